What follows belongs to an exercise in optimizing a design on an open flow for small area; a production flow would make more cautious choices.
RTL that was checked went through simulation tests only; none was proved equivalent to the original.
Order is by start time. A run may have started before the one above it ended, and the first run may already hold edits.
Not every run is shown, and edits may drop behaviour that the tests do not exercise.
No functional check of the RTL was part of run 22.
Power and IR drop assume default switching activity. The clock port is modelled as an ideal driver; clocking choices that lean on that would not hold on a real chip.

==> config.mk <==
export PLATFORM = sky130hd
export DESIGN_NAME = risc_v
export DESIGN_NICKNAME = risc_v
export VERILOG_FILES = /design/flow/design.v
export SDC_FILE = /design/flow/constraint.sdc
export NUM_CORES = 8
export LEC_CHECK = 0
export CAP_MARGIN = 20
export CORE_MARGIN = 2
export CORE_UTILIZATION = 30
export SLEW_MARGIN = 20
==> constraint.sdc <==
create_clock -name core_clock -period 20.0 [get_ports {CLK}]
set_input_delay 4.0000 -clock core_clock [delete_from_list [all_inputs] [get_ports {CLK}]]
set_output_delay 4.0000 -clock core_clock [all_outputs]
set_load 0.01 [all_outputs]
==> design.v <==
module PC #(parameter width = 32 )
           (
            input wire [width-1 : 0] PCNext ,
            input wire CLK ,
	          input wire RST ,
	          output reg [width-1 : 0] PC 
    );
  always @(posedge CLK or negedge RST)
  begin
   if(!RST)
     begin
       PC <= 32'b0 ;
     end
   else
	    begin
		     PC <= PCNext ;
		  end
	 end	
endmodule
module PCPlus4 (PC, PCPlus4);
	input  wire  [31:0] PC;
	output wire  [31:0] PCPlus4 ;
	assign PCPlus4 = PC + 4;
endmodule
module PCTargt (PC,ImmExt ,PCTargt);
	input  wire  [31:0] PC;
  input  wire  [31:0] ImmExt;
	output wire  [31:0] PCTargt ;
	assign PCTargt = PC + ImmExt;
endmodule
 module alu
   (
   input     wire  [31:0]  SrcA,
   input     wire  [31:0]  SrcB,
   input     wire  [2:0]   ALUControl,
   output    reg   [31:0]  ALUResult,
   output    wire          Zero
   );
 always @(*)  
   begin
   case(ALUControl)
	 3'b000: begin   
           ALUResult = SrcA+SrcB; 
           end
	 3'b001: begin   
           ALUResult = SrcA-SrcB; 
           end
	 3'b010: begin   
           ALUResult = SrcA&SrcB;
           end
	 3'b011: begin   
           ALUResult = SrcA|SrcB; 
           end
	 3'b101: begin   
           if(SrcA < SrcB)
           begin
				   ALUResult = 32'b1;
           end 
				   else
           begin
				   ALUResult = 0;
           end
	         end
    default:begin
            ALUResult = 0;
            end         
    endcase	
  end
  assign Zero = (ALUResult == 0 ) ? 1'b1 :1'b0;  
endmodule
module ALU_Decoder 
 (
  input   wire    [2:0]     funct3,
  input   wire              funct7,
  input   wire    [1:0]     ALUOP,
  input   wire              OP,
  output  reg     [2:0]     ALUControl
 );
  localparam    [2:0]    add           = 3'b000,
                         sub           = 3'b001,
                         less_than     = 3'b101,
                         OR            = 3'b011,
                         AND           = 3'b010;
  always@(*)
  begin
    case(ALUOP)
      2'b00: begin
             ALUControl = add;
             end 
      2'b01: begin
             ALUControl = sub;
             end
      2'b10: begin
             if (funct3 == 3'b000)
             begin
             if( {OP,funct7} == 2'b11 )
             begin
             ALUControl = sub;
             end
             else
             begin
             ALUControl = add;
             end
             end
             else if (funct3 == 3'b010)
             begin
             ALUControl = less_than;
             end
             else if (funct3 == 3'b110)
             begin
             ALUControl = OR;
             end
             else  
             begin
             ALUControl = AND;
             end
             end
    default: begin
             ALUControl = add;
             end 
   endcase
 end     
endmodule
module control_decode  (
 input   wire     [6:0]       OP,
 output  reg                  Branch,
 output  reg                  Jump, 
 output  reg                  ALUSrc,
 output  reg                  RegWrite,
 output  reg                  MemWrite,
 output  reg      [1:0]       ResultSrc, 
 output  reg      [1:0]       ALUOp,
 output  reg      [1:0]       ImmSrc
);
parameter   [6:0]   lw    = 7'b0000011,
                    sw    = 7'b0100011,
					R     = 7'b0110011,
					I     = 7'b0010011,
					jal   = 7'b1101111,
                    beq   = 7'b1100011;
always @ (*)
begin
 case(OP)
  lw      : {RegWrite,ImmSrc,ALUSrc,MemWrite,ResultSrc,Branch,ALUOp,Jump} = 11'b 1_00_1_0_01_0_00_0;          
  sw      : {RegWrite,ImmSrc,ALUSrc,MemWrite,ResultSrc,Branch,ALUOp,Jump} = 11'b 0_01_1_1_00_0_00_0;
  R       : {RegWrite,ImmSrc,ALUSrc,MemWrite,ResultSrc,Branch,ALUOp,Jump} = 11'b 1_00_0_0_00_0_10_0;
  beq     : {RegWrite,ImmSrc,ALUSrc,MemWrite,ResultSrc,Branch,ALUOp,Jump} = 11'b 0_10_0_0_00_1_01_0;
  I       : {RegWrite,ImmSrc,ALUSrc,MemWrite,ResultSrc,Branch,ALUOp,Jump} = 11'b 1_00_1_0_00_0_10_0;
  jal     : {RegWrite,ImmSrc,ALUSrc,MemWrite,ResultSrc,Branch,ALUOp,Jump} = 11'b 1_11_0_0_10_0_00_1;
  default : {RegWrite,ImmSrc,ALUSrc,MemWrite,ResultSrc,Branch,ALUOp,Jump} = 11'b 0_00_0_0_00_0_00_0;
  endcase            
 end 
endmodule
module Control_Unit 
(
 input   wire     [6:0]        OP,
 input   wire                  Zero,
 input   wire     [2:0]        funct3,
 input   wire                  funct7,
 output  wire                  PCSrc,
 output  wire                  ALUSrc,
 output  wire                  RegWrite,
 output  wire                  MemWrite,
 output  wire      [1:0]       ResultSrc, 
 output  wire      [2:0]       ALUControl,
 output  wire      [1:0]       ImmSrc
);
wire                            Branch_c,Jump_c;
wire               [1:0]        ALUOp_c;  
control_decode  U0_control_decode(
  .OP(OP),
  .Branch(Branch_c),
  .Jump(Jump_c), 
  .ALUSrc(ALUSrc),
  .RegWrite(RegWrite),
  .MemWrite(MemWrite),
  .ResultSrc(ResultSrc), 
  .ALUOp(ALUOp_c),
  .ImmSrc(ImmSrc)
);
ALU_Decoder U0_ALU_Decoder(
  .funct3(funct3),
  .funct7(funct7),
  .ALUOP(ALUOp_c),
  .OP(OP[5]),
  .ALUControl(ALUControl)
);
assign PCSrc = ( ( Zero & Branch_c) | (Jump_c) ) ? 1'b1 : 1'b0 ;
endmodule
module Extend #(parameter width = 32)(
    input wire  [31 : 7] INSTR ,
	 input wire [1 : 0] IMMSrc ,
	 output reg [31 : 0] IMMExt
    );
	 always @(*)
	 begin
	   case(IMMSrc)
		  2'b00 : begin 
		         IMMExt = {{20{INSTR[31]}} , INSTR[31 : 20]} ;
		       end
		  2'b01 : begin 
		         IMMExt = {{20{INSTR[31]}} , INSTR[31 : 25] , INSTR[11 : 7]} ;
		       end
		  2'b10 : begin
		         IMMExt = {{20{INSTR[31]}}, INSTR[7], INSTR[30 : 25], INSTR[11 : 8], 1'b0} ;
		       end
		  2'b11 : begin 
		         IMMExt = {{12{INSTR[31]}}, INSTR[19 : 12], INSTR[20], INSTR[30 : 21], 1'b0} ;
		       end
                 default : IMMExt =32'b0;
		endcase
	 end
endmodule
module mux_2x1 #(parameter width = 32)
          (
            input  wire [width-1 : 0] RD2 ,
	          input  wire [width-1 : 0] ImmExt ,
	          input  wire ALUSrc ,
	          output wire [width-1 : 0] SrcB 
    );
  assign SrcB = ALUSrc ? ImmExt : RD2 ;
endmodule
module mux_3x1 #(parameter N =32 )
				(
					input [N-1:0] ALUResult,
					input [N-1:0] ReadData,
					input [N-1:0] PCPlus4,
					input [1:0] ResultSrc,
					output reg [N-1:0] Result
				);
				always @(*)
				 begin
					case (ResultSrc)
					 2'b00   : Result = ALUResult;
					 2'b01   : Result = ReadData;
					 2'b10   : Result = PCPlus4;
					 default : Result = 0;
					endcase
				 end
endmodule
module Register_File( 
    input  wire [4:0]    A1,
    input  wire [4:0]    A2,
    input  wire [4:0]    A3,
    input  wire [31:0]   WD3,
    input  wire          CLK,
    input  wire          RST,
    input  wire          WE3,
    output wire [31:0]   RD1,
    output wire [31:0]   RD2
  );
reg [31:0] MEM [31:0];
integer i ;
always@(posedge CLK or negedge RST)
begin
     if(!RST)
        begin
         for(i=0;i<=31;i=i+1)
          begin
            MEM[i] <= 0 ;
          end
        end
      else if(WE3)
        begin
         MEM[A3] <= WD3 ;     
        end
end 
assign RD1 = MEM[A1];
assign RD2 = MEM[A2];
endmodule
module risc_v  
(
 input   wire                        CLK,
 input   wire                        RST,
 output  wire     [31:0]             PC,
 input   wire     [31:0]             Instr,
 output  wire                        MemWrite,
 output  wire     [31:0]             DataAdr,
 output  wire     [31:0]             WriteData,
 input   wire     [31:0]             ReadData
);
 wire      [6:0]       OP_c;
 wire                  Zero_c;
 wire      [2:0]       funct3_c;
 wire                  funct7_c;
 wire                  PCSrc_c;
 wire                  ALUSrc_c;
 wire                  RegWrite_c;
 wire                  MemWrite_c;
 wire       [1:0]      ResultSrc_c;
 wire       [2:0]      ALUControl_c;
 wire       [1:0]      ImmSrc_c;
 wire       [31:0]     PC_c;
 wire       [31:0]     PCNext_c;
 wire       [31:0]     RD2_c;
 wire       [31:0]     ImmExt_c;
 wire       [31:0]     PCPlus_c;
 wire       [31:0]     PCTargt_c;
 wire       [31:0]     ALU_Result_c;   
 wire       [31:0]     Result_c; 
 wire       [31:0]     RD1_c;
 wire       [31:0]     SrcB_c;
Control_Unit U0_Control_Unit (
    .OP(Instr[6:0]),
    .Zero(Zero_c),
    .funct3(Instr[14:12]),
    .funct7(Instr[30]),
    .PCSrc(PCSrc_c),
    .ALUSrc(ALUSrc_c),
    .RegWrite(RegWrite_c),
    .MemWrite(MemWrite_c),
    .ResultSrc(ResultSrc_c),
    .ALUControl(ALUControl_c),
    .ImmSrc(ImmSrc_c)
);
PC U0_PC(
    .PCNext(PCNext_c),
    .CLK(CLK),
    .RST(RST),
    .PC(PC_c) 
);
PCPlus4 U0_PCPlus4(
    .PC(PC_c),
    .PCPlus4(PCPlus_c)
);
PCTargt U0_PCTargt(
    .PC(PC_c),
    .ImmExt(ImmExt_c),
    .PCTargt(PCTargt_c)
);
mux_2x1 U0_mux_2x1(
    .RD2(RD2_c),
    .ImmExt(ImmExt_c),
    .ALUSrc(ALUSrc_c),
    .SrcB(SrcB_c) 
);
mux_2x1 U1_mux_2x1(
    .RD2(PCPlus_c),
    .ImmExt(PCTargt_c),
    .ALUSrc(PCSrc_c),
    .SrcB(PCNext_c) 
);
assign PC = PC_c;
Register_File U0_Register_File( 
    .A1(Instr[19:15]),
    .A2(Instr[24:20]),
    .A3(Instr[11:7]),
    .WD3(Result_c),
    .CLK(CLK),
    .RST(RST),
    .WE3(RegWrite_c),
    .RD1(RD1_c),
    .RD2(RD2_c)   
);
mux_3x1 U0_mux_3x1(
    .ALUResult(ALU_Result_c),
    .ReadData(ReadData),
    .PCPlus4(PCPlus_c),
    .ResultSrc(ResultSrc_c),
    .Result(Result_c)
);
Extend U0_Extend(
    .INSTR(Instr[31:7]),
    .IMMSrc(ImmSrc_c),
    .IMMExt(ImmExt_c)
);
alu  U0_alu(
    .SrcA(RD1_c),
    .SrcB(SrcB_c),
    .ALUControl(ALUControl_c),
    .ALUResult(ALU_Result_c),
    .Zero(Zero_c)
);
assign MemWrite  = MemWrite_c;
assign DataAdr   = ALU_Result_c;
assign WriteData = RD2_c;
endmodule
==> run.sh <==
#!/bin/bash
# synth_recipe.tcl (not shown) runs the flow's synth.tcl, then flattens the netlist and writes it again
# the make line also repeats each setting of config.mk as NAME=value (left out here)
make -C /OpenROAD-flow-scripts/flow DESIGN_CONFIG=/design/flow/config.mk WORK_HOME=/design/flow/orfs CLKGATE_MAP_FILE= SYNTH_SCRIPT=/design/flow/synth_recipe.tcl finish
==> summary.txt, run 1 <==
status no timing/DRC/antenna violations; clock tree from TritonCTS yes; Worst VDD drop 0.00007527 V; DP Area 61,370 um^2; setup TNS 0 ps; HPWL after DPL 178.9 mm; final instance area 65,550 um^2; die height 437.3 um; grt total ovfl 0; Initial Util 30.09%; fin crit share 81.61%; Total Wirelength 304.0 mm; fin. max-slew vios 0; global-route wire length before repair 418.7 mm; Final WS setup 3679 ps; Area Growth Syn to Fin 16.36%; critical path arrival 12,320 ps; Post-synth EDFFs 0; Synth cell types 80; Final ANT Viol Nets 0; GRT Overall Usage 30.54%; CTS buffer count 110; Maximum Capacitance Violations 0; Max Freq 61.27 MHz; Clock Skew 94.85 ps; Critical Path RT 16,000 ps; vias in the first global route 53.66k; normalized max-slew margin 16.67%; total power 5.465 mW; number of synthesized register bits 1,056; Post-Syn Instances 6,325; Ys Warns 8; DRC Markers 0; Mean Syn Cell Area 8.907 um^2; Port Buffers 162; drt pass-1 iters 14; worst-path maximum fanout 17; cell area power density 83.38 nW/um^2; GP Congestion 0.9795; min cycle time layout 16,320 ps; total number of vias 58.15k; pre-CTS setup slack 4274 ps; average routed wire per standard cell 34.51 um; CTS Buffer Depth 3; crit-path max cell delay 1020 ps; register area share after synthesis 46.91%; Die Wd 437.3 um; Final setup viols 0; Via density 6.600; worst-margin pin slew 1250 ps; Layout fillers 18.99k; Final Hold Vio Count 0; hold_buf cts 0; share of cells above drive strength 1 8.376%; main flop type after synthesis dfrtp_1; largest net degree at the start of global routing 160; I/O pins 163; Resize count post-CTS 0; Buf/Inv on CP 4; slowest cell on the critical path nor2_4; leading cell type in the layout, fill and taps excluded dfrtp_1; Crit Path Class input port to output pin; CP endpoint kind output pin; CTS root buf clkbuf_16; first-iteration detailed-routing DRC count 10.04k; startpoint types input port; RSZ-0062 raised after global routing no; Die Area 191,300 um^2; path type of the worst min-delay path flip-flop to flip-flop; static leakage 27.76 nW; syn_nets 6,524; asr flop ratio synth 100.0%; worst skew pair latency 820 ps; most frequent cells in the layout dfrtp_1, nand2_1, o21ai_0; clk sinks 1,056; initial antenna violation count 13; htree depth 3; CP delay by family, top compound AO/OA/AOI/OAI gates; FP Rows 159; crit-path cells clkdlybuf4s50_1, nand3_1, nor2_4, buf_4, a22o_1, a221oi_1, nand4_1, o32a_1, mux2i_1, ha_1, o211ai_1, a21oi_1, o21a_1, o31ai_1, a2111oi_0, o211ai_1, a2111oi_0, o31a_1, o41ai_1, a22oi_1, inv_1, clkdlybuf4s50_1; Setup Fix Bufs, Post-CTS 0; Mapped Area 56,330 um^2; Worst-path clk slew 60 ps; core area 187,200 um^2; Final #Nets 6,397
==> sequential cells by signal (all words and copies together) (netlist names) <==
register / flops
U0_PC.PC: 32
U0_Register_File.MEM: 1024
==> cell usage after synthesis, drive strengths merged (25+ instances only) <==
| library cell | instances | area [um^2] |
|---|---|---|
| a21o | 35 | 262.8 |
| a21oi | 563 | 2818 |
| a221oi | 281 | 2467 |
| a22o | 258 | 2260 |
| a22oi | 458 | 3438 |
| buf | 34 | 168.9 |
| clkbuf | 529 | 1986 |
| dfrtp | 1056 | 26430 |
| ha | 130 | 1627 |
| inv | 108 | 405.4 |
| mux2i | 37 | 370.4 |
| nand2 | 778 | 2920 |
| nand2b | 25 | 156.4 |
| nand3 | 147 | 735.7 |
| nand4 | 102 | 638.1 |
| nor2 | 577 | 2166 |
| nor3 | 38 | 190.2 |
| o211ai | 32 | 240.2 |
| o21a | 42 | 315.3 |
| o21ai | 711 | 3570 |
| o32a | 32 | 320.3 |
| or4 | 36 | 274.0 |
| xnor2 | 34 | 297.8 |
| xor2 | 43 | 376.6 |
==> final cells by class <==
class	instances	area, um^2	area share [%]
clock inverter	57	879.6	1.342
sequential	1056	26430	40.31
multi-input combinational	4598	28590	43.61
clock buffer	149	3129	4.774
timing repair buffer	324	2944	4.491
tap	2495	3122	4.762
inverter	108	405.4	0.6184
antenna	23	57.56	0.08780
==> stage by stage <==
step	hold slack, ps	instances	util (%)
floorplan	467.2	6325	-
global placement	486.0	8576	32.78
detailed placement	495.9	8576	32.78
CTS	509.2	8782	34.92
global route	532.1	8788	34.99
finish	508.1	8810	35.02
==> worst min-delay path: stages, from the launching register on <==
cell and delay [ps]:
dfrtp_1 360, nand2_1 50, o21ai_0 60
==> per-layer routing <==
layer  track usage (%)  part of all wire (%)  wire [um]  up-vias
met5             1.134                 0.047        144        -
met3             14.98                    16      49040     1676
li1                  -                     -          -    23030
met1             38.35                    37     113000    28180
met2             42.79                    40     120400     5246
met4             15.73                   7.0      21410       16
==> power by group <==
group	internal (mW)	switching (mW)
clock network	1.32	0.984
logic	0.298	0.542
registers	2.21	0.104
==> worst paths after layout <==
check / from / to / slack (ps) / cells past startpoint
setup reg to reg: U0_Register_File.MEM[12][1] / U0_PC.PC[1] / 12550 / 21
hold / removal: U0_Register_File.MEM[0][27] / U0_Register_File.MEM[0][27] / 510 / 2
hold reg to reg: U0_Register_File.MEM[0][27] / U0_Register_File.MEM[0][27] / 510 / 2
max in group asynchronous: RST / U0_Register_File.MEM[7][25] / 13020 / 5
setup / recovery: Instr[20] / DataAdr[31] / 3680 / 22
min in group asynchronous: RST / U0_PC.PC[7] / 3330 / 1
==> cell families (layout without fill, tap and decap cells) <==
group	count (synthesis)	after routing	synth area share, %
compound gates	2522	2522	29.47
simple gates	1816	1816	13.95
flops	1056	1056	46.91
buf+inv	671	638	4.544
fa+ha+maj	133	133	2.994
xor+xnor	77	77	1.197
mux	50	50	0.9440
other cells	0	23	0
==> run 2, diff against run 1 <==
==> design.v (replaced) <==
module risc_v
(
 input   wire                        CLK,
 input   wire                        RST,
 output  wire     [31:0]             PC,
 input   wire     [31:0]             Instr,
 output  wire                        MemWrite,
 output  wire     [31:0]             DataAdr,
 output  wire     [31:0]             WriteData,
 input   wire     [31:0]             ReadData
);
 reg  [4:0] cnt;
 reg        ph;      
 reg        run;     
 always @(posedge CLK or negedge RST)
   if (!RST) begin
     cnt <= 5'd0;
     ph  <= 1'b0;
     run <= 1'b0;
   end else begin
     cnt <= cnt + 5'd1;
     if (cnt == 5'd31) begin
       if (run) ph <= ~ph;
       run <= 1'b1;
     end
   end
 wire c0  = (cnt == 5'd0);
 wire c31 = (cnt == 5'd31);
 wire p1  = run & ~ph;
 wire p2  = run & ph;
 wire [6:0] op   = Instr[6:0];
 wire [2:0] f3   = Instr[14:12];
 wire isLd  = (op == 7'b0000011);
 wire isSt  = (op == 7'b0100011);
 wire isR   = (op == 7'b0110011);
 wire isI   = (op == 7'b0010011);
 wire isBr  = (op == 7'b1100011);
 wire isJal = (op == 7'b1101111);
 wire isAlu = isR | isI;
 wire fSlt  = (f3 == 3'b010);
 wire fOr   = (f3 == 3'b110);
 wire fAdd  = (f3 == 3'b000);
 wire sltu  = isAlu & fSlt;
 wire subop = isR & fAdd & Instr[30];
 wire doOr  = isAlu & fOr;
 wire doAnd = isAlu & ~(fAdd | fSlt | fOr);
 localparam [2:0] K_NONE = 3'd0, K_ALU = 3'd1, K_SLT0 = 3'd2, K_SLT1 = 3'd3,
                  K_LD   = 3'd4, K_ST  = 3'd5, K_JAL  = 3'd6, K_JMP  = 3'd7;
 reg  [2:0] cls;
 reg  [4:0] rdl;
 wire [31:0] rout;
 wire        wr;
 wire        wbit;
 wire        wb = run & wbit;
 genvar g;
 generate
   for (g = 0; g < 32; g = g + 1) begin : rf
     reg  [31:0] x;
     wire we = ~run | (p2 & wr & (rdl == g));
     always @(posedge CLK)
       x <= {(we ? wb : x[0]), x[31:1]};
     assign rout[g] = x[0];
   end
 endgenerate
 wire a = rout[Instr[19:15]];
 wire b = rout[Instr[24:20]];
 reg im;
 always @(*) begin
   if (cnt == 5'd0)
     im = (isBr | isJal) ? 1'b0 : (isSt ? Instr[7] : Instr[20]);
   else if (cnt <= 5'd4)
     im = (isSt | isBr) ? Instr[cnt + 5'd7] : Instr[cnt + 5'd20];
   else if (cnt <= 5'd10)
     im = Instr[cnt + 5'd20];
   else if (cnt == 5'd11)
     im = isBr ? Instr[7] : (isJal ? Instr[20] : Instr[31]);
   else if (cnt <= 5'd19)
     im = isJal ? Instr[cnt] : Instr[31];
   else
     im = Instr[31];
 end
 reg  [31:0] pc_r;
 reg  [31:0] da;
 reg  [31:0] wd;
 reg         c;      
 reg         eq;
 reg         lc;     
 wire opA  = a & ~(isBr | isJal);
 wire opB  = isR ? b : im;
 wire inv  = subop | sltu;
 wire opBx = opB ^ inv;
 wire cin  = c0 ? (inv & ~ph) : c;
 wire sum  = opA ^ opBx ^ cin;
 wire cout = (opA & opBx) | (opA & cin) | (opBx & cin);
 wire res  = doOr ? (opA | opB) : (doAnd ? (opA & opB) : sum);
 wire diff   = a ^ b;
 wire eqin   = (c0 | eq) & ~diff;
 wire jmp    = (cls == K_JAL) | (cls == K_JMP);
 wire pa     = pc_r[0];
 wire addend = jmp ? da[0] : (cnt == 5'd2);
 wire psum   = pa ^ addend ^ cin;
 wire pcout  = (pa & addend) | (pa & cin) | (addend & cin);
 wire lt     = (cnt == 5'd2) | lc;
 wire link   = pa ^ lt;
 always @(posedge CLK) begin
   c  <= ph ? pcout : cout;
   eq <= eqin;
   lc <= pa & lt & ~c31;
   da <= {res, da[31:1]};
   wd <= {b, (p2 & c0 & (cls == K_LD)) ? ReadData[31:1] : wd[31:1]};
   if (~p1)
     pc_r <= {(run & psum), pc_r[31:1]};
   if (p1 & c31) begin
     rdl <= Instr[11:7];
     if (isLd)       cls <= K_LD;
     else if (isSt)  cls <= K_ST;
     else if (isJal) cls <= K_JAL;
     else if (isBr)  cls <= eqin ? K_JMP : K_NONE;
     else if (isAlu) cls <= sltu ? (cout ? K_SLT0 : K_SLT1) : K_ALU;
     else            cls <= K_NONE;
   end
 end
 assign wr = (cls == K_ALU) | (cls == K_SLT0) | (cls == K_SLT1) |
             (cls == K_LD)  | (cls == K_JAL);
 assign wbit = (cls == K_ALU)  ? da[0] :
               (cls == K_SLT1) ? c0 :
               (cls == K_LD)   ? (c0 ? ReadData[0] : wd[0]) :
               (cls == K_JAL)  ? link : 1'b0;
 assign PC        = pc_r;
 assign DataAdr   = da;
 assign WriteData = wd;
 assign MemWrite  = p2 & c0 & (cls == K_ST);
endmodule
==> run 2 against run 1 <==
Effect of this change: setup slack gained 9000 ps; clock skew fell by 54 ps; critical path type is now flip-flop to output pin; flip-flop and latch count up 82; sequential share of layout area increased by 30 points; die area down 53%; routed wire length is 86% lower; sequential power fell by 2%; register-to-register slack improved by 2900 ps; largest cell class is now flip-flops and latches; via count fell by 80%.
==> summary.txt, run 2 <==
cell area power density 131.6 nW/um^2 (+58%); Worst VDD drop 0.00006979 V (-7.3%); R2R Path Start cnt[1]; average routed wire per standard cell 14.22 um (-59%); r2r setup slk 15,480 ps (+2930 ps); setup TNS 0 ps (unchanged); register with the most flip-flops rf.x; Initial Util 30.39% (+0.30 points); Worst Hold End rf[13].x[10]; global-route wire length before repair 66.62 mm (-84%); htree depth 3 (unchanged); normalized max-slew margin 25.27% (+8.6 points); leading cell type in the layout, fill and taps excluded dfxtp_1; area leader, netlist dfxtp_1; status no timing/DRC/antenna violations; fin crit share 36.59% (-45 points); vias in the first global route 11.61k (-78%); Via density 3.830 (-42%); total power 4.365 mW (-20%); GP Congestion 0.8706 (-11%); most frequent cells in the layout dfxtp_1, clkdlybuf4s50_1, clkbuf_16; Maximum Capacitance Violations 0 (unchanged); CTS buffer count 102 (-7.3%); Area Growth Syn to Fin 25.21%; startpoint types flip-flop; Crit Path Class flip-flop to output pin; DRC Markers 0 (unchanged); grt total ovfl 0 (unchanged); Final #Nets 1,838 (-71%); largest cells by area after synthesis dfxtp_1, edfxtp_1, mux4_2; Worst-path clk slew 60 ps (about the same); HPWL after DPL 27.41 mm (-85%); Synth cell types 53 (-34%); Final setup viols 0 (unchanged); critical path arrival 3320 ps (-9000 ps); Resize count post-CTS 0 (unchanged); register area share after synthesis 87.64% (+41 points); Ys Warns 1 (-7); I/O pins 163 (unchanged); Final Hold Vio Count 0 (unchanged); Port Buffers 162 (unchanged); RSZ-0062 raised after global routing no; path type of the worst min-delay path flip-flop to flip-flop; static leakage 12.82 nW (-54%); number of synthesized register bits 1,138 (+7.8%); syn_nets 1,599 (-75%); Total Wirelength 42.71 mm (-86%); largest net degree at the start of global routing 38 (-76%); hold_buf cts 0 (unchanged); Setup Fix Bufs, Post-CTS 0 (unchanged); clk sinks 1,138 (+7.8%); fin. max-slew vios 0 (unchanged); share of cells above drive strength 1 14.45% (+6.1 points); FP Rows 108 (-32%); Max Freq 136.7 MHz (+120%); top-area cell type share of the netlist area 82.44% (+36 points); Final ANT Viol Nets 0 (unchanged); most frequent cell after synthesis dfxtp_1; CTS root buf clkbuf_16; asr flop ratio synth 0.6151% (-99 points); antenna cells 0 (-100%); worst-path maximum fanout 22 (+5); Post-Syn Instances 1,521 (-76%); first-iteration detailed-routing DRC count 575 (-94%); CTS Buffer Depth 3 (unchanged); Clock Skew 40.86 ps (-53.99 ps); Mean Syn Cell Area 17.42 um^2 (+96%); FF-to-FF path depth 12 (-43%); drt pass-1 iters 5 (-9); CP endpoint kind output pin; Post-synth EDFFs 40 (+40); Mapped Area 26,490 um^2 (-53%); core area 87,160 um^2 (-53%); Util after Layout 38.06% (+3.0 points); clock tree from TritonCTS yes; Layout fillers 7,923 (-58%); Hold Path Origin rf[13].x[11]; GRT Overall Usage 9.513% (-21 points); min cycle time layout 7317 ps (-9004 ps); initial antenna violation count 6 (-7); Die Area 90,700 um^2 (-53%); total number of vias 11.50k (-80%); Critical Path RT 16,000 ps (about the same); main flop type after synthesis dfxtp_1; worst-margin pin slew 1118 ps (-131.4 ps); top cells by count, synth dfxtp_1, mux4_2, edfxtp_1; WHS Path Cells 0 (-2); max reg flops 1,024 (unchanged); Die Wd 301.2 um (-31%); die height 301.2 um (-31%); worst reg2reg endpoint cls[0]; worst skew pair latency 660 ps (-160 ps)
run 2: changes by cell type after synthesis, moves of 258 or more:
cell,before,now
a21oi_1,563,23
a221oi_1,280,0
a22o_1,258,0
a22oi_1,458,3
clkbuf_1,529,16
dfrtp_1,1056,7
dfxtp_1,0,1091
nand2_1,778,29
nor2_1,577,31
o21ai_0,703,5
run 2: how the worst max path moves through the flow:
stage / from / endpoint / slack [ps] / cells after the start
2_1_floorplan: Instr[20] / cls[0] / 13440 / 11
3_3_place_gp: Instr[20] / cls[0] / 12190 / 11
3_5_place_dp: Instr[20] / cls[0] / 12130 / 11
4_1_cts: cnt[3] / MemWrite / 12540 / 6
5_1_grt: cnt[3] / MemWrite / 12420 / 6
6_report: cnt[2] / MemWrite / 12680 / 7
run 2: layer usage:
metal	wire, um	global-route usage (%)	up-vias
li1	-	-	5565
met1	19620	12.29	5460
met2	18650	14.61	389
met3	3125	2.903	86
met4	1297	4.347	2
met5	14	0	-
run 2: cells by family (layout without fill, tap and decap cells):
logic type | Yosys count | count (layout) | synth area share (%)
XOR/XNOR | 9 | 9 | 0.2975
buffers and inverters | 45 | 372 | 0.7415
AO/OA/AOI/OAI | 76 | 76 | 2.054
AND/OR/NAND/NOR | 145 | 145 | 2.881
adder cells (fa/ha/maj) | 12 | 12 | 0.6234
multiplexers | 96 | 96 | 5.762
flip-flops | 1138 | 1138 | 87.64
run 2: where the power goes:
group          switching, mW  leakage [nW]  internal, mW
clock                  0.831          1.80          1.21
sequential           0.00270          9.19          2.28
combinational         0.0171          1.82        0.0256
total                  0.851          12.8          3.51
run 2: worst max-delay path: stages (launching register included):
cell and delay (ps):
dfrtp_1 360, buf_4 220, inv_1 310, ha_1 220, nor2b_1 260, nand2_1 290
nor4_1 380, clkdlybuf4s50_1 620
run 2: cell type report:
cell class	count	area (um^2)	share of cell area [%]
Sequential cell	1138	23220	69.99
Multi-Input combinational cell	338	3084	9.298
Clock buffer	136	2975	8.970
Timing Repair Buffer	168	1667	5.024
Tap cell	1155	1445	4.357
Clock inverter	56	737.0	2.222
Inverter	12	45.04	0.1358
run 2: metrics by stage:
stage                     std cells  hold slack (ps)  area (um^2)  setup WS (ps)
after global routing           3003            286.2        33170          12420
after global placement         2811            309.6        29460          12190
after floorplan                1521            309.6        26490          13440
final                          3003            287.9        33170          12680
after detailed placement       2811            312.1        29460          12130
after CTS                      3003            282.7        33170          12540
==> run 3, diff against run 2 <==
--- a/config.mk
+++ b/config.mk
@@ -8,4 +8,7 @@
 export CAP_MARGIN = 20
 export CORE_MARGIN = 2
 export CORE_UTILIZATION = 30
+export CTS_BUF_LIST = sky130_fd_sc_hd__clkbuf_8
+export CTS_CLUSTER_DIAMETER = 60
+export CTS_CLUSTER_SIZE = 20
 export SLEW_MARGIN = 20
==> run 3 against run 2 <==
Effect of this change: first-iteration DRC count is 1.7% higher; routed wire length shrank 2.6%; clock power fell by 46%; setup slack got worse by 61 ps; sequential share of layout area increased by 5.1 points; clock-buffer cell count fell by 55; largest power group unchanged; core utilization down 2.6 points; highest routed layer unchanged; critical path type unchanged; die area is the same; critical path depth stayed put; global-route usage decreased by 0.28 points.
==> summary.txt, run 3 <==
Resize count post-CTS 0 (unchanged); final instance area 30,920 um^2 (-6.8%); CTS buffer count 75 (-26%); average routed wire per standard cell 14.22 um (about the same); Clock Skew 48.20 ps (+7.344 ps); GRT Overall Usage 9.229% (-0.28 points); area leader, netlist dfxtp_1; Ys Warns 1 (unchanged); number of synthesized register bits 1,138 (unchanged); largest net degree at the start of global routing 38 (unchanged); Hold Path Origin rf[6].x[17]; Synth cell types 53 (unchanged); top cells by count, synth dfxtp_1, mux4_2, edfxtp_1; die height 301.2 um (unchanged); status no timing/DRC/antenna violations; first-iteration detailed-routing DRC count 585 (+1.7%); core area 87,160 um^2 (unchanged); static leakage 11.78 nW (-8.1%); CTS Buffer Depth 3 (unchanged); Total Wirelength 41.59 mm (-2.6%); simple logic cell fraction of the synthesized area 2.881% (unchanged); leading cell type in the layout, fill and taps excluded dfxtp_1; Final ANT Viol Nets 0 (unchanged); DP Area 29,460 um^2 (unchanged); Initial Util 30.39% (unchanged); Most Used Layer, Global Route met2; Final setup viols 0 (unchanged); register with the most flip-flops rf.x; fin. max-slew vios 0 (unchanged); Critical Path RT 16,000 ps (about the same); setup TNS 0 ps (unchanged); top-area cell type share of the netlist area 82.44% (unchanged); critical path arrival 3380 ps (+60 ps); HPWL after DPL 27.41 mm (unchanged); Worst-path clk slew 100 ps (+40 ps); crit-path max cell delay 620 ps (about the same); Synth Area in Compound Gates 2.055% (unchanged); DRC Markers 0 (unchanged); Critical path origin cnt[2]; Mean Syn Cell Area 17.42 um^2 (unchanged); fin crit share 36.89% (+0.31 points); Crit Path Class flip-flop to output pin; global-route met2 utilization 14.42% (-0.20 points); clock tree from TritonCTS yes; Util after Layout 35.47% (-2.6 points); Post-synth EDFFs 40 (unchanged); Final #Nets 1,811 (-1.5%); startpoint types flip-flop; met3 GRT Util 2.586% (-0.32 points); vias in the first global route 11.27k (-2.9%); total number of vias 11.21k (-2.5%); drt pass-1 iters 5 (unchanged); path type of the worst min-delay path flip-flop to flip-flop; Final Hold Vio Count 0 (unchanged); normalized max-slew margin 26.31% (+1.0 points); hold_buf cts 0 (unchanged); R2R Path Start cnt[1]; synthesized-area fraction occupied by adder cells 0.6234% (unchanged); most frequent cell after synthesis dfxtp_1; min cycle time layout 7378 ps (+61.10 ps); worst skew pair latency 700 ps (+40 ps); RSZ-0062 raised after global routing no; syn_nets 1,599 (unchanged); Mapped Area 26,490 um^2 (unchanged); Die Area 90,700 um^2 (unchanged); I/O pins 163 (unchanged); Worst VDD drop 0.00005265 V (-25%); crit-path cells buf_4, inv_1, ha_1, nor2b_1, nand2_1, nor4_1, clkdlybuf4s50_1; Max Freq 135.5 MHz (-0.83%); htree depth 3 (unchanged); Die Wd 301.2 um (unchanged); CTS root buf clkbuf_8; share of cells above drive strength 1 10.64% (-3.8 points); main combinational cell family by area after synthesis multiplexers; worst-path maximum fanout 22 (unchanged); clk sinks 1,138 (unchanged); Post-Syn Instances 1,521 (unchanged); global-route wire length before repair 64.51 mm (-3.2%); slowest cell on the critical path clkdlybuf4s50_1; Area Growth Syn to Fin 16.70%; CP endpoint kind output pin; worst-margin pin slew 1103 ps (-15.60 ps); Maximum Capacitance Violations 0 (unchanged); Global Route met1 Usage 12.04% (-0.25 points); total power 3.431 mW (-21%); post-synthesis xor/xnor area fraction 0.2975% (unchanged); grt total ovfl 0 (unchanged); initial antenna violation count 5 (-1); register area share after synthesis 87.64% (unchanged); Cells after DPL 2,811 (unchanged); Via density 3.835 (+0.13%); Setup Fix Bufs, Post-CTS 0 (unchanged); Port Buffers 162 (unchanged); max reg flops 1,024 (unchanged); fin cells 2,924 (-2.6%); FP Rows 108 (unchanged); main flop type after synthesis dfxtp_1; asr flop ratio synth 0.6151% (unchanged); mux cell area share after synthesis 5.762% (unchanged); cell area power density 111.0 nW/um^2 (-16%); most frequent cells in the layout dfxtp_1, clkdlybuf4s50_1, clkbuf_8; largest cells by area after synthesis dfxtp_1, edfxtp_1, mux4_2; GP Congestion 0.8706 (unchanged)
## run 3: per-layer routing
layer	vias up	wire length (um)	part of all wire [%]
li1	5430	-	-
met1	5362	19240	46
met2	344	18380	44
met3	76	2920	7.0
met4	2	1032	2.5
met5	-	14	0.034
## run 3: cell type report
class | count | area (um^2)
Antenna cell | 2 | 5.005
Clock buffer | 81 | 1115
Clock inverter | 30 | 337.8
Fill cell | 8157 | 56240
Inverter | 12 | 45.04
Multi-Input combinational cell | 338 | 3084
Sequential cell | 1138 | 23220
Tap cell | 1155 | 1445
Timing Repair Buffer | 168 | 1667
## run 3: path summary, 6_finish.rpt
kind	slack (ps)	end	cells past startpoint
min in group asynchronous	3580	ph	1
max	12620	MemWrite	7
max reg2reg	15490	cls[0]	12
min	290	rf[6].x[16]	0
min reg2reg	290	rf[6].x[16]	0
max in group asynchronous	16160	cnt[1]	1
## run 3: logic make-up (layout without fill, tap and decap cells)
family / Yosys count / in the layout
AOI/OAI and AO/OA: 76 / 76
muxes: 96 / 96
DFF: 1138 / 1138
xor gates and xnor gates: 9 / 9
other: 0 / 2
and+or+nand+nor: 145 / 145
buffers and inverters: 45 / 291
adders and majority gates: 12 / 12
## run 3: critical path: cells and delay by family, from the launching register on
kind,cells,cell delay [ps]
buf+inv,3,1160
fa+ha+maj,1,220
flops,1,370
simple gates,3,930
## run 3: where the power goes
group,total [mW],switching (mW),internal [mW]
Clock,1.10,0.682,0.423
Sequential,2.28,0.00277,2.28
Combinational,0.0426,0.0170,0.0256
## run 3: metrics by stage
step	setup WS [ps]	hold WS, ps
3_3_place_gp	12190	309.6
3_5_place_dp	12130	312.1
2_1_floorplan	13440	309.6
6_report	12620	286.9
5_1_grt	12340	284.3
4_1_cts	12470	289.2
==> run 4, diff against run 3 <==
==> flow/run.sh (new file) <==
#!/bin/bash
# Own flow: the standard layout with smaller port buffers and a
# clock tree without dummy loads.
set -euo pipefail
export BUFFER_PORTS_ARGS="-buffer_cell sky130_fd_sc_hd__buf_1"
export CTS_ARGS="-sink_clustering_enable -repair_clock_nets -dont_use_dummy_load -buf_list sky130_fd_sc_hd__clkbuf_8 -sink_clustering_size 20 -sink_clustering_max_diameter 60"
bash standard.sh > standard.log 2>&1
==> standard.sh (new file) <==
#!/bin/bash
# synth_recipe.tcl (not shown) runs the flow's synth.tcl, then flattens the netlist and writes it again
# the make line also repeats each setting of config.mk as NAME=value (left out here)
make -C /OpenROAD-flow-scripts/flow DESIGN_CONFIG=/design/flow/config.mk WORK_HOME=/design/flow/orfs CLKGATE_MAP_FILE= SYNTH_SCRIPT=/design/flow/synth_recipe.tcl "${@:-finish}"
--- a/config.mk
+++ b/config.mk
@@ -8,7 +8,4 @@
 export CAP_MARGIN = 20
 export CORE_MARGIN = 2
 export CORE_UTILIZATION = 30
-export CTS_BUF_LIST = sky130_fd_sc_hd__clkbuf_8
-export CTS_CLUSTER_DIAMETER = 60
-export CTS_CLUSTER_SIZE = 20
 export SLEW_MARGIN = 20
removed: run.sh
==> run 4 against run 3 <==
Effect of this change: flip-flop and latch count unchanged; clock skew increased by 54 ps; critical path depth decreased by 1; via count increased by 0.29%; clock-buffer cell count decreased by 6; critical path type unchanged; critical endpoint unchanged; largest power group unchanged.
==> summary.txt, run 4 <==
Cells after DPL 2,810 (-0.036%); vias in the first global route 11.03k (-2.1%); Setup Fix Bufs, Post-CTS 0 (unchanged); first-iteration detailed-routing DRC count 579 (-1.0%); Die Area 90,700 um^2 (unchanged); Post-synth EDFFs 40 (unchanged); clk sinks 1,138 (unchanged); largest cells by area after synthesis dfxtp_1, edfxtp_1, mux4_2; Post-Syn Instances 1,521 (unchanged); Final setup viols 0 (unchanged); register with the most flip-flops rf.x; RSZ-0062 raised after global routing no; fin cells 2,888 (-1.2%); Max Freq 138.6 MHz (+2.3%); static leakage 11.12 nW (-5.7%); worst-margin pin slew 1111 ps (+7.920 ps); HPWL after DPL 27.41 mm (about the same); main flop type after synthesis dfxtp_1; Via density 3.894 (+1.5%); crit-path max cell delay 660 ps (+40 ps); average routed wire per standard cell 14.43 um (+1.4%); leading cell type in the layout, fill and taps excluded dfxtp_1; die height 301.2 um (unchanged); Initial Util 30.39% (unchanged); Synth cell types 53 (unchanged); area leader, netlist dfxtp_1; Final ANT Viol Nets 0 (unchanged); drt pass-1 iters 5 (unchanged); critical path arrival 3210 ps (-170 ps); worst-path maximum fanout 13 (-41%); normalized max-slew margin 25.79% (-0.53 points); clock tree from TritonCTS yes; Worst-path clk slew 110 ps (about the same); min cycle time layout 7214 ps (-164.2 ps); core area 87,160 um^2 (unchanged); FP Rows 108 (unchanged); hold_buf cts 0 (unchanged); Resize count post-CTS 0 (unchanged); startpoint types flip-flop; total number of vias 11.25k (+0.29%); Util after Layout 33.83% (-1.6 points); Layout fillers 8,307 (+1.8%); top cells by count, synth dfxtp_1, mux4_2, edfxtp_1; Maximum Capacitance Violations 0 (unchanged); GRT Overall Usage 9.138% (-0.091 points); most frequent cell after synthesis dfxtp_1; syn_nets 1,599 (unchanged); slowest cell on the critical path dfrtp_1; fin crit share 36.07% (-0.82 points); htree depth 3 (unchanged); Die Wd 301.2 um (unchanged); worst skew pair latency 720 ps (+20 ps); path type of the worst min-delay path flip-flop to flip-flop; initial antenna violation count 10 (+5); asr flop ratio synth 0.6151% (unchanged); setup TNS 0 ps (unchanged); number of synthesized register bits 1,138 (unchanged); I/O pins 163 (unchanged); share of cells above drive strength 1 9.191% (-1.4 points); fin. max-slew vios 0 (unchanged); Area Growth Syn to Fin 11.29%; CP endpoint kind output pin; most frequent cells in the layout dfxtp_1, buf_1, clkbuf_8; GP Congestion 0.8554 (-1.7%); cell area power density 110.6 nW/um^2 (-0.31%); global-route wire length before repair 63.94 mm (-0.88%); DRC Markers 0 (unchanged); Total Wirelength 41.66 mm (+0.19%); crit-path cells inv_1, ha_1, nor2b_1, nand2_1, nor4_1, buf_1; status no timing/DRC/antenna violations; largest net degree at the start of global routing 38 (unchanged); Final Hold Vio Count 0 (unchanged); CTS root buf clkbuf_8; Crit Path Class flip-flop to output pin; Final #Nets 1,810 (-0.055%); top-area cell type share of the netlist area 82.44% (unchanged); Worst VDD drop 0.00005472 V (+3.9%); grt total ovfl 0 (unchanged); Port Buffers 162 (unchanged); register area share after synthesis 87.64% (unchanged); Mean Syn Cell Area 17.42 um^2 (unchanged); max reg flops 1,024 (unchanged); Ys Warns 1 (unchanged); CTS Buffer Depth 3 (unchanged); Clock Skew 102.5 ps (+54.29 ps); Critical Path RT 16,000 ps (about the same); Mapped Area 26,490 um^2 (unchanged); CTS buffer count 75 (unchanged)
[run 4: cell types whose count changed in the layout (fill, tap and decap cells not counted), moves of 3 or more]
cell             change
inv_6                -5
inv_1                -7
inv_12               -5
clkbuf_8             -6
clkdlybuf4s50_1    -162
clkinv_2             -3
buf_1              +162
[run 4: worst max-delay path: cells and delay by family, from the launching register on]
family,cells,cell delay [ps]
fa+ha+maj,1,250
flops,1,660
buf+inv,2,530
simple gates,3,1090
[run 4: cell type report]
class                      instances  area, um^2  share of cell area, %
timing repair buffer             167       645.6                  2.190
inverter                          12       45.04                 0.1528
multi-input combinational        338        3089                  10.48
sequential                      1138       23220                  78.75
antenna                            3       7.507                0.02546
clock buffer                      75        1032                  3.501
tap                             1155        1445                  4.902
[run 4: path summary, 6_finish.rpt]
check | from | to | slack (ps) | cells after the start
worst max-delay path | cnt[3] | MemWrite | 12790 | 6
worst min-delay path | rf[26].x[15] | rf[26].x[14] | 220 | 0
worst max register to register | cnt[1] | cls[0] | 15210 | 12
worst min register to register | rf[26].x[15] | rf[26].x[14] | 220 | 0
max in group asynchronous | RST | cnt[0] | 16400 | 1
min in group asynchronous | RST | cnt[1] | 3250 | 1
[run 4: cell families (layout without fill, tap and decap cells)]
logic type / count (synthesis) / in the layout / share of synthesized area [%]
buffers and inverters: 45 / 254 / 0.7415
flip-flops: 1138 / 1138 / 87.64
multiplexers: 96 / 96 / 5.762
AND/OR/NAND/NOR: 145 / 145 / 2.881
AO/OA/AOI/OAI: 76 / 76 / 2.054
XOR/XNOR: 9 / 9 / 0.2975
other: 0 / 3 / 0
adder cells (fa/ha/maj): 12 / 12 / 0.6234
[run 4: layer usage]
layer  global-route usage (%)  part of all wire (%)  vias to the layer above
met3                    2.745                   7.3                      101
met5                        0                 0.055                        -
li1                         -                     -                     5381
met1                    12.03                    47                     5417
met4                    3.637                   3.0                        4
met2                    14.05                    43                      344
[run 4: per-stage QoR]
step | setup WS, ps | total power [mW] | area, um^2 | hold slack [ps]
2_1_floorplan | 13440 | 2.348 | 26490 | 309.6
3_3_place_gp | 12460 | 2.365 | 28440 | 309.8
3_5_place_dp | 12530 | 2.365 | 28440 | 312.1
4_1_cts | 12650 | 3.321 | 29470 | 199.8
5_1_grt | 12510 | 3.404 | 29470 | 204.3
6_report | 12790 | 3.262 | 29480 | 217.1
[run 4: power breakdown]
part,switching (mW),leakage (nW),internal (mW),total (mW)
clock,0.611,0.539,0.338,0.949
combinational,0.0173,1.38,0.0116,0.0289
sequential,0.00274,9.19,2.28,2.28
==> run 5, diff against run 4 <==
==> flow/run.sh (replaced) <==
#!/bin/bash
# Own flow: the standard layout with smaller port buffers and a
# clock tree without dummy loads.
set -euo pipefail
export BUFFER_PORTS_ARGS="-buffer_cell sky130_fd_sc_hd__buf_1"
export CTS_ARGS="-sink_clustering_enable -repair_clock_nets -dont_use_dummy_load -buf_list sky130_fd_sc_hd__clkbuf_16 -sink_clustering_size 30 -sink_clustering_max_diameter 60"
bash standard.sh > standard.log 2>&1
==> run 5 against run 4 <==
Effect of this change: still clean; critical path depth unchanged; routed wire length shrank 0.71%; synthesized cell count unchanged; core utilization increased by 0.48 points; flip-flop and latch count stayed put; design area rose by 1.4%; worst hold slack improved by 33 ps; die area stayed put; final cell count is 0.55% lower.
==> summary.txt, run 5 <==
global-route wire length before repair 63.42 mm (-0.82%); Setup Fix Bufs, Post-CTS 0 (unchanged); Initial Util 30.39% (unchanged); Synth cell types 53 (unchanged); CTS Buffer Depth 3 (unchanged); status no timing/DRC/antenna violations; slowest cell on the critical path dfrtp_1; Die Wd 301.2 um (unchanged); Final #Nets 1,793 (-0.94%); area leader, netlist dfxtp_1; largest net degree at the start of global routing 38 (unchanged); CP endpoint kind output pin; Worst-path clk slew 100 ps (about the same); Buf/Inv on CP 2 (unchanged); Hold Path Origin rf[28].x[12]; top cells by count, synth dfxtp_1, mux4_2, edfxtp_1; initial antenna violation count 10 (unchanged); cell area power density 115.4 nW/um^2 (+4.3%); DRC Markers 0 (unchanged); most frequent cells in the layout dfxtp_1, buf_1, clkbuf_16; syn_nets 1,599 (unchanged); Ys Warns 1 (unchanged); path type of the worst min-delay path flip-flop to flip-flop; crit path to MemWrite; Post-synth EDFFs 40 (unchanged); largest cells by area after synthesis dfxtp_1, edfxtp_1, mux4_2; clock tree from TritonCTS yes; Maximum Capacitance Violations 0 (unchanged); Crit Path Class flip-flop to output pin; Die Area 90,700 um^2 (unchanged); clk sinks 1,138 (unchanged); Max Freq 140.9 MHz (+1.6%); GRT Overall Usage 8.984% (-0.15 points); GP Congestion 0.8554 (unchanged); total number of vias 11.10k (-1.3%); asr flop ratio synth 0.6151% (unchanged); fin. max-slew vios 0 (unchanged); critical path depth 6 (unchanged); drt pass-1 iters 4 (-1); hold_ws 250.2 ps (+33.13 ps); crit-path cells inv_1, ha_1, nor2b_1, nand2_1, nor4_1, buf_1; Worst VDD drop 0.00006561 V (+20%); max reg flops 1,024 (unchanged); FF-to-FF path depth 12 (unchanged); core area 87,160 um^2 (unchanged); Final Hold Vio Count 0 (unchanged); FP Rows 108 (unchanged); R2R Path Start cnt[1]; Total Wirelength 41.37 mm (-0.71%); RSZ-0062 raised after global routing no; CTS root buf clkbuf_16; register with the most flip-flops rf.x; Port Buffers 162 (unchanged); number of synthesized register bits 1,138 (unchanged); vias in the first global route 10.99k (-0.36%); first-iteration detailed-routing DRC count 568 (-1.9%); critical path arrival 3100 ps (-110 ps); HPWL after DPL 27.41 mm (unchanged); leading cell type in the layout, fill and taps excluded dfxtp_1; fin crit share 35.49% (-0.58 points); worst-margin pin slew 1129 ps (+18.48 ps); startpoint types flip-flop; Final setup viols 0 (unchanged); Layout fillers 8,251 (-0.67%); static leakage 11.29 nW (+1.6%); Critical path origin cnt[3]; Final ANT Viol Nets 0 (unchanged); register area share after synthesis 87.64% (unchanged); worst-path maximum fanout 13 (unchanged); crit-path max cell delay 640 ps (-20 ps); most frequent cell after synthesis dfxtp_1; normalized max-slew margin 24.55% (-1.2 points); Via density 3.864 (-0.78%); top-area cell type share of the netlist area 82.44% (unchanged); Mapped Area 26,490 um^2 (unchanged); Clock Skew 72.47 ps (-30.02 ps); Resize count post-CTS 0 (unchanged); worst skew pair latency 630 ps (-90 ps); Mean Syn Cell Area 17.42 um^2 (unchanged); Area Growth Syn to Fin 12.88%; average routed wire per standard cell 14.40 um (-0.15%); share of cells above drive strength 1 8.290% (-0.90 points); setup TNS 0 ps (unchanged); htree depth 2 (-1); worst reg2reg endpoint cls[0]; die height 301.2 um (unchanged); CTS buffer count 58 (-23%); I/O pins 163 (unchanged); CP delay by family, top simple AND/OR/NAND/NOR gates; r2r setup slk 15,260 ps (+50 ps); total power 3.450 mW (+5.8%); main flop type after synthesis dfxtp_1; Post-Syn Instances 1,521 (unchanged); grt total ovfl 0 (unchanged); Critical Path RT 16,000 ps (about the same); hold_buf cts 0 (unchanged); min cycle time layout 7098 ps (-116.2 ps)
==> run 5: cell counts after synthesis <==
No cell type changed its count.
==> run 5: cell type report <==
type | count | area (um^2) | share of cell area, %
diodes | 4 | 10.01 | 0.03347
inverters | 12 | 45.04 | 0.1506
flip-flops and latches | 1138 | 23220 | 77.64
repair buffers | 167 | 645.6 | 2.159
clock buffers | 58 | 1451 | 4.854
well taps | 1155 | 1445 | 4.833
multi-input cells | 338 | 3089 | 10.33
==> run 5: worst register-to-register path: cells and delay by family, from the launching register on <==
| family | cells | cell delay [ps] |
|---|---|---|
| muxes | 3 | 1330 |
| adders and majority gates | 2 | 1130 |
| DFF | 1 | 840 |
| AOI/OAI and AO/OA | 4 | 560 |
| buffers and inverters | 1 | 330 |
| and+or+nand+nor | 1 | 150 |
| xor gates and xnor gates | 1 | 150 |
==> run 5: logic make-up (layout without fill, tap and decap cells) <==
kind of cell	Yosys count	count (layout)	share of synthesized area, %
AOI/OAI and AO/OA	76	76	2.054
xor gates and xnor gates	9	9	0.2975
adders and majority gates	12	12	0.6234
buffers and inverters	45	237	0.7415
DFF	1138	1138	87.64
muxes	96	96	5.762
other	0	4	0
and+or+nand+nor	145	145	2.881
==> run 5: per-layer routing <==
metal / track usage [%] / vias up / share of wire [%] / wire (um)
li1: - / 5363 / - / -
met1: 11.93 / 5336 / 47 / 19580
met2: 14.28 / 313 / 43 / 17930
met3: 2.514 / 82 / 6.8 / 2815
met4: 2.594 / 4 / 2.5 / 1022
met5: 0 / - / 0.056 / 23
==> run 5: worst min-delay path by stage <==
stage	slack (ps)	cells after the start	to
floorplan	310	0	rf[0].x[0]
global placement	310	0	rf[7].x[7]
detailed placement	310	0	rf[11].x[22]
CTS	250	0	rf[28].x[11]
global route	240	0	rf[28].x[11]
finish	250	0	rf[28].x[11]
==> run 5: where the power goes <==
part	switching [mW]	leakage [nW]	total [mW]	internal [mW]
sequential	0.00277	9.19	2.28	2.28
combinational	0.0172	1.38	0.0288	0.0116
clock	0.625	0.715	1.14	0.513
==> run 5: through the flow <==
| step | cell area (um^2) | util (%) | instances | worst slack, ps |
|---|---|---|---|---|
| 2_1_floorplan | 26490 | - | 1521 | 13440 |
| 3_3_place_gp | 28440 | 32.63 | 2810 | 12460 |
| 3_5_place_dp | 28440 | 32.63 | 2810 | 12530 |
| 4_1_cts | 29890 | 34.29 | 2868 | 12750 |
| 5_1_grt | 29890 | 34.30 | 2868 | 12600 |
| 6_report | 29900 | 34.31 | 2872 | 12900 |
==> run 6, diff against run 5 <==
==> design.v (replaced) <==
module risc_v
(
 input   wire                        CLK,
 input   wire                        RST,
 output  wire     [31:0]             PC,
 input   wire     [31:0]             Instr,
 output  wire                        MemWrite,
 output  wire     [31:0]             DataAdr,
 output  wire     [31:0]             WriteData,
 input   wire     [31:0]             ReadData
);
 reg  [4:0] cnt;
 reg        ph;      
 reg        run;     
 always @(posedge CLK or negedge RST)
   if (!RST) begin
     cnt <= 5'd0;
     ph  <= 1'b0;
     run <= 1'b0;
   end else begin
     cnt <= cnt + 5'd1;
     if (cnt == 5'd31) begin
       if (run) ph <= ~ph;
       run <= 1'b1;
     end
   end
 wire c0  = (cnt == 5'd0);
 wire c2  = (cnt == 5'd2);
 wire c31 = (cnt == 5'd31);
 wire p1  = run & ~ph;
 wire p2  = run & ph;
 wire [6:0] op   = Instr[6:0];
 wire [2:0] f3   = Instr[14:12];
 wire isLd  = (op == 7'b0000011);
 wire isSt  = (op == 7'b0100011);
 wire isR   = (op == 7'b0110011);
 wire isI   = (op == 7'b0010011);
 wire isBr  = (op == 7'b1100011);
 wire isJal = (op == 7'b1101111);
 wire isAlu = isR | isI;
 wire fSlt  = (f3 == 3'b010);
 wire fOr   = (f3 == 3'b110);
 wire fAdd  = (f3 == 3'b000);
 wire sltu  = isAlu & fSlt;
 wire subop = isR & fAdd & Instr[30];
 wire doOr  = isAlu & fOr;
 wire doAnd = isAlu & ~(fAdd | fSlt | fOr);
 reg  [2:0] k;
 reg  [4:0] rdl;     
 wire wr   = k[2] | (k[1] & k[0]);
 wire jmp  = ~k[2] & k[1];
 wire st   = ~k[2] & ~k[1] & k[0];
 wire ld   = k[2] & ~k[1] & k[0];
 wire        swap = p1 ? isSt : (ph & st);
 wire [4:0]  adr2 = ph ? rdl : Instr[24:20];
 wire        wen  = swap | (p2 & wr);
 wire [31:0] rout;
 wire        wbit;
 reg  [31:0] wd;                        
 wire        wbus = run & (swap ? wd[0] : wbit);
 genvar g;
 generate
   for (g = 0; g < 31; g = g + 1) begin : rf
     reg  [31:0] x;
     wire we = ~run | (wen & (adr2 == g));
     always @(posedge CLK)
       x <= {(we ? wbus : x[0]), x[31:1]};
     assign rout[g] = x[0];
   end
 endgenerate
 assign rout[31] = wd[0];
 wire a = rout[Instr[19:15]];
 wire b = rout[adr2];
 reg im;
 always @(*) begin
   if (cnt == 5'd0)
     im = (isBr | isJal) ? 1'b0 : (isSt ? Instr[7] : Instr[20]);
   else if (cnt <= 5'd4)
     im = (isSt | isBr) ? Instr[cnt + 5'd7] : Instr[cnt + 5'd20];
   else if (cnt <= 5'd10)
     im = Instr[cnt + 5'd20];
   else if (cnt == 5'd11)
     im = isBr ? Instr[7] : (isJal ? Instr[20] : Instr[31]);
   else if (cnt <= 5'd19)
     im = isJal ? Instr[cnt] : Instr[31];
   else
     im = Instr[31];
 end
 reg  [31:0] pc_r;
 reg  [31:0] da;
 reg         c;      
 reg         e;      
 wire opA  = a & ~(isBr | isJal);
 wire opB  = isR ? b : im;
 wire inv  = subop | sltu;
 wire opBx = opB ^ inv;
 wire cin  = c0 ? (inv & ~ph) : c;
 wire sum  = opA ^ opBx ^ cin;
 wire cout = (opA & opBx) | (opA & cin) | (opBx & cin);
 wire res  = doOr ? (opA | opB) : (doAnd ? (opA & opB) : sum);
 wire eqin   = (c0 | e) & ~(a ^ b);
 wire pa     = pc_r[0];
 wire addend = jmp ? da[0] : c2;
 wire psum   = pa ^ addend ^ cin;
 wire pcout  = (pa & addend) | (pa & cin) | (addend & cin);
 wire inc    = c2 | (e & ~c0);
 wire link   = pa ^ inc;
 wire ldcap  = ph & c0 & ld;
 always @(posedge CLK) begin
   c  <= ph ? pcout : cout;
   e  <= ph ? (pa & inc) : eqin;
   da <= {res, (ldcap ? ReadData[31:1] : da[31:1])};
   if (~p1)
     pc_r <= {(run & psum), pc_r[31:1]};
   if (p1 & c31) begin
     rdl <= isSt ? Instr[24:20] : Instr[11:7];
     if (isLd)       k <= 3'b101;
     else if (isSt)  k <= 3'b001;
     else if (isJal) k <= 3'b011;
     else if (isBr)  k <= eqin ? 3'b010 : 3'b000;
     else if (isAlu) k <= sltu ? (cout ? 3'b110 : 3'b111) : 3'b100;
     else            k <= 3'b000;
   end
 end
 assign wbit = ~k[2] ? link :
               k[1]  ? (k[0] & c0) :
               ((k[0] & c0) ? ReadData[0] : da[0]);
 wire we31 = p2 & wr & (rdl == 5'd31);
 always @(posedge CLK)
   wd <= {(~run ? 1'b0 : swap ? b : we31 ? wbit : wd[0]), wd[31:1]};
 assign PC        = pc_r;
 assign DataAdr   = da;
 assign WriteData = wd;
 assign MemWrite  = p2 & c0 & st;
endmodule
==> flow/run.sh (replaced) <==
#!/bin/bash
# Own flow: the standard layout with smaller port buffers and a
# clock tree without dummy loads.
set -euo pipefail
export BUFFER_PORTS_ARGS="-buffer_cell sky130_fd_sc_hd__buf_1"
export CTS_ARGS="-sink_clustering_enable -repair_clock_nets -dont_use_dummy_load -buf_list sky130_fd_sc_hd__clkbuf_4 -sink_clustering_size 10 -sink_clustering_max_diameter 40"
bash standard.sh > standard.log 2>&1
==> run 6 against run 5 <==
Effect of this change: maximum frequency shrank 2.9%; first-iteration DRC count shrank 4.9%; clock skew grew 60 ps; still clean on timing, DRC and antenna; largest power group unchanged; largest cell class unchanged; sequential power shrank 3%; register-to-register slack gained 60 ps; critical path type unchanged; critical endpoint unchanged.
==> summary.txt, run 6 <==
Mean Syn Cell Area 17.13 um^2 (-1.7%); post-synthesis xor/xnor area fraction 0.2713% (-0.026 points); critical path arrival 3310 ps (+210 ps); number of synthesized register bits 1,105 (-2.9%); simple logic cell fraction of the synthesized area 2.233% (-0.65 points); Critical Path RT 16,000 ps (about the same); I/O pins 163 (unchanged); Initial Util 30.29% (-0.11 points); most frequent cell after synthesis dfxtp_1; GP Congestion 0.8416 (-1.6%); Total Wirelength 40.67 mm (-1.7%); most frequent cells in the layout dfxtp_1, buf_1, clkbuf_4; Final ANT Viol Nets 0 (unchanged); Clock Skew 132.4 ps (+59.94 ps); Worst-path clk slew 100 ps (about the same); share of cells above drive strength 1 12.30% (+4.0 points); Setup Fix Bufs, Post-CTS 0 (unchanged); asr flop ratio synth 0.6335% (+0.018 points); setup TNS 0 ps (unchanged); syn_nets 1,586 (-0.81%); hold_buf cts 0 (unchanged); Layout fillers 8,198 (-0.64%); synthesized-area fraction occupied by adder cells 0.6394% (+0.016 points); clk sinks 1,105 (-2.9%); static leakage 10.84 nW (-4.0%); CTS buffer count 136 (+130%); status no timing/DRC/antenna violations; average routed wire per standard cell 13.89 um (-3.5%); Area Growth Syn to Fin 11.50%; Worst VDD drop 0.00004066 V (-38%); initial antenna violation count 6 (-4); HPWL after DPL 26.19 mm (-4.5%); FP Rows 107 (-0.93%); GRT Overall Usage 9.375% (+0.39 points); Final WS setup 12,690 ps (-213.2 ps); DRC Markers 0 (unchanged); fin crit share 36.56% (+1.1 points); largest cells by area after synthesis dfxtp_1, edfxtp_1, mux4_2; register with the most flip-flops rf.x; storage element area 22,560 um^2 (-2.8%); startpoint types flip-flop; CTS root buf clkbuf_4; Util after Layout 33.77% (-0.54 points); Die Wd 297.4 um (-1.2%); Post-Syn Instances 1,508 (-0.85%); CP endpoint kind output pin; worst-margin pin slew 956.4 ps (-172.9 ps); largest net degree at the start of global routing 42 (+11%); hold_ws 241.4 ps (-8.809 ps); pre-CTS setup slack 12,510 ps (-11.60 ps); die height 297.4 um (-1.2%); Mapped Area 25,830 um^2 (-2.5%); Synth cell types 62 (+17%); final instance area 28,800 um^2 (-3.7%); clock tree from TritonCTS yes; vias in the first global route 11.87k (+8.0%); leading cell type in the layout, fill and taps excluded dfxtp_1; register area share after synthesis 87.33% (-0.31 points); Via density 3.923 (+1.5%); Maximum Capacitance Violations 0 (unchanged); total number of vias 11.48k (+3.5%); Synth Area in Compound Gates 3.367% (+1.3 points); CTS Buffer Depth 3 (unchanged); Cells after DPL 2,788 (-0.78%); fin. max-slew vios 0 (unchanged); min cycle time layout 7311 ps (+213.2 ps); global-route wire length before repair 64.99 mm (+2.5%); Ys Warns 1 (unchanged); max reg flops 992 (-3.1%); core area 85,280 um^2 (-2.2%); Port Buffers 162 (unchanged); DP Area 27,770 um^2 (-2.3%); Die Area 88,460 um^2 (-2.5%); Final setup viols 0 (unchanged); top-area cell type share of the netlist area 82.00% (-0.45 points); drt pass-1 iters 8 (+4); top cells by count, synth dfxtp_1, nand2_1, mux2_2; Max Freq 136.8 MHz (-2.9%); mux cell area share after synthesis 5.396% (-0.37 points); cell area power density 110.4 nW/um^2 (-4.3%); worst skew pair latency 960 ps (+330 ps); worst-path maximum fanout 16 (+3); Final Hold Vio Count 0 (unchanged); Resize count post-CTS 0 (unchanged); normalized max-slew margin 36.08% (+12 points); Crit Path Class flip-flop to output pin; r2r setup slk 15,320 ps (+60 ps); first-iteration detailed-routing DRC count 540 (-4.9%); Post-synth EDFFs 40 (unchanged); grt total ovfl 0 (unchanged); multi-input combinational cell area 3082 um^2 (-0.24%); main combinational cell family by area after synthesis multiplexers; main flop type after synthesis dfxtp_1; Final #Nets 1,860 (+3.7%); RSZ-0062 raised after global routing no; fin cells 2,927 (+1.9%); area leader, netlist dfxtp_1; htree depth 4 (+2); path type of the worst min-delay path flip-flop to flip-flop; total power 3.181 mW (-7.8%)
[run 6: area by class of cell]
cell class,instances,area share (%)
diodes,3,0.02607
clock buffers,136,3.545
inverters,17,0.2216
multi-input cells,356,10.70
flip-flops and latches,1105,78.32
well taps,1144,4.970
repair buffers,166,2.216
[run 6: worst max-delay path, cell delays in order (launching register included)]
cell      delay (ps)
dfrtp_1          760
clkinv_1         450
ha_1             390
nand3b_1         420
nor3_1           120
buf_1            200
[run 6: power breakdown]
group	internal (mW)	leakage, nW	total, mW	switching [mW]
Combinational	0.0155	1.30	0.0390	0.0235
Clock	0.314	0.626	0.924	0.610
Sequential	2.21	8.92	2.22	0.00283
Total	2.54	10.8	3.18	0.637
[run 6: logic make-up (layout without fill, tap and decap cells)]
family,count (synthesis),count (layout)
adders and majority gates,12,12
DFF,1105,1105
xor gates and xnor gates,8,8
buffers and inverters,47,319
and+or+nand+nor,120,120
AOI/OAI and AO/OA,119,119
other,0,3
muxes,97,97
[run 6: per-layer routing]
layer  routed length [um]  share of wire (%)  global-route usage [%]
met1                19380                 48                   12.13
met2                17810                 44                   14.17
met3                 2153                5.3                   3.053
met4                 1311                3.2                   4.425
met5                   11              0.027                       0
[run 6: final timing paths]
check                            startpoint  cells past startpoint          end
worst min register to register  rf[1].x[17]                      0  rf[1].x[16]
max in group asynchronous               RST                      1          run
worst max register to register       cnt[1]                     11         k[0]
min in group asynchronous               RST                      1       cnt[1]
worst max-delay path                 cnt[2]                      5     MemWrite
worst min-delay path            rf[1].x[17]                      0  rf[1].x[16]
==> run 7, diff against run 6 <==
==> flow/run.sh (replaced) <==
#!/bin/bash
# Own flow: the standard layout with smaller port buffers and a
# clock tree without dummy loads.
set -euo pipefail
export BUFFER_PORTS_ARGS="-buffer_cell sky130_fd_sc_hd__buf_1"
export CTS_ARGS="-sink_clustering_enable -repair_clock_nets -dont_use_dummy_load -buf_list sky130_fd_sc_hd__clkbuf_8 -sink_clustering_size 20 -sink_clustering_max_diameter 60"
bash standard.sh > standard.log 2>&1
==> run 7 against run 6 <==
Effect of this change: still clean; power shrank 0.82%; clock power shrank 2.9%; die area is the same; global-route usage shrank 0.37 points; flip-flop and latch count is the same; final cell count shrank 2.4%; maximum frequency grew 4.0%; clock skew shrank 0.93 ps; combinational power is essentially flat.
==> summary.txt, run 7 <==
status no timing/DRC/antenna violations; DRC Markers 0 (unchanged); Worst VDD drop 0.00004278 V (+5.2%); switching power 0.6113 mW (-4.0%); most frequent cells in the layout dfxtp_1, buf_1, clkbuf_8; Die Area 88,460 um^2 (unchanged); static leakage 10.71 nW (-1.2%); slowest cell on the critical path dfrtp_1; drt pass-1 iters 5 (-3); cell area power density 109.8 nW/um^2 (-0.55%); I/O pins 163 (unchanged); startpoint types flip-flop; Comb pwr share 1.2% (about the same); worst skew pair latency 670 ps (-290 ps); final instance area 28,720 um^2 (-0.27%); Net Sw Frac 19.38% (-0.64 points); worst reg2reg endpoint k[0]; area leader, netlist dfxtp_1; Port Buffers 162 (unchanged); GP Congestion 0.8416 (unchanged); normalized max-slew margin 36.43% (+0.35 points); Max Freq 142.2 MHz (+4.0%); largest cells by area after synthesis dfxtp_1, edfxtp_1, mux4_2; top cells by count, synth dfxtp_1, nand2_1, mux2_2; hold_buf cts 0 (unchanged); first-iteration detailed-routing DRC count 549 (+1.7%); leading cell type in the layout, fill and taps excluded dfxtp_1; Die Wd 297.4 um (unchanged); total power 3.155 mW (-0.82%); register area share after synthesis 87.33% (unchanged); fin crit share 35.15% (-1.4 points); Worst-path clk slew 110 ps (about the same); largest net degree at the start of global routing 42 (unchanged); setup TNS 0 ps (unchanged); CP endpoint kind output pin; r2r setup slk 15,360 ps (+40 ps); Mean Syn Cell Area 17.13 um^2 (unchanged); Via density 3.855 (-1.7%); Int Power 2.543 mW (about the same); Worst Hold End rf[4].x[28]; GRT Overall Usage 9.002% (-0.37 points); crit-path max cell delay 760 ps (about the same); asr flop ratio synth 0.6335% (unchanged); number of synthesized register bits 1,105 (unchanged); Final Hold Vio Count 0 (unchanged); Mapped Area 25,830 um^2 (unchanged); clk sinks 1,105 (unchanged); fin. max-slew vios 0 (unchanged); worst-path maximum fanout 16 (unchanged); most frequent cell after synthesis dfxtp_1; average routed wire per standard cell 13.93 um (+0.28%); top-area cell type share of the netlist area 82.00% (unchanged); Initial Util 30.29% (unchanged); Setup Fix Bufs, Post-CTS 0 (unchanged); Clock Skew 131.5 ps (-0.9340 ps); initial antenna violation count 4 (-2); Critical Path RT 16,000 ps (about the same); Final ANT Viol Nets 0 (unchanged); die height 297.4 um (unchanged); Maximum Capacitance Violations 0 (unchanged); CTS root buf clkbuf_8; Resize count post-CTS 0 (unchanged); Hold Path Origin rf[4].x[29]; Area Growth Syn to Fin 11.19%; main flop type after synthesis dfxtp_1; register with the most flip-flops rf.x; critical path arrival 3030 ps (-280 ps); core area 85,280 um^2 (unchanged); WHS Path Cells 0 (unchanged); antenna cells 0 (-3); htree depth 3 (-1); path type of the worst min-delay path flip-flop to flip-flop; total number of vias 11.01k (-4.1%); Final #Nets 1,793 (-3.6%); share of cells above drive strength 1 8.873% (-3.4 points); RSZ-0062 raised after global routing no; vias in the first global route 11.17k (-5.9%); grt total ovfl 0 (unchanged); syn_nets 1,586 (unchanged); CTS buffer count 69 (-49%); CTS Buffer Depth 3 (unchanged); Total Wirelength 39.80 mm (-2.1%); Final setup viols 0 (unchanged); global-route wire length before repair 62.88 mm (-3.2%); max reg flops 992 (unchanged); Ys Warns 1 (unchanged); Crit Path Class flip-flop to output pin; FF-to-FF path depth 11 (unchanged); HPWL after DPL 26.19 mm (unchanged); FP Rows 107 (unchanged); Reg power frac 70.3% (+0.6 points); Post-synth EDFFs 40 (unchanged); crit-path cells clkinv_1, ha_1, nand3b_1, nor3_1, buf_1; min cycle time layout 7031 ps (-280.4 ps); Clk pwr share 28.4% (-0.7 points); DP Area 27,770 um^2 (unchanged); R2R Path Start cnt[1]; Post-Syn Instances 1,508 (unchanged); hold_ws 236.1 ps (-5.256 ps); Synth cell types 62 (unchanged); clock tree from TritonCTS yes; worst-margin pin slew 951.3 ps (-5.161 ps)
==> run 7: cell counts after synthesis <==
Identical to the previous run, type by type.
==> run 7: cells by family (layout without fill, tap and decap cells) <==
family	count (synthesis)	in the layout	synth area share, %
compound gates	119	119	3.367
fa+ha+maj	12	12	0.6394
buf+inv	47	252	0.7654
simple gates	120	120	2.233
mux	97	97	5.396
flops	1105	1105	87.33
xor+xnor	8	8	0.2713
==> run 7: final cells by class <==
| class | count | area, um^2 |
|---|---|---|
| fillers | 8165 | 56560 |
| flip-flops and latches | 1105 | 22560 |
| multi-input cells | 356 | 3082 |
| well taps | 1144 | 1431 |
| clock buffers | 69 | 949.7 |
| repair buffers | 166 | 638.1 |
| inverters | 17 | 63.81 |
==> run 7: worst max-delay path by stage <==
stage | start | end | slack (ps) | cells after the start
final | cnt[2] | MemWrite | 12970 | 5
after global routing | cnt[2] | MemWrite | 12660 | 5
after CTS | cnt[2] | MemWrite | 12830 | 5
after detailed placement | Instr[5] | k[0] | 12510 | 12
after global placement | Instr[5] | da[31] | 12550 | 13
after floorplan | Instr[2] | da[31] | 13330 | 13
==> run 7: worst max-delay path, delay by kind of cell (launching register included) <==
kind	cells	cell delay, ps
flip-flops	1	760
AND/OR/NAND/NOR	2	540
adder cells (fa/ha/maj)	1	390
buffers and inverters	2	660
==> run 7: through the flow <==
| step | std cells | setup slack [ps] | util (%) |
|---|---|---|---|
| final | 2857 | 12970 | 33.68 |
| after global routing | 2857 | 12660 | 33.68 |
| after CTS | 2857 | 12830 | 33.68 |
| after detailed placement | 2788 | 12510 | 32.57 |
| after global placement | 2788 | 12550 | 32.57 |
| after floorplan | 1508 | 13330 | - |
==> run 7: routing by layer <==
layer / vias to the layer above / part of all wire [%] / track usage, % / wire length [um]
met5: - / 0.028 / 0 / 11
met2: 269 / 43 / 13.93 / 17300
met4: 2 / 2.6 / 3.331 / 1042
met1: 5271 / 49 / 12.16 / 19490
met3: 77 / 4.9 / 2.257 / 1959
li1: 5395 / - / - / -
==> run 7: power by group through the flow <==
stage,clock (mW),sequential (mW),combinational (mW)
detailed placement,0,2.27,0.0393
floorplan,0,2.27,0.0189
CTS,0.944,2.22,0.0397
global route,1.02,2.22,0.0425
finish,0.897,2.22,0.0390
global placement,0,2.27,0.0392
==> run 8, diff against run 7 <==
--- a/design.v
+++ b/design.v
@@ -58,11 +58,19 @@
  wire        wbit;
  reg  [31:0] wd;                        
  wire        wbus = run & (swap ? wd[0] : wbit);
+ wire [3:0] wl;
+ wire [7:0] wh;
  genvar g;
  generate
+   for (g = 0; g < 4; g = g + 1) begin : dl
+     assign wl[g] = ~run | (wen & (adr2[1:0] == g));
+   end
+   for (g = 0; g < 8; g = g + 1) begin : dh
+     assign wh[g] = ~run | (adr2[4:2] == g);
+   end
    for (g = 0; g < 31; g = g + 1) begin : rf
      reg  [31:0] x;
-     wire we = ~run | (wen & (adr2 == g));
+     wire we = wl[g % 4] & wh[g / 4];
      always @(posedge CLK)
        x <= {(we ? wbus : x[0]), x[31:1]};
      assign rout[g] = x[0];
@@ -72,19 +80,31 @@
  wire a = rout[Instr[19:15]];
  wire b = rout[adr2];
  reg im;
+ wire sb = isSt | isBr;
  always @(*) begin
-   if (cnt == 5'd0)
-     im = (isBr | isJal) ? 1'b0 : (isSt ? Instr[7] : Instr[20]);
-   else if (cnt <= 5'd4)
-     im = (isSt | isBr) ? Instr[cnt + 5'd7] : Instr[cnt + 5'd20];
-   else if (cnt <= 5'd10)
-     im = Instr[cnt + 5'd20];
-   else if (cnt == 5'd11)
-     im = isBr ? Instr[7] : (isJal ? Instr[20] : Instr[31]);
-   else if (cnt <= 5'd19)
-     im = isJal ? Instr[cnt] : Instr[31];
-   else
-     im = Instr[31];
+   case (cnt)
+     5'd0:  im = isSt ? Instr[7] : ((isBr | isJal) ? 1'b0 : Instr[20]);
+     5'd1:  im = sb ? Instr[8]  : Instr[21];
+     5'd2:  im = sb ? Instr[9]  : Instr[22];
+     5'd3:  im = sb ? Instr[10] : Instr[23];
+     5'd4:  im = sb ? Instr[11] : Instr[24];
+     5'd5:  im = Instr[25];
+     5'd6:  im = Instr[26];
+     5'd7:  im = Instr[27];
+     5'd8:  im = Instr[28];
+     5'd9:  im = Instr[29];
+     5'd10: im = Instr[30];
+     5'd11: im = isBr ? Instr[7] : (isJal ? Instr[20] : Instr[31]);
+     5'd12: im = isJal ? Instr[12] : Instr[31];
+     5'd13: im = isJal ? Instr[13] : Instr[31];
+     5'd14: im = isJal ? Instr[14] : Instr[31];
+     5'd15: im = isJal ? Instr[15] : Instr[31];
+     5'd16: im = isJal ? Instr[16] : Instr[31];
+     5'd17: im = isJal ? Instr[17] : Instr[31];
+     5'd18: im = isJal ? Instr[18] : Instr[31];
+     5'd19: im = isJal ? Instr[19] : Instr[31];
+     default: im = Instr[31];
+   endcase
  end
  reg  [31:0] pc_r;
  reg  [31:0] da;
==> run 8 against run 7 <==
Effect of this change: largest power group unchanged; via count fell by 2.8%; clock-buffer cell count is 2 higher; flip-flop and latch count did not move; combinational power increased by 100%; power increased by 2.8%; clock skew shrank 39 ps; setup slack improved by 35 ps; critical path depth shrank 1; design area down 1.3%; area after synthesis is 1.8% lower; sequential share of layout area increased by 1.1 points; critical endpoint unchanged; core utilization rose by 0.18 points.
==> summary.txt, run 8 <==
fin. max-slew vios 0 (unchanged); post-synthesis xor/xnor area fraction 0.1726% (-0.099 points); Crit Path Class flip-flop to output pin; area leader, netlist dfxtp_1; Worst Hold End rf[26].x[16]; grt total ovfl 0 (unchanged); fin crit share 34.98% (-0.18 points); Die Wd 294.8 um (-0.87%); status no timing/DRC/antenna violations; Mean Syn Cell Area 17.11 um^2 (about the same); CP delay by family, top simple AND/OR/NAND/NOR gates; Buf/Inv on CP 1 (-1); WHS Path Cells 0 (unchanged); Total Wirelength 38.91 mm (-2.2%); Worst-path clk slew 100 ps (about the same); worst-path maximum fanout 17 (+1); Final ANT Viol Nets 0 (unchanged); min cycle time layout 6996 ps (-35.30 ps); Hold Path Origin rf[26].x[17]; Ys Warns 1 (unchanged); startpoint types flip-flop; Port Buffers 162 (unchanged); hold_buf cts 0 (unchanged); mux cell area share after synthesis 4.625% (-0.77 points); vias in the first global route 10.76k (-3.7%); first-iteration detailed-routing DRC count 390 (-29%); RSZ-0062 raised after global routing no; Worst VDD drop 0.00004567 V (+6.8%); FF-to-FF path depth 13 (+2); asr flop ratio synth 0.6335% (unchanged); simple logic cell fraction of the synthesized area 2.529% (+0.30 points); storage element area 22,560 um^2 (unchanged); most frequent cell after synthesis dfxtp_1; share of cells above drive strength 1 9.412% (+0.54 points); core area 83,690 um^2 (-1.9%); static leakage 10.76 nW (+0.44%); R2R Path Start cnt[0]; largest net degree at the start of global routing 33 (-21%); GRT Overall Usage 8.967% (-0.035 points); worst-margin pin slew 1012 ps (+60.65 ps); Post-synth EDFFs 40 (unchanged); HPWL after DPL 25.21 mm (-3.7%); average routed wire per standard cell 13.72 um (-1.5%); CTS root buf clkbuf_8; FP Rows 106 (-0.93%); slowest cell on the critical path nor3_1; Net Sw Frac 20.09% (+0.72 points); Via density 3.776 (-2.1%); Area Growth Syn to Fin 11.67%; DRC Markers 0 (unchanged); drt pass-1 iters 4 (-1); Max Freq 142.9 MHz (+0.50%); Critical Path RT 16,000 ps (about the same); Clk pwr share 28.1% (-0.3 points); htree depth 3 (unchanged); total number of vias 10.70k (-2.8%); Clock Skew 91.98 ps (-39.49 ps); register area share after synthesis 88.89% (+1.6 points); Int Power 2.591 mW (+1.9%); max reg flops 992 (unchanged); leading cell type in the layout, fill and taps excluded dfxtp_1; Post-Syn Instances 1,483 (-1.7%); I/O pins 163 (unchanged); CTS buffer count 71 (+2.9%); Resize count post-CTS 0 (unchanged); Final Hold Vio Count 0 (unchanged); switching power 0.6515 mW (+6.6%); CTS Buffer Depth 3 (unchanged); Maximum Capacitance Violations 0 (unchanged); normalized max-slew margin 31.59% (-4.8 points); multi-input combinational cell area 2659 um^2 (-14%); clock tree from TritonCTS yes; synthesized-area fraction occupied by adder cells 0.5029% (-0.14 points); die height 294.8 um (-0.87%); largest cells by area after synthesis dfxtp_1, edfxtp_1, mux2_2; most frequent cells in the layout dfxtp_1, buf_1, mux2_2, clkbuf_8, nor2_1; global-route wire length before repair 60.53 mm (-3.7%); setup TNS 0 ps (unchanged); main flop type after synthesis dfxtp_1; top-area cell type share of the netlist area 83.46% (+1.5 points); most used cell, CP nor3_1; syn_nets 1,558 (-1.8%); worst skew pair latency 670 ps (about the same); clk sinks 1,105 (unchanged); r2r setup slk 16,060 ps (+700 ps); Die Area 86,930 um^2 (-1.7%); Setup Fix Bufs, Post-CTS 0 (unchanged); worst reg2reg endpoint k[0]; path type of the worst min-delay path flip-flop to flip-flop; Synth cell types 65 (+4.8%); Final setup viols 0 (unchanged); crit-path cells nor3_1, nand2_1, nor3_1, buf_1; main combinational cell family by area after synthesis multiplexers; hold_ws 226.7 ps (-9.446 ps); initial antenna violation count 2 (-2); Mapped Area 25,380 um^2 (-1.8%); critical path arrival 3000 ps (-30 ps); crit-path max cell delay 810 ps (+50 ps); Final #Nets 1,777 (-0.89%); GP Congestion 0.8055 (-4.3%); top cells by count, synth dfxtp_1, mux2_2, nor2_1; number of synthesized register bits 1,105 (unchanged); register with the most flip-flops rf.x; Comb pwr share 2.4% (+1.2 points); total power 3.242 mW (+2.8%); CP endpoint kind output pin; Synth Area in Compound Gates 2.589% (-0.78 points); Initial Util 30.32% (+0.035 points); cell area power density 114.4 nW/um^2 (+4.2%); Reg power frac 69.5% (-0.8 points); Layout fillers 8,005 (-2.0%)
-- run 8: cell count changes in the layout (fill, tap and decap cells not counted), sizes merged, moves of 9 or more --
cell,previous run,this run
nand3,8,17
nor2,18,42
mux2i,26,37
mux4,29,0
o31ai,31,3
a21boi,1,13
mux2,42,71
o211ai,34,3
nand2,49,28
-- run 8: logic make-up (layout without fill, tap and decap cells) --
family	after synthesis	in the layout
flops	1105	1105
mux	108	108
xor+xnor	5	5
buf+inv	38	255
fa+ha+maj	9	9
other cells	0	1
simple gates	131	131
compound gates	87	87
-- run 8: worst max path at each step --
stage | from | to | depth (start not counted) | slack, ps
2_1_floorplan | Instr[21] | k[0] | 12 | 13320
3_3_place_gp | Instr[21] | k[0] | 13 | 12610
3_5_place_dp | Instr[21] | k[0] | 13 | 12570
4_1_cts | cnt[2] | MemWrite | 4 | 12790
5_1_grt | cnt[2] | MemWrite | 4 | 12670
6_report | cnt[2] | MemWrite | 4 | 13000
-- run 8: metrics by stage --
step	worst slack, ps	utilization, %	cells	area (um^2)
global route	12670	33.86	2835	28340
floorplan	13320	-	1483	25380
finish	13000	33.86	2835	28340
global placement	12610	32.68	2763	27350
CTS	12790	33.85	2834	28330
detailed placement	12570	32.68	2763	27350
-- run 8: routing by layer --
| layer | routed length [um] | GRT usage (%) | vias up |
|---|---|---|---|
| met4 | 1440 | 4.928 | 0 |
| met2 | 16830 | 14.08 | 314 |
| met5 | 0 | 0 | - |
| li1 | - | - | 5245 |
| met1 | 17910 | 11.06 | 5050 |
| met3 | 2722 | 2.624 | 95 |
-- run 8: power by group through the flow --
| stage | logic, mW | clock network, mW | registers, mW |
|---|---|---|---|
| after CTS | 0.0794 | 0.964 | 2.25 |
| after global routing | 0.0874 | 1.04 | 2.26 |
| after global placement | 0.0789 | 0 | 2.30 |
| final | 0.0790 | 0.910 | 2.25 |
| after floorplan | 0.0333 | 0 | 2.31 |
| after detailed placement | 0.0790 | 0 | 2.30 |
-- run 8: layout make-up --
cell class              count  share of cell area (%)
flip-flops and latches   1105                   79.60
multi-input cells         340                   9.382
well taps                1134                   5.007
clock buffers              71                   3.448
repair buffers            171                   2.384
inverters                  13                  0.1722
diodes                      1                0.008830
==> run 9, diff against run 8 <==
==> flow/run.sh (replaced) <==
#!/bin/bash
# Own flow: the standard layout with the smallest buffer on the ports
# and a clock tree built from the buffers below, without dummy loads.
# make's full output goes to standard.log; ORFS keeps each step's log
# under orfs/logs.
set -euo pipefail
export BUFFER_PORTS_ARGS="-buffer_cell sky130_fd_sc_hd__buf_1"
export CTS_ARGS="-sink_clustering_enable -repair_clock_nets -dont_use_dummy_load -buf_list sky130_fd_sc_hd__clkbuf_8 sky130_fd_sc_hd__clkbuf_16 -sink_clustering_size 30 -sink_clustering_max_diameter 70"

bash standard.sh > standard.log 2>&1
==> run 9 against run 8 <==
Effect of this change: the run now fails in 4_1_cts; synthesized cell count did not move; area after synthesis unchanged.
==> summary.txt, run 9 <==
status stopped before the end; Failed at 4_1_cts; Error [ERROR STA-0564] clock_tree_synthesis positional arguments not supported.; main flop type after synthesis dfxtp_1; number of synthesized register bits 1,105 (unchanged); syn_nets 1,558 (unchanged); Mapped Area 25,380 um^2 (unchanged); area leader, netlist dfxtp_1; Mean Syn Cell Area 17.11 um^2 (unchanged); GP Congestion 0.8055 (unchanged); Ys Warns 1 (unchanged); asr flop ratio synth 0.6335% (unchanged); most frequent cell after synthesis dfxtp_1; top cells by count, synth dfxtp_1, mux2_2, nor2_1; Post-Syn Instances 1,483 (unchanged); Synth cell types 65 (unchanged); FP Rows 106 (unchanged); Initial Util 30.32% (unchanged); top-area cell type share of the netlist area 83.46% (unchanged); register area share after synthesis 88.89% (unchanged); I/O pins 163 (unchanged); Die Wd 294.8 um (unchanged); HPWL after DPL 25.21 mm (unchanged); Port Buffers 162 (unchanged); die height 294.8 um (unchanged); Post-synth EDFFs 40 (unchanged); Cells after DPL 2,763 (unchanged); largest cells by area after synthesis dfxtp_1, edfxtp_1, mux2_2
[run 9: kinds of logic after synthesis]
group	after synthesis	synth area share (%)
DFF	1105	88.89
and+or+nand+nor	131	2.529
muxes	108	4.625
AOI/OAI and AO/OA	87	2.588
buffers and inverters	38	0.6952
adders and majority gates	9	0.5029
xor gates and xnor gates	5	0.1726
[run 9: worst min path at each step]
stage / startpoint / to / slack [ps] / depth (start not counted)
after floorplan: rf[0].x[1] / rf[0].x[0] / 310 / 0
after detailed placement: rf[22].x[11] / rf[22].x[10] / 310 / 0
after global placement: rf[11].x[15] / rf[11].x[14] / 310 / 0
[run 9: through the flow]
stage,instance area (um^2),hold slack [ps],utilization (%),power (mW),worst slack [ps]
after detailed placement,27350,312.1,32.68,2.383,12570
after global placement,27350,309.6,32.68,2.382,12610
after floorplan,25380,309.6,-,2.340,13320
[run 9: power by group through the flow]
stage,clock [mW],sequential [mW],combinational [mW]
after floorplan,0,2.31,0.0333
after global placement,0,2.30,0.0789
after detailed placement,0,2.30,0.0790
==> run 10, diff against run 9 <==
==> flow/run.sh (replaced) <==
#!/bin/bash
# Own flow: the standard layout (standard.sh, synth_recipe.tcl) with
#  - an area-oriented ABC script for the combinational logic (the registers,
#    their names and cells are those of the standard synthesis),
#  - the smallest buffer on the ports,
#  - a clock tree of the buffers below, without dummy loads.
# make's full output goes to standard.log; ORFS keeps each step's log
# under orfs/logs.
set -euo pipefail
here=$(pwd)
rm -rf "$here/scripts"
cp -r "$FLOW_HOME/scripts" "$here/scripts"
cp "$here/flow/abc_area.script" "$here/scripts/abc_speed.script"
export SCRIPTS_DIR="$here/scripts"
export BUFFER_PORTS_ARGS="-buffer_cell sky130_fd_sc_hd__buf_1"
export CTS_ARGS="-sink_clustering_enable -repair_clock_nets -dont_use_dummy_load -buf_list {sky130_fd_sc_hd__clkbuf_4 sky130_fd_sc_hd__clkbuf_8} -sink_clustering_buffer sky130_fd_sc_hd__clkbuf_8 -sink_clustering_size 20 -sink_clustering_max_diameter 60"
bash standard.sh > standard.log 2>&1
==> flow/abc_area.script (new file) <==
strash
&get -n
&st
&synch2
&if -K 6
&mfs
&st
&dch -f
&put
amap
topo
==> run 10 against run 9 <==
Effect of this change: the run now finishes clean; synthesized cell count rose by 0.27%; area after synthesis fell by 2.5%.
==> summary.txt, run 10 <==
Final Hold Vio Count 0; clk sinks 1,105; FP Rows 105 (-0.94%); startpoint types input port; hold_buf cts 0; worst skew pair latency 660 ps; path type of the worst min-delay path flip-flop to flip-flop; number of synthesized register bits 1,105 (unchanged); CTS Buffer Depth 3; Buf/Inv on CP 3; drt pass-1 iters 5; largest net degree at the start of global routing 33; clock tree from TritonCTS yes; Cells after DPL 2,720 (-1.6%); total number of vias 10.83k; status no timing/DRC/antenna violations; Setup Fix Bufs, Post-CTS 0; RSZ-0062 raised after global routing no; asr flop ratio synth 0.6335% (unchanged); slowest cell on the critical path nor2_1; normalized max-slew margin 36.28%; Die Wd 291.2 um (-1.2%); Post-Syn Instances 1,487 (+0.27%); Crit Path Class input port to flip-flop; register area share after synthesis 91.14% (+2.3 points); Maximum Capacitance Violations 0; max reg flops 992; die height 291.2 um (-1.2%); Area Growth Syn to Fin 12.02%; main flop type after synthesis dfxtp_1; I/O pins 163 (unchanged); static leakage 10.30 nW; top-area cell type share of the netlist area 85.58% (+2.1 points); fin. max-slew vios 0; Total Wirelength 38.65 mm; Clock Skew 84.13 ps; vias in the first global route 10.79k; Worst VDD drop 0.00004228 V; Max Freq 126.1 MHz; FF-to-FF path depth 12; Worst-path clk slew 100 ps; Mapped Area 24,750 um^2 (-2.5%); Final setup viols 0; DRC Markers 0; Synth cell types 39 (-40%); register with the most flip-flops rf.x; fin crit share 39.64%; Port Buffers 162 (unchanged); initial antenna violation count 2; Via density 3.873; worst-path maximum fanout 11; share of cells above drive strength 1 4.411%; htree depth 3; CTS buffer count 73; largest cells by area after synthesis dfxtp_1, edfxtp_1, o22a_1; GRT Overall Usage 9.206%; crit-path max cell delay 710 ps; HPWL after DPL 25.84 mm (+2.5%); first-iteration detailed-routing DRC count 556; leading cell type in the layout, fill and taps excluded dfxtp_1; cell area power density 117.4 nW/um^2; final instance area 27,720 um^2; setup TNS 0 ps; Post-synth EDFFs 40 (unchanged); Resize count post-CTS 0; core area 81,850 um^2; syn_nets 1,562 (+0.26%); Final ANT Viol Nets 0; Critical Path RT 20,360 ps; Final #Nets 1,800; grt total ovfl 0; Die Area 84,810 um^2; critical path depth 15; DP Area 26,710 um^2 (-2.4%); Initial Util 30.24% (-0.086 points); Ys Warns 1 (unchanged); CTS root buf clkbuf_8; crit-path cells buf_1, clkinv_1, nor2_1, nand2_1, nor2_1, clkinv_1, nand2_1, o21ai_0, a2111oi_0, o41ai_1, o32ai_1, a21oi_1, fa_1, a31oi_1, o21ai_0; GP Congestion 0.8436 (+4.7%); most frequent cell after synthesis dfxtp_1; average routed wire per standard cell 13.83 um; top cells by count, synth dfxtp_1, nor2_1, a21oi_1, o22a_1, edfxtp_1; WHS Path Cells 0; Mean Syn Cell Area 16.64 um^2 (-2.7%); area leader, netlist dfxtp_1; worst-margin pin slew 949.9 ps; most frequent cells in the layout dfxtp_1, buf_1, nor2_1; critical path arrival 8290 ps; global-route wire length before repair 61.23 mm; fin cells 2,795; CP endpoint kind flip-flop; Layout fillers 7,790; CP delay by family, top compound AO/OA/AOI/OAI gates; min cycle time layout 7929 ps
==> run 10: cell count changes after synthesis, moves of 21 or more <==
| cell | change |
|---|---|
| nor2_1 | +55 |
| clkinv_1 | +36 |
| o22a_1 | +43 |
| a21oi_1 | +35 |
| mux2i_1 | -36 |
| mux2_2 | -71 |
| o22ai_1 | +21 |
==> run 10: worst paths after layout <==
path | startpoint | endpoint | slack (ps)
min in group asynchronous | RST | cnt[0] | 3300
hold reg to reg | rf[15].x[25] | rf[15].x[24] | 240
max in group asynchronous | RST | cnt[1] | 16340
setup reg to reg | ph | k[0] | 15430
hold / removal | rf[15].x[25] | rf[15].x[24] | 240
setup / recovery | Instr[5] | k[0] | 12070
==> run 10: cell families after synthesis <==
kind of cell | Yosys count | share of synthesized area [%]
simple gates | 154 | 2.558
fa+ha+maj | 9 | 0.5157
buf+inv | 37 | 0.5764
flops | 1105 | 91.14
compound gates | 182 | 5.207
==> run 10: final cells by class <==
class | count | area, um^2 | share of cell area, %
Inverter | 36 | 135.1 | 0.4874
Timing Repair Buffer | 164 | 623.1 | 2.247
Antenna cell | 2 | 5.005 | 0.01805
Clock buffer | 73 | 1005 | 3.624
Multi-Input combinational cell | 345 | 2061 | 7.433
Sequential cell | 1105 | 22560 | 81.36
Tap cell | 1070 | 1339 | 4.829
==> run 10: per-layer routing <==
layer,global-route usage [%],routed length (um)
met1,12.19,18500
met2,14.17,16530
met3,2.726,2468
met4,3.513,1156
met5,0,0
==> run 10: worst register-to-register path, cell delays in order (launching register included) <==
cell	delay (ps)
dfrtp_1	630
clkinv_1	410
o22ai_1	700
clkinv_1	450
a22oi_1	250
o22ai_1	90
o22ai_1	520
o32ai_1	290
nor2_1	150
a21oi_1	70
fa_1	470
a31oi_1	190
o21ai_0	120
==> run 10: power breakdown <==
part           switching [mW]  total [mW]  internal (mW)
Combinational          0.0468      0.0852         0.0384
Clock                   0.584       0.913          0.329
Sequential             0.0200        2.26           2.24
Total                   0.651        3.25           2.60
==> run 10: stage by stage <==
step                      utilization (%)  hold slack, ps  worst slack [ps]  total power [mW]
after global placement              32.63           309.7             11490             2.392
after CTS                           33.86           234.8             12160             3.307
after floorplan                         -           309.6             12590             2.347
final                               33.87           243.2             12070             3.255
after detailed placement            32.63           312.1             11450             2.394
after global routing                33.87           236.0             11600             3.398
==> run 11, diff against run 10 <==
--- a/flow/run.sh
+++ b/flow/run.sh
@@ -13,5 +13,5 @@
 cp "$here/flow/abc_area.script" "$here/scripts/abc_speed.script"
 export SCRIPTS_DIR="$here/scripts"
 export BUFFER_PORTS_ARGS="-buffer_cell sky130_fd_sc_hd__buf_1"
-export CTS_ARGS="-sink_clustering_enable -repair_clock_nets -dont_use_dummy_load -buf_list {sky130_fd_sc_hd__clkbuf_4 sky130_fd_sc_hd__clkbuf_8} -sink_clustering_buffer sky130_fd_sc_hd__clkbuf_8 -sink_clustering_size 20 -sink_clustering_max_diameter 60"
+export CTS_ARGS="-sink_clustering_enable -repair_clock_nets -dont_use_dummy_load -buf_list sky130_fd_sc_hd__clkbuf_16 -sink_clustering_size 32 -sink_clustering_max_diameter 50"
 bash standard.sh > standard.log 2>&1
==> run 11 against run 10 <==
Effect of this change: still clean on timing, DRC and antenna; clock skew is 6.5 ps lower; synthesized cell count did not move; worst hold slack better by 25 ps; combinational power about the same; first-iteration DRC count increased by 3.6%; sequential share of layout area fell by 2.7 points; core utilization rose by 1.2 points; register-to-register slack improved by 30 ps; final cell count is 0.14% higher; design area rose by 3.4%; critical endpoint unchanged; highest routed layer unchanged.
==> summary.txt, run 11 <==
Hold Path Origin rf[19].x[8]; worst reg2reg endpoint k[0]; asr flop ratio synth 0.6335% (unchanged); Final setup viols 0 (unchanged); grt total ovfl 0 (unchanged); GRT Overall Usage 9.288% (+0.082 points); share of cells above drive strength 1 4.688% (+0.28 points); DRC Markers 0 (unchanged); R2R Path Start ph; Max Freq 125.9 MHz (-0.15%); most frequent cells in the layout dfxtp_1, buf_1, nor2_1; clock tree from TritonCTS yes; largest cells by area after synthesis dfxtp_1, edfxtp_1, o22a_1; worst-margin pin slew 951.6 ps (+1.778 ps); most frequent cell after synthesis dfxtp_1; worst skew pair latency 630 ps (-30 ps); RSZ-0062 raised after global routing no; hold_buf cts 0 (unchanged); Setup Fix Bufs, Post-CTS 0 (unchanged); register with the most flip-flops rf.x; total number of vias 10.87k (+0.42%); GP Congestion 0.8436 (unchanged); number of synthesized register bits 1,105 (unchanged); Final Hold Vio Count 0 (unchanged); CTS Buffer Depth 3 (unchanged); Ys Warns 1 (unchanged); clk sinks 1,105 (unchanged); startpoint types input port; syn_nets 1,562 (unchanged); static leakage 10.74 nW (+4.2%); Total Wirelength 39.16 mm (+1.3%); top-area cell type share of the netlist area 85.58% (unchanged); CP endpoint kind flip-flop; Mean Syn Cell Area 16.64 um^2 (unchanged); path type of the worst min-delay path flip-flop to flip-flop; largest net degree at the start of global routing 33 (unchanged); Critical Path RT 20,330 ps (-30 ps); Layout fillers 7,683 (-1.4%); drt pass-1 iters 5 (unchanged); Area Growth Syn to Fin 15.84%; Clock Skew 77.67 ps (-6.458 ps); Port Buffers 162 (unchanged); main flop type after synthesis dfxtp_1; CP delay by family, top compound AO/OA/AOI/OAI gates; average routed wire per standard cell 13.99 um (+1.2%); global-route wire length before repair 61.72 mm (+0.80%); Final WS setup 12,060 ps (-11.50 ps); status no timing/DRC/antenna violations; Initial Util 30.24% (unchanged); r2r setup slk 15,460 ps (+30 ps); core area 81,850 um^2 (unchanged); fin. max-slew vios 0 (unchanged); met3 GRT Util 2.741% (+0.015 points); FP Rows 105 (unchanged); HPWL after DPL 25.84 mm (unchanged); CTS buffer count 78 (+6.8%); multi-input combinational cell area 2061 um^2 (unchanged); storage element area 22,560 um^2 (unchanged); register area share after synthesis 91.14% (unchanged); fin crit share 39.70% (+0.057 points); global-route met2 utilization 14.23% (+0.058 points); Worst VDD drop 0.00006282 V (+49%); Post-Syn Instances 1,487 (unchanged); setup TNS 0 ps (unchanged); die height 291.2 um (unchanged); Buf/Inv on CP 3 (unchanged); slowest cell on the critical path nor2_1; Most Used Layer, Global Route met2; min cycle time layout 7940 ps (+11.50 ps); Worst Hold End rf[19].x[7]; pre-CTS setup slack 11,450 ps (unchanged); Die Area 84,810 um^2 (unchanged); vias in the first global route 10.88k (+0.78%); Via density 3.884 (+0.28%); first-iteration detailed-routing DRC count 576 (+3.6%); normalized max-slew margin 36.17% (-0.12 points); Post-synth EDFFs 40 (unchanged); FF-to-FF path depth 12 (unchanged); area leader, netlist dfxtp_1; crit-path max cell delay 700 ps (about the same); worst-path maximum fanout 11 (unchanged); Maximum Capacitance Violations 0 (unchanged); Die Wd 291.2 um (unchanged); initial antenna violation count 2 (unchanged); top cells by count, synth dfxtp_1, nor2_1, a21oi_1, o22a_1, edfxtp_1; cell area power density 128.1 nW/um^2 (+9.1%); htree depth 3 (unchanged); Final #Nets 1,805 (+0.28%); max reg flops 992 (unchanged); Final ANT Viol Nets 0 (unchanged); Global Route met1 Usage 12.21% (+0.022 points); Resize count post-CTS 0 (unchanged); I/O pins 163 (unchanged); critical path arrival 8270 ps (-20 ps); WHS Path Cells 0 (unchanged); Synth cell types 39 (unchanged); CTS root buf clkbuf_16; Worst-path clk slew 80 ps (-20 ps); Crit Path Class input port to flip-flop; leading cell type in the layout, fill and taps excluded dfxtp_1; crit-path cells buf_1, clkinv_1, nor2_1, nand2_1, nor2_1, clkinv_1, nand2_1, o21ai_0, a2111oi_0, o41ai_1, o32ai_1, a21oi_1, fa_1, a31oi_1, o21ai_0; Mapped Area 24,750 um^2 (unchanged)
## run 11: cell counts after synthesis
No cell type changed its count.
## run 11: stage by stage
step                instance area (um^2)  total power [mW]  hold slack (ps)  utilization, %  instances
CTS                                28660             3.725            266.9           35.01       2798
detailed placement                 26710             2.394            312.1           32.63       2720
floorplan                          24750             2.347            309.6               -       1487
global placement                   26710             2.392            309.7           32.63       2720
global route                       28670             3.812            274.2           35.03       2799
finish                             28670             3.672            268.4           35.03       2799
## run 11: worst max path at each step
| stage | start | endpoint | slack (ps) | cells past startpoint |
|---|---|---|---|---|
| 6_report | Instr[5] | k[0] | 12060 | 15 |
| 2_1_floorplan | Instr[1] | rf[0].x[31] | 12590 | 9 |
| 3_3_place_gp | Instr[5] | k[0] | 11490 | 15 |
| 4_1_cts | Instr[5] | k[0] | 12100 | 15 |
| 3_5_place_dp | Instr[5] | k[0] | 11450 | 15 |
| 5_1_grt | Instr[5] | k[0] | 11540 | 15 |
## run 11: layer usage
layer  vias to the layer above  part of all wire, %  routed length (um)
met5                         -                    0                   0
met4                         0                  2.8                1115
met3                        80                  6.4                2525
met2                       347                   43               16830
met1                      5066                   48               18690
li1                       5378                    -                   -
## run 11: cell type report
| class | count | area share (%) |
|---|---|---|
| clock buffers | 78 | 6.808 |
| well taps | 1070 | 4.670 |
| diodes | 1 | 0.008729 |
| flip-flops and latches | 1105 | 78.68 |
| repair buffers | 164 | 2.173 |
| multi-input cells | 345 | 7.188 |
| inverters | 36 | 0.4714 |
## run 11: kinds of logic (layout without fill, tap and decap cells)
logic type	after synthesis	after routing	share of synthesized area [%]
buffers and inverters	37	278	0.5764
DFF	1105	1105	91.14
and+or+nand+nor	154	154	2.558
other	0	1	0
adders and majority gates	9	9	0.5157
AOI/OAI and AO/OA	182	182	5.207
## run 11: power breakdown
group,total [mW],internal (mW),switching [mW]
logic,0.0853,0.0384,0.0469
clock network,1.33,0.687,0.643
registers,2.26,2.24,0.0197
total,3.67,2.96,0.710
==> run 12, diff against run 11 <==
--- a/flow/run.sh
+++ b/flow/run.sh
@@ -13,5 +13,5 @@
 cp "$here/flow/abc_area.script" "$here/scripts/abc_speed.script"
 export SCRIPTS_DIR="$here/scripts"
 export BUFFER_PORTS_ARGS="-buffer_cell sky130_fd_sc_hd__buf_1"
-export CTS_ARGS="-sink_clustering_enable -repair_clock_nets -dont_use_dummy_load -buf_list sky130_fd_sc_hd__clkbuf_16 -sink_clustering_size 32 -sink_clustering_max_diameter 50"
+export CTS_ARGS="-sink_clustering_enable -repair_clock_nets -dont_use_dummy_load -buf_list sky130_fd_sc_hd__clkbuf_8 -sink_clustering_size 20 -sink_clustering_max_diameter 60"
 bash standard.sh > standard.log 2>&1
==> run 12 against run 11 <==
Effect of this change: still clean; critical path depth is the same; die area stayed put; global-route usage shrank 0.082 points; critical endpoint unchanged; critical path type unchanged; final cell count shrank 0.14%.
==> summary.txt, run 12 <==
register area share after synthesis 91.14% (unchanged); Die Area 84,810 um^2 (unchanged); fin crit share 39.64% (-0.057 points); initial antenna violation count 2 (unchanged); Initial Util 30.24% (unchanged); Final #Nets 1,800 (-0.28%); number of synthesized register bits 1,105 (unchanged); asr flop ratio synth 0.6335% (unchanged); main flop type after synthesis dfxtp_1; Global Route met1 Usage 12.19% (-0.022 points); storage element area 22,560 um^2 (unchanged); fin. max-slew vios 0 (unchanged); Most Used Layer, Global Route met2; Setup Fix Bufs, Post-CTS 0 (unchanged); Post-synth EDFFs 40 (unchanged); most frequent cell after synthesis dfxtp_1; most frequent cells in the layout dfxtp_1, buf_1, nor2_1; GRT Overall Usage 9.206% (-0.082 points); GP Congestion 0.8436 (unchanged); Post-Syn Instances 1,487 (unchanged); Total Wirelength 38.65 mm (-1.3%); Worst-path clk slew 100 ps (+20 ps); drt pass-1 iters 5 (unchanged); hold_buf cts 0 (unchanged); area leader, netlist dfxtp_1; Crit Path Class input port to flip-flop; Die Wd 291.2 um (unchanged); global-route met2 utilization 14.17% (-0.058 points); Resize count post-CTS 0 (unchanged); min cycle time layout 7929 ps (-11.50 ps); Final ANT Viol Nets 0 (unchanged); FP Rows 105 (unchanged); register with the most flip-flops rf.x; DRC Markers 0 (unchanged); Ys Warns 1 (unchanged); hold_ws 243.2 ps (-25.17 ps); I/O pins 163 (unchanged); Maximum Capacitance Violations 0 (unchanged); syn_nets 1,562 (unchanged); grt total ovfl 0 (unchanged); critical path arrival 8290 ps (+20 ps); Via density 3.873 (-0.28%); path type of the worst min-delay path flip-flop to flip-flop; Mapped Area 24,750 um^2 (unchanged); die height 291.2 um (unchanged); Util after Layout 33.87% (-1.2 points); average routed wire per standard cell 13.83 um (-1.1%); core area 81,850 um^2 (unchanged); status no timing/DRC/antenna violations; startpoint types input port; RSZ-0062 raised after global routing no; HPWL after DPL 25.84 mm (unchanged); clock tree from TritonCTS yes; Clock Skew 84.13 ps (+6.458 ps); Layout fillers 7,790 (+1.4%); Final setup viols 0 (unchanged); worst-margin pin slew 949.9 ps (-1.778 ps); share of cells above drive strength 1 4.411% (-0.28 points); leading cell type in the layout, fill and taps excluded dfxtp_1; vias in the first global route 10.79k (-0.77%); Worst VDD drop 0.00004228 V (-33%); total power 3.255 mW (-11%); Port Buffers 162 (unchanged); Mean Syn Cell Area 16.64 um^2 (unchanged); setup TNS 0 ps (unchanged); worst-path maximum fanout 11 (unchanged); largest net degree at the start of global routing 33 (unchanged); worst skew pair latency 660 ps (+30 ps); max reg flops 992 (unchanged); normalized max-slew margin 36.28% (+0.12 points); top-area cell type share of the netlist area 85.58% (unchanged); met3 GRT Util 2.726% (-0.015 points); first-iteration detailed-routing DRC count 556 (-3.5%); largest cells by area after synthesis dfxtp_1, edfxtp_1, o22a_1; clk sinks 1,105 (unchanged); Critical Path RT 20,360 ps (+30 ps); Max Freq 126.1 MHz (+0.15%); Final Hold Vio Count 0 (unchanged); htree depth 3 (unchanged); CP endpoint kind flip-flop; top cells by count, synth dfxtp_1, nor2_1, a21oi_1, o22a_1, edfxtp_1; global-route wire length before repair 61.23 mm (-0.79%); total number of vias 10.83k (-0.42%); CTS buffer count 73 (-6.4%); static leakage 10.30 nW (-4.1%); Synth cell types 39 (unchanged); cell area power density 117.4 nW/um^2 (-8.3%); CTS root buf clkbuf_8; Area Growth Syn to Fin 12.02%; multi-input combinational cell area 2061 um^2 (unchanged); CTS Buffer Depth 3 (unchanged)
==> run 12: cell counts after synthesis <==
No cell type changed its count.
==> run 12: layout make-up <==
cell class | count | share of cell area, %
Timing Repair Buffer | 164 | 2.247
Sequential cell | 1105 | 81.36
Clock buffer | 73 | 3.624
Antenna cell | 2 | 0.01805
Tap cell | 1070 | 4.829
Inverter | 36 | 0.4874
Multi-Input combinational cell | 345 | 7.433
==> run 12: final timing paths <==
kind | start | to | slack, ps | cells after the start
setup / recovery | Instr[5] | k[0] | 12070 | 15
hold / removal | rf[15].x[25] | rf[15].x[24] | 240 | 0
setup reg to reg | ph | k[0] | 15430 | 12
hold reg to reg | rf[15].x[25] | rf[15].x[24] | 240 | 0
max in group asynchronous | RST | cnt[1] | 16340 | 1
min in group asynchronous | RST | cnt[0] | 3300 | 1
==> run 12: routing by layer <==
metal	share of wire (%)	up-vias
li1	-	5353
met1	48	5054
met2	43	332
met3	6.4	86
met4	3.0	0
met5	0	-
==> run 12: per-stage QoR <==
step,cells,setup WS (ps),area (um^2)
after floorplan,1487,12590,24750
after global placement,2720,11490,26710
after detailed placement,2720,11450,26710
after CTS,2793,12160,27710
after global routing,2793,11600,27720
final,2795,12070,27720
==> run 12: cells by family (layout without fill, tap and decap cells) <==
kind of cell,Yosys count,in the layout,share of synthesized area [%]
AND/OR/NAND/NOR,154,154,2.558
adder cells (fa/ha/maj),9,9,0.5157
other,0,2,0
buffers and inverters,37,273,0.5764
flip-flops,1105,1105,91.14
AO/OA/AOI/OAI,182,182,5.207
==> run 12: worst max-delay path: stages <==
cell and delay [ps]:
buf_1 100, clkinv_1 80, nor2_1 190, nand2_1 100, nor2_1 710, clkinv_1 520
nand2_1 220, o21ai_0 110, a2111oi_0 530, o41ai_1 160, o32ai_1 590, a21oi_1 200
fa_1 470, a31oi_1 190, o21ai_0 120
==> run 12: power breakdown <==
part | internal (mW) | total [mW] | switching, mW
clock | 0.329 | 0.913 | 0.584
combinational | 0.0384 | 0.0852 | 0.0468
sequential | 2.24 | 2.26 | 0.0200
==> run 13, diff against run 12 <==
--- a/flow/run.sh
+++ b/flow/run.sh
@@ -13,5 +13,5 @@
 cp "$here/flow/abc_area.script" "$here/scripts/abc_speed.script"
 export SCRIPTS_DIR="$here/scripts"
 export BUFFER_PORTS_ARGS="-buffer_cell sky130_fd_sc_hd__buf_1"
-export CTS_ARGS="-sink_clustering_enable -repair_clock_nets -dont_use_dummy_load -buf_list sky130_fd_sc_hd__clkbuf_8 -sink_clustering_size 20 -sink_clustering_max_diameter 60"
+export CTS_ARGS="-sink_clustering_enable -repair_clock_nets -dont_use_dummy_load -buf_list sky130_fd_sc_hd__clkbuf_16 -sink_clustering_size 36 -sink_clustering_max_diameter 80"
 bash standard.sh > standard.log 2>&1
==> run 13 against run 12 <==
Effect of this change: area after synthesis did not move; final cell count fell by 1.2%; clock power rose by 5.4%; via count fell by 1.6%; register-to-register slack got worse by 30 ps; critical path depth did not move; maximum frequency fell by 0.79%; design area rose by 0.15%; die area did not move; first-iteration DRC count rose by 9.2%; critical endpoint unchanged; largest power group unchanged.
==> summary.txt, run 13 <==
status no timing/DRC/antenna violations; clk sinks 1,105 (unchanged); Initial Util 30.24% (unchanged); Total Wirelength 38.49 mm (-0.41%); share of cells above drive strength 1 2.660% (-1.8 points); CTS Buffer Depth 3 (unchanged); switching power 0.6486 mW (-0.35%); Net Sw Frac 19.63% (-0.37 points); min cycle time layout 7992 ps (+62.90 ps); GRT Overall Usage 9.039% (-0.17 points); fin. max-slew vios 0 (unchanged); Max Freq 125.1 MHz (-0.79%); top cells by count, synth dfxtp_1, nor2_1, a21oi_1, o22a_1, edfxtp_1; top-area cell type share of the netlist area 85.58% (unchanged); hold_buf cts 0 (unchanged); FF-to-FF path depth 12 (unchanged); Final ANT Viol Nets 0 (unchanged); Final setup viols 0 (unchanged); Clock Skew 79.26 ps (-4.870 ps); static leakage 10.29 nW (about the same); Setup Fix Bufs, Post-CTS 0 (unchanged); r2r setup slk 15,400 ps (-30 ps); setup TNS 0 ps (unchanged); WHS Path Cells 0 (unchanged); Die Area 84,810 um^2 (unchanged); Via density 3.856 (-0.43%); clock tree from TritonCTS yes; max reg flops 992 (unchanged); Resize count post-CTS 0 (unchanged); CP endpoint kind flip-flop; asr flop ratio synth 0.6335% (unchanged); worst reg2reg endpoint k[0]; core area 81,850 um^2 (unchanged); worst-path maximum fanout 11 (unchanged); Reg power frac 68.3% (-1.0 points); drt pass-1 iters 7 (+2); first-iteration detailed-routing DRC count 607 (+9.2%); area leader, netlist dfxtp_1; average routed wire per standard cell 13.94 um (+0.78%); I/O pins 163 (unchanged); Ys Warns 1 (unchanged); Maximum Capacitance Violations 0 (unchanged); die height 291.2 um (unchanged); Post-Syn Instances 1,487 (unchanged); main flop type after synthesis dfxtp_1; Final #Nets 1,769 (-1.7%); HPWL after DPL 25.84 mm (unchanged); Crit Path Class input port to flip-flop; RSZ-0062 raised after global routing no; global-route wire length before repair 60.31 mm (-1.5%); total power 3.304 mW (+1.5%); startpoint types input port; path type of the worst min-delay path flip-flop to flip-flop; grt total ovfl 0 (unchanged); number of synthesized register bits 1,105 (unchanged); antenna cells 0 (-2); fin crit share 39.96% (+0.31 points); vias in the first global route 10.44k (-3.3%); Die Wd 291.2 um (unchanged); total number of vias 10.65k (-1.6%); initial antenna violation count 1 (-1); most frequent cells in the layout dfxtp_1, buf_1, nor2_1; syn_nets 1,562 (unchanged); register area share after synthesis 91.14% (unchanged); critical path arrival 8280 ps (about the same); register with the most flip-flops rf.x; most frequent cell after synthesis dfxtp_1; Mean Syn Cell Area 16.64 um^2 (unchanged); CTS buffer count 42 (-42%); Int Power 2.655 mW (+2.0%); Clk pwr share 29.1% (+1.0 points); FP Rows 105 (unchanged); worst skew pair latency 610 ps (-50 ps); Port Buffers 162 (unchanged); cell area power density 119.0 nW/um^2 (+1.3%); GP Congestion 0.8436 (unchanged); Worst-path clk slew 120 ps (+20 ps); worst-margin pin slew 943.7 ps (-6.155 ps); Final Hold Vio Count 0 (unchanged); Post-synth EDFFs 40 (unchanged); Comb pwr share 2.6% (about the same); Worst Hold End rf[27].x[21]; Worst VDD drop 0.00005736 V (+36%); largest cells by area after synthesis dfxtp_1, edfxtp_1, o22a_1; htree depth 2 (-1); Hold Path Origin rf[27].x[22]; Mapped Area 24,750 um^2 (unchanged); normalized max-slew margin 36.70% (+0.41 points); Synth cell types 39 (unchanged); Critical Path RT 20,290 ps (-70 ps); largest net degree at the start of global routing 37 (+12%); DRC Markers 0 (unchanged); CTS root buf clkbuf_16; R2R Path Start ph; Area Growth Syn to Fin 12.19%; leading cell type in the layout, fill and taps excluded dfxtp_1
run 13: changes by cell type in the layout (fill, tap and decap cells not counted), sizes merged:
cell,previous run,this run
clkbuf,73,42
diode,2,0
run 13: stage by stage:
stage | cells | utilization, % | worst slack, ps | hold WS (ps) | instance area, um^2
after floorplan | 1487 | - | 12590 | 309.6 | 24750
after global placement | 2720 | 32.63 | 11490 | 309.7 | 26710
after detailed placement | 2720 | 32.63 | 11450 | 312.1 | 26710
after CTS | 2762 | 33.91 | 12060 | 247.3 | 27760
after global routing | 2762 | 33.92 | 11500 | 244.2 | 27770
final | 2762 | 33.92 | 12010 | 241.8 | 27770
run 13: how the worst max path moves through the flow:
stage	from	to	slack [ps]	cells past startpoint
2_1_floorplan	Instr[1]	rf[0].x[31]	12590	9
3_3_place_gp	Instr[5]	k[0]	11490	15
3_5_place_dp	Instr[5]	k[0]	11450	15
4_1_cts	Instr[5]	k[0]	12060	15
5_1_grt	Instr[5]	k[0]	11500	15
6_report	Instr[5]	k[0]	12010	15
run 13: cells by family after synthesis:
| family | after synthesis | synth area share (%) |
|---|---|---|
| compound gates | 182 | 5.207 |
| fa+ha+maj | 9 | 0.5157 |
| buf+inv | 37 | 0.5764 |
| flops | 1105 | 91.14 |
| simple gates | 154 | 2.558 |
run 13: metal layers:
layer,wire length (um),global-route usage (%),up-vias
met5,0,0,-
met4,991,3.159,0
met3,2372,2.176,68
met2,16440,14.10,309
met1,18690,12.24,4982
li1,-,-,5292
run 13: area by class of cell:
class	instances	area, um^2
Clock buffer	42	1051
Fill cell	7781	54080
Inverter	36	135.1
Multi-Input combinational cell	345	2061
Sequential cell	1105	22560
Tap cell	1070	1339
Timing Repair Buffer	164	623.1
run 13: power groups by stage:
stage	Sequential [mW]	Clock, mW	Combinational, mW
6_report	2.26	0.962	0.0855
5_1_grt	2.26	1.08	0.0930
4_1_cts	2.26	1.01	0.0865
3_5_place_dp	2.31	0	0.0862
3_3_place_gp	2.31	0	0.0862
2_1_floorplan	2.31	0	0.0371
run 13: worst max-delay path: stages:
cell and delay, ps:
buf_1 100, clkinv_1 80, nor2_1 190, nand2_1 100, nor2_1 700, clkinv_1 520
nand2_1 220, o21ai_0 110, a2111oi_0 530, o41ai_1 160, o32ai_1 590, a21oi_1 200
fa_1 470, a31oi_1 190, o21ai_0 120
==> run 14, diff against run 13 <==
--- a/flow/run.sh
+++ b/flow/run.sh
@@ -13,5 +13,5 @@
 cp "$here/flow/abc_area.script" "$here/scripts/abc_speed.script"
 export SCRIPTS_DIR="$here/scripts"
 export BUFFER_PORTS_ARGS="-buffer_cell sky130_fd_sc_hd__buf_1"
-export CTS_ARGS="-sink_clustering_enable -repair_clock_nets -dont_use_dummy_load -buf_list sky130_fd_sc_hd__clkbuf_16 -sink_clustering_size 36 -sink_clustering_max_diameter 80"
+export CTS_ARGS="-sink_clustering_enable -repair_clock_nets -dont_use_dummy_load -buf_list sky130_fd_sc_hd__clkbuf_8 -sink_clustering_size 22 -sink_clustering_max_diameter 45"
 bash standard.sh > standard.log 2>&1
--- a/config.mk
+++ b/config.mk
@@ -7,5 +7,6 @@
 export LEC_CHECK = 0
 export CAP_MARGIN = 20
 export CORE_MARGIN = 2
-export CORE_UTILIZATION = 30
+export CORE_UTILIZATION = 60
+export PLACE_DENSITY = 0.85
 export SLEW_MARGIN = 20
==> run 14 against run 13 <==
Effect of this change: still clean on timing, DRC and antenna; design area fell by 2.7%; maximum frequency rose by 11%; register-to-register slack got worse by 170 ps; core utilization rose by 32 points; largest cell class unchanged; combinational power fell by 0.6%; critical endpoint unchanged; power fell by 1.9%; largest power group unchanged; via count rose by 2.4%; routed wire length rose by 7.0%; critical path depth rose by 1.
==> summary.txt, run 14 <==
path type of the worst min-delay path flip-flop to flip-flop; startpoint types input port; Die Wd 207.1 um (-29%); Port Buffers 162 (unchanged); register with the most flip-flops rf.x; Ys Warns 1 (unchanged); GP Congestion 0.9249 (+9.6%); DP Area 26,040 um^2 (-2.5%); htree depth 3 (+1); global-route wire length before repair 63.10 mm (+4.6%); most frequent cell after synthesis dfxtp_1; Resize count post-CTS 0 (unchanged); number of synthesized register bits 1,105 (unchanged); asr flop ratio synth 0.6335% (unchanged); post-synthesis xor/xnor area fraction 0% (unchanged); largest cells by area after synthesis dfxtp_1, edfxtp_1, o22a_1; Crit Path Class input port to flip-flop; fin. max-slew vios 0 (unchanged); Initial Util 60.75% (+31 points); drt pass-1 iters 5 (-2); worst skew pair latency 650 ps (+40 ps); core area 40,740 um^2 (-50%); max reg flops 992 (unchanged); cell area power density 120.0 nW/um^2 (+0.88%); Final setup viols 0 (unchanged); clock tree from TritonCTS yes; status no timing/DRC/antenna violations; Worst VDD drop 0.00009792 V (+71%); CTS buffer count 69 (+64%); Post-Syn Instances 1,487 (unchanged); FP Rows 74 (-30%); Mean Syn Cell Area 16.64 um^2 (unchanged); RSZ-0062 raised after global routing no; mux cell area share after synthesis 0% (unchanged); Final ANT Viol Nets 0 (unchanged); syn_nets 1,562 (unchanged); total power 3.241 mW (-1.9%); simple logic cell fraction of the synthesized area 2.558% (unchanged); Synth Area in Compound Gates 5.207% (unchanged); static leakage 10.28 nW (-0.16%); critical path arrival 7510 ps (-770 ps); Via density 4.838 (+25%); leading cell type in the layout, fill and taps excluded dfxtp_1; Max Freq 138.8 MHz (+11%); Clock Skew 93.51 ps (+14.25 ps); top-area cell type share of the netlist area 85.58% (unchanged); HPWL after DPL 27.54 mm (+6.6%); most frequent cells in the layout dfxtp_1, buf_1, nor2_1; CP endpoint kind flip-flop; top cells by count, synth dfxtp_1, nor2_1, a21oi_1, o22a_1, edfxtp_1; min cycle time layout 7207 ps (-785.3 ps); Area Growth Syn to Fin 9.110%; Layout fillers 2,589 (-67%); fin crit share 36.03% (-3.9 points); Final Hold Vio Count 0 (unchanged); normalized max-slew margin 42.84% (+6.1 points); main combinational cell family by area after synthesis compound AO/OA/AOI/OAI gates; average routed wire per standard cell 18.27 um (+31%); CTS Buffer Depth 3 (unchanged); area leader, netlist dfxtp_1; Die Area 42,890 um^2 (-49%); setup TNS 0 ps (unchanged); Final #Nets 1,797 (+1.6%); grt total ovfl 0 (unchanged); share of cells above drive strength 1 4.244% (+1.6 points); Critical Path RT 20,300 ps (about the same); initial antenna violation count 1 (unchanged); register area share after synthesis 91.14% (unchanged); GRT Overall Usage 19.21% (+10 points); largest net degree at the start of global routing 33 (-11%); synthesized-area fraction occupied by adder cells 0.5157% (unchanged); total number of vias 10.90k (+2.4%); Worst-path clk slew 120 ps (about the same); first-iteration detailed-routing DRC count 635 (+4.6%); worst-margin pin slew 857.4 ps (-86.35 ps); die height 207.1 um (-29%); vias in the first global route 11.14k (+6.7%); Setup Fix Bufs, Post-CTS 0 (unchanged); Total Wirelength 41.17 mm (+7.0%); I/O pins 163 (unchanged); worst-path maximum fanout 11 (unchanged); clk sinks 1,105 (unchanged); Mapped Area 24,750 um^2 (unchanged); Post-synth EDFFs 40 (unchanged); DRC Markers 0 (unchanged); Maximum Capacitance Violations 0 (unchanged); CTS root buf clkbuf_8; hold_buf cts 0 (unchanged); main flop type after synthesis dfxtp_1; Synth cell types 39 (unchanged); final instance area 27,000 um^2 (-2.7%)
run 14: cell count changes in the layout (fill, tap and decap cells not counted):
cell and delta:
clkbuf_16 -42, clkbuf_8 +69, buf_4 +1, diode_2 +2
run 14: layout make-up:
| class | count | area, um^2 | share of cell area [%] |
|---|---|---|---|
| antenna | 2 | 5.005 | 0.01853 |
| clock buffer | 69 | 949.7 | 3.517 |
| inverter | 36 | 135.1 | 0.5004 |
| multi-input combinational | 345 | 2061 | 7.631 |
| sequential | 1105 | 22560 | 83.53 |
| tap | 532 | 665.6 | 2.465 |
| timing repair buffer | 165 | 630.6 | 2.335 |
run 14: cell families after synthesis:
| kind of cell | after synthesis |
|---|---|
| adders and majority gates | 9 |
| buffers and inverters | 37 |
| and+or+nand+nor | 154 |
| DFF | 1105 |
| AOI/OAI and AO/OA | 182 |
run 14: layer usage:
| layer | wire (um) | vias up | GRT usage (%) |
|---|---|---|---|
| met5 | 0 | - | 0 |
| met4 | 1760 | 0 | 9.113 |
| met3 | 2279 | 94 | 4.063 |
| met2 | 18910 | 350 | 31.25 |
| met1 | 18220 | 5126 | 24.78 |
| li1 | - | 5334 | - |
run 14: stage by stage:
step	util (%)	worst slack (ps)	instances	hold WS [ps]
2_1_floorplan	-	12590	1487	309.6
3_3_place_gp	63.92	12290	2183	309.7
3_5_place_dp	63.92	12330	2183	312.1
4_1_cts	66.25	12920	2252	255.4
5_1_grt	66.28	12220	2253	250.6
6_report	66.28	12790	2254	253.9
run 14: power by group:
part	internal (mW)	switching [mW]	leakage [nW]
Sequential	2.24	0.0165	8.92
Clock	0.313	0.591	0.496
Combinational	0.0386	0.0464	0.863
Total	2.59	0.653	10.3
run 14: critical path, stage by stage:
cell and delay, ps:
buf_1 100, clkinv_1 80, nor2_1 200, nand2_1 100, nor2_1 120, buf_4 200
clkinv_1 250, nand2_1 190, o21ai_0 100, a2111oi_0 520, o41ai_1 170, o32ai_1 550
a21oi_1 180, fa_1 480, a31oi_1 170, o21ai_0 110
run 14: worst paths after layout:
kind,slack [ps],cells after the start,endpoint,from
setup / recovery,12790,16,k[0],Instr[5]
hold / removal,250,0,rf[18].x[20],rf[18].x[21]
setup reg to reg,15230,12,k[0],ph
hold reg to reg,250,0,rf[18].x[20],rf[18].x[21]
max in group asynchronous,16250,1,cnt[1],RST
min in group asynchronous,3310,1,ph,RST
==> run 15, diff against run 14 <==
--- a/flow/run.sh
+++ b/flow/run.sh
@@ -13,5 +13,5 @@
 cp "$here/flow/abc_area.script" "$here/scripts/abc_speed.script"
 export SCRIPTS_DIR="$here/scripts"
 export BUFFER_PORTS_ARGS="-buffer_cell sky130_fd_sc_hd__buf_1"
-export CTS_ARGS="-sink_clustering_enable -repair_clock_nets -dont_use_dummy_load -buf_list sky130_fd_sc_hd__clkbuf_8 -sink_clustering_size 22 -sink_clustering_max_diameter 45"
+export CTS_ARGS="-sink_clustering_enable -repair_clock_nets -dont_use_dummy_load -buf_list sky130_fd_sc_hd__clkbuf_16 -sink_clustering_size 34 -sink_clustering_max_diameter 55"
 bash standard.sh > standard.log 2>&1
==> run 15 against run 14 <==
Effect of this change: combinational power rose by 0.9%; power rose by 3.1%; core utilization rose by 0.43 points; flip-flop and latch count did not move; maximum frequency fell by 1.3%; worst hold slack got worse by 1.6 ps; clock skew fell by 8.0 ps; routed wire length rose by 4.6%; critical endpoint unchanged; highest routed layer is now met5.
==> summary.txt, run 15 <==
status no timing/DRC/antenna violations; Most Used Layer, Global Route met2; Worst-path clk slew 110 ps (about the same); Mean Syn Cell Area 16.64 um^2 (unchanged); most frequent cells in the layout dfxtp_1, buf_1, nor2_1; CP endpoint kind flip-flop; Crit Path Class input port to flip-flop; Final #Nets 1,773 (-1.3%); Die Wd 207.1 um (unchanged); register with the most flip-flops rf.x; Via density 4.926 (+1.8%); die height 207.1 um (unchanged); Initial Util 60.75% (unchanged); FP Rows 74 (unchanged); Worst VDD drop 0.0001027 V (+4.8%); Setup Fix Bufs, Post-CTS 0 (unchanged); Post-Syn Instances 1,487 (unchanged); Final Hold Vio Count 0 (unchanged); Port Buffers 162 (unchanged); syn_nets 1,562 (unchanged); worst-path maximum fanout 11 (unchanged); RSZ-0062 raised after global routing no; Post-synth EDFFs 40 (unchanged); main flop type after synthesis dfxtp_1; critical path arrival 7570 ps (+60 ps); I/O pins 163 (unchanged); Int Power 2.681 mW (+3.6%); Ys Warns 1 (unchanged); switching power 0.6615 mW (+1.2%); top cells by count, synth dfxtp_1, nor2_1, a21oi_1, o22a_1, edfxtp_1; startpoint types input port; fin cells 2,230 (-1.1%); DRC Markers 0 (unchanged); GP Congestion 0.9249 (unchanged); Die Area 42,890 um^2 (unchanged); Critical Path RT 20,260 ps (-40 ps); global-route met2 utilization 33.78% (+2.5 points); DP Area 26,040 um^2 (unchanged); FF-to-FF path depth 12 (unchanged); area leader, netlist dfxtp_1; largest net degree at the start of global routing 35 (+6.1%); max reg flops 992 (unchanged); fin crit share 36.51% (+0.48 points); Resize count post-CTS 0 (unchanged); worst skew pair latency 610 ps (-40 ps); min cycle time layout 7303 ps (+96.20 ps); Area Growth Syn to Fin 9.823%; grt total ovfl 0 (unchanged); Total Wirelength 43.06 mm (+4.6%); Cells after DPL 2,183 (unchanged); met3 GRT Util 3.957% (-0.11 points); crit-path max cell delay 550 ps (about the same); CTS Buffer Depth 3 (unchanged); CP delay by family, top compound AO/OA/AOI/OAI gates; setup TNS 0 ps (unchanged); normalized max-slew margin 40.99% (-1.9 points); average routed wire per standard cell 19.31 um (+5.7%); largest cells by area after synthesis dfxtp_1, edfxtp_1, o22a_1; most frequent cell after synthesis dfxtp_1; Clock Skew 85.51 ps (-8.002 ps); Final setup viols 0 (unchanged); GRT Overall Usage 20.03% (+0.82 points); core area 40,740 um^2 (unchanged); critical path depth 16 (unchanged); top-area cell type share of the netlist area 85.58% (unchanged); static leakage 10.34 nW (+0.57%); slowest cell on the critical path o32ai_1; WHS Path Cells 0 (unchanged); leading cell type in the layout, fill and taps excluded dfxtp_1; register area share after synthesis 91.14% (unchanged); hold_buf cts 0 (unchanged); vias in the first global route 11.21k (+0.61%); initial antenna violation count 4 (+3); Global Route met1 Usage 25.43% (+0.66 points); fin. max-slew vios 0 (unchanged); Final ANT Viol Nets 0 (unchanged); Mapped Area 24,750 um^2 (unchanged); Buf/Inv on CP 4 (unchanged); cell area power density 123.0 nW/um^2 (+2.5%); r2r setup slk 15,260 ps (+30 ps); first-iteration detailed-routing DRC count 707 (+11%); worst-margin pin slew 879.7 ps (+22.35 ps); asr flop ratio synth 0.6335% (unchanged); Net Sw Frac 19.79% (-0.37 points); clock tree from TritonCTS yes; Max Freq 136.9 MHz (-1.3%); Maximum Capacitance Violations 0 (unchanged); Reg power frac 67.4% (-2.1 points); share of cells above drive strength 1 2.889% (-1.4 points); final instance area 27,180 um^2 (+0.65%); Util after Layout 66.72% (+0.43 points); crit-path cells buf_1, clkinv_1, nor2_1, nand2_1, nor2_1, buf_4, clkinv_1, nand2_1, o21ai_0, a2111oi_0, o41ai_1, o32ai_1, a21oi_1, fa_1, a31oi_1, o21ai_0; htree depth 2 (-1); HPWL after DPL 27.54 mm (unchanged); path type of the worst min-delay path flip-flop to flip-flop; CTS buffer count 45 (-35%); CTS root buf clkbuf_16; total number of vias 10.99k (+0.74%); number of synthesized register bits 1,105 (unchanged); global-route wire length before repair 65.41 mm (+3.7%); Comb pwr share 2.6% (about the same); Synth cell types 39 (unchanged); Clk pwr share 30.0% (+2.1 points); drt pass-1 iters 6 (+1); clk sinks 1,105 (unchanged)
-- run 15: worst paths after layout --
check	end	start
worst max-delay path	k[0]	Instr[5]
worst min-delay path	rf[27].x[26]	rf[27].x[27]
worst max register to register	k[0]	ph
worst min register to register	rf[27].x[26]	rf[27].x[27]
max in group asynchronous	cnt[0]	RST
min in group asynchronous	cnt[4]	RST
-- run 15: final cells by class --
type / instances / area, um^2
tap: 532 / 665.6
multi-input combinational: 345 / 2061
fill: 2626 / 13560
sequential: 1105 / 22560
inverter: 36 / 135.1
timing repair buffer: 165 / 630.6
clock buffer: 45 / 1126
antenna: 2 / 5.005
-- run 15: power groups by stage --
stage | registers, mW | clock network [mW] | logic [mW]
3_5_place_dp | 2.30 | 0 | 0.0850
6_report | 2.25 | 1.00 | 0.0858
5_1_grt | 2.26 | 1.09 | 0.0920
3_3_place_gp | 2.30 | 0 | 0.0836
2_1_floorplan | 2.31 | 0 | 0.0371
4_1_cts | 2.25 | 1.03 | 0.0861
-- run 15: through the flow --
stage          hold slack [ps]  worst slack, ps  power [mW]
2_1_floorplan            309.6            12590       2.347
3_3_place_gp             309.7            12290       2.385
3_5_place_dp             312.1            12330       2.388
4_1_cts                  250.6            12850       3.367
5_1_grt                  252.8            12160       3.442
6_report                 252.3            12700       3.342
-- run 15: worst register-to-register path, delay by kind of cell, from the launching register on --
kind	cells	cell delay [ps]
and+or+nand+nor	1	150
AOI/OAI and AO/OA	8	2290
buffers and inverters	2	880
adders and majority gates	1	470
DFF	1	660
-- run 15: layer usage --
layer,vias up,wire [um]
met5,-,11
met1,5239,18490
li1,5300,-
met4,2,1602
met2,364,20540
met3,80,2419
-- run 15: kinds of logic (layout without fill, tap and decap cells) --
group,after synthesis,after routing,share of synthesized area (%)
other,0,2,0
and+or+nand+nor,154,154,2.558
AOI/OAI and AO/OA,182,182,5.207
buffers and inverters,37,246,0.5764
DFF,1105,1105,91.14
adders and majority gates,9,9,0.5157
==> run 16, diff against run 15 <==
--- a/flow/run.sh
+++ b/flow/run.sh
@@ -13,5 +13,5 @@
 cp "$here/flow/abc_area.script" "$here/scripts/abc_speed.script"
 export SCRIPTS_DIR="$here/scripts"
 export BUFFER_PORTS_ARGS="-buffer_cell sky130_fd_sc_hd__buf_1"
-export CTS_ARGS="-sink_clustering_enable -repair_clock_nets -dont_use_dummy_load -buf_list sky130_fd_sc_hd__clkbuf_16 -sink_clustering_size 34 -sink_clustering_max_diameter 55"
+export CTS_ARGS="-sink_clustering_enable -repair_clock_nets -dont_use_dummy_load -buf_list sky130_fd_sc_hd__clkbuf_8 -sink_clustering_size 20 -sink_clustering_max_diameter 40"
 bash standard.sh > standard.log 2>&1
==> run 16 against run 15 <==
Effect of this change: via count is 0.98% higher; maximum frequency increased by 2.0%; design area increased by 0.32%; flip-flop and latch count is the same; sequential power about the same; synthesized cell count unchanged; die area did not move; routed wire length decreased by 3.6%; critical endpoint unchanged; largest power group unchanged.
==> summary.txt, run 16 <==
status no timing/DRC/antenna violations; Area Growth Syn to Fin 10.18%; path type of the worst min-delay path flip-flop to flip-flop; number of synthesized register bits 1,105 (unchanged); mux cell area share after synthesis 0% (unchanged); register with the most flip-flops rf.x; clk sinks 1,105 (unchanged); Die Wd 207.1 um (unchanged); total number of vias 11.09k (+0.98%); fin cells 2,274 (+2.0%); CTS buffer count 88 (+96%); Final setup viols 0 (unchanged); Worst-path clk slew 110 ps (about the same); Worst Hold End rf[0].x[30]; Mapped Area 24,750 um^2 (unchanged); hold_buf cts 0 (unchanged); CP endpoint kind flip-flop; normalized max-slew margin 39.74% (-1.2 points); leading cell type in the layout, fill and taps excluded dfxtp_1; DRC Markers 0 (unchanged); first-iteration detailed-routing DRC count 649 (-8.2%); cell area power density 122.4 nW/um^2 (-0.49%); fin crit share 35.81% (-0.70 points); CTS Buffer Depth 3 (unchanged); Synth cell types 39 (unchanged); worst-margin pin slew 903.9 ps (+24.15 ps); GP Congestion 0.9249 (unchanged); post-synthesis xor/xnor area fraction 0% (unchanged); area leader, netlist dfxtp_1; most frequent cells in the layout dfxtp_1, buf_1, nor2_1; crit-path cells buf_1, clkinv_1, nor2_1, nand2_1, nor2_1, buf_4, clkinv_1, nand2_1, o21ai_0, a2111oi_0, o41ai_1, o32ai_1, a21oi_1, fa_1, a31oi_1, o21ai_0; Cells after DPL 2,183 (unchanged); Port Buffers 162 (unchanged); Max Freq 139.6 MHz (+2.0%); Hold Path Origin rf[0].x[31]; static leakage 10.41 nW (+0.76%); Ys Warns 1 (unchanged); max reg flops 992 (unchanged); slowest cell on the critical path o32ai_1; largest cells by area after synthesis dfxtp_1, edfxtp_1, o22a_1; die height 207.1 um (unchanged); Post-Syn Instances 1,487 (unchanged); global-route wire length before repair 63.58 mm (-2.8%); critical path arrival 7460 ps (-110 ps); Clock Skew 104.7 ps (+19.23 ps); Post-synth EDFFs 40 (unchanged); Maximum Capacitance Violations 0 (unchanged); Final #Nets 1,816 (+2.4%); worst reg2reg endpoint k[0]; CTS root buf clkbuf_8; Total Wirelength 41.50 mm (-3.6%); startpoint types input port; most frequent cell after synthesis dfxtp_1; top-area cell type share of the netlist area 85.58% (unchanged); crit-path max cell delay 540 ps (about the same); share of cells above drive strength 1 5.290% (+2.4 points); fin. max-slew vios 0 (unchanged); Via density 4.878 (-0.97%); min cycle time layout 7162 ps (-140.6 ps); FP Rows 74 (unchanged); GRT Overall Usage 19.33% (-0.70 points); Worst VDD drop 0.00008555 V (-17%); core area 40,740 um^2 (unchanged); Initial Util 60.75% (unchanged); FF-to-FF path depth 12 (unchanged); Mean Syn Cell Area 16.64 um^2 (unchanged); HPWL after DPL 27.54 mm (unchanged); asr flop ratio synth 0.6335% (unchanged); register area share after synthesis 91.14% (unchanged); Die Area 42,890 um^2 (unchanged); Crit Path Class input port to flip-flop; Critical Path RT 20,290 ps (+30 ps); average routed wire per standard cell 18.25 um (-5.5%); syn_nets 1,562 (unchanged); worst-path maximum fanout 11 (unchanged); r2r setup slk 15,330 ps (+70 ps); htree depth 3 (+1); top cells by count, synth dfxtp_1, nor2_1, a21oi_1, o22a_1, edfxtp_1; setup TNS 0 ps (unchanged); Setup Fix Bufs, Post-CTS 0 (unchanged); simple logic cell fraction of the synthesized area 2.558% (unchanged); Synth Area in Compound Gates 5.207% (unchanged); Resize count post-CTS 0 (unchanged); WHS Path Cells 0 (unchanged); worst skew pair latency 670 ps (+60 ps); largest net degree at the start of global routing 33 (-5.7%); Final ANT Viol Nets 0 (unchanged); grt total ovfl 0 (unchanged); Final Hold Vio Count 0 (unchanged); drt pass-1 iters 7 (+1); synthesized-area fraction occupied by adder cells 0.5157% (unchanged); main combinational cell family by area after synthesis compound AO/OA/AOI/OAI gates; main flop type after synthesis dfxtp_1; RSZ-0062 raised after global routing no; I/O pins 163 (unchanged); initial antenna violation count 4 (unchanged); vias in the first global route 11.41k (+1.8%); R2R Path Start ph; clock tree from TritonCTS yes
==> run 16: cell counts after synthesis <==
Identical to the previous run, type by type.
==> run 16: worst max-delay path by stage <==
| stage | start | endpoint | slack (ps) |
|---|---|---|---|
| after floorplan | Instr[1] | rf[0].x[31] | 12590 |
| after global placement | Instr[5] | k[0] | 12290 |
| after detailed placement | Instr[5] | k[0] | 12330 |
| after CTS | Instr[5] | k[0] | 12900 |
| after global routing | Instr[5] | k[0] | 12220 |
| final | Instr[5] | k[0] | 12840 |
==> run 16: final cells by class <==
cell class	instances	area (um^2)
flip-flops and latches	1105	22560
fillers	2575	13470
multi-input cells	345	2061
well taps	532	665.6
diodes	3	7.507
repair buffers	165	630.6
inverters	36	135.1
clock buffers	88	1211
==> run 16: critical path, delay by kind of cell <==
family | cells | cell delay, ps
AOI/OAI and AO/OA | 7 | 1770
adders and majority gates | 1 | 470
buffers and inverters | 4 | 620
and+or+nand+nor | 4 | 580
==> run 16: per-layer routing <==
layer | track usage [%] | vias up | share of wire (%)
met2 | 31.20 | 401 | 46
met5 | 0 | - | 0
met1 | 24.80 | 5205 | 44
met3 | 4.351 | 113 | 5.8
li1 | - | 5374 | -
met4 | 9.557 | 0 | 4.3
==> run 16: through the flow <==
stage	setup slack [ps]	total power, mW	util, %	hold slack [ps]	area [um^2]
after detailed placement	12330	2.388	63.92	312.1	26040
after global placement	12290	2.385	63.92	309.7	26040
final	12840	3.337	66.93	224.8	27270
after CTS	12900	3.369	66.90	220.2	27250
after floorplan	12590	2.347	-	309.6	24750
after global routing	12220	3.447	66.93	209.9	27260
==> run 16: cell families after synthesis <==
kind of cell	after synthesis
buf+inv	37
flops	1105
simple gates	154
compound gates	182
fa+ha+maj	9
==> run 16: where the power goes <==
part	internal, mW	switching (mW)
clock network	0.393	0.606
logic	0.0386	0.0462
registers	2.24	0.0164
total	2.67	0.669
==> run 17, diff against run 16 <==
--- a/flow/run.sh
+++ b/flow/run.sh
@@ -13,5 +13,5 @@
 cp "$here/flow/abc_area.script" "$here/scripts/abc_speed.script"
 export SCRIPTS_DIR="$here/scripts"
 export BUFFER_PORTS_ARGS="-buffer_cell sky130_fd_sc_hd__buf_1"
-export CTS_ARGS="-sink_clustering_enable -repair_clock_nets -dont_use_dummy_load -buf_list sky130_fd_sc_hd__clkbuf_8 -sink_clustering_size 20 -sink_clustering_max_diameter 40"
+export CTS_ARGS="-sink_clustering_enable -repair_clock_nets -dont_use_dummy_load -buf_list {sky130_fd_sc_hd__clkbuf_4 sky130_fd_sc_hd__clkbuf_8} -sink_clustering_buffer sky130_fd_sc_hd__clkbuf_4 -sink_clustering_size 12 -sink_clustering_max_diameter 35"
 bash standard.sh > standard.log 2>&1
==> run 17 against run 16 <==
Effect of this change: worst hold slack improved by 18 ps; clock-buffer cell count is 23 higher; routed wire length is 2.6% lower; final cell count grew 1.0%; design area decreased by 1.2%; largest cell class unchanged; highest routed layer unchanged.
==> summary.txt, run 17 <==
status no timing/DRC/antenna violations; asr flop ratio synth 0.6335% (unchanged); Layout fillers 2,689 (+4.4%); multi-input combinational cell area 2061 um^2 (unchanged); worst-path maximum fanout 11 (unchanged); I/O pins 163 (unchanged); CTS Buffer Depth 3 (unchanged); max reg flops 992 (unchanged); vias in the first global route 11.48k (+0.59%); normalized max-slew margin 41.01% (+1.3 points); Final setup viols 0 (unchanged); static leakage 10.31 nW (-0.95%); hold_ws 242.9 ps (+18.13 ps); Final #Nets 1,839 (+1.3%); most frequent cell after synthesis dfxtp_1; DP Area 26,040 um^2 (unchanged); Critical Path RT 20,300 ps (about the same); core area 40,740 um^2 (unchanged); worst-margin pin slew 884.9 ps (-18.97 ps); CP endpoint kind flip-flop; largest net degree at the start of global routing 33 (unchanged); initial antenna violation count 3 (-1); Util after Layout 66.14% (-0.79 points); path type of the worst min-delay path flip-flop to flip-flop; Synth cell types 39 (unchanged); fin crit share 36.00% (+0.19 points); top-area cell type share of the netlist area 85.58% (unchanged); Maximum Capacitance Violations 0 (unchanged); share of cells above drive strength 1 6.527% (+1.2 points); fin. max-slew vios 0 (unchanged); number of synthesized register bits 1,105 (unchanged); Port Buffers 162 (unchanged); CTS root buf clkbuf_8; htree depth 3 (unchanged); Resize count post-CTS 0 (unchanged); Die Area 42,890 um^2 (unchanged); storage element area 22,560 um^2 (unchanged); startpoint types input port; Crit Path Class input port to flip-flop; total number of vias 11.19k (+0.88%); global-route wire length before repair 62.57 mm (-1.6%); Final ANT Viol Nets 0 (unchanged); largest cells by area after synthesis dfxtp_1, edfxtp_1, o22a_1; CTS buffer count 111 (+26%); area leader, netlist dfxtp_1; Mapped Area 24,750 um^2 (unchanged); GP Congestion 0.9249 (unchanged); Post-synth EDFFs 40 (unchanged); worst skew pair latency 670 ps (about the same); Post-Syn Instances 1,487 (unchanged); main flop type after synthesis dfxtp_1; min cycle time layout 7199 ps (+37.10 ps); Worst VDD drop 0.00007570 V (-12%); setup TNS 0 ps (unchanged); FP Rows 74 (unchanged); register with the most flip-flops rf.x; GRT Overall Usage 18.93% (-0.40 points); leading cell type in the layout, fill and taps excluded dfxtp_1; clk sinks 1,105 (unchanged); grt total ovfl 0 (unchanged); DRC Markers 0 (unchanged); Max Freq 138.9 MHz (-0.51%); most frequent cells in the layout dfxtp_1, buf_1, clkbuf_4; Via density 4.872 (-0.13%); critical path arrival 7500 ps (+40 ps); Die Wd 207.1 um (unchanged); Worst-path clk slew 110 ps (about the same); hold_buf cts 0 (unchanged); first-iteration detailed-routing DRC count 684 (+5.4%); Mean Syn Cell Area 16.64 um^2 (unchanged); die height 207.1 um (unchanged); final instance area 26,950 um^2 (-1.2%); HPWL after DPL 27.54 mm (unchanged); Setup Fix Bufs, Post-CTS 0 (unchanged); Initial Util 60.75% (unchanged); syn_nets 1,562 (unchanged); clock tree from TritonCTS yes; Clock Skew 91.42 ps (-13.33 ps); top cells by count, synth dfxtp_1, nor2_1, a21oi_1, o22a_1, edfxtp_1; average routed wire per standard cell 17.61 um (-3.5%); Area Growth Syn to Fin 8.877%; register area share after synthesis 91.14% (unchanged); cell area power density 118.7 nW/um^2 (-3.0%); drt pass-1 iters 6 (-1); Final Hold Vio Count 0 (unchanged); Ys Warns 1 (unchanged); RSZ-0062 raised after global routing no; Total Wirelength 40.44 mm (-2.6%)
run 17: critical path: stages:
cell and delay, ps:
buf_1 100, clkinv_1 80, nor2_1 190, nand2_1 100, nor2_1 120, buf_4 190, clkinv_1 260, nand2_1 190
o21ai_0 100, a2111oi_0 530, o41ai_1 170, o32ai_1 550, a21oi_1 180, fa_1 470, a31oi_1 170, o21ai_0 110
run 17: final cells by class:
| cell class | count | area share, % |
|---|---|---|
| Clock buffer | 111 | 3.301 |
| Sequential cell | 1105 | 83.71 |
| Tap cell | 532 | 2.470 |
| Antenna cell | 3 | 0.02786 |
| Multi-Input combinational cell | 345 | 7.648 |
| Inverter | 36 | 0.5015 |
| Timing Repair Buffer | 165 | 2.340 |
run 17: final timing paths:
path	from	to	slack, ps	depth (start not counted)
max	Instr[5]	k[0]	12800	16
min	rf[3].x[18]	rf[3].x[17]	240	0
max reg2reg	ph	k[0]	15260	12
min reg2reg	rf[3].x[18]	rf[3].x[17]	240	0
max in group asynchronous	RST	cnt[2]	16260	1
min in group asynchronous	RST	cnt[4]	3310	1
run 17: report_power, final:
part / internal, mW / switching, mW / total, mW
combinational: 0.0387 / 0.0462 / 0.0849
sequential: 2.24 / 0.0163 / 2.25
clock: 0.278 / 0.584 / 0.862
total: 2.55 / 0.647 / 3.20
run 17: per-layer routing:
layer | GRT usage, % | vias up | share of wire (%)
met3 | 4.594 | 88 | 5.6
met5 | 0 | - | 0
met4 | 9.483 | 0 | 3.9
met2 | 30.39 | 377 | 46
met1 | 24.16 | 5254 | 44
li1 | - | 5472 | -
run 17: cell families (layout without fill, tap and decap cells):
logic type,Yosys count,after routing,share of synthesized area (%)
simple gates,154,154,2.558
flops,1105,1105,91.14
buf+inv,37,312,0.5764
compound gates,182,182,5.207
other cells,0,3,0
fa+ha+maj,9,9,0.5157
run 17: metrics by stage:
step	worst slack, ps	cells	power (mW)
after floorplan	12590	1487	2.347
after CTS	12890	2294	3.233
after detailed placement	12330	2183	2.388
after global routing	12220	2296	3.323
final	12800	2297	3.199
after global placement	12290	2183	2.385
==> run 18, diff against run 17 <==
--- a/flow/run.sh
+++ b/flow/run.sh
@@ -13,5 +13,5 @@
 cp "$here/flow/abc_area.script" "$here/scripts/abc_speed.script"
 export SCRIPTS_DIR="$here/scripts"
 export BUFFER_PORTS_ARGS="-buffer_cell sky130_fd_sc_hd__buf_1"
-export CTS_ARGS="-sink_clustering_enable -repair_clock_nets -dont_use_dummy_load -buf_list {sky130_fd_sc_hd__clkbuf_4 sky130_fd_sc_hd__clkbuf_8} -sink_clustering_buffer sky130_fd_sc_hd__clkbuf_4 -sink_clustering_size 12 -sink_clustering_max_diameter 35"
+export CTS_ARGS="-sink_clustering_enable -repair_clock_nets -dont_use_dummy_load -buf_list sky130_fd_sc_hd__clkbuf_4 -sink_clustering_size 13 -sink_clustering_max_diameter 30"
 bash standard.sh > standard.log 2>&1
--- a/config.mk
+++ b/config.mk
@@ -7,6 +7,6 @@
 export LEC_CHECK = 0
 export CAP_MARGIN = 20
 export CORE_MARGIN = 2
-export CORE_UTILIZATION = 60
-export PLACE_DENSITY = 0.85
+export CORE_UTILIZATION = 70
+export PLACE_DENSITY = 0.92
 export SLEW_MARGIN = 20
==> run 18 against run 17 <==
Effect of this change: still clean; non-clock buffer count down 2; power rose by 0.42%; clock skew grew 4.4 ps; worst hold slack better by 24 ps; largest power group unchanged; highest routed layer is now met5.
==> summary.txt, run 18 <==
crit-path cells buf_1, clkinv_1, nor2_1, nand2_1, nor2_1, clkinv_1, nand2_1, o21ai_0, a2111oi_0, o41ai_1, o32ai_1, a21oi_1, fa_1, a31oi_1, o21ai_0; Port Buffers 162 (unchanged); Clock Skew 95.79 ps (+4.369 ps); I/O pins 163 (unchanged); Hold Path Origin rf[5].x[18]; asr flop ratio synth 0.6335% (unchanged); Util after Layout 77.37% (+11 points); die height 192.0 um (-7.3%); multi-input combinational cell area 2063 um^2 (+0.12%); Comb pwr share 2.8% (about the same); most frequent cells in the layout dfxtp_1, buf_1, clkbuf_4; Worst VDD drop 0.00007294 V (-3.7%); global-route wire length before repair 66.21 mm (+5.8%); path type of the worst min-delay path flip-flop to flip-flop; drt pass-1 iters 5 (-1); fin. max-slew vios 0 (unchanged); Die Area 36,880 um^2 (-14%); htree depth 3 (unchanged); worst skew pair latency 850 ps (+180 ps); Post-synth EDFFs 40 (unchanged); Critical Path RT 20,540 ps (+240 ps); setup TNS 0 ps (unchanged); average routed wire per standard cell 19.78 um (+12%); syn_nets 1,562 (unchanged); critical path arrival 8090 ps (+590 ps); Layout fillers 1,837 (-32%); worst reg2reg endpoint k[0]; Final #Nets 1,847 (+0.44%); startpoint types input port; Mapped Area 24,750 um^2 (unchanged); Net Sw Frac 20.59% (+0.38 points); Buf/Inv on CP 3 (-1); GRT Overall Usage 24.53% (+5.6 points); worst-path maximum fanout 11 (unchanged); largest cells by area after synthesis dfxtp_1, edfxtp_1, o22a_1; largest net degree at the start of global routing 33 (unchanged); normalized max-slew margin 44.16% (+3.1 points); first-iteration detailed-routing DRC count 594 (-13%); register area share after synthesis 91.14% (unchanged); initial antenna violation count 7 (+4); main flop type after synthesis dfxtp_1; Final ANT Viol Nets 0 (unchanged); worst-margin pin slew 834.5 ps (-50.33 ps); Max Freq 132.4 MHz (-4.7%); Crit Path Class input port to flip-flop; share of cells above drive strength 1 7.006% (+0.48 points); r2r setup slk 15,460 ps (+200 ps); Maximum Capacitance Violations 0 (unchanged); Worst-path clk slew 110 ps (about the same); CTS Buffer Depth 3 (unchanged); Synth cell types 39 (unchanged); leading cell type in the layout, fill and taps excluded dfxtp_1; fin crit share 37.77% (+1.8 points); most frequent cell after synthesis dfxtp_1; R2R Path Start ph; Final setup viols 0 (unchanged); DRC Markers 0 (unchanged); Die Wd 192.0 um (-7.3%); hold_ws 267.0 ps (+24.06 ps); Post-Syn Instances 1,487 (unchanged); WHS Path Cells 0 (unchanged); CTS root buf clkbuf_4; Area Growth Syn to Fin 8.524%; top-area cell type share of the netlist area 85.58% (unchanged); CP delay by family, top compound AO/OA/AOI/OAI gates; FP Rows 68 (-8.1%); CTS buffer count 121 (+9.0%); max reg flops 992 (unchanged); cell area power density 119.6 nW/um^2 (+0.75%); total number of vias 11.48k (+2.6%); slowest cell on the critical path nor2_1; Worst Hold End rf[5].x[17]; clk sinks 1,105 (unchanged); vias in the first global route 12.01k (+4.6%); Final Hold Vio Count 0 (unchanged); GP Congestion 0.8600 (-7.0%); grt total ovfl 0 (unchanged); hold_buf cts 0 (unchanged); number of synthesized register bits 1,105 (unchanged); storage element area 22,560 um^2 (unchanged); core area 34,710 um^2 (-15%); Clk pwr share 27.1% (+0.2 points); min cycle time layout 7554 ps (+354.7 ps); Resize count post-CTS 0 (unchanged); Reg power frac 70.1% (-0.3 points); CP endpoint kind flip-flop; switching power 0.6614 mW (+2.3%); area leader, netlist dfxtp_1; static leakage 10.33 nW (+0.11%); Mean Syn Cell Area 16.64 um^2 (unchanged); top cells by count, synth dfxtp_1, nor2_1, a21oi_1, o22a_1, edfxtp_1; Setup Fix Bufs, Post-CTS 0 (unchanged); RSZ-0062 raised after global routing no; Total Wirelength 44.09 mm (+9.0%); HPWL after DPL 30.35 mm (+10%); FF-to-FF path depth 12 (unchanged); register with the most flip-flops rf.x; crit-path max cell delay 600 ps (+50 ps); Int Power 2.551 mW (about the same); clock tree from TritonCTS yes; Ys Warns 1 (unchanged); Initial Util 71.29% (+11 points); status no timing/DRC/antenna violations; Via density 5.151 (+5.7%)
run 18: cell counts after synthesis:
Identical to the previous run, type by type.
run 18: logic make-up after synthesis:
group | Yosys count | share of synthesized area (%)
AOI/OAI and AO/OA | 182 | 5.207
adders and majority gates | 9 | 0.5157
buffers and inverters | 37 | 0.5764
DFF | 1105 | 91.14
and+or+nand+nor | 154 | 2.558
run 18: layout make-up:
| type | count | area share (%) |
|---|---|---|
| clock buffers | 121 | 3.382 |
| well taps | 455 | 2.120 |
| inverters | 36 | 0.5031 |
| repair buffers | 163 | 2.292 |
| multi-input cells | 345 | 7.682 |
| diodes | 4 | 0.03727 |
| flip-flops and latches | 1105 | 83.98 |
run 18: power by group through the flow:
| stage | sequential [mW] | clock, mW | combinational [mW] |
|---|---|---|---|
| after CTS | 2.25 | 0.904 | 0.0876 |
| after global placement | 2.30 | 0 | 0.0850 |
| after floorplan | 2.31 | 0 | 0.0371 |
| after global routing | 2.26 | 0.982 | 0.0978 |
| final | 2.25 | 0.871 | 0.0890 |
| after detailed placement | 2.30 | 0 | 0.0870 |
run 18: worst register-to-register path, delay by kind of cell, from the launching register on:
family	cells	cell delay, ps
adders and majority gates	1	470
buffers and inverters	2	840
and+or+nand+nor	1	150
AOI/OAI and AO/OA	8	2220
DFF	1	640
run 18: routing by layer:
| metal | part of all wire (%) | track usage [%] | wire [um] |
|---|---|---|---|
| met2 | 49 | 41.47 | 21450 |
| met5 | 0.061 | 0 | 27 |
| met3 | 7.9 | 6.358 | 3470 |
| met1 | 40 | 29.20 | 17470 |
| met4 | 3.8 | 12.36 | 1674 |
run 18: how the worst max path moves through the flow:
stage	from	slack, ps	depth (start not counted)	end
after floorplan	Instr[1]	12590	9	rf[0].x[31]
after detailed placement	Instr[5]	11610	15	k[0]
after CTS	Instr[5]	12510	15	k[0]
final	Instr[5]	12450	15	k[0]
after global routing	Instr[5]	11880	15	k[0]
after global placement	Instr[5]	11630	15	k[0]
run 18: metrics by stage:
step	instance area, um^2	cells	power [mW]	setup slack (ps)
floorplan	24750	1487	2.347	12590
global placement	25930	2104	2.384	11630
detailed placement	25940	2104	2.390	11610
CTS	26850	2225	3.243	12510
global route	26850	2227	3.335	11880
finish	26860	2229	3.213	12450
==> run 19, diff against run 18 <==
--- a/flow/run.sh
+++ b/flow/run.sh
@@ -13,5 +13,5 @@
 cp "$here/flow/abc_area.script" "$here/scripts/abc_speed.script"
 export SCRIPTS_DIR="$here/scripts"
 export BUFFER_PORTS_ARGS="-buffer_cell sky130_fd_sc_hd__buf_1"
-export CTS_ARGS="-sink_clustering_enable -repair_clock_nets -dont_use_dummy_load -buf_list sky130_fd_sc_hd__clkbuf_4 -sink_clustering_size 13 -sink_clustering_max_diameter 30"
+export CTS_ARGS="-sink_clustering_enable -repair_clock_nets -dont_use_dummy_load -buf_list sky130_fd_sc_hd__clkbuf_4 -sink_clustering_size 12 -sink_clustering_max_diameter 35"
 bash standard.sh > standard.log 2>&1
--- a/config.mk
+++ b/config.mk
@@ -7,6 +7,6 @@
 export LEC_CHECK = 0
 export CAP_MARGIN = 20
 export CORE_MARGIN = 2
-export CORE_UTILIZATION = 70
-export PLACE_DENSITY = 0.92
+export CORE_UTILIZATION = 60
+export PLACE_DENSITY = 0.85
 export SLEW_MARGIN = 20
==> run 19 against run 18 <==
Effect of this change: highest routed layer is now met4; largest power group unchanged; clock-buffer cell count down 10; sequential power about the same; non-clock buffer count rose by 2.
==> summary.txt, run 19 <==
status no timing/DRC/antenna violations; final instance area 26,890 um^2 (+0.13%); vias in the first global route 11.42k (-4.9%); largest cells by area after synthesis dfxtp_1, edfxtp_1, o22a_1; htree depth 3 (unchanged); share of cells above drive strength 1 6.527% (-0.48 points); Clock Skew 111.4 ps (+15.57 ps); worst-margin pin slew 916.0 ps (+81.49 ps); max reg flops 992 (unchanged); Area Growth Syn to Fin 8.670%; syn_nets 1,562 (unchanged); hold_buf cts 0 (unchanged); I/O pins 163 (unchanged); register area share after synthesis 91.14% (unchanged); fin cells 2,299 (+3.1%); area leader, netlist dfxtp_1; cell area power density 118.0 nW/um^2 (-1.4%); Final WS setup 12,930 ps (+485.6 ps); r2r setup slk 15,200 ps (-260 ps); clk sinks 1,105 (unchanged); die height 207.1 um (+7.8%); Max Freq 141.5 MHz (+6.9%); FP Rows 74 (+8.8%); top-area cell type share of the netlist area 85.58% (unchanged); min cycle time layout 7068 ps (-485.6 ps); DRC Markers 0 (unchanged); worst-path maximum fanout 11 (unchanged); Critical Path RT 20,440 ps (-100 ps); startpoint types input port; Maximum Capacitance Violations 0 (unchanged); Die Wd 207.1 um (+7.8%); Ys Warns 1 (unchanged); Initial Util 60.75% (-11 points); Mean Syn Cell Area 16.64 um^2 (unchanged); Final setup viols 0 (unchanged); CP endpoint kind flip-flop; Crit Path Class input port to flip-flop; Total Wirelength 40.23 mm (-8.8%); number of synthesized register bits 1,105 (unchanged); Worst VDD drop 0.00007555 V (+3.6%); average routed wire per standard cell 17.50 um (-12%); grt total ovfl 0 (unchanged); GP Congestion 0.9249 (+7.5%); CTS root buf clkbuf_4; RSZ-0062 raised after global routing no; Final #Nets 1,839 (-0.43%); leading cell type in the layout, fill and taps excluded dfxtp_1; core area 40,740 um^2 (+17%); multi-input combinational cell area 2061 um^2 (-0.12%); path type of the worst min-delay path flip-flop to flip-flop; Final Hold Vio Count 0 (unchanged); Resize count post-CTS 0 (unchanged); Worst-path clk slew 110 ps (about the same); storage element area 22,560 um^2 (unchanged); Post-Syn Instances 1,487 (unchanged); CTS buffer count 111 (-8.3%); main flop type after synthesis dfxtp_1; GRT Overall Usage 18.78% (-5.8 points); asr flop ratio synth 0.6335% (unchanged); setup TNS 0 ps (unchanged); Setup Fix Bufs, Post-CTS 0 (unchanged); largest net degree at the start of global routing 33 (unchanged); static leakage 10.29 nW (-0.33%); Cells after DPL 2,183 (+3.8%); Port Buffers 162 (unchanged); slowest cell on the critical path o32ai_1; top cells by count, synth dfxtp_1, nor2_1, a21oi_1, o22a_1, edfxtp_1; initial antenna violation count 4 (-3); HPWL after DPL 27.54 mm (-9.3%); first-iteration detailed-routing DRC count 654 (+10%); critical path arrival 7510 ps (-580 ps); fin crit share 35.34% (-2.4 points); register with the most flip-flops rf.x; global-route wire length before repair 62.03 mm (-6.3%); pre-CTS setup slack 12,330 ps (+718.1 ps); Die Area 42,890 um^2 (+16%); Final ANT Viol Nets 0 (unchanged); most frequent cell after synthesis dfxtp_1; total number of vias 11.22k (-2.3%); CTS Buffer Depth 3 (unchanged); normalized max-slew margin 38.93% (-5.2 points); most frequent cells in the layout dfxtp_1, buf_1, clkbuf_4; clock tree from TritonCTS yes; drt pass-1 iters 6 (+1); worst skew pair latency 820 ps (-30 ps); Via density 4.880 (-5.2%); Layout fillers 2,705 (+47%); Synth cell types 39 (unchanged); crit-path max cell delay 550 ps (-50 ps); Mapped Area 24,750 um^2 (unchanged); crit-path cells buf_1, clkinv_1, nor2_1, nand2_1, nor2_1, buf_4, clkinv_1, nand2_1, o21ai_0, a2111oi_0, o41ai_1, o32ai_1, a21oi_1, fa_1, a31oi_1, o21ai_0; Post-synth EDFFs 40 (unchanged); fin. max-slew vios 0 (unchanged); DP Area 26,040 um^2 (+0.39%)
==> run 19: logic make-up (layout without fill, tap and decap cells) <==
kind of cell	after synthesis	after routing	synth area share (%)
compound gates	182	182	5.207
fa+ha+maj	9	9	0.5157
buf+inv	37	312	0.5764
flops	1105	1105	91.14
other cells	0	5	0
simple gates	154	154	2.558
==> run 19: stage by stage <==
step	total power [mW]	hold WS [ps]	util, %
global route	3.295	229.9	66.00
detailed placement	2.388	312.1	63.92
global placement	2.385	309.7	63.92
finish	3.173	230.3	66.02
floorplan	2.347	309.6	-
CTS	3.205	225.0	65.97
==> run 19: worst max-delay path: cells and delay by family <==
family                   cells  cell delay, ps
AND/OR/NAND/NOR              4             590
AO/OA/AOI/OAI                7            1820
adder cells (fa/ha/maj)      1             470
buffers and inverters        4             620
==> run 19: worst paths after layout <==
kind / to / start / cells after the start
worst max-delay path: k[0] / Instr[5] / 16
worst min-delay path: rf[3].x[17] / rf[3].x[18] / 0
worst max register to register: k[0] / ph / 12
worst min register to register: rf[3].x[17] / rf[3].x[18] / 0
max in group asynchronous: cnt[2] / RST / 1
min in group asynchronous: cnt[4] / RST / 1
==> run 19: power breakdown <==
part	leakage [nW]	internal, mW	switching [mW]
logic	0.863	0.0387	0.0462
registers	8.92	2.24	0.0165
clock network	0.511	0.255	0.581
==> run 19: cell type report <==
cell class | count | area share (%)
Inverter | 36 | 0.5024
Clock buffer | 111 | 3.098
Sequential cell | 1105 | 83.87
Multi-Input combinational cell | 345 | 7.662
Antenna cell | 5 | 0.04652
Tap cell | 532 | 2.475
Timing Repair Buffer | 165 | 2.345
==> run 19: layer usage <==
metal / vias up / track usage, % / routed length [um]
li1: 5480 / - / -
met1: 5251 / 24.03 / 17680
met2: 394 / 29.97 / 18540
met3: 95 / 4.488 / 2441
met4: 0 / 9.754 / 1579
met5: - / 0 / 0
==> run 20, diff against run 19 <==
--- a/flow/run.sh
+++ b/flow/run.sh
@@ -13,5 +13,5 @@
 cp "$here/flow/abc_area.script" "$here/scripts/abc_speed.script"
 export SCRIPTS_DIR="$here/scripts"
 export BUFFER_PORTS_ARGS="-buffer_cell sky130_fd_sc_hd__buf_1"
-export CTS_ARGS="-sink_clustering_enable -repair_clock_nets -dont_use_dummy_load -buf_list sky130_fd_sc_hd__clkbuf_4 -sink_clustering_size 12 -sink_clustering_max_diameter 35"
+export CTS_ARGS="-sink_clustering_enable -repair_clock_nets -dont_use_dummy_load -buf_list sky130_fd_sc_hd__clkbuf_4 -sink_clustering_size 12 -sink_clustering_max_diameter 30"
 bash standard.sh > standard.log 2>&1
--- a/config.mk
+++ b/config.mk
@@ -8,5 +8,5 @@
 export CAP_MARGIN = 20
 export CORE_MARGIN = 2
 export CORE_UTILIZATION = 60
-export PLACE_DENSITY = 0.85
+export PLACE_DENSITY = 0.9
 export SLEW_MARGIN = 20
==> run 20 against run 19 <==
Effect of this change: final cell count is 0.91% higher; sequential power hardly changed; still clean; combinational power is 0.7% higher; die area stayed put; non-clock buffer count is 1 higher; flip-flop and latch count stayed put; clock-buffer cell count is 20 higher.
==> summary.txt, run 20 <==
status no timing/DRC/antenna violations; Post-synth EDFFs 40 (unchanged); crit-path cells nor2_1, clkinv_1, nor2_1, clkinv_1, nor3_1, buf_1; die height 207.1 um (unchanged); asr flop ratio synth 0.6335% (unchanged); post-synthesis xor/xnor area fraction 0% (unchanged); FP Rows 74 (unchanged); Mapped Area 24,750 um^2 (unchanged); worst-path maximum fanout 6 (-5); Worst-path clk slew 110 ps (about the same); global-route wire length before repair 65.13 mm (+5.0%); number of synthesized register bits 1,105 (unchanged); GRT Overall Usage 20.19% (+1.4 points); Max Freq 137.5 MHz (-2.8%); leading cell type in the layout, fill and taps excluded dfxtp_1; I/O pins 163 (unchanged); largest net degree at the start of global routing 33 (unchanged); Util after Layout 66.39% (+0.38 points); Final setup viols 0 (unchanged); Die Area 42,890 um^2 (unchanged); Clock Skew 122.6 ps (+11.26 ps); HPWL after DPL 29.29 mm (+6.3%); worst-margin pin slew 866.9 ps (-49.12 ps); Resize count post-CTS 0 (unchanged); DP Area 26,050 um^2 (about the same); total power 3.241 mW (+2.1%); hold_ws 240.5 ps (+10.27 ps); main flop type after synthesis dfxtp_1; first-iteration detailed-routing DRC count 637 (-2.6%); startpoint types flip-flop; Final ANT Viol Nets 0 (unchanged); area leader, netlist dfxtp_1; top cells by count, synth dfxtp_1, nor2_1, a21oi_1, o22a_1, edfxtp_1; Synth cell types 39 (unchanged); Synth Area in Compound Gates 5.207% (unchanged); htree depth 4 (+1); most frequent cells in the layout dfxtp_1, buf_1, clkbuf_4; setup TNS 0 ps (unchanged); register area share after synthesis 91.14% (unchanged); fin. max-slew vios 0 (unchanged); fin crit share 36.37% (+1.0 points); Area Growth Syn to Fin 9.292%; slowest cell on the critical path nor3_1; RSZ-0062 raised after global routing no; Total Wirelength 42.76 mm (+6.3%); Critical Path RT 16,000 ps (-4440 ps); Cells after DPL 2,184 (+0.046%); crit-path max cell delay 490 ps (-60 ps); Maximum Capacitance Violations 0 (unchanged); average routed wire per standard cell 18.43 um (+5.3%); DRC Markers 0 (unchanged); clk sinks 1,105 (unchanged); path type of the worst min-delay path flip-flop to flip-flop; CP endpoint kind output pin; CTS buffer count 131 (+18%); core area 40,740 um^2 (unchanged); total number of vias 11.34k (+1.1%); synthesized-area fraction occupied by adder cells 0.5157% (unchanged); Ys Warns 1 (unchanged); GP Congestion 0.9204 (-0.49%); main combinational cell family by area after synthesis compound AO/OA/AOI/OAI gates; CTS root buf clkbuf_4; static leakage 10.39 nW (+0.94%); Post-Syn Instances 1,487 (unchanged); Final Hold Vio Count 0 (unchanged); Layout fillers 2,736 (+1.1%); share of cells above drive strength 1 7.628% (+1.1 points); most frequent cell after synthesis dfxtp_1; pre-CTS setup slack 12,190 ps (-137.3 ps); Die Wd 207.1 um (unchanged); drt pass-1 iters 6 (unchanged); r2r setup slk 15,480 ps (+280 ps); initial antenna violation count 6 (+2); min cycle time layout 7275 ps (+206.4 ps); top-area cell type share of the netlist area 85.58% (unchanged); Worst VDD drop 0.00007078 V (-6.3%); largest cells by area after synthesis dfxtp_1, edfxtp_1, o22a_1; Initial Util 60.75% (unchanged); clock tree from TritonCTS yes; critical path arrival 3270 ps (-4240 ps); max reg flops 992 (unchanged); register with the most flip-flops rf.x; simple logic cell fraction of the synthesized area 2.558% (unchanged); FF-to-FF path depth 12 (unchanged); Port Buffers 162 (unchanged); Setup Fix Bufs, Post-CTS 0 (unchanged); WHS Path Cells 0 (unchanged); syn_nets 1,562 (unchanged); cell area power density 119.8 nW/um^2 (+1.6%); final instance area 27,050 um^2 (+0.57%); Final #Nets 1,860 (+1.1%); vias in the first global route 11.70k (+2.5%); normalized max-slew margin 42.21% (+3.3 points); Final WS setup 12,730 ps (-206.4 ps); Via density 4.888 (+0.15%); hold_buf cts 0 (unchanged); grt total ovfl 0 (unchanged); Crit Path Class flip-flop to output pin; CTS Buffer Depth 3 (unchanged); worst skew pair latency 870 ps (+50 ps); mux cell area share after synthesis 0% (unchanged); Mean Syn Cell Area 16.64 um^2 (unchanged); fin cells 2,320 (+0.91%)
## run 20: changes by cell type in the layout (fill, tap and decap cells not counted)
cell / previous run / this run
clkbuf_4: 111 / 131
buf_6: 0 / 1
o21ai_2: 0 / 1
o21ai_4: 1 / 0
## run 20: cell families (layout without fill, tap and decap cells)
| family | count (synthesis) | in the layout |
|---|---|---|
| compound gates | 182 | 182 |
| fa+ha+maj | 9 | 9 |
| buf+inv | 37 | 333 |
| flops | 1105 | 1105 |
| other cells | 0 | 5 |
| simple gates | 154 | 154 |
## run 20: final timing paths
kind,startpoint,to
hold / removal,rf[0].x[17],rf[0].x[16]
hold reg to reg,rf[0].x[17],rf[0].x[16]
max in group asynchronous,RST,ph
setup reg to reg,ph,k[0]
min in group asynchronous,RST,cnt[1]
setup / recovery,cnt[3],MemWrite
## run 20: per-layer routing
| metal | vias to the layer above | wire length (um) | global-route usage, % | share of wire [%] |
|---|---|---|---|---|
| met5 | - | 13 | 0 | 0.030 |
| met4 | 2 | 1264 | 8.596 | 3.0 |
| met3 | 97 | 2737 | 5.609 | 6.4 |
| met2 | 434 | 20470 | 33.37 | 48 |
| met1 | 5294 | 18270 | 25.05 | 43 |
| li1 | 5512 | - | - | - |
## run 20: area by class of cell
| type | instances | area [um^2] | share of cell area (%) |
|---|---|---|---|
| sequential | 1105 | 22560 | 83.39 |
| multi-input combinational | 345 | 2053 | 7.591 |
| clock buffer | 131 | 983.4 | 3.636 |
| tap | 532 | 665.6 | 2.461 |
| timing repair buffer | 166 | 641.9 | 2.373 |
| inverter | 36 | 135.1 | 0.4996 |
| antenna | 5 | 12.51 | 0.04626 |
## run 20: power breakdown
part	leakage, nW	internal, mW	total, mW	switching [mW]
clock network	0.603	0.303	0.902	0.599
logic	0.868	0.0387	0.0855	0.0468
registers	8.92	2.24	2.25	0.0170
## run 20: critical path, delay by kind of cell (launching register included)
| family | cells | cell delay, ps |
|---|---|---|
| buf+inv | 3 | 760 |
| flops | 1 | 450 |
| simple gates | 3 | 1230 |
==> run 21, diff against run 20 <==
--- a/flow/run.sh
+++ b/flow/run.sh
@@ -13,5 +13,5 @@
 cp "$here/flow/abc_area.script" "$here/scripts/abc_speed.script"
 export SCRIPTS_DIR="$here/scripts"
 export BUFFER_PORTS_ARGS="-buffer_cell sky130_fd_sc_hd__buf_1"
-export CTS_ARGS="-sink_clustering_enable -repair_clock_nets -dont_use_dummy_load -buf_list sky130_fd_sc_hd__clkbuf_4 -sink_clustering_size 12 -sink_clustering_max_diameter 30"
+export CTS_ARGS="-sink_clustering_enable -repair_clock_nets -dont_use_dummy_load -buf_list sky130_fd_sc_hd__clkbuf_4 -sink_clustering_size 13 -sink_clustering_max_diameter 35"
 bash standard.sh > standard.log 2>&1
--- a/config.mk
+++ b/config.mk
@@ -8,5 +8,5 @@
 export CAP_MARGIN = 20
 export CORE_MARGIN = 2
 export CORE_UTILIZATION = 60
-export PLACE_DENSITY = 0.9
+export PLACE_DENSITY = 0.85
 export SLEW_MARGIN = 20
==> run 21 against run 20 <==
Effect of this change: global-route usage fell by 1.4 points; synthesized cell count did not move; setup slack improved by 200 ps; critical path type is now input port to flip-flop; critical endpoint is now k[0]; largest cell class unchanged; largest power group unchanged.
==> summary.txt, run 21 <==
Via density 4.894 (+0.14%); I/O pins 163 (unchanged); setup TNS 0 ps (unchanged); Crit Path Class input port to flip-flop; CTS root buf clkbuf_4; register with the most flip-flops rf.x; multi-input combinational cell area 2061 um^2 (+0.37%); worst-margin pin slew 917.4 ps (+50.52 ps); GRT Overall Usage 18.79% (-1.4 points); Final Hold Vio Count 0 (unchanged); HPWL after DPL 27.54 mm (-6.0%); top cells by count, synth dfxtp_1, nor2_1, a21oi_1, o22a_1, edfxtp_1; max reg flops 992 (unchanged); Post-Syn Instances 1,487 (unchanged); fin. max-slew vios 0 (unchanged); grt total ovfl 0 (unchanged); Setup Fix Bufs, Post-CTS 0 (unchanged); hold_buf cts 0 (unchanged); worst-path maximum fanout 11 (+5); storage element area 22,560 um^2 (unchanged); Port Buffers 162 (unchanged); clock tree from TritonCTS yes; main flop type after synthesis dfxtp_1; Die Wd 207.1 um (unchanged); CP endpoint kind flip-flop; Final setup viols 0 (unchanged); path type of the worst min-delay path flip-flop to flip-flop; CTS buffer count 108 (-18%); die height 207.1 um (unchanged); most frequent cells in the layout dfxtp_1, buf_1, clkbuf_4; normalized max-slew margin 38.84% (-3.4 points); RSZ-0062 raised after global routing no; Worst VDD drop 0.00007987 V (+13%); critical path arrival 7480 ps (+4210 ps); Maximum Capacitance Violations 0 (unchanged); area leader, netlist dfxtp_1; clk sinks 1,105 (unchanged); Mapped Area 24,750 um^2 (unchanged); most frequent cell after synthesis dfxtp_1; crit-path cells buf_1, clkinv_1, nor2_1, nand2_1, nor2_1, buf_4, clkinv_1, nand2_1, o21ai_0, a2111oi_0, o41ai_1, o32ai_1, a21oi_1, fa_1, a31oi_1, o21ai_0; initial antenna violation count 5 (-1); FP Rows 74 (unchanged); total power 3.163 mW (-2.4%); startpoint types input port; total number of vias 11.24k (-0.90%); R2R Path Start ph; worst skew pair latency 820 ps (-50 ps); Post-synth EDFFs 40 (unchanged); largest net degree at the start of global routing 33 (unchanged); status no timing/DRC/antenna violations; Worst-path clk slew 110 ps (about the same); Clock Skew 141.1 ps (+18.53 ps); Synth cell types 39 (unchanged); Die Area 42,890 um^2 (unchanged); core area 40,740 um^2 (unchanged); cell area power density 117.7 nW/um^2 (-1.7%); CTS Buffer Depth 3 (unchanged); Final #Nets 1,836 (-1.3%); WHS Path Cells 0 (unchanged); crit-path max cell delay 550 ps (+60 ps); asr flop ratio synth 0.6335% (unchanged); Area Growth Syn to Fin 8.579%; Hold Path Origin rf[29].x[1]; register area share after synthesis 91.14% (unchanged); global-route wire length before repair 62.18 mm (-4.5%); top-area cell type share of the netlist area 85.58% (unchanged); GP Congestion 0.9249 (+0.49%); first-iteration detailed-routing DRC count 647 (+1.6%); Final ANT Viol Nets 0 (unchanged); DRC Markers 0 (unchanged); r2r setup slk 15,250 ps (-230 ps); drt pass-1 iters 5 (-1); number of synthesized register bits 1,105 (unchanged); Layout fillers 2,697 (-1.4%); Total Wirelength 40.26 mm (-5.8%); Resize count post-CTS 0 (unchanged); Ys Warns 1 (unchanged); leading cell type in the layout, fill and taps excluded dfxtp_1; Critical Path RT 20,410 ps (+4410 ps); fin crit share 35.37% (-1.0 points); Worst Hold End rf[29].x[0]; htree depth 3 (-1); syn_nets 1,562 (unchanged); average routed wire per standard cell 17.53 um (-4.9%); FF-to-FF path depth 12 (unchanged); slowest cell on the critical path o32ai_1; Initial Util 60.75% (unchanged); worst reg2reg endpoint k[0]; static leakage 10.28 nW (-1.1%); vias in the first global route 11.47k (-2.0%); share of cells above drive strength 1 6.367% (-1.3 points); largest cells by area after synthesis dfxtp_1, edfxtp_1, o22a_1; Max Freq 141.4 MHz (+2.8%); Mean Syn Cell Area 16.64 um^2 (unchanged); min cycle time layout 7073 ps (-201.4 ps)
-- run 21: cell counts after synthesis --
No cell type changed its count.
-- run 21: cell type report --
cell class | count | area share [%]
Sequential cell | 1105 | 83.94
Timing Repair Buffer | 165 | 2.347
Inverter | 36 | 0.5029
Multi-Input combinational cell | 345 | 7.669
Antenna cell | 5 | 0.04656
Tap cell | 532 | 2.477
Clock buffer | 108 | 3.017
-- run 21: worst max-delay path by stage --
stage	from	depth (start not counted)	to	slack (ps)
CTS	cnt[3]	6	MemWrite	13000
global route	Instr[5]	16	k[0]	12370
global placement	Instr[5]	16	k[0]	12290
floorplan	Instr[1]	9	rf[0].x[31]	12590
finish	Instr[5]	16	k[0]	12930
detailed placement	Instr[5]	16	k[0]	12330
-- run 21: where the power goes --
group	internal, mW	total (mW)	switching, mW
registers	2.24	2.25	0.0164
clock network	0.248	0.826	0.578
logic	0.0386	0.0848	0.0462
total	2.52	3.16	0.640
-- run 21: stage by stage --
stage                     utilization (%)  hold slack (ps)  std cells  cell area, um^2  setup WS, ps
after floorplan                         -            309.6       1487            24750         12590
after global placement              63.92            309.7       2183            26040         12290
after detailed placement            63.92            312.1       2183            26040         12330
after CTS                           65.91            213.5       2291            26850         13000
after global routing                65.95            205.7       2294            26870         12370
final                               65.96            197.8       2296            26870         12930
-- run 21: cell families (layout without fill, tap and decap cells) --
kind of cell,count (synthesis),after routing,synth area share [%]
buffers and inverters,37,309,0.5764
AND/OR/NAND/NOR,154,154,2.558
other,0,5,0
adder cells (fa/ha/maj),9,9,0.5157
AO/OA/AOI/OAI,182,182,5.207
flip-flops,1105,1105,91.14
-- run 21: per-layer routing --
layer  vias up  part of all wire (%)  global-route usage, %
met5         -                     0                      0
met4         0                   4.3                  9.704
met3       105                   6.2                  4.366
met2       384                    46                  30.08
met1      5278                    44                  24.09
li1       5470                     -                      -
-- run 21: worst max-delay path: cells and delay by family --
| kind | cells | cell delay [ps] |
|---|---|---|
| AO/OA/AOI/OAI | 7 | 1800 |
| buffers and inverters | 4 | 630 |
| AND/OR/NAND/NOR | 4 | 580 |
| adder cells (fa/ha/maj) | 1 | 470 |
==> run 22, diff against run 21 <==
--- a/design.v
+++ b/design.v
@@ -18,15 +18,15 @@
      ph  <= 1'b0;
      run <= 1'b0;
    end else begin
-     cnt <= cnt + 5'd1;
-     if (cnt == 5'd31) begin
+     cnt <= {cnt[3:0], cnt[4] ^ cnt[2] ^ (cnt[3:0] == 4'd0)};
+     if (cnt == 5'd16) begin
        if (run) ph <= ~ph;
        run <= 1'b1;
      end
    end
  wire c0  = (cnt == 5'd0);
  wire c2  = (cnt == 5'd2);
- wire c31 = (cnt == 5'd31);
+ wire c31 = (cnt == 5'd16);    
  wire p1  = run & ~ph;
  wire p2  = run & ph;
  wire [6:0] op   = Instr[6:0];
@@ -83,26 +83,26 @@
  wire sb = isSt | isBr;
  always @(*) begin
    case (cnt)
-     5'd0:  im = isSt ? Instr[7] : ((isBr | isJal) ? 1'b0 : Instr[20]);
-     5'd1:  im = sb ? Instr[8]  : Instr[21];
-     5'd2:  im = sb ? Instr[9]  : Instr[22];
-     5'd3:  im = sb ? Instr[10] : Instr[23];
-     5'd4:  im = sb ? Instr[11] : Instr[24];
-     5'd5:  im = Instr[25];
-     5'd6:  im = Instr[26];
-     5'd7:  im = Instr[27];
-     5'd8:  im = Instr[28];
-     5'd9:  im = Instr[29];
-     5'd10: im = Instr[30];
-     5'd11: im = isBr ? Instr[7] : (isJal ? Instr[20] : Instr[31]);
-     5'd12: im = isJal ? Instr[12] : Instr[31];
-     5'd13: im = isJal ? Instr[13] : Instr[31];
-     5'd14: im = isJal ? Instr[14] : Instr[31];
-     5'd15: im = isJal ? Instr[15] : Instr[31];
-     5'd16: im = isJal ? Instr[16] : Instr[31];
-     5'd17: im = isJal ? Instr[17] : Instr[31];
-     5'd18: im = isJal ? Instr[18] : Instr[31];
-     5'd19: im = isJal ? Instr[19] : Instr[31];
+     5'd0 : im = isSt ? Instr[7] : ((isBr | isJal) ? 1'b0 : Instr[20]);    
+     5'd1 : im = sb ? Instr[8] : Instr[21];    
+     5'd2 : im = sb ? Instr[9] : Instr[22];    
+     5'd4 : im = sb ? Instr[10] : Instr[23];    
+     5'd9 : im = sb ? Instr[11] : Instr[24];    
+     5'd18: im = Instr[25];    
+     5'd5 : im = Instr[26];    
+     5'd11: im = Instr[27];    
+     5'd22: im = Instr[28];    
+     5'd12: im = Instr[29];    
+     5'd25: im = Instr[30];    
+     5'd19: im = isBr ? Instr[7] : (isJal ? Instr[20] : Instr[31]);    
+     5'd7 : im = isJal ? Instr[12] : Instr[31];    
+     5'd15: im = isJal ? Instr[13] : Instr[31];    
+     5'd31: im = isJal ? Instr[14] : Instr[31];    
+     5'd30: im = isJal ? Instr[15] : Instr[31];    
+     5'd28: im = isJal ? Instr[16] : Instr[31];    
+     5'd24: im = isJal ? Instr[17] : Instr[31];    
+     5'd17: im = isJal ? Instr[18] : Instr[31];    
+     5'd3 : im = isJal ? Instr[19] : Instr[31];    
      default: im = Instr[31];
    endcase
  end
--- a/flow/run.sh
+++ b/flow/run.sh
@@ -13,5 +13,5 @@
 cp "$here/flow/abc_area.script" "$here/scripts/abc_speed.script"
 export SCRIPTS_DIR="$here/scripts"
 export BUFFER_PORTS_ARGS="-buffer_cell sky130_fd_sc_hd__buf_1"
-export CTS_ARGS="-sink_clustering_enable -repair_clock_nets -dont_use_dummy_load -buf_list sky130_fd_sc_hd__clkbuf_4 -sink_clustering_size 13 -sink_clustering_max_diameter 35"
+export CTS_ARGS="-sink_clustering_enable -repair_clock_nets -dont_use_dummy_load -buf_list sky130_fd_sc_hd__clkbuf_4 -sink_clustering_size 12 -sink_clustering_max_diameter 35"
 bash standard.sh > standard.log 2>&1
==> run 22 against run 21 <==
Effect of this change: via count increased by 1.4%; die area is essentially flat; setup slack worse by 320 ps; flip-flop and latch count is the same; power grew 0.42%; critical path type unchanged; critical path depth down 2; first-iteration DRC count is 29% higher; worst hold slack gained 60 ps; maximum frequency decreased by 4.4%; clock-buffer cell count up 3; combinational power down 2%.
==> summary.txt, run 22 <==
CP endpoint kind flip-flop; syn_nets 1,584 (+1.4%); total number of vias 11.40k (+1.4%); R2R Path Start ph; most used cell, CP o21ai_0; storage element area 22,560 um^2 (unchanged); I/O pins 163 (unchanged); asr flop ratio synth 0.6335% (unchanged); Most Used Layer, Global Route met2; worst reg2reg endpoint k[0]; CTS Buffer Depth 3 (unchanged); Final WS setup 12,600 ps (-322.2 ps); Post-Syn Instances 1,515 (+1.9%); Die Wd 207.2 um (about the same); CP delay by family, top compound AO/OA/AOI/OAI gates; area leader, netlist dfxtp_1; crit-path max cell delay 840 ps (+290 ps); total power 3.177 mW (+0.42%); clock tree from TritonCTS yes; Worst Hold End rf[17].x[11]; Critical Path RT 20,490 ps (+80 ps); crit-path cells buf_1, o22ai_1, clkinv_1, a32oi_1, o22ai_1, nand2_1, o21ai_0, a211oi_1, o31ai_1, nand2_1, o21ai_0, fa_1, a31oi_1, o21ai_0; Final #Nets 1,861 (+1.4%); Port Buffers 162 (unchanged); Layout fillers 2,743 (+1.7%); startpoint types input port; fin. max-slew vios 0 (unchanged); first-iteration detailed-routing DRC count 836 (+29%); simple logic cell fraction of the synthesized area 3.056% (+0.50 points); Initial Util 60.66% (-0.092 points); Final ANT Viol Nets 0 (unchanged); Crit Path Class input port to flip-flop; Die Area 42,920 um^2 (about the same); HPWL after DPL 26.99 mm (-2.0%); hold_buf cts 0 (unchanged); Buf/Inv on CP 2 (-2); core area 40,830 um^2 (+0.23%); multi-input combinational cell area 2049 um^2 (-0.55%); fin crit share 36.98% (+1.6 points); min cycle time layout 7396 ps (+322.2 ps); status no timing/DRC/antenna violations; leading cell type in the layout, fill and taps excluded dfxtp_1; average routed wire per standard cell 17.21 um (-1.8%); Post-synth EDFFs 40 (unchanged); grt total ovfl 0 (unchanged); Area Growth Syn to Fin 8.669% (about the same); global-route wire length before repair 62.11 mm (-0.11%); largest cells by area after synthesis dfxtp_1, edfxtp_1, nor2_1; Mapped Area 24,770 um^2 (about the same); top cells by count, synth dfxtp_1, nor2_1, clkinv_1; static leakage 10.28 nW (about the same); Hold Path Origin rf[17].x[12]; worst-margin pin slew 1094 ps (+177.0 ps); pre-CTS setup slack 11,870 ps (-460.4 ps); Synth Area in Compound Gates 4.976% (-0.23 points); largest net degree at the start of global routing 33 (unchanged); FF-to-FF path depth 14 (+2); DRC Markers 0 (unchanged); Worst VDD drop 0.00007387 V (-7.5%); most frequent cells in the layout dfxtp_1, buf_1, clkbuf_4; Via density 4.894 (about the same); share of cells above drive strength 1 6.480% (+0.11 points); Maximum Capacitance Violations 0 (unchanged); drt pass-1 iters 5 (unchanged); CTS root buf clkbuf_4; main flop type after synthesis dfxtp_1; critical path arrival 7880 ps (+400 ps); vias in the first global route 11.66k (+1.7%); r2r setup slk 14,790 ps (-460 ps); GP Congestion 0.8882 (-4.0%); synthesized-area fraction occupied by adder cells 0.2122% (-0.30 points); Final Hold Vio Count 0 (unchanged); post-synthesis xor/xnor area fraction 0% (unchanged); setup TNS 0 ps (unchanged); Mean Syn Cell Area 16.35 um^2 (-1.8%); WHS Path Cells 0 (unchanged); Worst-path clk slew 110 ps (about the same); GRT Overall Usage 18.74% (-0.054 points); path type of the worst min-delay path flip-flop to flip-flop; register area share after synthesis 91.07% (about the same); Setup Fix Bufs, Post-CTS 0 (unchanged); Resize count post-CTS 0 (unchanged); cell area power density 118.0 nW/um^2 (+0.26%); mux cell area share after synthesis 0% (unchanged); CTS buffer count 111 (+2.8%); htree depth 3 (unchanged); Final setup viols 0 (unchanged); top-area cell type share of the netlist area 85.52% (about the same); Global Route met1 Usage 23.83% (-0.26 points); most frequent cell after synthesis dfxtp_1; global-route met2 utilization 29.86% (-0.22 points); normalized max-slew margin 27.04% (-12 points); Ys Warns 1 (unchanged); Clock Skew 102.9 ps (-38.19 ps); Max Freq 135.2 MHz (-4.4%); number of synthesized register bits 1,105 (unchanged); RSZ-0062 raised after global routing no; slowest cell on the critical path o22ai_1; worst-path maximum fanout 13 (+2); FP Rows 74 (unchanged); main combinational cell family by area after synthesis compound AO/OA/AOI/OAI gates; initial antenna violation count 7 (+2); worst skew pair latency 830 ps (about the same); Synth cell types 35 (-10%); die height 207.2 um (about the same); met3 GRT Util 4.791% (+0.42 points); Total Wirelength 40.09 mm (-0.43%); clk sinks 1,105 (unchanged); register with the most flip-flops rf.x; max reg flops 992 (unchanged)
==> run 22: cell types whose count changed after synthesis, sizes merged, moves of 8 or more <==
cell / previous run / this run
o22ai: 22 / 36
o21ai: 11 / 24
nor2: 97 / 109
nand3: 4 / 14
o221ai: 11 / 2
a21oi: 44 / 36
==> run 22: cells by family (layout without fill, tap and decap cells) <==
logic type / Yosys count / count (layout)
adders and majority gates: 3 / 3
and+or+nand+nor: 182 / 182
AOI/OAI and AO/OA: 181 / 181
other: 0 / 7
buffers and inverters: 44 / 319
DFF: 1105 / 1105
==> run 22: per-stage QoR <==
stage | instance area, um^2 | std cells | hold slack [ps] | util [%]
6_report | 26910 | 2329 | 258.0 | 65.92
5_1_grt | 26900 | 2325 | 250.3 | 65.89
4_1_cts | 26900 | 2322 | 252.8 | 65.87
3_5_place_dp | 26060 | 2211 | 312.1 | 63.83
3_3_place_gp | 26060 | 2211 | 309.8 | 63.83
2_1_floorplan | 24770 | 1515 | 309.6 | -
==> run 22: area by class of cell <==
cell class                      instances  share of cell area [%]
Multi-Input combinational cell        366                   7.615
Tap cell                              532                   2.473
Timing Repair Buffer                  165                   2.343
Sequential cell                      1105                   83.81
Clock buffer                          111                   3.096
Inverter                               43                  0.5997
Antenna cell                            7                 0.06508
==> run 22: worst register-to-register path, stage by stage (launching register included) <==
cell	delay [ps]
dfrtp_1	690
clkinv_1	390
o22ai_1	920
clkinv_1	620
a32oi_1	350
o22ai_1	100
nand2_1	90
o21ai_0	80
a211oi_1	600
o31ai_1	190
nand2_1	90
o21ai_0	110
fa_1	430
a31oi_1	170
o21ai_0	100
==> run 22: report_power, final <==
part | switching, mW | total (mW) | internal, mW
registers | 0.0179 | 2.25 | 2.24
logic | 0.0461 | 0.0832 | 0.0371
clock network | 0.585 | 0.840 | 0.255
==> run 22: metal layers <==
layer  routed length, um  vias up  part of all wire (%)
li1                    -     5546                     -
met1               17270     5315                    43
met2               18540      440                    46
met3                2650       98                   6.6
met4                1628        0                   4.1
met5                   0        -                     0
==> run 22: worst max-delay path by stage <==
stage	startpoint	endpoint	slack, ps	cells after the start
6_report	Instr[22]	k[0]	12600	14
5_1_grt	Instr[22]	k[0]	12240	14
4_1_cts	Instr[22]	k[0]	12690	14
3_5_place_dp	Instr[22]	k[0]	11870	14
3_3_place_gp	Instr[22]	k[0]	11720	14
2_1_floorplan	Instr[21]	k[0]	12460	13
==> run 23, diff against run 22 <==
==> design.v: back to that of run 8 <==
==> flow/abc_area.script (replaced) <==
strash
&get -n
&st
&deepsyn -T 60
&st
&synch2
&if -K 6
&mfs
&st
&dch -f
&put
amap
topo
==> run 23 against run 22 <==
Effect of this change: register-to-register slack better by 530 ps; clock power is essentially flat; flip-flop and latch count unchanged; sequential power about the same; worst hold slack worse by 8.2 ps; clock-buffer cell count unchanged; first-iteration DRC count down 26%; die area about the same; via count decreased by 0.60%; combinational power decreased by 7.8%; setup slack better by 530 ps; final cell count fell by 0.60%; largest power group unchanged.
==> summary.txt, run 23 <==
static leakage 10.28 nW (about the same); fin. max-slew vios 0 (unchanged); register with the most flip-flops rf.x; CTS buffer count 111 (unchanged); Via density 4.895 (about the same); total number of vias 11.33k (-0.60%); grt total ovfl 0 (unchanged); Post-synth EDFFs 40 (unchanged); crit-path cells buf_1, o22ai_1, clkinv_1, nor2_1, clkinv_1, o22ai_1, nor3_1, o311ai_1, nor2_1, nor2_1, a21oi_1, fa_1, a31oi_1, o21ai_0; Critical path origin Instr[20]; RSZ-0062 raised after global routing no; Final ANT Viol Nets 0 (unchanged); fin crit share 34.34% (-2.6 points); HPWL after DPL 29.59 mm (+9.6%); Critical Path RT 20,540 ps (+50 ps); max reg flops 992 (unchanged); top-area cell type share of the netlist area 85.45% (about the same); CTS root buf clkbuf_4; largest cells by area after synthesis dfxtp_1, edfxtp_1, o21ai_0; Final #Nets 1,856 (-0.27%); CP endpoint kind flip-flop; startpoint types input port; Max Freq 145.6 MHz (+7.7%); Setup Fix Bufs, Post-CTS 0 (unchanged); CTS Buffer Depth 3 (unchanged); Initial Util 60.70% (about the same); share of cells above drive strength 1 6.521% (+0.040 points); Resize count post-CTS 0 (unchanged); Hold Path Origin rf[30].x[21]; number of synthesized register bits 1,105 (unchanged); most used cell, CP nor2_1; slowest cell on the critical path o311ai_1; GP Congestion 0.8920 (+0.43%); main flop type after synthesis dfxtp_1; cell area power density 117.5 nW/um^2 (-0.41%); Crit Path Class input port to flip-flop; clock tree from TritonCTS yes; Port Buffers 162 (unchanged); Buf/Inv on CP 3 (+1); I/O pins 163 (unchanged); Die Area 42,950 um^2 (about the same); Synth cell types 41 (+17%); average routed wire per standard cell 18.31 um (+6.4%); Mean Syn Cell Area 16.48 um^2 (+0.81%); Clock Skew 127.5 ps (+24.56 ps); status no timing/DRC/antenna violations; hold_buf cts 0 (unchanged); Area Growth Syn to Fin 8.632% (about the same); Die Wd 207.3 um (about the same); Worst VDD drop 0.00007533 V (+2.0%); core area 40,830 um^2 (unchanged); crit-path max cell delay 610 ps (-230 ps); Mapped Area 24,790 um^2 (about the same); most frequent cell after synthesis dfxtp_1; setup TNS 0 ps (unchanged); critical path arrival 7410 ps (-470 ps); Final WS setup 13,130 ps (+528.4 ps); path type of the worst min-delay path flip-flop to flip-flop; asr flop ratio synth 0.6335% (unchanged); Worst-path clk slew 100 ps (about the same); worst skew pair latency 840 ps (about the same); pre-CTS setup slack 12,030 ps (+153.5 ps); worst-path maximum fanout 5 (-8); register area share after synthesis 91.00% (about the same); worst-margin pin slew 855.9 ps (-238.5 ps); area leader, netlist dfxtp_1; global-route wire length before repair 65.27 mm (+5.1%); min cycle time layout 6867 ps (-528.4 ps); initial antenna violation count 7 (unchanged); GRT Overall Usage 20.02% (+1.3 points); first-iteration detailed-routing DRC count 622 (-26%); hold_ws 249.8 ps (-8.216 ps); Ys Warns 1 (unchanged); DRC Markers 0 (unchanged); CP delay by family, top compound AO/OA/AOI/OAI gates; syn_nets 1,579 (-0.32%); Total Wirelength 42.39 mm (+5.7%); FP Rows 74 (unchanged); htree depth 3 (unchanged); R2R Path Start ph; total power 3.165 mW (-0.37%); drt pass-1 iters 6 (+1); largest net degree at the start of global routing 33 (unchanged); Final Hold Vio Count 0 (unchanged); Post-Syn Instances 1,504 (-0.73%); most frequent cells in the layout dfxtp_1, buf_1, clkbuf_4; die height 207.3 um (about the same); clk sinks 1,105 (unchanged); Final setup viols 0 (unchanged); leading cell type in the layout, fill and taps excluded dfxtp_1; vias in the first global route 11.68k (+0.19%); normalized max-slew margin 42.73% (+16 points); top cells by count, synth dfxtp_1, nor2_1, o21ai_0; Maximum Capacitance Violations 0 (unchanged)
run 23: cell count changes after synthesis, moves of 14 or more:
cell,change
a21oi_1,-14
o21ai_0,+44
nand2_1,-14
nor2_1,-28
clkinv_1,+18
o22ai_1,-14
run 23: path summary, 6_finish.rpt:
path / cells after the start / slack, ps / endpoint
max: 14 / 13130 / k[0]
min: 0 / 250 / rf[30].x[20]
max reg2reg: 14 / 15320 / k[0]
min reg2reg: 0 / 250 / rf[30].x[20]
max in group asynchronous: 1 / 16530 / run
min in group asynchronous: 1 / 3110 / cnt[4]
run 23: stage by stage:
step	cell area (um^2)	instances	util, %
after CTS	26920	2311	65.92
final	26930	2315	65.94
after global placement	26080	2200	63.87
after floorplan	24790	1504	-
after detailed placement	26080	2200	63.88
after global routing	26920	2314	65.94
run 23: power by group:
part / internal [mW] / leakage (nW) / switching, mW
logic: 0.0341 / 0.855 / 0.0425
registers: 2.23 / 8.92 / 0.0143
clock network: 0.255 / 0.511 / 0.585
run 23: layer usage:
metal / wire (um) / up-vias / global-route usage, % / part of all wire [%]
met2: 19930 / 413 / 32.68 / 47
met4: 1559 / 6 / 9.163 / 3.7
met1: 18380 / 5314 / 24.96 / 43
met3: 2484 / 109 / 5.552 / 5.9
li1: - / 5489 / - / -
met5: 36 / - / 0 / 0.085
run 23: final cells by class:
class	instances	area, um^2
flip-flops and latches	1105	22560
fillers	2789	13910
multi-input cells	337	2001
clock buffers	111	833.3
well taps	532	665.6
repair buffers	165	630.6
inverters	61	229.0
diodes	4	10.01
run 23: cells by family (layout without fill, tap and decap cells):
logic type	count (synthesis)	after routing	synth area share (%)
buf+inv	62	337	0.9541
fa+ha+maj	9	9	0.5149
simple gates	132	132	2.236
compound gates	196	196	5.290
flops	1105	1105	91.00
other cells	0	4	0
==> run 24, diff against run 23 <==
--- a/flow/run.sh
+++ b/flow/run.sh
@@ -13,5 +13,5 @@
 cp "$here/flow/abc_area.script" "$here/scripts/abc_speed.script"
 export SCRIPTS_DIR="$here/scripts"
 export BUFFER_PORTS_ARGS="-buffer_cell sky130_fd_sc_hd__buf_1"
-export CTS_ARGS="-sink_clustering_enable -repair_clock_nets -dont_use_dummy_load -buf_list sky130_fd_sc_hd__clkbuf_4 -sink_clustering_size 12 -sink_clustering_max_diameter 35"
+export CTS_ARGS="-sink_clustering_enable -repair_clock_nets -dont_use_dummy_load -buf_list sky130_fd_sc_hd__buf_4 -sink_clustering_size 14 -sink_clustering_max_diameter 40"
 bash standard.sh > standard.log 2>&1
==> flow/abc_area.script (replaced) <==
strash
&get -n
&st
&synch2
&if -K 6
&mfs
&st
&dch -f
&put
amap
topo
==> run 24 against run 23 <==
Effect of this change: still clean on timing, DRC and antenna; sequential power about the same; routed wire length down 4.6%; sequential share of layout area up 0.39 points; non-clock buffer count unchanged; worst hold slack worse by 19 ps; highest routed layer is now met4; via count down 2.3%; critical path type unchanged.
==> summary.txt, run 24 <==
top cells by count, synth dfxtp_1, nor2_1, a21oi_1, o22a_1, edfxtp_1; Max Used Layer met4; Setup Fix Bufs, Post-CTS 0 (unchanged); CTS Buffer Depth 3 (unchanged); CTS root buf buf_4; syn_nets 1,562 (-1.1%); hold_buf cts 0 (unchanged); number of synthesized register bits 1,105 (unchanged); area leader, netlist dfxtp_1; worst-path maximum fanout 11 (+6); global-route wire length before repair 62.51 mm (-4.2%); fin. max-slew vios 0 (unchanged); initial antenna violation count 2 (-5); Mapped Area 24,750 um^2 (-0.15%); CP endpoint kind flip-flop; RSZ-0062 raised after global routing no; R2R Path Start ph; Critical path origin Instr[5]; drt pass-1 iters 6 (unchanged); storage element area 22,560 um^2 (unchanged); Final Hold Vio Count 0 (unchanged); setup TNS 0 ps (unchanged); main flop type after synthesis dfxtp_1; Util after Layout 65.78% (-0.16 points); CTS buffer count 99 (-11%); largest cells by area after synthesis dfxtp_1, edfxtp_1, o22a_1; Total Wirelength 40.43 mm (-4.6%); Mean Syn Cell Area 16.64 um^2 (+0.99%); worst skew pair latency 740 ps (-100 ps); final instance area 26,800 um^2 (-0.47%); Hold Path Origin rf[29].x[1]; largest net degree at the start of global routing 33 (unchanged); startpoint types input port; die height 207.1 um (about the same); routed wl met2 18.63 mm (-6.5%); Worst-path clk slew 120 ps (+20 ps); first-iteration detailed-routing DRC count 637 (+2.4%); total number of vias 11.07k (-2.3%); fin crit share 35.55% (+1.2 points); Max Freq 140.6 MHz (-3.4%); DP Area 26,040 um^2 (-0.16%); Worst VDD drop 0.00008329 V (+11%); Final WS setup 12,890 ps (-242.9 ps); Critical Path RT 20,350 ps (-190 ps); share of cells above drive strength 1 5.886% (-0.63 points); Routed met1 length 18.37 mm (about the same); path type of the worst min-delay path flip-flop to flip-flop; cell area power density 118.4 nW/um^2 (+0.71%); top-area cell type share of the netlist area 85.58% (+0.13 points); Via density 4.845 (-1.0%); HPWL after DPL 27.54 mm (-6.9%); static leakage 10.26 nW (-0.26%); clock tree from TritonCTS yes; status no timing/DRC/antenna violations; Die Wd 207.1 um (about the same); register with the most flip-flops rf.x; DRC Markers 0 (unchanged); normalized max-slew margin 38.78% (-4.0 points); clk sinks 1,105 (unchanged); Resize count post-CTS 0 (unchanged); GP Congestion 0.9249 (+3.7%); htree depth 3 (unchanged); max reg flops 992 (unchanged); leading cell type in the layout, fill and taps excluded dfxtp_1; Final #Nets 1,827 (-1.6%); register area share after synthesis 91.14% (+0.14 points); I/O pins 163 (unchanged); vias in the first global route 11.35k (-2.8%); metal3 WL 2.142 mm (-14%); multi-input combinational cell area 2061 um^2 (+3.0%); Initial Util 60.75% (about the same); Synth cell types 39 (-4.9%); Die Area 42,890 um^2 (-0.15%); Final ANT Viol Nets 0 (unchanged); Post-Syn Instances 1,487 (-1.1%); grt total ovfl 0 (unchanged); most frequent cell after synthesis dfxtp_1; Post-synth EDFFs 40 (unchanged); worst-margin pin slew 918.3 ps (+62.42 ps); min cycle time layout 7110 ps (+242.9 ps); core area 40,740 um^2 (-0.23%); pre-CTS setup slack 12,330 ps (+306.9 ps); Maximum Capacitance Violations 0 (unchanged); most frequent cells in the layout dfxtp_1, buf_1, buf_4; FP Rows 74 (unchanged); fin cells 2,285 (-1.3%); GRT Overall Usage 18.87% (-1.1 points); Layout fillers 2,704 (-3.0%); asr flop ratio synth 0.6335% (unchanged); average routed wire per standard cell 17.69 um (-3.4%); Clock Skew 115.4 ps (-12.12 ps); Final setup viols 0 (unchanged); Ys Warns 1 (unchanged); Area Growth Syn to Fin 8.286%; Port Buffers 162 (unchanged); critical path arrival 7460 ps (+50 ps); Cells after DPL 2,183 (-0.77%); Crit Path Class input port to flip-flop
-- run 24: area by class of cell --
class	instances	share of cell area [%]
tap	532	2.484
sequential	1105	84.17
antenna	3	0.02801
clock buffer	99	2.773
multi-input combinational	345	7.689
timing repair buffer	165	2.353
inverter	36	0.5042
-- run 24: worst max-delay path, cell delays in order --
cell and delay, ps:
buf_1 100, clkinv_1 80, nor2_1 190, nand2_1 90, nor2_1 110, buf_4 190, clkinv_1 240, nand2_1 180
o21ai_0 100, a2111oi_0 520, o41ai_1 170, o32ai_1 550, a21oi_1 180, fa_1 470, a31oi_1 170, o21ai_0 110
-- run 24: routing by layer --
metal / vias to the layer above / track usage, %
met4: 0 / 7.734
met1: 5233 / 24.55
met5: - / 0
li1: 5401 / -
met3: 89 / 4.533
met2: 347 / 30.61
-- run 24: stage by stage --
step | hold slack [ps] | power [mW]
after CTS | 237.2 | 3.203
after global routing | 219.7 | 3.287
after detailed placement | 312.1 | 2.388
after global placement | 309.7 | 2.385
after floorplan | 309.6 | 2.347
final | 230.7 | 3.173
-- run 24: power by group --
group          internal, mW  switching [mW]  leakage (nW)
sequential             2.24          0.0163          8.92
combinational        0.0387          0.0463         0.863
clock                 0.251           0.584         0.476
total                  2.53           0.647          10.3
-- run 24: final timing paths --
check	endpoint	slack, ps	cells after the start
hold reg to reg	rf[29].x[0]	230	0
setup / recovery	k[0]	12890	16
setup reg to reg	k[0]	15270	12
min in group asynchronous	run	3270	1
hold / removal	rf[29].x[0]	230	0
max in group asynchronous	cnt[2]	16270	1
-- run 24: kinds of logic after synthesis --
family | Yosys count | synth area share (%)
adders and majority gates | 9 | 0.5157
and+or+nand+nor | 154 | 2.558
AOI/OAI and AO/OA | 182 | 5.207
buffers and inverters | 37 | 0.5764
DFF | 1105 | 91.14
==> run 25, diff against run 24 <==
--- a/flow/run.sh
+++ b/flow/run.sh
@@ -13,5 +13,5 @@
 cp "$here/flow/abc_area.script" "$here/scripts/abc_speed.script"
 export SCRIPTS_DIR="$here/scripts"
 export BUFFER_PORTS_ARGS="-buffer_cell sky130_fd_sc_hd__buf_1"
-export CTS_ARGS="-sink_clustering_enable -repair_clock_nets -dont_use_dummy_load -buf_list sky130_fd_sc_hd__buf_4 -sink_clustering_size 14 -sink_clustering_max_diameter 40"
+export CTS_ARGS="-sink_clustering_enable -repair_clock_nets -dont_use_dummy_load -buf_list sky130_fd_sc_hd__buf_4 -sink_clustering_size 13 -sink_clustering_max_diameter 40"
 bash standard.sh > standard.log 2>&1
==> run 25 against run 24 <==
Effect of this change: power increased by 0.33%; clock-buffer cell count is 3 higher; clock skew grew 14 ps; first-iteration DRC count rose by 12%; critical path type unchanged; die area did not move; worst hold slack got worse by 21 ps; flip-flop and latch count is the same; design area is essentially flat; clock power increased by 1%; combinational power barely moved; setup slack got worse by 73 ps; critical path depth stayed put.
==> summary.txt, run 25 <==
FP Rows 74 (unchanged); share of cells above drive strength 1 6.047% (+0.16 points); Buf/Inv on CP 4 (unchanged); drt pass-1 iters 9 (+3); DP Area 26,040 um^2 (unchanged); top cells by count, synth dfxtp_1, nor2_1, a21oi_1, o22a_1, edfxtp_1; grt total ovfl 0 (unchanged); normalized max-slew margin 42.79% (+4.0 points); initial antenna violation count 5 (+3); Mapped Area 24,750 um^2 (unchanged); area leader, netlist dfxtp_1; slowest cell on the critical path o32ai_1; Mean Syn Cell Area 16.64 um^2 (unchanged); FF-to-FF path depth 12 (unchanged); hold_buf cts 0 (unchanged); static leakage 10.27 nW (+0.14%); critical path depth 16 (unchanged); crit-path cells buf_1, clkinv_1, nor2_1, nand2_1, nor2_1, buf_4, clkinv_1, nand2_1, o21ai_0, a2111oi_0, o41ai_1, o32ai_1, a21oi_1, fa_1, a31oi_1, o21ai_0; worst reg2reg endpoint k[0]; Port Buffers 162 (unchanged); Via density 4.867 (+0.46%); GRT Overall Usage 18.90% (+0.031 points); largest net degree at the start of global routing 33 (unchanged); Worst-path clk slew 110 ps (about the same); clock tree from TritonCTS yes; max reg flops 992 (unchanged); Maximum Capacitance Violations 0 (unchanged); Final ANT Viol Nets 0 (unchanged); Synth cell types 39 (unchanged); startpoint types input port; clk sinks 1,105 (unchanged); RSZ-0062 raised after global routing no; status no timing/DRC/antenna violations; crit-path max cell delay 550 ps (about the same); most frequent cells in the layout dfxtp_1, buf_1, buf_4; worst-path maximum fanout 11 (unchanged); syn_nets 1,562 (unchanged); Post-synth EDFFs 40 (unchanged); Die Wd 207.1 um (unchanged); worst skew pair latency 710 ps (-30 ps); number of synthesized register bits 1,105 (unchanged); CP endpoint kind flip-flop; Cells after DPL 2,183 (unchanged); Critical path origin Instr[5]; Clock Skew 128.9 ps (+13.54 ps); Initial Util 60.75% (unchanged); Worst VDD drop 0.00007826 V (-6.0%); register area share after synthesis 91.14% (unchanged); htree depth 3 (unchanged); I/O pins 163 (unchanged); CTS buffer count 102 (+3.0%); asr flop ratio synth 0.6335% (unchanged); R2R Path Start ph; GP Congestion 0.9249 (unchanged); DRC Markers 0 (unchanged); setup TNS 0 ps (unchanged); leading cell type in the layout, fill and taps excluded dfxtp_1; worst-margin pin slew 858.1 ps (-60.20 ps); core area 40,740 um^2 (unchanged); register with the most flip-flops rf.x; Critical Path RT 20,310 ps (-40 ps); total number of vias 11.14k (+0.59%); min cycle time layout 7183 ps (+72.80 ps); largest cells by area after synthesis dfxtp_1, edfxtp_1, o22a_1; fin crit share 35.91% (+0.36 points); Max Freq 139.2 MHz (-1.0%); Area Growth Syn to Fin 8.377% (about the same); HPWL after DPL 27.54 mm (unchanged); die height 207.1 um (unchanged); CP delay by family, top compound AO/OA/AOI/OAI gates; critical path arrival 7490 ps (+30 ps); CTS root buf buf_4; Total Wirelength 40.77 mm (+0.84%); cell area power density 118.7 nW/um^2 (+0.25%); first-iteration detailed-routing DRC count 712 (+12%); Final setup viols 0 (unchanged); global-route wire length before repair 62.41 mm (-0.16%); top-area cell type share of the netlist area 85.58% (unchanged); r2r setup slk 15,350 ps (+80 ps); Crit Path Class input port to flip-flop; Ys Warns 1 (unchanged); crit path to k[0]; most frequent cell after synthesis dfxtp_1; Post-Syn Instances 1,487 (unchanged); fin. max-slew vios 0 (unchanged); Final #Nets 1,830 (+0.16%); Die Area 42,890 um^2 (unchanged); main flop type after synthesis dfxtp_1; fin cells 2,288 (+0.13%); average routed wire per standard cell 17.82 um (+0.71%); path type of the worst min-delay path flip-flop to flip-flop; Final Hold Vio Count 0 (unchanged); Resize count post-CTS 0 (unchanged); vias in the first global route 11.41k (+0.48%); final instance area 26,820 um^2 (about the same); CTS Buffer Depth 3 (unchanged); Setup Fix Bufs, Post-CTS 0 (unchanged)
[run 25: cell counts after synthesis]
No cell type changed its count.
[run 25: final cells by class]
type,instances,area [um^2]
flip-flops and latches,1105,22560
fillers,2705,13920
multi-input cells,345,2061
clock buffers,102,765.7
well taps,532,665.6
repair buffers,165,630.6
inverters,36,135.1
diodes,3,7.507
[run 25: how the worst min path moves through the flow]
stage,from,to,slack (ps),cells after the start
final,rf[29].x[1],rf[29].x[0],210,0
after global routing,rf[29].x[1],rf[29].x[0],210,0
after CTS,rf[29].x[1],rf[29].x[0],220,0
after detailed placement,rf[17].x[26],rf[17].x[25],310,0
after global placement,rf[10].x[1],rf[10].x[0],310,0
after floorplan,rf[0].x[1],rf[0].x[0],310,0
[run 25: per-layer routing]
layer  GRT usage (%)  wire length (um)  vias to the layer above
li1                -                 -                     5405
met1           24.16             17900                     5227
met2           30.32             18610                      405
met3           4.624              2660                       98
met4           9.360              1596                        0
met5               0                 0                        -
[run 25: worst reg2reg max path, cell delays in order (launching register included)]
cell and delay, ps:
dfrtp_1 650, clkinv_1 410, o22ai_1 770, clkinv_1 460, a22oi_1 260, o22ai_1 100
o22ai_1 480, o32ai_1 260, nor2_1 140, a21oi_1 70, fa_1 470, a31oi_1 170
o21ai_0 110
[run 25: stage by stage]
stage | util [%] | setup slack [ps] | hold WS [ps] | total power, mW
finish | 65.84 | 12820 | 210.1 | 3.183
global route | 65.84 | 12250 | 207.5 | 3.298
CTS | 65.80 | 12950 | 215.2 | 3.213
detailed placement | 63.92 | 12330 | 312.1 | 2.388
global placement | 63.92 | 12290 | 309.7 | 2.385
floorplan | - | 12590 | 309.6 | 2.347
[run 25: power by group]
| part | leakage (nW) | internal, mW | switching, mW |
|---|---|---|---|
| combinational | 0.863 | 0.0387 | 0.0463 |
| clock | 0.490 | 0.259 | 0.587 |
| sequential | 8.92 | 2.24 | 0.0166 |
[run 25: cell families after synthesis]
logic type                 after synthesis  synth area share [%]
AOI/OAI and AO/OA                      182                 5.207
adders and majority gates                9                0.5157
DFF                                   1105                 91.14
and+or+nand+nor                        154                 2.558
buffers and inverters                   37                0.5764
==> run 26, diff against run 25 <==
--- a/design.v
+++ b/design.v
@@ -79,32 +79,26 @@
  assign rout[31] = wd[0];
  wire a = rout[Instr[19:15]];
  wire b = rout[adr2];
+ wire [15:0] i20 = {5'b0, Instr[30:20]};
+ wire [7:0]  i7  = {3'b0, Instr[11:7]};
+ wire [7:0]  i12 = Instr[19:12];
+ wire m20 = i20[cnt[3:0]];                  
+ wire m7  = i7[cnt[2:0]];                   
+ wire m12 = i12[{cnt[4], cnt[1:0]}];        
+ wire sb = isSt | isBr;
+ wire lo5  = (cnt[4:3] == 2'b00) & (cnt[2:0] <= 3'd4);    
+ wire lo11 = (cnt[4] == 1'b0) & (cnt[3:0] <= 4'd10);      
+ wire k11  = (cnt == 5'd11);
+ wire kj   = (cnt >= 5'd12) & (cnt <= 5'd19);
  reg im;
- wire sb = isSt | isBr;
  always @(*) begin
-   case (cnt)
-     5'd0:  im = isSt ? Instr[7] : ((isBr | isJal) ? 1'b0 : Instr[20]);
-     5'd1:  im = sb ? Instr[8]  : Instr[21];
-     5'd2:  im = sb ? Instr[9]  : Instr[22];
-     5'd3:  im = sb ? Instr[10] : Instr[23];
-     5'd4:  im = sb ? Instr[11] : Instr[24];
-     5'd5:  im = Instr[25];
-     5'd6:  im = Instr[26];
-     5'd7:  im = Instr[27];
-     5'd8:  im = Instr[28];
-     5'd9:  im = Instr[29];
-     5'd10: im = Instr[30];
-     5'd11: im = isBr ? Instr[7] : (isJal ? Instr[20] : Instr[31]);
-     5'd12: im = isJal ? Instr[12] : Instr[31];
-     5'd13: im = isJal ? Instr[13] : Instr[31];
-     5'd14: im = isJal ? Instr[14] : Instr[31];
-     5'd15: im = isJal ? Instr[15] : Instr[31];
-     5'd16: im = isJal ? Instr[16] : Instr[31];
-     5'd17: im = isJal ? Instr[17] : Instr[31];
-     5'd18: im = isJal ? Instr[18] : Instr[31];
-     5'd19: im = isJal ? Instr[19] : Instr[31];
-     default: im = Instr[31];
-   endcase
+   if (c0 & (isBr | isJal))       im = 1'b0;
+   else if (lo5 & sb)             im = m7;
+   else if (lo11)                 im = m20;
+   else if (k11 & isBr)           im = Instr[7];
+   else if (k11 & isJal)          im = Instr[20];
+   else if (kj & isJal)           im = m12;
+   else                           im = Instr[31];
  end
  reg  [31:0] pc_r;
  reg  [31:0] da;
==> run 26 against run 25 <==
Effect of this change: maximum frequency fell by 1.4%; die area decreased by 0.23%; first-iteration DRC count fell by 17%; power grew 0.12%; area after synthesis down 0.23%; clock skew down 71 ps; setup slack worse by 98 ps; core utilization shrank 0.12 points; routed wire length decreased by 1.2%; worst hold slack improved by 64 ps; largest power group unchanged.
==> summary.txt, run 26 <==
status no timing/DRC/antenna violations; Post-synth EDFFs 40 (unchanged); Layout fillers 2,710 (+0.18%); Hold Path Origin rf[20].x[20]; normalized max-slew margin 29.14% (-14 points); Die Wd 206.9 um (-0.11%); initial antenna violation count 5 (unchanged); top cells by count, synth dfxtp_1, nor2_1, a21oi_1; crit-path cells clkinv_1, ha_1, clkinv_1, nor3_1, clkinv_1, nor3_1, buf_1; total number of vias 11.06k (-0.71%); die height 206.9 um (-0.11%); CTS buffer count 102 (unchanged); CTS Buffer Depth 3 (unchanged); Initial Util 60.61% (-0.14 points); core area 40,740 um^2 (unchanged); I/O pins 163 (unchanged); largest net degree at the start of global routing 33 (unchanged); CTS root buf buf_4; setup TNS 0 ps (unchanged); register with the most flip-flops rf.x; largest cells by area after synthesis dfxtp_1, edfxtp_1, nor2_1; GP Congestion 0.8322 (-10%); Max Freq 137.3 MHz (-1.4%); clock tree from TritonCTS yes; worst-path maximum fanout 13 (+2); HPWL after DPL 26.88 mm (-2.4%); fin. max-slew vios 0 (unchanged); static leakage 10.22 nW (-0.53%); Total Wirelength 40.26 mm (-1.2%); drt pass-1 iters 5 (-4); Resize count post-CTS 0 (unchanged); FP Rows 74 (unchanged); Crit Path Class flip-flop to output pin; fin crit share 36.41% (+0.49 points); Clock Skew 57.85 ps (-71.09 ps); path type of the worst min-delay path flip-flop to flip-flop; Port Buffers 162 (unchanged); Final #Nets 1,823 (-0.38%); critical path arrival 3280 ps (-4210 ps); asr flop ratio synth 0.6335% (unchanged); Util after Layout 65.72% (-0.12 points); Final ANT Viol Nets 0 (unchanged); leading cell type in the layout, fill and taps excluded dfxtp_1; GRT Overall Usage 18.70% (-0.20 points); Critical path origin cnt[1]; min cycle time layout 7281 ps (+98.50 ps); register area share after synthesis 91.36% (+0.21 points); most used cell, CP clkinv_1; R2R Path Start ph; syn_nets 1,554 (-0.51%); number of synthesized register bits 1,105 (unchanged); Via density 4.845 (-0.45%); first-iteration detailed-routing DRC count 592 (-17%); r2r setup slk 15,540 ps (+190 ps); Die Area 42,790 um^2 (-0.23%); RSZ-0062 raised after global routing no; vias in the first global route 11.15k (-2.3%); Post-Syn Instances 1,481 (-0.40%); Worst-path clk slew 110 ps (about the same); Synth cell types 35 (-10%); cell area power density 119.0 nW/um^2 (+0.30%); Mapped Area 24,690 um^2 (-0.23%); Final setup viols 0 (unchanged); worst-margin pin slew 1058 ps (+199.8 ps); area leader, netlist dfxtp_1; Mean Syn Cell Area 16.67 um^2 (+0.17%); average routed wire per standard cell 17.64 um (-0.99%); clk sinks 1,105 (unchanged); CP endpoint kind output pin; most frequent cells in the layout dfxtp_1, buf_1, buf_4; max reg flops 992 (unchanged); grt total ovfl 0 (unchanged); crit-path max cell delay 550 ps (about the same); Ys Warns 1 (unchanged); most frequent cell after synthesis dfxtp_1; global-route wire length before repair 59.95 mm (-3.9%); main flop type after synthesis dfxtp_1; top-area cell type share of the netlist area 85.78% (+0.20 points); Area Growth Syn to Fin 8.427% (about the same); DRC Markers 0 (unchanged); htree depth 3 (unchanged); Critical Path RT 16,000 ps (-4310 ps); slowest cell on the critical path nor3_1; Worst VDD drop 0.00007286 V (-6.9%); share of cells above drive strength 1 6.236% (+0.19 points); Setup Fix Bufs, Post-CTS 0 (unchanged); hold_buf cts 0 (unchanged); worst skew pair latency 720 ps (about the same); Maximum Capacitance Violations 0 (unchanged); startpoint types flip-flop; Final Hold Vio Count 0 (unchanged)
## run 26: worst max-delay path, delay by kind of cell, from the launching register on
family / cells / cell delay (ps)
and+or+nand+nor: 2 / 890
DFF: 1 / 520
adders and majority gates: 1 / 210
buffers and inverters: 4 / 960
## run 26: metrics by stage
step           cells  setup slack [ps]  instance area [um^2]  hold slack [ps]  power, mW
6_report        2282             12720                 26770            274.6      3.187
4_1_cts         2280             12590                 26770            281.3      3.216
3_3_place_gp    2178             12580                 26000            309.8      2.384
2_1_floorplan   1481             12670                 24690            309.6      2.345
5_1_grt         2281             12500                 26770            274.9      3.305
3_5_place_dp    2178             12560                 26000            312.1      2.387
## run 26: kinds of logic (layout without fill, tap and decap cells)
| kind of cell | after synthesis | count (layout) | share of synthesized area, % |
|---|---|---|---|
| buffers and inverters | 37 | 304 | 0.5777 |
| AOI/OAI and AO/OA | 184 | 184 | 5.169 |
| DFF | 1105 | 1105 | 91.36 |
| adders and majority gates | 7 | 7 | 0.4155 |
| other | 0 | 2 | 0 |
| and+or+nand+nor | 148 | 148 | 2.483 |
## run 26: power breakdown
group | switching (mW) | internal (mW) | total [mW]
registers | 0.0169 | 2.24 | 2.25
clock network | 0.592 | 0.259 | 0.851
logic | 0.0458 | 0.0376 | 0.0834
## run 26: path summary, 6_finish.rpt
kind | to | depth (start not counted)
min in group asynchronous | cnt[1] | 1
max in group asynchronous | ph | 1
worst min-delay path | rf[20].x[19] | 0
worst max register to register | k[0] | 14
worst max-delay path | MemWrite | 7
worst min register to register | rf[20].x[19] | 0
## run 26: cell type report
| type | instances | area [um^2] | share of cell area, % |
|---|---|---|---|
| antenna | 2 | 5.005 | 0.01869 |
| clock buffer | 102 | 765.7 | 2.860 |
| inverter | 36 | 135.1 | 0.5047 |
| multi-input combinational | 339 | 2006 | 7.492 |
| sequential | 1105 | 22560 | 84.25 |
| tap | 532 | 665.6 | 2.486 |
| timing repair buffer | 166 | 638.1 | 2.384 |
## run 26: per-layer routing
layer | GRT usage [%] | vias to the layer above | routed length, um
li1 | - | 5394 | -
met1 | 23.14 | 5203 | 17670
met2 | 31.77 | 366 | 19070
met3 | 3.972 | 89 | 2276
met4 | 8.283 | 4 | 1221
met5 | 0 | - | 26
==> run 27, diff against run 26 <==
--- a/config.mk
+++ b/config.mk
@@ -7,6 +7,6 @@
 export LEC_CHECK = 0
 export CAP_MARGIN = 20
 export CORE_MARGIN = 2
-export CORE_UTILIZATION = 60
-export PLACE_DENSITY = 0.85
+export CORE_UTILIZATION = 50
+export PLACE_DENSITY = 0.8
 export SLEW_MARGIN = 20
==> run 27 against run 26 <==
Effect of this change: global-route usage decreased by 3.4 points; final cell count increased by 6.0%; critical path depth is the same; core utilization down 11 points; power down 0.15%; setup slack worse by 110 ps; clock power shrank 0.6%; critical endpoint unchanged; largest power group unchanged; highest routed layer is now met4.
==> summary.txt, run 27 <==
core area 48,850 um^2 (+20%); Clock Skew 125.1 ps (+67.24 ps); leading cell type in the layout, fill and taps excluded dfxtp_1; Hold Path Origin rf[22].x[14]; top-area cell type share of the netlist area 85.78% (unchanged); Maximum Capacitance Violations 0 (unchanged); Initial Util 50.55% (-10 points); worst-margin pin slew 1109 ps (+50.55 ps); register with the most flip-flops rf.x; Final Hold Vio Count 0 (unchanged); Final WS setup 12,610 ps (-113.1 ps); worst skew pair latency 770 ps (+50 ps); Int Power 2.534 mW (about the same); Total Wirelength 39.23 mm (-2.6%); top cells by count, synth dfxtp_1, nor2_1, a21oi_1; Die Wd 226.2 um (+9.4%); CTS Buffer Depth 3 (unchanged); static leakage 10.22 nW (about the same); clk sinks 1,105 (unchanged); first-iteration detailed-routing DRC count 634 (+7.1%); area leader, netlist dfxtp_1; Via density 4.586 (-5.3%); Ys Warns 1 (unchanged); Mean Syn Cell Area 16.67 um^2 (unchanged); Setup Fix Bufs, Post-CTS 0 (unchanged); global-route wire length before repair 59.92 mm (about the same); HPWL after DPL 25.77 mm (-4.1%); Clk pwr share 26.6% (about the same); RSZ-0062 raised after global routing no; max reg flops 992 (unchanged); Mapped Area 24,690 um^2 (unchanged); largest net degree at the start of global routing 33 (unchanged); htree depth 3 (unchanged); Crit Path Class flip-flop to output pin; Die Area 51,180 um^2 (+20%); normalized max-slew margin 25.75% (-3.4 points); vias in the first global route 11.19k (+0.38%); Post-synth EDFFs 40 (unchanged); Worst-path clk slew 110 ps (about the same); I/O pins 163 (unchanged); Reg power frac 70.8% (about the same); Worst VDD drop 0.00006240 V (-14%); asr flop ratio synth 0.6335% (unchanged); share of cells above drive strength 1 6.346% (+0.11 points); switching power 0.6481 mW (-1.0%); syn_nets 1,554 (unchanged); worst reg2reg endpoint k[0]; status no timing/DRC/antenna violations; Port Buffers 162 (unchanged); drt pass-1 iters 5 (unchanged); DRC Markers 0 (unchanged); die height 226.2 um (+9.4%); most frequent cell after synthesis dfxtp_1; Net Sw Frac 20.37% (-0.18 points); Max Freq 135.2 MHz (-1.5%); Final #Nets 1,824 (+0.055%); FF-to-FF path depth 14 (unchanged); Final ANT Viol Nets 0 (unchanged); hold_buf cts 0 (unchanged); fin. max-slew vios 0 (unchanged); Final setup viols 0 (unchanged); startpoint types flip-flop; critical path arrival 3390 ps (+110 ps); Post-Syn Instances 1,481 (unchanged); grt total ovfl 0 (unchanged); R2R Path Start ph; Critical Path RT 16,000 ps (about the same); min cycle time layout 7394 ps (+113.1 ps); most frequent cells in the layout dfxtp_1, buf_1, buf_4; Synth cell types 35 (unchanged); total number of vias 11.09k (+0.31%); Cells after DPL 2,310 (+6.1%); fin cells 2,418 (+6.0%); WHS Path Cells 0 (unchanged); hold_ws 248.7 ps (-25.89 ps); main flop type after synthesis dfxtp_1; largest cells by area after synthesis dfxtp_1, edfxtp_1, nor2_1; clock tree from TritonCTS yes; GRT Overall Usage 15.34% (-3.4 points); pre-CTS setup slack 12,590 ps (+28.40 ps); setup TNS 0 ps (unchanged); Comb pwr share 2.6% (about the same); Resize count post-CTS 0 (unchanged); path type of the worst min-delay path flip-flop to flip-flop; worst-path maximum fanout 13 (unchanged); average routed wire per standard cell 16.22 um (-8.0%); Layout fillers 3,821 (+41%); register area share after synthesis 91.36% (unchanged); r2r setup slk 15,580 ps (+40 ps); FP Rows 81 (+9.5%); Worst Hold End rf[22].x[13]; initial antenna violation count 5 (unchanged); Area Growth Syn to Fin 9.182%; GP Congestion 0.8337 (+0.18%); CTS buffer count 103 (+0.98%); CP endpoint kind output pin; number of synthesized register bits 1,105 (unchanged); cell area power density 118.0 nW/um^2 (-0.84%); CTS root buf buf_4; fin crit share 36.97% (+0.57 points)
-- run 27: cell counts after synthesis --
No cell type changed its count.
-- run 27: kinds of logic (layout without fill, tap and decap cells) --
logic type | Yosys count | count (layout) | synth area share (%)
compound gates | 184 | 184 | 5.169
fa+ha+maj | 7 | 7 | 0.4155
buf+inv | 37 | 305 | 0.5777
flops | 1105 | 1105 | 91.36
other cells | 0 | 5 | 0
simple gates | 148 | 148 | 2.483
-- run 27: how the worst max path moves through the flow --
| stage | slack [ps] | cells after the start | to | startpoint |
|---|---|---|---|---|
| 3_3_place_gp | 12590 | 14 | k[0] | Instr[22] |
| 4_1_cts | 12560 | 7 | MemWrite | cnt[1] |
| 5_1_grt | 12310 | 7 | MemWrite | cnt[1] |
| 6_report | 12610 | 7 | MemWrite | cnt[1] |
| 3_5_place_dp | 12590 | 14 | k[0] | Instr[22] |
| 2_1_floorplan | 12670 | 12 | k[0] | Instr[21] |
-- run 27: layer usage --
metal | vias to the layer above | global-route usage, % | share of wire [%]
li1 | 5400 | - | -
met1 | 5212 | 18.91 | 45
met2 | 385 | 24.67 | 45
met3 | 93 | 4.450 | 6.4
met4 | 0 | 7.683 | 3.6
met5 | - | 0 | 0
-- run 27: area by class of cell --
class	count	area [um^2]	area share, %
sequential	1105	22560	83.67
tap	664	830.8	3.082
antenna	5	12.51	0.04641
inverter	36	135.1	0.5013
multi-input combinational	339	2012	7.463
clock buffer	103	773.2	2.868
timing repair buffer	166	638.1	2.367
-- run 27: critical path, stage by stage (launching register included) --
cell and delay, ps:
dfrtp_1 570, clkinv_1 390, ha_1 220, clkinv_1 80, nor3_1 520, clkinv_1 370
nor3_1 380, buf_1 210
-- run 27: per-stage QoR --
stage	cell area (um^2)	power (mW)	util (%)
after global routing	26950	3.311	55.18
after detailed placement	26170	2.387	53.57
after floorplan	24690	2.345	-
final	26960	3.182	55.19
after global placement	26160	2.384	53.56
after CTS	26940	3.215	55.15
-- run 27: power by group through the flow --
stage	registers, mW	clock network (mW)	logic, mW
detailed placement	2.30	0	0.0836
global placement	2.30	0	0.0820
floorplan	2.31	0	0.0356
global route	2.26	0.963	0.0924
finish	2.25	0.846	0.0835
CTS	2.25	0.879	0.0838
==> run 28, diff against run 27 <==
--- a/flow/run.sh
+++ b/flow/run.sh
@@ -13,5 +13,5 @@
 cp "$here/flow/abc_area.script" "$here/scripts/abc_speed.script"
 export SCRIPTS_DIR="$here/scripts"
 export BUFFER_PORTS_ARGS="-buffer_cell sky130_fd_sc_hd__buf_1"
-export CTS_ARGS="-sink_clustering_enable -repair_clock_nets -dont_use_dummy_load -buf_list sky130_fd_sc_hd__buf_4 -sink_clustering_size 13 -sink_clustering_max_diameter 40"
+export CTS_ARGS="-sink_clustering_enable -repair_clock_nets -dont_use_dummy_load -buf_list sky130_fd_sc_hd__buf_4 -sink_clustering_size 12 -sink_clustering_max_diameter 45"
 bash standard.sh > standard.log 2>&1
--- a/config.mk
+++ b/config.mk
@@ -7,6 +7,6 @@
 export LEC_CHECK = 0
 export CAP_MARGIN = 20
 export CORE_MARGIN = 2
-export CORE_UTILIZATION = 50
-export PLACE_DENSITY = 0.8
+export CORE_UTILIZATION = 60
+export PLACE_DENSITY = 0.85
 export SLEW_MARGIN = 20
==> run 28 against run 27 <==
Effect of this change: sequential share of layout area up 0.54 points; combinational power up 0.6%; power up 0.12%; clock-buffer cell count up 1; final cell count down 5.5%; flip-flop and latch count unchanged; maximum frequency up 1.2%; worst hold slack better by 48 ps; clock power up 0.5%; routed wire length up 2.1%; clock skew down 67 ps; critical path type unchanged; largest power group unchanged; highest routed layer is now met5.
==> summary.txt, run 28 <==
most frequent cells in the layout dfxtp_1, buf_1, buf_4; Post-synth EDFFs 40 (unchanged); Total Wirelength 40.05 mm (+2.1%); Initial Util 60.61% (+10 points); CTS Buffer Depth 3 (unchanged); hold_buf cts 0 (unchanged); register area share after synthesis 91.36% (unchanged); die height 206.9 um (-8.6%); clock tree from TritonCTS yes; hold_ws 296.8 ps (+48.14 ps); pre-CTS setup slack 12,560 ps (-28.40 ps); Ys Warns 1 (unchanged); I/O pins 163 (unchanged); FP Rows 74 (-8.6%); Setup Fix Bufs, Post-CTS 0 (unchanged); number of synthesized register bits 1,105 (unchanged); top-area cell type share of the netlist area 85.78% (unchanged); main flop type after synthesis dfxtp_1; Maximum Capacitance Violations 0 (unchanged); average routed wire per standard cell 17.54 um (+8.1%); Mapped Area 24,690 um^2 (unchanged); CTS buffer count 104 (+0.97%); worst-margin pin slew 1023 ps (-85.44 ps); Synth cell types 35 (unchanged); top cells by count, synth dfxtp_1, nor2_1, a21oi_1; Die Wd 206.9 um (-8.6%); CP delay by family, top buffers and inverters; largest net degree at the start of global routing 33 (unchanged); global-route wire length before repair 60.31 mm (+0.66%); GRT Overall Usage 18.68% (+3.3 points); syn_nets 1,554 (unchanged); critical path arrival 3310 ps (-80 ps); register with the most flip-flops rf.x; Mean Syn Cell Area 16.67 um^2 (unchanged); Final setup viols 0 (unchanged); total number of vias 11.14k (+0.41%); grt total ovfl 0 (unchanged); fin crit share 36.53% (-0.44 points); crit-path cells clkinv_1, ha_1, clkinv_1, nor3_1, clkinv_1, nor3_1, buf_1; Die Area 42,790 um^2 (-16%); Final WS setup 12,690 ps (+88.30 ps); worst-path maximum fanout 13 (unchanged); Max Freq 136.9 MHz (+1.2%); vias in the first global route 11.18k (-0.12%); Critical Path RT 16,000 ps (about the same); first-iteration detailed-routing DRC count 537 (-15%); worst skew pair latency 700 ps (-70 ps); fin. max-slew vios 0 (unchanged); Worst VDD drop 0.00009169 V (+47%); htree depth 3 (unchanged); CTS root buf buf_4; Layout fillers 2,696 (-29%); HPWL after DPL 26.88 mm (+4.3%); Final Hold Vio Count 0 (unchanged); Final ANT Viol Nets 0 (unchanged); Final #Nets 1,825 (+0.055%); Crit Path Class flip-flop to output pin; share of cells above drive strength 1 6.343% (about the same); most frequent cell after synthesis dfxtp_1; crit-path max cell delay 550 ps (-20 ps); slowest cell on the critical path nor3_1; Area Growth Syn to Fin 8.488%; path type of the worst min-delay path flip-flop to flip-flop; Clock Skew 57.65 ps (-67.44 ps); leading cell type in the layout, fill and taps excluded dfxtp_1; asr flop ratio synth 0.6335% (unchanged); status no timing/DRC/antenna violations; core area 40,740 um^2 (-17%); DRC Markers 0 (unchanged); initial antenna violation count 4 (-1); largest cells by area after synthesis dfxtp_1, edfxtp_1, nor2_1; Worst-path clk slew 100 ps (about the same); CP endpoint kind output pin; cell area power density 118.9 nW/um^2 (+0.76%); static leakage 10.23 nW (about the same); most used cell, CP clkinv_1; setup TNS 0 ps (unchanged); area leader, netlist dfxtp_1; max reg flops 992 (unchanged); Post-Syn Instances 1,481 (unchanged); min cycle time layout 7306 ps (-88.30 ps); normalized max-slew margin 31.48% (+5.7 points); RSZ-0062 raised after global routing no; Via density 4.875 (+6.3%); drt pass-1 iters 5 (unchanged); Resize count post-CTS 0 (unchanged); startpoint types flip-flop; GP Congestion 0.8322 (-0.18%); Port Buffers 162 (unchanged); Buf/Inv on CP 4 (unchanged); clk sinks 1,105 (unchanged)
-- run 28: cell counts after synthesis --
Identical to the previous run, type by type.
-- run 28: routing by layer --
layer | global-route usage [%] | vias to the layer above | wire (um)
li1 | - | 5400 | -
met1 | 23.10 | 5262 | 17310
met2 | 31.67 | 377 | 18800
met3 | 4.066 | 92 | 2487
met4 | 8.283 | 4 | 1426
met5 | 0 | - | 23
-- run 28: stage by stage --
step | utilization [%] | instances | cell area, um^2 | power, mW
after floorplan | - | 1481 | 24690 | 2.345
after global placement | 63.82 | 2178 | 26000 | 2.384
after detailed placement | 63.82 | 2178 | 26000 | 2.387
after CTS | 65.74 | 2282 | 26780 | 3.218
after global routing | 65.75 | 2283 | 26780 | 3.310
final | 65.75 | 2284 | 26790 | 3.186
-- run 28: cell type report --
cell class | instances | area, um^2 | area share, %
flip-flops and latches | 1105 | 22560 | 84.21
multi-input cells | 339 | 2006 | 7.488
clock buffers | 104 | 780.7 | 2.915
well taps | 532 | 665.6 | 2.485
repair buffers | 166 | 638.1 | 2.382
inverters | 36 | 135.1 | 0.5045
diodes | 2 | 5.005 | 0.01868
-- run 28: final timing paths --
path	start	to	slack, ps	depth (start not counted)
max	cnt[1]	MemWrite	12690	7
min reg2reg	rf[9].x[28]	rf[9].x[27]	300	0
max in group asynchronous	RST	cnt[2]	16520	1
min	rf[9].x[28]	rf[9].x[27]	300	0
max reg2reg	ph	k[0]	15520	14
min in group asynchronous	RST	cnt[4]	3200	1
-- run 28: report_power, final --
part	switching [mW]	leakage (nW)	internal, mW	total (mW)
Sequential	0.0170	8.92	2.23	2.25
Clock	0.586	0.500	0.264	0.850
Combinational	0.0463	0.809	0.0376	0.0840
Total	0.649	10.2	2.54	3.19
-- run 28: logic make-up after synthesis --
group	Yosys count	share of synthesized area, %
AOI/OAI and AO/OA	184	5.169
DFF	1105	91.36
adders and majority gates	7	0.4155
and+or+nand+nor	148	2.483
buffers and inverters	37	0.5777
==> run 29, diff against run 28 <==
--- a/flow/run.sh
+++ b/flow/run.sh
@@ -13,5 +13,5 @@
 cp "$here/flow/abc_area.script" "$here/scripts/abc_speed.script"
 export SCRIPTS_DIR="$here/scripts"
 export BUFFER_PORTS_ARGS="-buffer_cell sky130_fd_sc_hd__buf_1"
-export CTS_ARGS="-sink_clustering_enable -repair_clock_nets -dont_use_dummy_load -buf_list sky130_fd_sc_hd__buf_4 -sink_clustering_size 12 -sink_clustering_max_diameter 45"
+export CTS_ARGS="-sink_clustering_enable -repair_clock_nets -dont_use_dummy_load -buf_list sky130_fd_sc_hd__buf_4 -sink_clustering_size 13 -sink_clustering_max_diameter 40"
 bash standard.sh > standard.log 2>&1
==> flow/abc_area.script (replaced) <==
strash
&get -n
&st
&synch2
&if -K 5
&mfs
&st
&synch2
&if -K 6
&mfs
&st
&dch -f
&put
amap
topo
==> run 29 against run 28 <==
Effect of this change: maximum frequency increased by 1.7%; critical path depth is 5 higher; first-iteration DRC count increased by 16%; worst hold slack lost 28 ps; clock power hardly changed; register-to-register slack worse by 470 ps; design area is 0.17% lower; sequential share of layout area increased by 0.15 points; power barely moved; final cell count is 0.18% lower; highest routed layer is now met4.
==> summary.txt, run 29 <==
status no timing/DRC/antenna violations; Die Area 42,750 um^2 (about the same); die height 206.8 um (about the same); critical path arrival 7560 ps (+4250 ps); min cycle time layout 7187 ps (-119.6 ps); Cells after DPL 2,174 (-0.18%); cell area power density 119.1 nW/um^2 (+0.18%); setup TNS 0 ps (unchanged); most frequent cell after synthesis dfxtp_1; register area share after synthesis 91.44% (about the same); htree depth 3 (unchanged); max reg flops 992 (unchanged); worst-path maximum fanout 9 (-4); Max Freq 139.1 MHz (+1.7%); Port Buffers 162 (unchanged); total number of vias 10.93k (-1.8%); slowest cell on the critical path o22ai_1; RSZ-0062 raised after global routing no; vias in the first global route 11.03k (-1.3%); Global Route met1 Usage 22.58% (-0.52 points); Mean Syn Cell Area 16.68 um^2 (about the same); initial antenna violation count 1 (-3); Area Growth Syn to Fin 8.405% (about the same); Worst VDD drop 0.00007420 V (-19%); Resize count post-CTS 0 (unchanged); Die Wd 206.8 um (about the same); worst skew pair latency 720 ps (+20 ps); met3 GRT Util 4.490% (+0.42 points); fin cells 2,280 (-0.18%); GRT Overall Usage 18.13% (-0.55 points); static leakage 10.30 nW (+0.67%); largest net degree at the start of global routing 33 (unchanged); Mapped Area 24,670 um^2 (about the same); share of cells above drive strength 1 6.186% (-0.16 points); grt total ovfl 0 (unchanged); worst-margin pin slew 875.5 ps (-147.6 ps); hold_buf cts 0 (unchanged); first-iteration detailed-routing DRC count 623 (+16%); Final setup viols 0 (unchanged); top cells by count, synth dfxtp_1, nor2_1, o22a_1; Post-synth EDFFs 40 (unchanged); leading cell type in the layout, fill and taps excluded dfxtp_1; global-route met2 utilization 30.41% (-1.3 points); startpoint types input port; Final Hold Vio Count 0 (unchanged); core area 40,740 um^2 (unchanged); average routed wire per standard cell 17.04 um (-2.8%); GP Congestion 0.8464 (+1.7%); clk sinks 1,105 (unchanged); Crit Path Class input port to flip-flop; Final ANT Viol Nets 0 (unchanged); number of synthesized register bits 1,105 (unchanged); Total Wirelength 38.86 mm (-3.0%); HPWL after DPL 26.32 mm (-2.1%); Final #Nets 1,821 (-0.22%); asr flop ratio synth 0.6335% (unchanged); main flop type after synthesis dfxtp_1; clock tree from TritonCTS yes; Maximum Capacitance Violations 0 (unchanged); pre-CTS setup slack 12,180 ps (-375.8 ps); path type of the worst min-delay path flip-flop to flip-flop; Clock Skew 81.83 ps (+24.18 ps); I/O pins 163 (unchanged); Via density 4.794 (-1.7%); CTS Buffer Depth 3 (unchanged); fin. max-slew vios 0 (unchanged); drt pass-1 iters 5 (unchanged); Post-Syn Instances 1,479 (-0.14%); largest cells by area after synthesis dfxtp_1, edfxtp_1, nor2_1; Critical Path RT 20,380 ps (+4380 ps); Setup Fix Bufs, Post-CTS 0 (unchanged); register with the most flip-flops rf.x; CP delay by family, top compound AO/OA/AOI/OAI gates; Most Used Layer, Global Route met2; most frequent cells in the layout dfxtp_1, buf_1, nor2_1; crit-path max cell delay 700 ps (+150 ps); Ys Warns 1 (unchanged); Synth cell types 39 (+11%); Worst-path clk slew 100 ps (about the same); fin crit share 35.93% (-0.60 points); DRC Markers 0 (unchanged); top-area cell type share of the netlist area 85.86% (about the same); FP Rows 74 (unchanged); normalized max-slew margin 41.42% (+9.9 points); Buf/Inv on CP 2 (-2); global-route wire length before repair 57.91 mm (-4.0%); CP endpoint kind flip-flop; Initial Util 60.55% (about the same); Final WS setup 12,810 ps (+119.6 ps); crit-path cells buf_1, o22ai_1, clkinv_1, nor4_1, nor3_1, o32ai_1, nand2_1, o41ai_1, a21oi_1, fa_1, a31oi_1, o21ai_0; CTS buffer count 104 (unchanged); CTS root buf buf_4; syn_nets 1,552 (-0.13%); area leader, netlist dfxtp_1
run 29: power by group:
part / internal (mW) / leakage, nW / switching [mW]
sequential: 2.24 / 8.92 / 0.0165
combinational: 0.0386 / 0.878 / 0.0474
clock: 0.264 / 0.500 / 0.584
total: 2.54 / 10.3 / 0.648
run 29: cell type report:
| type | instances | area (um^2) |
|---|---|---|
| Antenna cell | 2 | 5.005 |
| Clock buffer | 104 | 780.7 |
| Fill cell | 2697 | 14000 |
| Inverter | 30 | 112.6 |
| Multi-Input combinational cell | 343 | 1997 |
| Sequential cell | 1105 | 22560 |
| Tap cell | 532 | 665.6 |
| Timing Repair Buffer | 164 | 623.1 |
run 29: per-layer routing:
layer / wire length [um] / vias up
met5: 0 / -
met4: 1213 / 0
met3: 2802 / 98
met2: 17890 / 396
met1: 16950 / 5072
li1: - / 5364
run 29: stage by stage:
step	hold slack, ps	cell area, um^2	util [%]	power, mW
floorplan	309.6	24670	-	2.346
global placement	310.3	25950	63.70	2.385
detailed placement	312.1	25950	63.71	2.389
CTS	267.2	26740	65.63	3.217
global route	260.0	26740	65.63	3.303
finish	268.5	26740	65.64	3.186
run 29: path summary, 6_finish.rpt:
path,from,endpoint,slack [ps],cells past startpoint
setup / recovery,Instr[23],k[0],12810,12
hold / removal,rf[1].x[22],rf[1].x[21],270,0
setup reg to reg,ph,k[0],15050,12
hold reg to reg,rf[1].x[22],rf[1].x[21],270,0
max in group asynchronous,RST,cnt[0],16400,1
min in group asynchronous,RST,ph,3220,1
run 29: logic make-up (layout without fill, tap and decap cells):
| group | after synthesis | after routing | synth area share (%) |
|---|---|---|---|
| adder cells (fa/ha/maj) | 7 | 7 | 0.4159 |
| AND/OR/NAND/NOR | 158 | 158 | 2.668 |
| AO/OA/AOI/OAI | 178 | 178 | 4.986 |
| flip-flops | 1105 | 1105 | 91.44 |
| buffers and inverters | 31 | 298 | 0.4870 |
| other | 0 | 2 | 0 |

==> re-timing with driven ports <==
How much do the figures lean on ideal ports? The routed layouts below were timed once more, with nothing changed but the port constraints. Step 1 assumes that a clkbuf_16 drives the clock port and a buf_2 every other input. Step 2 times the ports against the registers' clock, not the clock port: input delays grow and output delays shrink by t, the midpoint of the rising clock arrivals with the driver on. Three values: no drivers, after step 1, after step 2; two values: the first two.
run | t, ns | setup slack, ns | pins driven straight from the clock port
run 1 | 0.859 | 3.679 / 3.653 / 3.653 | 1
run 2 | 0.695 | 12.683 / 12.626 / 12.057 | 1
run 3 | 0.729 | 12.622 / 12.568 / 12.051 | 1
run 4 | 0.696 | 12.786 / 12.735 / 12.408 | 1
run 5 | 0.659 | 12.902 / 12.844 / 12.438 | 1
run 6 | 0.927 | 12.689 / 12.634 / 12.504 | 1
run 7 | 0.661 | 12.969 / 12.914 / 12.475 | 1
run 8 | 0.677 | 13.004 / 12.951 / 12.750 | 1
run 10 | 0.663 | 12.071 / 12.086 / 11.422 | 1
run 11 | 0.642 | 12.060 / 12.077 / 11.435 | 1
run 12 | 0.663 | 12.071 / 12.086 / 11.422 | 1
run 13 | 0.615 | 12.008 / 12.026 / 11.411 | 1
run 14 | 0.647 | 12.794 / 12.808 / 12.161 | 1
run 15 | 0.619 | 12.697 / 12.708 / 12.089 | 1
run 16 | 0.664 | 12.838 / 12.854 / 12.190 | 1
run 17 | 0.668 | 12.801 / 12.818 / 12.149 | 1
run 18 | 0.847 | 12.446 / 12.465 / 11.618 | 1
run 19 | 0.816 | 12.932 / 12.949 / 12.133 | 1
run 20 | 0.859 | 12.725 / 12.675 / 12.032 | 1
run 21 | 0.802 | 12.927 / 12.945 / 12.142 | 1
run 22 | 0.822 | 12.604 / 12.598 / 11.776 | 1
run 23 | 0.829 | 13.133 / 13.133 / 12.305 | 1
run 24 | 0.732 | 12.890 / 12.908 / 12.176 | 1
run 25 | 0.696 | 12.817 / 12.833 / 12.138 | 1
run 26 | 0.727 | 12.719 / 12.676 / 12.482 | 1
run 27 | 0.730 | 12.606 / 12.565 / 12.527 | 1
run 28 | 0.712 | 12.694 / 12.652 / 12.502 | 1
run 29 | 0.727 | 12.813 / 12.832 / 12.105 | 1
After both steps setup and hold are still met in every run listed.
